This design comes from an exercise in tuning for small area on the open sky130 flow, not from production work.
Where RTL was checked, it was by simulation tests only, not by an equivalence proof against the original.
Runs are listed by start time; runs that overlapped did not see each other's results, and the first one shown may already differ from the original design.
The series may have gaps, and a smaller design here may also do less where the tests do not look.
No functional check of the RTL was part of run 6.
No activity file was given, so power comes from the tool's default toggle rates.

--- flow/config.mk ---
export PLATFORM = sky130hd
export DESIGN_NAME = pwm_ctrl
export DESIGN_NICKNAME = pwm_ctrl
export VERILOG_FILES = /design/flow/design.v
export SDC_FILE = /design/flow/constraint.sdc
export NUM_CORES = 4
export LEC_CHECK = 0
export CAP_MARGIN = 20
export CORE_MARGIN = 2
export CORE_UTILIZATION = 40
export SLEW_MARGIN = 20
--- flow/constraint.sdc ---
create_clock -name core_clock -period 10.0 [get_ports {clock}]
set_input_delay 2.0000 -clock core_clock [delete_from_list [all_inputs] [get_ports {clock}]]
set_output_delay 2.0000 -clock core_clock [all_outputs]
set_load 0.01 [all_outputs]
--- flow/design.v ---
module pwm_ctrl #(
  parameter 	NUM_CH = 8,
  parameter 	CNT_WIDTH = 16
)(
  input clock, 
  input resetn, 
  input read, 
  input write, 
  input [5:0] address,
  input chipselect,
  input [3:0] byteenable,
  input [31:0] writedata,
  output [31:0] readdata,
  output logic [NUM_CH-1:0] 	pwm_out_ff
);
localparam CTRL_1_REG_ADDR   = 10'h0;
localparam CTRL_2_REG_ADDR   = 10'h1;
localparam CH_CTRL_REG_ADDR  = 10'h2;
logic [NUM_CH-1:0]      ch_en_ff;
logic [CNT_WIDTH-1:0]   cnt_max_ff;
logic [CNT_WIDTH-1:0]   ch_duty_ff [NUM_CH-1:0];
logic [CNT_WIDTH-1:0]   cnt_ff;
integer i, k, l;
genvar j;
logic [3:0] local_byteenable;
logic ctrl_1_reg_sel;
logic ctrl_2_reg_sel;
logic [NUM_CH-1:0] ch_duty_n_reg_sel;
logic [31:0] ctrl_1_read_data;
logic [31:0] ctrl_2_read_data;
logic [31:0] ch_duty_n_read_data;
logic [31:0] byteenable_ext;
logic [63:0] byteenable_ext_2;
assign ctrl_1_reg_sel   = address == CTRL_1_REG_ADDR;
assign ctrl_2_reg_sel   = address == CTRL_2_REG_ADDR;
always_comb
for (i = 0; i < NUM_CH ; i=i+1)
  begin
  ch_duty_n_reg_sel[i]  = address == (CH_CTRL_REG_ADDR + i);
  end
assign local_byteenable = (chipselect & write) ? byteenable : 4'd0;
assign readdata = (ctrl_1_read_data   & {32{ctrl_1_reg_sel}}) |
		  (ctrl_2_read_data   & {32{ctrl_2_reg_sel}}) |
		  ch_duty_n_read_data ;
assign byteenable_ext = {{8{local_byteenable[3]}},
			 {8{local_byteenable[2]}},
			 {8{local_byteenable[1]}},
			 {8{local_byteenable[0]}}};
always_ff@(posedge clock, negedge resetn)
  if (!resetn)
    cnt_max_ff <= {CNT_WIDTH{1'b1}};
  else if (ctrl_1_reg_sel)
    cnt_max_ff <=  ~byteenable_ext & cnt_max_ff |
                    byteenable_ext & writedata;		  
assign ctrl_1_read_data = cnt_max_ff;
always_ff@(posedge clock, negedge resetn)
  if (!resetn)
    ch_en_ff <= {NUM_CH{1'b0}};
  else if (ctrl_2_reg_sel)
    ch_en_ff <= ~byteenable_ext & ch_en_ff | 
          	 byteenable_ext & writedata;
assign ctrl_2_read_data = ch_en_ff;
generate
  for (j=0; j<NUM_CH; j=j+1) 
  begin: ch_duty
    always_ff@(posedge clock, negedge resetn)
    begin
      if (!resetn)
        ch_duty_ff[j] <= {CNT_WIDTH{1'b0}};
      else if (ch_duty_n_reg_sel[j])
        ch_duty_ff[j] <= ~byteenable_ext & ch_duty_ff[j] | 
          	          byteenable_ext & writedata;
    end
  end
endgenerate
always_comb
begin
  ch_duty_n_read_data = 32'd0;
  for (k=0; k<NUM_CH; k=k+1)
     ch_duty_n_read_data = ch_duty_n_read_data | 
			   ({{{32-CNT_WIDTH}{1'b0}},ch_duty_ff[k]} &
			   {32{ch_duty_n_reg_sel[k]}});
end
always_ff@(posedge clock, negedge resetn)
  if (!resetn)
    cnt_ff <= 'd0;
  else if (!(|ch_en_ff) || cnt_ff == cnt_max_ff)
    cnt_ff <= 'd0;
  else 
    cnt_ff <= cnt_ff + 1;
always_ff@(posedge clock, negedge resetn)
  if (!resetn)
    pwm_out_ff <= {NUM_CH{1'b0}};
  else for (l=0; l<NUM_CH; l=l+1) 
    pwm_out_ff[l] <= (cnt_ff < ch_duty_ff[l]) && ch_en_ff[l];
endmodule
--- flow/run.sh ---
#!/bin/bash
# synth_recipe.tcl (not shown) runs the flow's synth.tcl, then flattens the netlist and writes it again
# the make line also repeats each setting of config.mk as NAME=value (left out here)
make -C /OpenROAD-flow-scripts/flow DESIGN_CONFIG=/design/flow/config.mk WORK_HOME=/design/flow/orfs CLKGATE_MAP_FILE= SYNTH_SCRIPT=/design/flow/synth_recipe.tcl finish
==> results of run 1 <==
## cell families (layout without fill, tap and decap cells)
| family | after synthesis | in the layout | share of synthesized area |
|---|---|---|---|
| AOI/OAI and AO/OA | 177 | 177 | 0.119 |
| xor gates and xnor gates | 30 | 30 | 0.0242 |
| adders and majority gates | 121 | 121 | 0.139 |
| buffers and inverters | 175 | 215 | 0.0698 |
| DFF | 176 | 176 | 0.407 |
| muxes | 137 | 137 | 0.142 |
| other | 1 | 16 | 0.000345 |
| and+or+nand+nor | 187 | 187 | 0.0991 |
## cell type report
class                   instances  area [µm²]  area share
flip-flops and latches        176        4420       0.362
clock inverters                 9         135      0.0111
repair buffers                 58         564      0.0462
well taps                     341         427      0.0349
inverters                     126         473      0.0387
clock buffers                  22         454      0.0372
multi-input cells             668        5750       0.470
## worst max-delay path, cell delays in order
cell and delay (ns):
clkdlybuf4s50_1 0.76, and3b_1 0.52, a22o_1 0.30, a221oi_1 0.53, nand4_1 0.29, clkdlybuf4s50_1 0.56
## per-layer routing
metal | global-route usage | vias to the layer above | wire length (µm)
met5 | 0 | - | 0
met4 | 0.0555 | 0 | 561
met3 | 0.0341 | 33 | 1040
met2 | 0.347 | 181 | 13700
met1 | 0.287 | 3992 | 13600
li1 | - | 3687 | -
## worst max-delay path by stage
stage                     startpoint  slack [ns]  cells past startpoint           end
after floorplan           address[2]        4.76                      7   readdata[3]
after global placement    address[5]        3.08                      7  readdata[15]
after detailed placement  address[5]        3.05                      7  readdata[15]
after CTS                 address[5]        3.06                      7  readdata[15]
after global routing      address[5]        2.88                      7  readdata[15]
final                     address[0]        3.03                      6   readdata[7]
## layout by cell type (no fill, tap or decap), types with 25 or more instances in the layout
cell type,synthesis,routed
mux2_2,136,136
clkdlybuf4s50_1,0,50
ha_1,121,121
a21oi_1,26,26
inv_1,126,126
a22oi_1,32,32
nand4_1,26,26
nand3_1,25,25
nand2_1,39,39
o21ai_0,27,27
dfrtp_1,160,160
## power by group
group | switching [mW] | internal [mW] | total, mW
sequential | 0.0399 | 0.749 | 0.789
combinational | 0.112 | 0.0851 | 0.197
clock | 0.287 | 0.399 | 0.687
total | 0.439 | 1.23 | 1.67
==> results by group, run 1 <==
Synthesis
  • Async set or reset register ratio after synthesis: 1.00
  • Yosys top cell area share: 0.368
  • Synth top area cells: dfrtp_1 (37%), mux2_2 (14%), ha_1 (14%), inv_1 (4.3%), dfstp_2 (3.9%)
  • Most common cell in the netlist: dfrtp_1
  • Synth Register Bits: 176
  • Cell Area, Synth: 10900 µm²
  • Yosys Warn Count: 2
  • Post-synth EDFFs: 0
  • Sequential share of the synthesized area: 0.407
  • Synth Area per Inst: 10.8 µm²
  • Post-synth top area cell: dfrtp_1
  • Synth Flop Type: dfrtp_1
  • Synth cell types: 54
  • Syn Inst Count: 1004
  • Most frequent cells after synthesis: dfrtp_1 (160), mux2_2 (136), inv_1 (126)

Timing
  • RSZ-0062 raised after global routing: false
  • Clock skew: 0.00925 ns
  • Final period util: 0.697
  • Setup TNS: 0 ns
  • Final Hold Fails: 0
  • Minimum clock period: 6.97 ns
  • Final WS setup: 3.03 ns
  • Fmax: 0.144 GHz
  • WHS: 0.534 ns
  • Slew Viols, Final: 0
  • Setup violators final: 0
  • Worst rel slew slack: 0.273
  • Worst Tran Pin Value: 1.09 ns

GRT
  • Initial antenna violation count: 0
  • Vias in the first global route: 7897
  • First-pass GRT wire length: 45700 µm
  • Largest net degree at the start of global routing: 67
  • Gr usage total: 0.210
  • Gr ovfl total: 0

Job
  • MaxCap Viol Count: 0

Worst hold path
  • Hold depth: 1
  • Min-Delay Path Class: register to register

Final layout
  • Ant diodes: 0
  • Post-Layout Cell Count: 1400
  • Layout cells sized above 1: 0.195
  • P&R area growth vs syn: 12.4%
  • Fillcell total: 2500
  • Final core utilization: 0.456
  • Final-stage net count: 1215
  • Final non-filler cell area: 12200 µm²

Run status
  • Run status: complete, no violations

Die
  • Die Ht: 169 µm
  • Initial core utilization: 0.406
  • Ports: 87
  • Die width: 169 µm
  • Core ar.: 26800 µm²
  • DIE AREA: 28500 µm²
  • Row cnt: 60

Power and ir drop
  • Pleak: 5.81 nW
  • Worst VDD drop: 0.000107 V
  • Total chip power: 1.67 mW
  • PD cells: 137 nW/µm²

Placement
  • Placed instance count: 1369
  • Input/output buffers: 51
  • Global placer's final weighted congestion: 0.859
  • Pre-CTS WS: 3.05 ns
  • Area of placed instances: 11600 µm²
  • Detailed Place HPWL: 20900 µm

Clocking
  • Post-CTS Setup Bufs: 0
  • CTS max path bufs: 2
  • Hold Buf Count CTS: 0
  • Worst-skew pair later-pin latency: 0.43 ns
  • CTS Buf Count: 17
  • Post-CTS Resized: 0
  • Root buf cell: clkbuf_16
  • Clock Sinks: 176
  • TritonCTS clock tree: built
  • Clock Pin Slew Worst Setup and Hold Paths: 0.06 ns
  • CTS HTree Levels: 4

Detailed routing
  • DRT iter0 DRCs: 552
  • Via Count: 7893
  • Vias per Instance: 5.64
  • Final wirelength: 28900 µm
  • Residual DRC: 0
  • Drt first pass iters: 5
  • DRT antenna net count: 0
  • Wirelength per Cell: 20.6 µm

Critical path
  • Max FO, Critical Path: 18
  • CP required: 8.00 ns
  • Worst reg2reg path endpoint: pwm_out_ff[4]
  • Reg2reg start: cnt_ff[7]
  • Crit. End Element: output pin
  • Startpoint Class: primary input
  • Reg2reg path depth: 6
  • Critical path type: primary input to output pin
  • Crit path DAT: 4.97 ns
  • Internal reg-to-reg setup slack: 7.53 ns
==> run 2: changes to the inputs <==
==> flow/design.v (replaced) <==
module pwm_ctrl #(
  parameter 	NUM_CH = 8,
  parameter 	CNT_WIDTH = 16
)(
  input clock,
  input resetn,
  input read,
  input write,
  input [5:0] address,
  input chipselect,
  input [3:0] byteenable,
  input [31:0] writedata,
  output [31:0] readdata,
  output logic [NUM_CH-1:0] 	pwm_out_ff
);
integer i;
genvar j, k;
logic              we;
logic              sel_max;
logic              sel_en;
logic [NUM_CH-1:0] sel_duty;
assign we      = chipselect & write;
assign sel_max = address == 6'd0;
assign sel_en  = address == 6'd1;
always_comb
  for (i = 0; i < NUM_CH; i = i + 1)
    sel_duty[i] = address == 6'(i + 2);
logic [15:0] wd_max;
logic [15:0] wd_duty;
assign wd_max  = writedata[15:0] | {{8{~byteenable[1]}}, {8{~byteenable[0]}}};
assign wd_duty = writedata[15:0] & {{8{byteenable[1]}}, {8{byteenable[0]}}};
logic              max_wr_ff;
logic [CNT_WIDTH-1:0] max_raw_ff;
logic [CNT_WIDTH-1:0] cnt_max;
always_ff @(posedge clock, negedge resetn)
  if (!resetn)
    max_wr_ff <= 1'b0;
  else if (we && sel_max)
    max_wr_ff <= 1'b1;
generate
  for (k = 0; k < 2; k = k + 1) begin: max_byte
    always_ff @(posedge clock)
      if (we && sel_max && (byteenable[k] || !max_wr_ff))
        max_raw_ff[8*k +: 8] <= wd_max[8*k +: 8];
  end
endgenerate
assign cnt_max = max_raw_ff | {CNT_WIDTH{~max_wr_ff}};
logic [NUM_CH-1:0] ch_en_ff;
always_ff @(posedge clock, negedge resetn)
  if (!resetn)
    ch_en_ff <= {NUM_CH{1'b0}};
  else if (we && sel_en && byteenable[0])
    ch_en_ff <= writedata[NUM_CH-1:0];
logic [NUM_CH-1:0]    duty_wr_ff;
logic [CNT_WIDTH-1:0] duty_raw_ff [NUM_CH-1:0];
generate
  for (j = 0; j < NUM_CH; j = j + 1) begin: ch
    always_ff @(posedge clock, negedge resetn)
      if (!resetn)
        duty_wr_ff[j] <= 1'b0;
      else if (we && sel_duty[j])
        duty_wr_ff[j] <= 1'b1;
    for (k = 0; k < 2; k = k + 1) begin: duty_byte
      always_ff @(posedge clock)
        if (we && sel_duty[j] && (byteenable[k] || !duty_wr_ff[j]))
          duty_raw_ff[j][8*k +: 8] <= wd_duty[8*k +: 8];
    end
  end
endgenerate
logic [15:0] rd;
always_comb begin
  rd = (cnt_max & {16{sel_max}}) |
       ({8'd0, ch_en_ff} & {16{sel_en}});
  for (i = 0; i < NUM_CH; i = i + 1)
    rd = rd | (duty_raw_ff[i] & {16{sel_duty[i] & duty_wr_ff[i]}});
end
assign readdata = {16'd0, rd};
logic [CNT_WIDTH-1:0] cnt_ff;
always_ff @(posedge clock)
  if (!(|ch_en_ff) || cnt_ff == cnt_max)
    cnt_ff <= '0;
  else
    cnt_ff <= cnt_ff + 1'b1;
function automatic logic less(input logic [CNT_WIDTH-1:0] c,
                              input logic [CNT_WIDTH-1:0] d);
  logic lt;
  lt = 1'b0;
  for (int b = 0; b < CNT_WIDTH; b = b + 1)
    lt = (~c[b] & d[b]) | ((~c[b] | d[b]) & lt);
  less = lt;
endfunction
always_ff @(posedge clock, negedge resetn)
  if (!resetn)
    pwm_out_ff <= {NUM_CH{1'b0}};
  else
    for (i = 0; i < NUM_CH; i = i + 1)
      pwm_out_ff[i] <= ch_en_ff[i] && duty_wr_ff[i] && less(cnt_ff, duty_raw_ff[i]);
endmodule
==> run 2 against run 1 <==
Net effect: worst hold slack improved by 0.014 ns; critical endpoint is now readdata[4]; wire length increased by 6.5%; combinational power decreased by 45%; sequential power increased by 9.1%; count of clock-buffer cells in the layout decreased by 5; core utilization increased by 0.88 points; register-to-register slack got worse by 1.2 ns; critical path depth increased by 1; cell count decreased by 9.8%; sequential share of layout area increased by 12 points; largest cell class is now registers; area after synthesis decreased by 11%; worst setup slack got worse by 0.45 ns.
==> results by group, run 2 <==
Timing
  • Worst rel slew slack: 0.222 (was 0.273)
  • RSZ-0062 raised after global routing: false (unchanged)
  • Final Hold Fails: 0 (unchanged)
  • Slew Viols, Final: 0 (unchanged)
  • Clock skew: 0.00847 ns (was 0.00925 ns)
  • Worst Tran Pin Value: 1.17 ns (was 1.09 ns)
  • Setup TNS: 0 ns (unchanged)
  • Final period util: 0.742 (was 0.697)
  • Minimum clock period: 7.42 ns (was 6.97 ns)
  • Fmax: 0.135 GHz (was 0.144 GHz)
  • Setup violators final: 0 (unchanged)

GRT
  • Largest net degree at the start of global routing: 31 (was 67)
  • Gr ovfl total: 0 (unchanged)
  • Gr usage total: 0.241 (was 0.210)
  • Initial antenna violation count: 0 (unchanged)
  • Vias in the first global route: 7274 (was 7897)
  • First-pass GRT wire length: 45200 µm (was 45700 µm)

Detailed routing
  • Residual DRC: 0 (unchanged)
  • Vias per Instance: 6.05 (was 5.64)
  • Drt first pass iters: 6 (was 5)
  • Final wirelength: 30800 µm (was 28900 µm)
  • Wirelength per Cell: 24.4 µm (was 20.6 µm)
  • DRT iter0 DRCs: 1080 (was 552)
  • DRT antenna net count: 0 (unchanged)
  • Via Count: 7643 (was 7893)

Clocking
  • CTS max path bufs: 2 (unchanged)
  • Clock Sinks: 185 (was 176)
  • Worst-skew pair later-pin latency: 0.43 ns (about the same)
  • Root buf cell: clkbuf_16 (unchanged)
  • CTS Buf Count: 17 (unchanged)
  • Hold Buf Count CTS: 0 (unchanged)
  • CTS HTree Levels: 4 (unchanged)
  • TritonCTS clock tree: built (unchanged)
  • Post-CTS Resized: 0 (unchanged)
  • Clock Pin Slew Worst Setup and Hold Paths: 0.07 ns (was 0.06 ns)
  • Post-CTS Setup Bufs: 0 (unchanged)

Synthesis
  • Synth Area per Inst: 10.7 µm² (was 10.8 µm²)
  • Sequential share of the synthesized area: 0.547 (was 0.407)
  • Synth Register Bits: 185 (was 176)
  • Most frequent cells after synthesis: edfxtp_1 (144), a21oi_1 (63), nand2_1 (55) (was dfrtp_1 (160), mux2_2 (136), inv_1 (126))
  • Synth top area cells: edfxtp_1 (45%), dfrtp_1 (6.5%), dfxtp_1 (3.3%), a21oi_1 (3.3%), maj3_1 (2.6%) (was dfrtp_1 (37%), mux2_2 (14%), ha_1 (14%), inv_1 (4.3%), dfstp_2 (3.9%))
  • Cell Area, Synth: 9630 µm² (was 10900 µm²)
  • Post-synth top area cell: edfxtp_1 (was dfrtp_1)
  • Post-synth EDFFs: 144 (was 0)
  • Async set or reset register ratio after synthesis: 0.135 (was 1.00)
  • Synth Flop Type: edfxtp_1 (was dfrtp_1)
  • Yosys top cell area share: 0.449 (was 0.368)
  • Syn Inst Count: 899 (was 1004)
  • Most common cell in the netlist: edfxtp_1 (was dfrtp_1)
  • Yosys Warn Count: 2 (unchanged)
  • Synth cell types: 63 (was 54)

Critical path
  • CP required: 8.00 ns (about the same)
  • CP max stage cell: nor4_1 (was clkdlybuf4s50_1)
  • Crit path DAT: 5.42 ns (was 4.97 ns)
  • Worst reg2reg path endpoint: pwm_out_ff[6] (was pwm_out_ff[4])
  • Crit. End Element: output pin (unchanged)
  • Crit path largest cell delay: 0.76 ns (about the same)
  • Most used cell, CP: clkdlybuf4s50_1 (unchanged)
  • Internal reg-to-reg setup slack: 6.29 ns (was 7.53 ns)
  • Critical Path Start: address[0] (unchanged)
  • Startpoint Class: primary input (unchanged)
  • Worst path cell trace: clkdlybuf4s50_1 > nor4_1 > nand2_1 > o21ai_0 > a221oi_1 > nand4_1 > clkdlybuf4s50_1 (was clkdlybuf4s50_1 > and3b_1 > a22o_1 > a221oi_1 > nand4_1 > clkdlybuf4s50_1)
  • Critical path type: primary input to output pin (unchanged)
  • Max FO, Critical Path: 14 (was 18)
  • Reg2reg start: cnt_ff[7] (unchanged)
  • Worst Path Buf+Inv: 2 (unchanged)
  • Reg2reg path depth: 9 (was 6)
  • Cell family with most CP delay: simple AND/OR/NAND/NOR gates (was buffers and inverters)

Final layout
  • Most frequent cells in the layout: edfxtp_1 (144), a21oi_1 (60), nand2_1 (55), inv_1 (53), clkdlybuf4s50_1 (51) (was dfrtp_1 (160), mux2_2 (136), inv_1 (126), ha_1 (121), clkdlybuf4s50_1 (50))
  • Commonest non-fill, non-tap cell in the layout: edfxtp_1 (was dfrtp_1)
  • Layout cells sized above 1: 0.0731 (was 0.195)
  • Final-stage net count: 979 (was 1215)
  • Ant diodes: 0 (unchanged)
  • Regs by FF count: duty_raw_ff x128, cnt_ff x16, max_raw_ff x16
  • Max reg flops: 128
  • Fillcell total: 2255 (was 2500)
  • Largest Register: duty_raw_ff
  • Final non-filler cell area: 10900 µm² (was 12200 µm²)
  • P&R area growth vs syn: 13.7% (was 12.4%)

Die
  • Core ar.: 23500 µm² (was 26800 µm²)
  • Initial core utilization: 0.409 (was 0.406)
  • Row cnt: 56 (was 60)
  • Die Ht: 159 µm (was 169 µm)
  • Ports: 87 (unchanged)
  • DIE AREA: 25300 µm² (was 28500 µm²)
  • Die width: 159 µm (was 169 µm)

Worst hold path
  • Min-Delay Path Class: register to register (unchanged)
  • Hold depth: 1 (unchanged)
  • WHS Endpoint: duty_wr_ff[6]
  • HP Start: duty_wr_ff[6]

Power and ir drop
  • Worst VDD drop: 0.0000964 V (was 0.000107 V)
  • Clock share of power: 0.404 (was 0.411)
  • Comb pwr share: 0.067 (was 0.118)
  • Register share of total power: 0.529 (was 0.472)
  • Int Power: 1.21 mW (was 1.23 mW)
  • Sw power: 0.415 mW (was 0.439 mW)
  • Pleak: 3.79 nW (was 5.81 nW)
  • PD cells: 149 nW/µm² (was 137 nW/µm²)
  • Sw frac: 0.255 (was 0.263)

Placement
  • Area of placed instances: 10400 µm² (was 11600 µm²)
  • Detailed Place HPWL: 21800 µm (was 20900 µm)
  • Input/output buffers: 51 (unchanged)
  • Global placer's final weighted congestion: 0.879 (was 0.859)

Run status
  • Run status: complete, no violations (unchanged)

Job
  • MaxCap Viol Count: 0 (unchanged)
run 2: through the flow:
stage | total power, mW | hold WS, ns | instances | util | setup WS, ns
after floorplan | 0.940 | 0.485 | 914 | - | 4.50
after global placement | 0.983 | 0.515 | 1230 | 0.440 | 2.82
after detailed placement | 0.985 | 0.521 | 1231 | 0.441 | 2.68
after CTS | 1.63 | 0.541 | 1263 | 0.465 | 2.68
after global routing | 1.67 | 0.573 | 1263 | 0.465 | 2.37
final | 1.63 | 0.548 | 1263 | 0.465 | 2.58
run 2: layer usage:
layer | share of wire | vias to the layer above | global-route usage
li1 | - | 3428 | -
met2 | 0.45 | 372 | 0.373
met5 | 0 | - | 0
met1 | 0.43 | 3789 | 0.330
met4 | 0.038 | 0 | 0.102
met3 | 0.078 | 54 | 0.0508
run 2: kinds of logic (layout without fill, tap and decap cells):
logic type | Yosys count | after routing | share of synthesized area
AND/OR/NAND/NOR | 260 | 260 | 0.140
AO/OA/AOI/OAI | 257 | 257 | 0.186
flip-flops | 185 | 185 | 0.547
buffers and inverters | 129 | 159 | 0.0574
adder cells (fa/ha/maj) | 30 | 30 | 0.0320
XOR/XNOR | 22 | 22 | 0.0200
multiplexers | 15 | 15 | 0.0166
other | 1 | 16 | 0.000390
run 2: worst max-delay path by stage:
| stage | end | cells after the start | slack, ns |
|---|---|---|---|
| 6_report | readdata[4] | 7 | 2.58 |
| 5_1_grt | readdata[4] | 7 | 2.37 |
| 4_1_cts | readdata[4] | 7 | 2.68 |
| 3_5_place_dp | readdata[4] | 7 | 2.68 |
| 3_3_place_gp | readdata[4] | 7 | 2.82 |
| 2_1_floorplan | readdata[6] | 6 | 4.50 |
run 2: layout make-up:
type / instances / area [µm²] / share of cell area
clock buffer: 17 / 425 / 0.0389
clock inverter: 15 / 134 / 0.0122
inverter: 63 / 236 / 0.0216
multi-input combinational: 600 / 3870 / 0.354
sequential: 185 / 5270 / 0.481
tap: 319 / 399 / 0.0365
timing repair buffer: 64 / 608 / 0.0556
run 2: power groups by stage:
| stage | Combinational [mW] | Sequential, mW | Clock, mW |
|---|---|---|---|
| final | 0.109 | 0.861 | 0.657 |
| after global placement | 0.107 | 0.877 | 0 |
| after global routing | 0.118 | 0.863 | 0.693 |
| after CTS | 0.108 | 0.860 | 0.662 |
| after floorplan | 0.0723 | 0.868 | 0 |
| after detailed placement | 0.108 | 0.877 | 0 |
==> run 3: changes to the inputs <==
--- a/flow/config.mk
+++ b/flow/config.mk
@@ -8,4 +8,6 @@
 export CAP_MARGIN = 20
 export CORE_MARGIN = 2
 export CORE_UTILIZATION = 40
+export CTS_BUF_LIST = sky130_fd_sc_hd__clkbuf_2 sky130_fd_sc_hd__clkbuf_4 sky130_fd_sc_hd__clkbuf_8
+export CTS_CLUSTER_SIZE = 30
 export SLEW_MARGIN = 20
==> run 3 against run 2 <==
Net effect: die area did not move; worst hold slack improved by 0.0089 ns; cell count did not move; fmax rose by 0.61%; critical endpoint unchanged; sequential power barely moved; total power fell by 10%.
==> results by group, run 3 <==
Synthesis
  • Most frequent cells after synthesis: edfxtp_1 (144), a21oi_1 (63), nand2_1 (55) (unchanged)
  • Synth top area cells: edfxtp_1 (45%), dfrtp_1 (6.5%), dfxtp_1 (3.3%), a21oi_1 (3.3%), maj3_1 (2.6%) (unchanged)
  • Synth Flop Type: edfxtp_1 (unchanged)
  • Yosys Warn Count: 2 (unchanged)
  • Syn Inst Count: 899 (unchanged)
  • Synth Area per Inst: 10.7 µm² (unchanged)
  • Cell Area, Synth: 9630 µm² (unchanged)
  • Post-synth EDFFs: 144 (unchanged)
  • Async set or reset register ratio after synthesis: 0.135 (unchanged)
  • Synth Register Bits: 185 (unchanged)
  • Post-synth top area cell: edfxtp_1 (unchanged)
  • Synth cell types: 63 (unchanged)
  • Most common cell in the netlist: edfxtp_1 (unchanged)
  • Yosys top cell area share: 0.449 (unchanged)
  • Sequential share of the synthesized area: 0.547 (unchanged)

Critical path
  • Internal reg-to-reg setup slack: 6.25 ns (was 6.29 ns)
  • Crit path largest cell delay: 0.77 ns (was 0.76 ns)
  • CP max stage cell: nor4_1 (unchanged)
  • Most used cell, CP: clkdlybuf4s50_1 (unchanged)
  • Crit path DAT: 5.37 ns (was 5.42 ns)
  • Reg2reg path depth: 9 (unchanged)
  • Reg2reg start: cnt_ff[7] (unchanged)
  • CP required: 8.00 ns (about the same)
  • Cell family with most CP delay: simple AND/OR/NAND/NOR gates (unchanged)
  • Worst path cell trace: clkdlybuf4s50_1 > nor4_1 > nand2_1 > o21ai_0 > a221oi_1 > nand4_1 > clkdlybuf4s50_1 (unchanged)
  • Worst reg2reg path endpoint: pwm_out_ff[6] (unchanged)
  • Critical path type: primary input to output pin (unchanged)
  • Critical Path Start: address[0] (unchanged)
  • Max FO, Critical Path: 14 (unchanged)
  • Startpoint Class: primary input (unchanged)
  • Crit. End Element: output pin (unchanged)
  • Worst Path Buf+Inv: 2 (unchanged)

Clocking
  • Root buf cell: clkbuf_8 (was clkbuf_16)
  • CTS HTree Levels: 4 (unchanged)
  • Post-CTS Setup Bufs: 0 (unchanged)
  • Worst-skew pair later-pin latency: 0.48 ns (was 0.43 ns)
  • Hold Buf Count CTS: 0 (unchanged)
  • CTS Buf Count: 17 (unchanged)
  • Clock Pin Slew Worst Setup and Hold Paths: 0.10 ns (was 0.07 ns)
  • Post-CTS Resized: 0 (unchanged)
  • TritonCTS clock tree: built (unchanged)
  • Clock Sinks: 185 (unchanged)
  • CTS max path bufs: 2 (unchanged)

Timing
  • Final Hold Fails: 0 (unchanged)
  • Clock skew: 0.0106 ns (was 0.00847 ns)
  • Setup violators final: 0 (unchanged)
  • Final period util: 0.737 (was 0.742)
  • Slew Viols, Final: 0 (unchanged)
  • Fmax: 0.136 GHz (was 0.135 GHz)
  • Worst Tran Pin Value: 1.15 ns (was 1.17 ns)
  • Minimum clock period: 7.37 ns (was 7.42 ns)
  • RSZ-0062 raised after global routing: false (unchanged)
  • Setup TNS: 0 ns (unchanged)
  • Worst rel slew slack: 0.236 (was 0.222)

Placement
  • Placed instance count: 1231 (unchanged)
  • Area of placed instances: 10400 µm² (unchanged)
  • Input/output buffers: 51 (unchanged)
  • Global placer's final weighted congestion: 0.879 (unchanged)
  • Detailed Place HPWL: 21800 µm (unchanged)

Final layout
  • Max reg flops: 128 (unchanged)
  • Post-Layout Cell Count: 1263 (unchanged)
  • Final-stage net count: 979 (unchanged)
  • Most frequent cells in the layout: edfxtp_1 (144), a21oi_1 (60), nand2_1 (55), inv_1 (53), clkdlybuf4s50_1 (51) (unchanged)
  • Largest Register: duty_raw_ff (unchanged)
  • Layout cells sized above 1: 0.0731 (unchanged)
  • P&R area growth vs syn: 11.7% (was 13.7%)
  • Regs by FF count: duty_raw_ff x128, cnt_ff x16, max_raw_ff x16 (unchanged)
  • Final non-filler cell area: 10800 µm² (was 10900 µm²)
  • Final core utilization: 0.457 (was 0.465)
  • Ant diodes: 0 (unchanged)
  • Commonest non-fill, non-tap cell in the layout: edfxtp_1 (unchanged)

Power and ir drop
  • Worst VDD drop: 0.0000902 V (was 0.0000964 V)
  • Register share of total power: 0.590 (was 0.529)
  • Pleak: 3.71 nW (was 3.79 nW)
  • Sw power: 0.395 mW (was 0.415 mW)
  • Int Power: 1.06 mW (was 1.21 mW)
  • Sw frac: 0.271 (was 0.255)
  • Clock share of power: 0.335 (was 0.404)
  • PD cells: 136 nW/µm² (was 149 nW/µm²)
  • Comb pwr share: 0.075 (was 0.067)

Die
  • Initial core utilization: 0.409 (unchanged)
  • Die width: 159 µm (unchanged)
  • DIE AREA: 25300 µm² (unchanged)
  • Core ar.: 23500 µm² (unchanged)
  • Ports: 87 (unchanged)
  • Die Ht: 159 µm (unchanged)
  • Row cnt: 56 (unchanged)

Detailed routing
  • Via Count: 7605 (was 7643)
  • DRT antenna net count: 0 (unchanged)
  • Residual DRC: 0 (unchanged)
  • DRT iter0 DRCs: 1050 (was 1080)
  • Wirelength per Cell: 24.3 µm (was 24.4 µm)
  • Final wirelength: 30700 µm (was 30800 µm)
  • Vias per Instance: 6.02 (was 6.05)
  • Drt first pass iters: 6 (unchanged)

GRT
  • First-pass GRT wire length: 44900 µm (was 45200 µm)
  • Initial antenna violation count: 0 (unchanged)
  • Gr ovfl total: 0 (unchanged)
  • Largest net degree at the start of global routing: 31 (unchanged)
  • Vias in the first global route: 7256 (was 7274)
  • Gr usage total: 0.240 (was 0.241)

Worst hold path
  • Hold depth: 1 (unchanged)
  • Min-Delay Path Class: register to register (unchanged)
  • HP Start: duty_wr_ff[6] (unchanged)
  • WHS Endpoint: duty_wr_ff[6] (unchanged)

Run status
  • Run status: complete, no violations (unchanged)

Job
  • MaxCap Viol Count: 0 (unchanged)
## run 3: cell counts after synthesis
No cell type changed its count.
## run 3: logic make-up after synthesis
group,share of synthesized area
buf+inv,0.0574
fa+ha+maj,0.0320
other cells,0.000390
compound gates,0.186
simple gates,0.140
xor+xnor,0.0200
flops,0.547
mux,0.0166
## run 3: worst max path at each step
stage	end	slack, ns	cells after the start
after floorplan	readdata[6]	4.50	6
after global placement	readdata[4]	2.82	7
after detailed placement	readdata[4]	2.68	7
after CTS	readdata[4]	2.68	7
after global routing	readdata[4]	2.37	7
final	readdata[4]	2.63	7
## run 3: area by class of cell
| type | count | area, µm² |
|---|---|---|
| fillers | 2282 | 12800 |
| flip-flops and latches | 185 | 5270 |
| multi-input cells | 600 | 3870 |
| repair buffers | 64 | 608 |
| well taps | 319 | 399 |
| inverters | 63 | 236 |
| clock buffers | 17 | 234 |
| clock inverters | 15 | 134 |
## run 3: worst register-to-register path: stages, from the launching register on
cell and delay (ns):
dfxtp_1 0.75, clkinv_1 0.48, a221o_1 0.49, o31ai_1 0.55, a21oi_1 0.14, o221ai_1 0.32
a221oi_1 0.13, a311oi_1 0.45, maj3_1 0.28, nor2_1 0.05
## run 3: metrics by stage
step | hold slack [ns] | total power [mW] | setup WS, ns
5_1_grt | 0.581 | 1.50 | 2.37
4_1_cts | 0.548 | 1.46 | 2.68
2_1_floorplan | 0.485 | 0.940 | 4.50
3_3_place_gp | 0.515 | 0.983 | 2.82
6_report | 0.557 | 1.46 | 2.63
3_5_place_dp | 0.521 | 0.985 | 2.68
## run 3: power by group through the flow
stage / Combinational, mW / Sequential, mW / Clock, mW
2_1_floorplan: 0.0723 / 0.868 / 0
3_3_place_gp: 0.107 / 0.877 / 0
3_5_place_dp: 0.108 / 0.877 / 0
4_1_cts: 0.108 / 0.860 / 0.492
5_1_grt: 0.118 / 0.863 / 0.523
6_report: 0.109 / 0.861 / 0.489
## run 3: routing by layer
| metal | routed length [µm] | global-route usage |
|---|---|---|
| met4 | 1180 | 0.102 |
| met5 | 0 | 0 |
| met1 | 13200 | 0.330 |
| met2 | 13900 | 0.371 |
| met3 | 2480 | 0.0474 |
==> run 4: changes to the inputs <==
==> flow/flow/run.sh (new file) <==
#!/bin/bash
set -e
cat >> config.mk <<'EOC'
export BUFFER_PORTS_ARGS = -buffer_cell sky130_fd_sc_hd__buf_1
export CTS_ARGS = -sink_clustering_enable -repair_clock_nets -dont_use_dummy_load -sink_clustering_size 30 -sink_clustering_max_diameter 200 -buf_list {sky130_fd_sc_hd__clkbuf_8}
EOC
bash standard.sh > standard.log 2>&1
==> flow/standard.sh (new file) <==
#!/bin/bash
# synth_recipe.tcl (not shown) runs the flow's synth.tcl, then flattens the netlist and writes it again
# the make line also repeats each setting of config.mk as NAME=value (left out here)
make -C /OpenROAD-flow-scripts/flow DESIGN_CONFIG=/design/flow/config.mk WORK_HOME=/design/flow/orfs CLKGATE_MAP_FILE= SYNTH_SCRIPT=/design/flow/synth_recipe.tcl "${@:-finish}"
--- a/flow/config.mk
+++ b/flow/config.mk
@@ -8,6 +8,6 @@
 export CAP_MARGIN = 20
 export CORE_MARGIN = 2
 export CORE_UTILIZATION = 40
-export CTS_BUF_LIST = sky130_fd_sc_hd__clkbuf_2 sky130_fd_sc_hd__clkbuf_4 sky130_fd_sc_hd__clkbuf_8
-export CTS_CLUSTER_SIZE = 30
 export SLEW_MARGIN = 20
+export BUFFER_PORTS_ARGS = -buffer_cell sky130_fd_sc_hd__buf_1
+export CTS_ARGS = -sink_clustering_enable -repair_clock_nets -dont_use_dummy_load -sink_clustering_size 30 -sink_clustering_max_diameter 200 -buf_list {sky130_fd_sc_hd__clkbuf_8}
removed: flow/run.sh
==> run 4 against run 3 <==
Net effect: clock power is about 20% lower; die area stayed put; still clean on timing, DRC and antenna; global-route usage hardly changed; critical endpoint unchanged; wire length is 0.16% higher; synthesized cell count stayed put; first-iteration DRC count is 1.3% lower; sequential share of layout area is 2.1 points higher; area after synthesis stayed put; combinational power is 9% lower; critical path type unchanged.
==> results by group, run 4 <==
Run status
  • Run status: complete, no violations (unchanged)

Clocking
  • Hold Buf Count CTS: 0 (unchanged)
  • TritonCTS clock tree: built (unchanged)
  • CTS max path bufs: 2 (unchanged)
  • Clock Pin Slew Worst Setup and Hold Paths: 0.07 ns (was 0.10 ns)
  • CTS HTree Levels: 4 (unchanged)
  • Post-CTS Resized: 0 (unchanged)
  • Post-CTS Setup Bufs: 0 (unchanged)
  • CTS Buf Count: 17 (unchanged)
  • Worst-skew pair later-pin latency: 0.47 ns (was 0.48 ns)
  • Clock Sinks: 185 (unchanged)
  • Root buf cell: clkbuf_8 (unchanged)

Synthesis
  • Synth Area in Simple Gates: 0.140 (unchanged)
  • Post-synth top area cell: edfxtp_1 (unchanged)
  • Main combinational cell family by area after synthesis: compound AO/OA/AOI/OAI gates (unchanged)
  • Yosys Warn Count: 2 (unchanged)
  • Synth Flop Type: edfxtp_1 (unchanged)
  • Most frequent cells after synthesis: edfxtp_1 (144), a21oi_1 (63), nand2_1 (55) (unchanged)
  • Post-synthesis compound-gate area fraction: 0.186 (unchanged)
  • Post-synth EDFFs: 144 (unchanged)
  • XOR/XNOR share of the synthesized area: 0.0200 (unchanged)
  • Synth Register Bits: 185 (unchanged)
  • Cell Area, Synth: 9630 µm² (unchanged)
  • Adder-cell share of the synthesized area: 0.0320 (unchanged)
  • Synth top area cells: edfxtp_1 (45%), dfrtp_1 (6.5%), dfxtp_1 (3.3%), a21oi_1 (3.3%), maj3_1 (2.6%) (unchanged)
  • Synth Area per Inst: 10.7 µm² (unchanged)
  • Synth cell types: 63 (unchanged)
  • Syn Inst Count: 899 (unchanged)
  • Post-synthesis mux area share: 0.0166 (unchanged)
  • Most common cell in the netlist: edfxtp_1 (unchanged)
  • Async set or reset register ratio after synthesis: 0.135 (unchanged)
  • Yosys top cell area share: 0.449 (unchanged)
  • Sequential share of the synthesized area: 0.547 (unchanged)

GRT
  • Initial antenna violation count: 0 (unchanged)
  • Largest net degree at the start of global routing: 31 (unchanged)
  • First-pass GRT wire length: 45200 µm (was 44900 µm)
  • Gr usage total: 0.240 (about the same)
  • Gr ovfl total: 0 (unchanged)
  • Vias in the first global route: 7249 (was 7256)

Critical path
  • Reg2reg start: cnt_ff[7] (unchanged)
  • Max FO, Critical Path: 14 (unchanged)
  • Crit path DAT: 4.60 ns (was 5.37 ns)
  • Critical Path Start: address[5] (was address[0])
  • Critical path type: primary input to output pin (unchanged)
  • Crit. End Element: output pin (unchanged)
  • CP required: 8.00 ns (about the same)
  • Startpoint Class: primary input (unchanged)
  • Reg2reg path depth: 9 (unchanged)
  • CP Capture Point: readdata[4] (unchanged)
  • Worst reg2reg path endpoint: pwm_out_ff[6] (unchanged)
  • Internal reg-to-reg setup slack: 6.41 ns (was 6.25 ns)

Timing
  • Minimum clock period: 6.60 ns (was 7.37 ns)
  • Clock skew: 0.0284 ns (was 0.0106 ns)
  • RSZ-0062 raised after global routing: false (unchanged)
  • Setup TNS: 0 ns (unchanged)
  • Final WS setup: 3.40 ns (was 2.63 ns)
  • Setup violators final: 0 (unchanged)
  • Worst rel slew slack: 0.242 (was 0.236)
  • Final period util: 0.660 (was 0.737)
  • Fmax: 0.151 GHz (was 0.136 GHz)
  • Final Hold Fails: 0 (unchanged)
  • Slew Viols, Final: 0 (unchanged)
  • Worst Tran Pin Value: 1.14 ns (was 1.15 ns)
  • WHS: 0.559 ns (was 0.557 ns)

Final layout
  • Final non-filler cell area: 10300 µm² (was 10800 µm²)
  • Ant diodes: 0 (unchanged)
  • Most frequent cells in the layout: edfxtp_1 (144), a21oi_1 (61), nand2_1 (55), inv_1 (53), buf_1 (51) (was edfxtp_1 (144), a21oi_1 (60), nand2_1 (55), inv_1 (53), clkdlybuf4s50_1 (51))
  • Layout cells sized above 1: 0.0591 (was 0.0731)
  • Regs by FF count: duty_raw_ff x128, cnt_ff x16, max_raw_ff x16 (unchanged)
  • Final core utilization: 0.438 (was 0.457)
  • Commonest non-fill, non-tap cell in the layout: edfxtp_1 (unchanged)
  • P&R area growth vs syn: 7.11% (was 11.7%)
  • Largest Register: duty_raw_ff (unchanged)
  • Max reg flops: 128 (unchanged)
  • Post-Layout Cell Count: 1250 (was 1263)
  • Final-stage net count: 981 (was 979)

Die
  • Die Ht: 159 µm (unchanged)
  • Die width: 159 µm (unchanged)
  • Row cnt: 56 (unchanged)
  • Core ar.: 23500 µm² (unchanged)
  • Ports: 87 (unchanged)
  • DIE AREA: 25300 µm² (unchanged)
  • Initial core utilization: 0.409 (unchanged)

Power and ir drop
  • Clock share of power: 0.288 (was 0.335)
  • Worst VDD drop: 0.0000793 V (was 0.0000902 V)
  • Pleak: 3.53 nW (was 3.71 nW)
  • Sw frac: 0.243 (was 0.271)
  • Sw power: 0.327 mW (was 0.395 mW)
  • Comb pwr share: 0.074 (was 0.075)
  • Int Power: 1.02 mW (was 1.06 mW)
  • PD cells: 131 nW/µm² (was 136 nW/µm²)
  • Register share of total power: 0.638 (was 0.590)
  • Total chip power: 1.35 mW (was 1.46 mW)

Job
  • MaxCap Viol Count: 0 (unchanged)

Detailed routing
  • DRT iter0 DRCs: 1036 (was 1050)
  • Via Count: 7579 (was 7605)
  • Drt first pass iters: 9 (was 6)
  • Vias per Instance: 6.06 (was 6.02)
  • Wirelength per Cell: 24.6 µm (was 24.3 µm)
  • DRT antenna net count: 0 (unchanged)
  • Residual DRC: 0 (unchanged)
  • Final wirelength: 30800 µm (was 30700 µm)

Placement
  • Pre-CTS WS: 3.49 ns (was 2.68 ns)
  • Input/output buffers: 51 (unchanged)
  • Detailed Place HPWL: 21800 µm (about the same)
  • Area of placed instances: 10100 µm² (was 10400 µm²)
  • Global placer's final weighted congestion: 0.864 (was 0.879)
  • Placed instance count: 1231 (unchanged)

Worst hold path
  • Min-Delay Path Class: register to register (unchanged)
## run 4: changes by cell type in the layout (fill, tap and decap cells not counted), moves of 2 or more
cell / change
inv_6: -5
clkdlybuf4s50_1: -51
inv_8: -4
clkinv_4: -3
buf_1: +51
clkinvlp_4: -2
## run 4: layout make-up
class | count | area [µm²]
clock buffers | 17 | 234
fillers | 2262 | 13200
inverters | 63 | 236
multi-input cells | 600 | 3870
flip-flops and latches | 185 | 5270
well taps | 319 | 399
repair buffers | 66 | 304
## run 4: cells by family after synthesis
group	count (synthesis)
other cells	1
fa+ha+maj	30
simple gates	260
xor+xnor	22
compound gates	257
buf+inv	129
flops	185
mux	15
## run 4: worst min path at each step
| stage | startpoint | end | slack [ns] | depth (start not counted) |
|---|---|---|---|---|
| global placement | duty_wr_ff[2] | duty_wr_ff[2] | 0.52 | 1 |
| detailed placement | duty_wr_ff[6] | duty_wr_ff[6] | 0.53 | 1 |
| global route | duty_wr_ff[0] | duty_wr_ff[0] | 0.59 | 1 |
| CTS | duty_wr_ff[6] | duty_wr_ff[6] | 0.55 | 1 |
| floorplan | duty_wr_ff[0] | duty_wr_ff[0] | 0.49 | 1 |
| finish | duty_wr_ff[2] | duty_wr_ff[2] | 0.56 | 1 |
## run 4: power by group through the flow
stage               clock (mW)  sequential (mW)  combinational (mW)
global placement             0            0.877              0.0965
floorplan                    0            0.868              0.0723
detailed placement           0            0.877              0.0975
finish                   0.389            0.861              0.0995
global route             0.423            0.863               0.109
CTS                      0.392            0.860              0.0978
## run 4: layer usage
metal,global-route usage,routed length (µm),part of all wire,up-vias
li1,-,-,-,3410
met1,0.337,13200,0.43,3691
met2,0.373,14000,0.45,422
met3,0.0354,2460,0.080,56
met4,0.102,1140,0.037,0
met5,0,0,0,-
## run 4: critical path, cell delays in order
cell	delay, ns
buf_1	0.08
nor4_1	0.78
nand2_1	0.62
o21ai_0	0.65
a221oi_1	0.12
nand4_1	0.18
buf_1	0.17
==> run 5: changes to the inputs <==
==> flow/flow/run.sh (replaced) <==
#!/bin/bash
set -e
cp standard.sh standard.sh.orig_copy
echo 'export BUFFER_PORTS_ARGS = -buffer_cell sky130_fd_sc_hd__buf_1' >> config.mk
bash standard.sh > standard.log 2>&1
--- a/flow/config.mk
+++ b/flow/config.mk
@@ -10,4 +10,3 @@
 export CORE_UTILIZATION = 40
 export SLEW_MARGIN = 20
 export BUFFER_PORTS_ARGS = -buffer_cell sky130_fd_sc_hd__buf_1
-export CTS_ARGS = -sink_clustering_enable -repair_clock_nets -dont_use_dummy_load -sink_clustering_size 30 -sink_clustering_max_diameter 200 -buf_list {sky130_fd_sc_hd__clkbuf_8}
==> run 5 against run 4 <==
Net effect: still clean on timing, DRC and antenna; worst hold slack worse by 0.0094 ns; core utilization up 1.6 points; sequential share of layout area down 1.8 points; critical path depth unchanged; critical path type unchanged; largest cell class unchanged; largest power group unchanged.
==> results by group, run 5 <==
GRT
  • Initial antenna violation count: 0 (unchanged)
  • First-pass GRT wire length: 45300 µm (was 45200 µm)
  • Vias in the first global route: 7249 (unchanged)
  • Gr ovfl total: 0 (unchanged)
  • Gr usage total: 0.240 (about the same)
  • Largest net degree at the start of global routing: 31 (unchanged)

Synthesis
  • Async set or reset register ratio after synthesis: 0.135 (unchanged)
  • Syn Inst Count: 899 (unchanged)
  • Sequential share of the synthesized area: 0.547 (unchanged)
  • Synth top area cells: edfxtp_1 (45%), dfrtp_1 (6.5%), dfxtp_1 (3.3%), a21oi_1 (3.3%), maj3_1 (2.6%) (unchanged)
  • Yosys top cell area share: 0.449 (unchanged)
  • Cell Area, Synth: 9630 µm² (unchanged)
  • Synth cell types: 63 (unchanged)
  • Post-synth top area cell: edfxtp_1 (unchanged)
  • Yosys Warn Count: 2 (unchanged)
  • Most frequent cells after synthesis: edfxtp_1 (144), a21oi_1 (63), nand2_1 (55) (unchanged)
  • Synth Register Bits: 185 (unchanged)
  • Post-synth EDFFs: 144 (unchanged)
  • Synth Flop Type: edfxtp_1 (unchanged)
  • Synth Area per Inst: 10.7 µm² (unchanged)
  • Most common cell in the netlist: edfxtp_1 (unchanged)

Detailed routing
  • DRT antenna net count: 0 (unchanged)
  • Drt first pass iters: 8 (was 9)
  • Final wirelength: 30900 µm (was 30800 µm)
  • Residual DRC: 0 (unchanged)
  • Vias per Instance: 6.13 (was 6.06)
  • Via Count: 7754 (was 7579)
  • DRT iter0 DRCs: 1095 (was 1036)
  • Wirelength per Cell: 24.4 µm (was 24.6 µm)

Clocking
  • Hold Buf Count CTS: 0 (unchanged)
  • Clock Pin Slew Worst Setup and Hold Paths: 0.07 ns (about the same)
  • Clock Sinks: 185 (unchanged)
  • Post-CTS Setup Bufs: 0 (unchanged)
  • Post-CTS Resized: 0 (unchanged)
  • CTS HTree Levels: 4 (unchanged)
  • CTS max path bufs: 2 (unchanged)
  • Worst-skew pair later-pin latency: 0.44 ns (was 0.47 ns)
  • Root buf cell: clkbuf_16 (was clkbuf_8)
  • CTS Buf Count: 17 (unchanged)
  • TritonCTS clock tree: built (unchanged)

Critical path
  • Startpoint Class: primary input (unchanged)
  • Critical path type: primary input to output pin (unchanged)
  • Crit. End Element: output pin (unchanged)
  • Max FO, Critical Path: 14 (unchanged)
  • CP required: 8.00 ns (about the same)
  • CP max stage cell: nor4_1 (unchanged)
  • Worst path cell trace: buf_1 > nor4_1 > nand2_1 > o21ai_0 > a221oi_1 > nand4_1 > buf_1 (unchanged)
  • Most used cell, CP: buf_1 (unchanged)
  • Crit path DAT: 4.60 ns (about the same)
  • Crit path largest cell delay: 0.78 ns (about the same)

Power and ir drop
  • Clock share of power: 0.427 (was 0.288)
  • Worst VDD drop: 0.000117 V (was 0.0000793 V)
  • Comb pwr share: 0.059 (was 0.074)
  • Pleak: 3.71 nW (was 3.53 nW)
  • Int Power: 1.28 mW (was 1.02 mW)
  • Register share of total power: 0.513 (was 0.638)
  • Sw power: 0.395 mW (was 0.327 mW)
  • PD cells: 157 nW/µm² (was 131 nW/µm²)
  • Sw frac: 0.235 (was 0.243)

Timing
  • Clock skew: 0.0116 ns (was 0.0284 ns)
  • Setup violators final: 0 (unchanged)
  • Worst rel slew slack: 0.239 (was 0.242)
  • Minimum clock period: 6.60 ns (about the same)
  • Worst Tran Pin Value: 1.14 ns (about the same)
  • Final period util: 0.660 (about the same)
  • Final Hold Fails: 0 (unchanged)
  • RSZ-0062 raised after global routing: false (unchanged)
  • Fmax: 0.151 GHz (about the same)
  • Slew Viols, Final: 0 (unchanged)
  • Setup TNS: 0 ns (unchanged)

Die
  • Die width: 159 µm (unchanged)
  • DIE AREA: 25300 µm² (unchanged)
  • Die Ht: 159 µm (unchanged)
  • Row cnt: 56 (unchanged)
  • Initial core utilization: 0.409 (unchanged)
  • Core ar.: 23500 µm² (unchanged)
  • Ports: 87 (unchanged)

Final layout
  • Layout cells sized above 1: 0.0729 (was 0.0591)
  • Final-stage net count: 981 (unchanged)
  • Most frequent cells in the layout: edfxtp_1 (144), a21oi_1 (61), nand2_1 (55), inv_1 (53), buf_1 (51) (unchanged)
  • Ant diodes: 0 (unchanged)
  • P&R area growth vs syn: 11.1% (was 7.11%)
  • Post-Layout Cell Count: 1265 (was 1250)
  • Max reg flops: 128 (unchanged)
  • Commonest non-fill, non-tap cell in the layout: edfxtp_1 (unchanged)
  • Largest Register: duty_raw_ff (unchanged)
  • Fillcell total: 2217 (was 2262)
  • Regs by FF count: duty_raw_ff x128, cnt_ff x16, max_raw_ff x16 (unchanged)

Job
  • MaxCap Viol Count: 0 (unchanged)

Run status
  • Run status: complete, no violations (unchanged)

Placement
  • Detailed Place HPWL: 21800 µm (unchanged)
  • Global placer's final weighted congestion: 0.864 (unchanged)
  • Input/output buffers: 51 (unchanged)
  • Placed instance count: 1231 (unchanged)

Worst hold path
  • Min-Delay Path Class: register to register (unchanged)
run 5: cell counts after synthesis:
No cell type changed its count.
run 5: metrics by stage:
stage / worst slack [ns] / hold slack (ns) / instance area, µm² / power, mW / utilization
3_5_place_dp: 3.49 / 0.532 / 10100 / 0.975 / 0.427
2_1_floorplan: 4.50 / 0.485 / 9680 / 0.940 / -
4_1_cts: 3.49 / 0.548 / 10700 / 1.68 / 0.453
5_1_grt: 3.28 / 0.584 / 10700 / 1.72 / 0.454
3_3_place_gp: 3.51 / 0.515 / 10000 / 0.973 / 0.427
6_report: 3.40 / 0.550 / 10700 / 1.68 / 0.454
run 5: final timing paths:
kind / startpoint / endpoint / slack, ns / cells after the start
max: address[5] / readdata[4] / 3.40 / 7
min: duty_wr_ff[1] / duty_wr_ff[1] / 0.55 / 1
max reg2reg: cnt_ff[7] / pwm_out_ff[6] / 6.35 / 9
min reg2reg: duty_wr_ff[1] / duty_wr_ff[1] / 0.55 / 1
max in group asynchronous: resetn / duty_wr_ff[4] / 8.18 / 2
min in group asynchronous: resetn / pwm_out_ff[6] / 1.54 / 2
run 5: cell type report:
class / count / area, µm² / area share
tap: 319 / 399 / 0.0373
inverter: 63 / 236 / 0.0221
multi-input combinational: 600 / 3870 / 0.362
sequential: 185 / 5270 / 0.493
timing repair buffer: 66 / 304 / 0.0284
clock inverter: 12 / 164 / 0.0153
clock buffer: 20 / 457 / 0.0427
run 5: cells by family after synthesis:
group | share of synthesized area
buf+inv | 0.0574
fa+ha+maj | 0.0320
mux | 0.0166
other cells | 0.000390
compound gates | 0.186
simple gates | 0.140
flops | 0.547
xor+xnor | 0.0200
run 5: critical path: cells and delay by family:
kind,cells,cell delay (ns)
AOI/OAI and AO/OA,2,0.80
buffers and inverters,2,0.24
and+or+nand+nor,3,1.57
run 5: routing by layer:
metal | share of wire | track usage | vias up
li1 | - | - | 3420
met1 | 0.43 | 0.336 | 3823
met2 | 0.46 | 0.376 | 444
met3 | 0.079 | 0.0310 | 67
met4 | 0.039 | 0.106 | 0
met5 | 0 | 0 | -
run 5: power groups by stage:
stage,clock network (mW),logic (mW),registers (mW)
final,0.717,0.0996,0.861
after global routing,0.751,0.108,0.863
after floorplan,0,0.0723,0.868
after CTS,0.717,0.0978,0.861
after global placement,0,0.0965,0.877
after detailed placement,0,0.0975,0.877
==> run 6: changes to the inputs <==
--- a/flow/design.v
+++ b/flow/design.v
@@ -63,7 +63,7 @@
     for (k = 0; k < 2; k = k + 1) begin: duty_byte
       always_ff @(posedge clock)
         if (we && sel_duty[j] && (byteenable[k] || !duty_wr_ff[j]))
-          duty_raw_ff[j][8*k +: 8] <= wd_duty[8*k +: 8];
+          duty_raw_ff[j][8*k +: 8] <= ~wd_duty[8*k +: 8];
     end
   end
 endgenerate
@@ -72,7 +72,7 @@
   rd = (cnt_max & {16{sel_max}}) |
        ({8'd0, ch_en_ff} & {16{sel_en}});
   for (i = 0; i < NUM_CH; i = i + 1)
-    rd = rd | (duty_raw_ff[i] & {16{sel_duty[i] & duty_wr_ff[i]}});
+    rd = rd | (~duty_raw_ff[i] & {16{sel_duty[i] & duty_wr_ff[i]}});
 end
 assign readdata = {16'd0, rd};
 logic [CNT_WIDTH-1:0] cnt_ff;
@@ -94,5 +94,5 @@
     pwm_out_ff <= {NUM_CH{1'b0}};
   else
     for (i = 0; i < NUM_CH; i = i + 1)
-      pwm_out_ff[i] <= ch_en_ff[i] && duty_wr_ff[i] && less(cnt_ff, duty_raw_ff[i]);
+      pwm_out_ff[i] <= ch_en_ff[i] && duty_wr_ff[i] && less(cnt_ff, ~duty_raw_ff[i]);
 endmodule
==> flow/flow/run.sh (replaced) <==
#!/bin/bash
# The standard layout (standard.sh) with three changes:
#  - synthesis maps logic with an area-oriented ABC script (flow/synth.tcl);
#  - the port buffers are buf_1 cells;
#  - the clock tree uses clkbuf_8 cells and no dummy loads.
set -e
export FLOW_ABC_SCRIPT=$PWD/flow/abc_area_min.script
cat >> config.mk <<'EOC'
export BUFFER_PORTS_ARGS = -buffer_cell sky130_fd_sc_hd__buf_1
export CTS_ARGS = -sink_clustering_enable -repair_clock_nets -dont_use_dummy_load -buf_list {sky130_fd_sc_hd__clkbuf_8}
EOC
bash standard.sh SYNTH_SCRIPT=$PWD/flow/synth.tcl finish > standard.log 2>&1
==> flow/flow/abc_area_min.script (new file) <==
strash
ifraig
dc2
dch -f
map -a
==> flow/flow/synth.tcl (new file) <==
# synth_recipe.tcl (the standard synthesis) with one change: ABC maps the
# logic with the area-oriented script in abc_area_min.script.
proc synth {args} { yosys synth -nofsm -noshare {*}$args }
proc abc {args} {
  set i [lsearch -exact $args -script]
  if {$i >= 0} { lset args [expr {$i + 1}] $::env(FLOW_ABC_SCRIPT) }
  yosys abc {*}$args
}
source $::env(SCRIPTS_DIR)/synth.tcl
# left out here: clear keep_hierarchy, flatten, clean up, hide names made inside functions, write 1_2_yosys.v
--- a/flow/config.mk
+++ b/flow/config.mk
@@ -10,3 +10,4 @@
 export CORE_UTILIZATION = 40
 export SLEW_MARGIN = 20
 export BUFFER_PORTS_ARGS = -buffer_cell sky130_fd_sc_hd__buf_1
+export CTS_ARGS = -sink_clustering_enable -repair_clock_nets -dont_use_dummy_load -buf_list {sky130_fd_sc_hd__clkbuf_8}
==> run 6 against run 5 <==
Net effect: worst setup slack got worse by 0.90 ns; critical path depth rose by 4; area after synthesis fell by 9.6%; worst hold slack got worse by 0.043 ns; final area fell by 11%; sequential power fell by 2%; global-route usage rose by 1.1 points; first-iteration DRC count fell by 13%; via count fell by 6.1%; wire length fell by 8.6%; flip-flop and latch count did not move; largest cell class unchanged; highest routed layer unchanged.
==> results by group, run 6 <==
Synthesis
  • Post-synth EDFFs: 144 (unchanged)
  • Sequential share of the synthesized area: 0.606 (was 0.547)
  • Syn Inst Count: 838 (was 899)
  • Yosys top cell area share: 0.497 (was 0.449)
  • Synth Area per Inst: 10.4 µm² (was 10.7 µm²)
  • Async set or reset register ratio after synthesis: 0.135 (unchanged)
  • Synth Register Bits: 185 (unchanged)
  • Most frequent cells after synthesis: edfxtp_1 (144), nand2_1 (99), clkinv_1 (97) (was edfxtp_1 (144), a21oi_1 (63), nand2_1 (55))
  • Most common cell in the netlist: edfxtp_1 (unchanged)
  • Synth cell types: 34 (was 63)
  • Synth Flop Type: edfxtp_1 (unchanged)
  • Cell Area, Synth: 8700 µm² (was 9630 µm²)
  • Post-synth top area cell: edfxtp_1 (unchanged)
  • Synth top area cells: edfxtp_1 (50%), dfrtp_1 (7.2%), o22ai_1 (5.6%), nand2_1 (4.3%), a21oi_1 (4.3%) (was edfxtp_1 (45%), dfrtp_1 (6.5%), dfxtp_1 (3.3%), a21oi_1 (3.3%), maj3_1 (2.6%))
  • Yosys Warn Count: 2 (unchanged)

Placement
  • Input/output buffers: 51 (unchanged)
  • Detailed Place HPWL: 19800 µm (was 21800 µm)
  • Pre-CTS WS: 2.58 ns (was 3.49 ns)
  • Global placer's final weighted congestion: 0.891 (was 0.864)

Final layout
  • Ant diodes: 0 (unchanged)
  • Commonest non-fill, non-tap cell in the layout: edfxtp_1 (unchanged)
  • Regs by FF count: duty_raw_ff x128, cnt_ff x16, max_raw_ff x16 (unchanged)
  • Most frequent cells in the layout: edfxtp_1 (144), nand2_1 (99), clkinv_1 (97), o22ai_1 (78), nor2_1 (77) (was edfxtp_1 (144), a21oi_1 (61), nand2_1 (55), inv_1 (53), buf_1 (51))
  • P&R area growth vs syn: 9.33% (was 11.1%)
  • Max reg flops: 128 (unchanged)
  • Largest Register: duty_raw_ff (unchanged)
  • Final-stage net count: 966 (was 981)
  • Layout cells sized above 1: 0.0568 (was 0.0729)

Timing
  • Final WS setup: 2.49 ns (was 3.40 ns)
  • Minimum clock period: 7.51 ns (was 6.60 ns)
  • Fmax: 0.133 GHz (was 0.151 GHz)
  • Clock skew: 0.0254 ns (was 0.0116 ns)
  • Worst rel slew slack: 0.188 (was 0.239)
  • Final Hold Fails: 0 (unchanged)
  • Setup TNS: 0 ns (unchanged)
  • Final period util: 0.751 (was 0.660)
  • Worst Tran Pin Value: 1.22 ns (was 1.14 ns)
  • Setup violators final: 0 (unchanged)
  • Slew Viols, Final: 0 (unchanged)
  • RSZ-0062 raised after global routing: false (unchanged)

GRT
  • First-pass GRT wire length: 41500 µm (was 45300 µm)
  • M1 GR Usage: 0.345 (was 0.336)
  • Met2 Use GR: 0.395 (was 0.376)
  • Gr ovfl total: 0 (unchanged)
  • Vias in the first global route: 6994 (was 7249)
  • Met3 GRT Util: 0.0578 (was 0.0310)
  • Initial antenna violation count: 0 (unchanged)
  • Top Usage Layer GRT: met2 (unchanged)
  • Gr usage total: 0.252 (was 0.240)
  • Largest net degree at the start of global routing: 26 (was 31)

Clocking
  • CTS Buf Count: 17 (unchanged)
  • Post-CTS Setup Bufs: 0 (unchanged)
  • Hold Buf Count CTS: 0 (unchanged)
  • CTS max path bufs: 2 (unchanged)
  • Clock Pin Slew Worst Setup and Hold Paths: 0.10 ns (was 0.07 ns)
  • Worst-skew pair later-pin latency: 0.47 ns (was 0.44 ns)
  • Post-CTS Resized: 0 (unchanged)
  • Root buf cell: clkbuf_8 (was clkbuf_16)
  • Clock Sinks: 185 (unchanged)
  • CTS HTree Levels: 4 (unchanged)
  • TritonCTS clock tree: built (unchanged)

Job
  • MaxCap Viol Count: 0 (unchanged)

Die
  • Ports: 87 (unchanged)
  • Initial core utilization: 0.411 (was 0.409)
  • DIE AREA: 22900 µm² (was 25300 µm²)
  • Row cnt: 53 (was 56)
  • Die width: 151 µm (was 159 µm)
  • Core ar.: 21200 µm² (was 23500 µm²)
  • Die Ht: 151 µm (was 159 µm)

Power and ir drop
  • PD cells: 140 nW/µm² (was 157 nW/µm²)
  • Pleak: 3.07 nW (was 3.71 nW)
  • Worst VDD drop: 0.0000820 V (was 0.000117 V)

Critical path
  • Startpoint Class: primary input (unchanged)
  • Max FO, Critical Path: 10 (was 14)
  • CP required: 8.00 ns (about the same)
  • Crit. End Element: output pin (unchanged)
  • Crit path DAT: 5.51 ns (was 4.60 ns)
  • Critical path type: primary input to output pin (unchanged)

Detailed routing
  • Drt first pass iters: 5 (was 8)
  • Vias per Instance: 6.12 (was 6.13)
  • DRT antenna net count: 0 (unchanged)
  • DRT iter0 DRCs: 951 (was 1095)
  • Via Count: 7284 (was 7754)
  • Final wirelength: 28200 µm (was 30900 µm)
  • Residual DRC: 0 (unchanged)
  • Wirelength per Cell: 23.7 µm (was 24.4 µm)

Run status
  • Run status: complete, no violations (unchanged)

Worst hold path
  • Min-Delay Path Class: register to register (unchanged)
[run 6: changes by cell type after synthesis, moves of 24 or more]
| cell | delta |
|---|---|
| inv_1 | -53 |
| nor2_1 | +30 |
| o22ai_1 | +64 |
| clkinv_1 | +91 |
| nor2b_1 | -29 |
| maj3_1 | -24 |
| nand2b_1 | -39 |
| nand2_1 | +44 |
| clkbuf_1 | -43 |
[run 6: per-stage QoR]
| step | cells | instance area [µm²] | utilization | hold WS, ns | total power [mW] |
|---|---|---|---|---|---|
| 3_3_place_gp | 1174 | 9260 | 0.438 | 0.479 | 0.952 |
| 3_5_place_dp | 1174 | 9270 | 0.438 | 0.489 | 0.953 |
| 6_report | 1191 | 9510 | 0.450 | 0.506 | 1.33 |
| 4_1_cts | 1191 | 9500 | 0.449 | 0.497 | 1.33 |
| 5_1_grt | 1191 | 9510 | 0.450 | 0.518 | 1.36 |
| 2_1_floorplan | 853 | 8760 | - | 0.461 | 0.913 |
[run 6: per-layer routing]
metal	wire length, µm	vias to the layer above
met1	11800	3528
li1	-	3295
met5	0	-
met4	771	0
met2	12900	412
met3	2810	49
[run 6: final timing paths]
path	start	to	slack (ns)	depth (start not counted)
setup / recovery	address[5]	readdata[15]	2.49	11
hold / removal	duty_raw_ff[3][15]	pwm_out_ff[3]	0.51	1
setup reg to reg	cnt_ff[2]	pwm_out_ff[4]	6.44	15
hold reg to reg	duty_raw_ff[3][15]	pwm_out_ff[3]	0.51	1
max in group asynchronous	resetn	max_wr_ff	8.22	2
min in group asynchronous	resetn	pwm_out_ff[3]	1.50	2
[run 6: kinds of logic (layout without fill, tap and decap cells)]
group	after synthesis	in the layout	synth area share
xor+xnor	5	5	0.00503
compound gates	287	287	0.211
flops	185	185	0.606
buf+inv	113	176	0.0557
simple gates	245	245	0.120
other cells	1	16	0.000431
fa+ha+maj	2	2	0.00259
[run 6: layout make-up]
class                      instances  area, µm²
tap                              275        344
fill                            2016      11600
clock buffer                      17        234
inverter                          97        364
sequential                       185       5270
multi-input combinational        555       3030
timing repair buffer              62        274
[run 6: power breakdown]
part | internal (mW) | switching [mW] | total [mW] | leakage (nW)
logic | 0.0271 | 0.0652 | 0.0923 | 1.14
clock network | 0.151 | 0.239 | 0.390 | 0.122
registers | 0.834 | 0.0107 | 0.845 | 1.81
total | 1.01 | 0.315 | 1.33 | 3.07
[run 6: critical path: stages]
cell	delay (ns)
buf_1	0.07
nor2_1	0.14
clkinv_1	0.10
nor3_1	0.66
clkinv_1	0.19
nor3_2	0.79
clkinv_1	0.81
o22ai_1	0.37
nor4_1	0.08
o211ai_1	0.11
buf_1	0.19
==> run 7: changes to the inputs <==
--- a/flow/design.v
+++ b/flow/design.v
@@ -25,26 +25,24 @@
 always_comb
   for (i = 0; i < NUM_CH; i = i + 1)
     sel_duty[i] = address == 6'(i + 2);
-logic [15:0] wd_max;
 logic [15:0] wd_duty;
-assign wd_max  = writedata[15:0] | {{8{~byteenable[1]}}, {8{~byteenable[0]}}};
 assign wd_duty = writedata[15:0] & {{8{byteenable[1]}}, {8{byteenable[0]}}};
-logic              max_wr_ff;
+logic [1:0]           max_wr_ff;
 logic [CNT_WIDTH-1:0] max_raw_ff;
 logic [CNT_WIDTH-1:0] cnt_max;
-always_ff @(posedge clock, negedge resetn)
-  if (!resetn)
-    max_wr_ff <= 1'b0;
-  else if (we && sel_max)
-    max_wr_ff <= 1'b1;
 generate
   for (k = 0; k < 2; k = k + 1) begin: max_byte
+    always_ff @(posedge clock, negedge resetn)
+      if (!resetn)
+        max_wr_ff[k] <= 1'b0;
+      else if (we && sel_max && byteenable[k])
+        max_wr_ff[k] <= 1'b1;
     always_ff @(posedge clock)
-      if (we && sel_max && (byteenable[k] || !max_wr_ff))
-        max_raw_ff[8*k +: 8] <= wd_max[8*k +: 8];
+      if (we && sel_max && byteenable[k])
+        max_raw_ff[8*k +: 8] <= writedata[8*k +: 8];
+    assign cnt_max[8*k +: 8] = max_raw_ff[8*k +: 8] | {8{~max_wr_ff[k]}};
   end
 endgenerate
-assign cnt_max = max_raw_ff | {CNT_WIDTH{~max_wr_ff}};
 logic [NUM_CH-1:0] ch_en_ff;
 always_ff @(posedge clock, negedge resetn)
   if (!resetn)
==> run 7 against run 6 <==
Net effect: final area fell by 0.85%; via count is 1.1% lower; total power grew 9.4%; synthesized cell count is 2.1% lower; non-clock buffer count grew 2; register-to-register slack better by 0.16 ns; clock power decreased by 2%.
==> results by group, run 7 <==
Clocking
  • Clock Sinks: 186 (was 185)
  • Hold Buf Count CTS: 0 (unchanged)
  • CTS Buf Count: 17 (unchanged)
  • Clock Pin Slew Worst Setup and Hold Paths: 0.09 ns (was 0.10 ns)
  • Post-CTS Setup Bufs: 0 (unchanged)
  • Post-CTS Resized: 0 (unchanged)
  • Root buf cell: clkbuf_8 (unchanged)
  • Worst-skew pair later-pin latency: 0.48 ns (was 0.47 ns)
  • CTS HTree Levels: 4 (unchanged)
  • CTS max path bufs: 2 (unchanged)
  • TritonCTS clock tree: built (unchanged)

Final layout
  • Largest Register: duty_raw_ff (unchanged)
  • Layout cells sized above 1: 0.0422 (was 0.0568)
  • Area of the multi-input gates: 2930 µm² (was 3030 µm²)
  • Commonest non-fill, non-tap cell in the layout: edfxtp_1 (unchanged)
  • Final-stage net count: 950 (was 966)
  • Regs by FF count: duty_raw_ff x128, cnt_ff x16, max_raw_ff x16 (unchanged)
  • Max reg flops: 128 (unchanged)
  • Fillcell total: 2048 (was 2016)
  • Ant diodes: 0 (unchanged)
  • Register Area: 5300 µm² (was 5270 µm²)
  • P&R area growth vs syn: 9.45% (was 9.33%)
  • Most frequent cells in the layout: edfxtp_1 (144), o22ai_1 (97), nor2_1 (91), clkinv_1 (90), a21oi_1 (84) (was edfxtp_1 (144), nand2_1 (99), clkinv_1 (97), o22ai_1 (78), nor2_1 (77))

Synthesis
  • Synth Flop Type: edfxtp_1 (unchanged)
  • Synth Register Bits: 186 (was 185)
  • Yosys Warn Count: 2 (unchanged)
  • Post-synth EDFFs: 144 (unchanged)
  • Most common cell in the netlist: edfxtp_1 (unchanged)
  • Synth top area cells: edfxtp_1 (50%), dfrtp_1 (7.6%), o22ai_1 (7.0%), a21oi_1 (5.1%), nor2_1 (4.0%) (was edfxtp_1 (50%), dfrtp_1 (7.2%), o22ai_1 (5.6%), nand2_1 (4.3%), a21oi_1 (4.3%))
  • Syn Inst Count: 820 (was 838)
  • Post-synth top area cell: edfxtp_1 (unchanged)
  • Yosys top cell area share: 0.502 (was 0.497)
  • Most frequent cells after synthesis: edfxtp_1 (144), o22ai_1 (97), nor2_1 (91) (was edfxtp_1 (144), nand2_1 (99), clkinv_1 (97))
  • Synth cell types: 33 (was 34)
  • Synth Area per Inst: 10.5 µm² (was 10.4 µm²)
  • Cell Area, Synth: 8620 µm² (was 8700 µm²)
  • Async set or reset register ratio after synthesis: 0.140 (was 0.135)
  • Sequential share of the synthesized area: 0.614 (was 0.606)

Die
  • Ports: 87 (unchanged)
  • Initial core utilization: 0.409 (was 0.411)
  • DIE AREA: 22700 µm² (was 22900 µm²)
  • Row cnt: 53 (unchanged)
  • Core ar.: 21100 µm² (was 21200 µm²)
  • Die width: 151 µm (about the same)
  • Die Ht: 151 µm (about the same)

Power and ir drop
  • Comb pwr share: 0.116 (was 0.070)
  • PD cells: 154 nW/µm² (was 140 nW/µm²)
  • Pleak: 3.16 nW (was 3.07 nW)
  • Worst VDD drop: 0.0000767 V (was 0.0000820 V)
  • Register share of total power: 0.620 (was 0.637)
  • Sw power: 0.394 mW (was 0.315 mW)
  • Clock share of power: 0.264 (was 0.294)
  • Sw frac: 0.272 (was 0.238)
  • Int Power: 1.06 mW (was 1.01 mW)

Critical path
  • Crit. End Element: output pin (unchanged)
  • Max FO, Critical Path: 13 (was 10)
  • Crit path DAT: 4.95 ns (was 5.51 ns)
  • CP required: 8.00 ns (about the same)
  • Critical path type: primary input to output pin (unchanged)
  • Reg2reg path depth: 16 (was 15)
  • Startpoint Class: primary input (unchanged)

Placement
  • Detailed Place HPWL: 19400 µm (was 19800 µm)
  • Input/output buffers: 51 (unchanged)
  • Global placer's final weighted congestion: 0.939 (was 0.891)
  • Pre-CTS WS: 3.19 ns (was 2.58 ns)

Worst hold path
  • Min-Delay Path Class: register to register (unchanged)
  • Hold depth: 1 (unchanged)

GRT
  • Gr ovfl total: 0 (unchanged)
  • Initial antenna violation count: 0 (unchanged)
  • M1 GR Usage: 0.351 (was 0.345)
  • Top Usage Layer GRT: met2 (unchanged)
  • Met3 GRT Util: 0.0485 (was 0.0578)
  • Largest net degree at the start of global routing: 27 (was 26)
  • Vias in the first global route: 6805 (was 6994)
  • Met2 Use GR: 0.388 (was 0.395)
  • First-pass GRT wire length: 40900 µm (was 41500 µm)
  • Gr usage total: 0.248 (was 0.252)

Detailed routing
  • Final wirelength: 27700 µm (was 28200 µm)
  • DRT antenna net count: 0 (unchanged)
  • Wirelength per Cell: 23.6 µm (was 23.7 µm)
  • Vias per Instance: 6.13 (was 6.12)
  • Drt first pass iters: 7 (was 5)
  • Via Count: 7204 (was 7284)
  • Residual DRC: 0 (unchanged)
  • DRT iter0 DRCs: 1044 (was 951)

Timing
  • Final WS setup: 3.05 ns (was 2.49 ns)
  • Setup TNS: 0 ns (unchanged)
  • Fmax: 0.144 GHz (was 0.133 GHz)
  • Final Hold Fails: 0 (unchanged)
  • Slew Viols, Final: 0 (unchanged)
  • Setup violators final: 0 (unchanged)
  • RSZ-0062 raised after global routing: false (unchanged)
  • Final period util: 0.695 (was 0.751)
  • Worst Tran Pin Value: 1.11 ns (was 1.22 ns)
  • Minimum clock period: 6.95 ns (was 7.51 ns)
  • Clock skew: 0.0262 ns (was 0.0254 ns)
  • Worst rel slew slack: 0.259 (was 0.188)

Job
  • MaxCap Viol Count: 0 (unchanged)

Run status
  • Run status: complete, no violations (unchanged)
run 7: cell types whose count changed in the layout (fill, tap and decap cells not counted), sizes merged, moves of 8 or more:
cell and change:
a21oi +13, o21ai -14, or2 -10, nand2 -29, nand3 +8, nor2 +14, o22ai +19
run 7: logic make-up (layout without fill, tap and decap cells):
kind of cell / count (synthesis) / in the layout / share of synthesized area
compound gates: 286 / 286 / 0.207
other cells: 1 / 16 / 0.000435
xor+xnor: 11 / 11 / 0.0112
fa+ha+maj: 1 / 1 / 0.00145
flops: 186 / 186 / 0.614
buf+inv: 106 / 171 / 0.0531
simple gates: 229 / 229 / 0.113
run 7: power by group through the flow:
| stage | logic [mW] | clock network, mW | registers (mW) |
|---|---|---|---|
| detailed placement | 0.165 | 0 | 0.915 |
| finish | 0.168 | 0.383 | 0.901 |
| floorplan | 0.114 | 0 | 0.898 |
| global route | 0.186 | 0.415 | 0.906 |
| CTS | 0.166 | 0.387 | 0.898 |
| global placement | 0.164 | 0 | 0.915 |
run 7: area by class of cell:
class,instances,share of cell area
sequential,186,0.561
timing repair buffer,64,0.0306
inverter,90,0.0358
tap,275,0.0365
clock buffer,17,0.0248
multi-input combinational,543,0.311
run 7: worst max-delay path, cell delays in order:
cell and delay, ns:
buf_1 0.07, nor2_1 0.17, clkinv_1 0.09, nor3_1 0.60, nand3_1 0.94, clkinv_1 0.61
a21oi_1 0.12, o2111ai_1 0.14, buf_1 0.20
run 7: per-stage QoR:
stage / instance area, µm² / utilization / hold slack, ns / total power, mW / cells
detailed placement: 9190 / 0.436 / 0.496 / 1.08 / 1158
global placement: 9190 / 0.436 / 0.503 / 1.08 / 1158
CTS: 9430 / 0.447 / 0.508 / 1.45 / 1175
floorplan: 8670 / - / 0.465 / 1.01 / 835
global route: 9430 / 0.447 / 0.540 / 1.51 / 1175
finish: 9430 / 0.447 / 0.512 / 1.45 / 1175
run 7: worst paths after layout:
check / to / slack (ns) / from
min: pwm_out_ff[2] / 0.51 / duty_raw_ff[2][15]
max reg2reg: pwm_out_ff[7] / 6.60 / cnt_ff[1]
max: readdata[9] / 3.05 / address[5]
min reg2reg: pwm_out_ff[2] / 0.51 / duty_raw_ff[2][15]
max in group asynchronous: ch_en_ff[4] / 8.20 / resetn
min in group asynchronous: pwm_out_ff[2] / 1.50 / resetn
run 7: layer usage:
layer | share of wire | up-vias | wire [µm]
met5 | 0 | - | 0
met4 | 0.024 | 0 | 676
met3 | 0.095 | 43 | 2640
met2 | 0.47 | 387 | 12900
met1 | 0.41 | 3534 | 11400
li1 | - | 3240 | -
==> run 8: changes to the inputs <==
--- a/flow/flow/run.sh
+++ b/flow/flow/run.sh
@@ -7,6 +7,6 @@
 export FLOW_ABC_SCRIPT=$PWD/flow/abc_area_min.script
 cat >> config.mk <<'EOC'
 export BUFFER_PORTS_ARGS = -buffer_cell sky130_fd_sc_hd__buf_1
-export CTS_ARGS = -sink_clustering_enable -repair_clock_nets -dont_use_dummy_load -buf_list {sky130_fd_sc_hd__clkbuf_8}
+export CTS_ARGS = -repair_clock_nets -dont_use_dummy_load -buf_list {sky130_fd_sc_hd__clkbuf_4 sky130_fd_sc_hd__clkbuf_8}
 EOC
 bash standard.sh SYNTH_SCRIPT=$PWD/flow/synth.tcl finish > standard.log 2>&1
--- a/flow/config.mk
+++ b/flow/config.mk
@@ -10,4 +10,4 @@
 export CORE_UTILIZATION = 40
 export SLEW_MARGIN = 20
 export BUFFER_PORTS_ARGS = -buffer_cell sky130_fd_sc_hd__buf_1
-export CTS_ARGS = -sink_clustering_enable -repair_clock_nets -dont_use_dummy_load -buf_list {sky130_fd_sc_hd__clkbuf_8}
+export CTS_ARGS = -repair_clock_nets -dont_use_dummy_load -buf_list {sky130_fd_sc_hd__clkbuf_4 sky130_fd_sc_hd__clkbuf_8}
==> run 8 against run 7 <==
Net effect: core utilization did not move; non-clock buffer count stayed put; flip-flop and latch count did not move; wire length is the same; via count did not move; synthesized cell count is the same; still clean; global-route usage unchanged; die area stayed put; critical endpoint unchanged; worst hold slack unchanged; combinational power about the same; fmax is the same.
==> results by group, run 8 <==
Die
  • DIE AREA: 22700 µm² (unchanged)
  • Ports: 87 (unchanged)
  • Die Ht: 151 µm (unchanged)
  • Core ar.: 21100 µm² (unchanged)
  • Initial core utilization: 0.409 (unchanged)
  • Row cnt: 53 (unchanged)
  • Die width: 151 µm (unchanged)

Synthesis
  • Sequential share of the synthesized area: 0.614 (unchanged)
  • Main combinational cell family by area after synthesis: compound AO/OA/AOI/OAI gates (unchanged)
  • Syn Inst Count: 820 (unchanged)
  • Most frequent cells after synthesis: edfxtp_1 (144), o22ai_1 (97), nor2_1 (91) (unchanged)
  • Synth cell types: 33 (unchanged)
  • Synth Register Bits: 186 (unchanged)
  • Yosys Warn Count: 2 (unchanged)
  • Synth Flop Type: edfxtp_1 (unchanged)
  • Post-synth top area cell: edfxtp_1 (unchanged)
  • Synth top area cells: edfxtp_1 (50%), dfrtp_1 (7.6%), o22ai_1 (7.0%), a21oi_1 (5.1%), nor2_1 (4.0%) (unchanged)
  • Most common cell in the netlist: edfxtp_1 (unchanged)
  • Cell Area, Synth: 8620 µm² (unchanged)
  • Async set or reset register ratio after synthesis: 0.140 (unchanged)
  • Synth Area in Simple Gates: 0.113 (unchanged)
  • Post-synthesis compound-gate area fraction: 0.207 (unchanged)
  • Synth Area per Inst: 10.5 µm² (unchanged)
  • Yosys top cell area share: 0.502 (unchanged)
  • Post-synth EDFFs: 144 (unchanged)
  • XOR/XNOR share of the synthesized area: 0.0112 (unchanged)
  • Post-synthesis mux area share: 0 (unchanged)
  • Adder-cell share of the synthesized area: 0.00145 (unchanged)

Clocking
  • Hold Buf Count CTS: 0 (unchanged)
  • Worst-skew pair later-pin latency: 0.48 ns (about the same)
  • CTS max path bufs: 2 (unchanged)
  • CTS Buf Count: 17 (unchanged)
  • Clock Sinks: 186 (unchanged)
  • TritonCTS clock tree: built (unchanged)
  • Root buf cell: clkbuf_8 (unchanged)
  • Clock Pin Slew Worst Setup and Hold Paths: 0.09 ns (about the same)
  • CTS HTree Levels: 4 (unchanged)
  • Post-CTS Resized: 0 (unchanged)
  • Post-CTS Setup Bufs: 0 (unchanged)

Timing
  • Worst rel slew slack: 0.259 (unchanged)
  • Final period util: 0.695 (unchanged)
  • RSZ-0062 raised after global routing: false (unchanged)
  • Minimum clock period: 6.95 ns (unchanged)
  • Setup TNS: 0 ns (unchanged)
  • Setup violators final: 0 (unchanged)
  • Fmax: 0.144 GHz (unchanged)
  • Worst Tran Pin Value: 1.11 ns (unchanged)
  • Final Hold Fails: 0 (unchanged)
  • Slew Viols, Final: 0 (unchanged)
  • Clock skew: 0.0262 ns (unchanged)

Critical path
  • Crit path largest cell delay: 0.94 ns (about the same)
  • Critical path type: primary input to output pin (unchanged)
  • Crit path DAT: 4.95 ns (about the same)
  • Worst path cell trace: buf_1 > nor2_1 > clkinv_1 > nor3_1 > nand3_1 > clkinv_1 > a21oi_1 > o2111ai_1 > buf_1 (unchanged)
  • CP required: 8.00 ns (about the same)
  • Max FO, Critical Path: 13 (unchanged)
  • Startpoint Class: primary input (unchanged)
  • Crit. End Element: output pin (unchanged)
  • CP max stage cell: nand3_1 (unchanged)

Power and ir drop
  • Pleak: 3.16 nW (unchanged)
  • Sw frac: 0.272 (unchanged)
  • Int Power: 1.06 mW (unchanged)
  • Sw power: 0.394 mW (unchanged)
  • Comb pwr share: 0.116 (about the same)
  • PD cells: 154 nW/µm² (unchanged)
  • Clock share of power: 0.264 (about the same)
  • Register share of total power: 0.620 (about the same)
  • Worst VDD drop: 0.0000767 V (unchanged)

Detailed routing
  • Wirelength per Cell: 23.6 µm (unchanged)
  • Final wirelength: 27700 µm (unchanged)
  • Vias per Instance: 6.13 (unchanged)
  • Drt first pass iters: 7 (unchanged)
  • DRT iter0 DRCs: 1044 (unchanged)
  • DRT antenna net count: 0 (unchanged)
  • Residual DRC: 0 (unchanged)
  • Via Count: 7204 (unchanged)

GRT
  • Met3 GRT Util: 0.0485 (unchanged)
  • M1 GR Usage: 0.351 (unchanged)
  • Gr usage total: 0.248 (unchanged)
  • Top Usage Layer GRT: met2 (unchanged)
  • Gr ovfl total: 0 (unchanged)
  • First-pass GRT wire length: 40900 µm (unchanged)
  • Vias in the first global route: 6805 (unchanged)
  • Largest net degree at the start of global routing: 27 (unchanged)
  • Met2 Use GR: 0.388 (unchanged)
  • Initial antenna violation count: 0 (unchanged)

Final layout
  • Final core utilization: 0.447 (unchanged)
  • Largest Register: duty_raw_ff (unchanged)
  • Ant diodes: 0 (unchanged)
  • Layout cells sized above 1: 0.0422 (unchanged)
  • Regs by FF count: duty_raw_ff x128, cnt_ff x16, max_raw_ff x16 (unchanged)
  • P&R area growth vs syn: 9.45% (unchanged)
  • Commonest non-fill, non-tap cell in the layout: edfxtp_1 (unchanged)
  • Fillcell total: 2048 (unchanged)
  • Most frequent cells in the layout: edfxtp_1 (144), o22ai_1 (97), nor2_1 (91), clkinv_1 (90), a21oi_1 (84) (unchanged)
  • Max reg flops: 128 (unchanged)
  • Final-stage net count: 950 (unchanged)

Job
  • MaxCap Viol Count: 0 (unchanged)

Placement
  • Input/output buffers: 51 (unchanged)
  • Global placer's final weighted congestion: 0.939 (unchanged)
  • Detailed Place HPWL: 19400 µm (unchanged)

Worst hold path
  • Min-Delay Path Class: register to register (unchanged)

Run status
  • Run status: complete, no violations (unchanged)
==> run 8: cell counts after synthesis <==
Identical to the previous run, type by type.
==> run 8: power groups by stage <==
stage	logic (mW)	clock network (mW)	registers, mW
floorplan	0.114	0	0.898
global placement	0.164	0	0.915
detailed placement	0.165	0	0.915
CTS	0.166	0.387	0.898
global route	0.186	0.415	0.906
finish	0.168	0.383	0.901
==> run 8: path summary, 6_finish.rpt <==
check / from / endpoint / slack, ns / depth (start not counted)
setup reg to reg: cnt_ff[1] / pwm_out_ff[7] / 6.60 / 16
hold reg to reg: duty_raw_ff[2][15] / pwm_out_ff[2] / 0.51 / 1
min in group asynchronous: resetn / pwm_out_ff[2] / 1.50 / 2
max in group asynchronous: resetn / ch_en_ff[4] / 8.20 / 2
hold / removal: duty_raw_ff[2][15] / pwm_out_ff[2] / 0.51 / 1
setup / recovery: address[5] / readdata[9] / 3.05 / 9
==> run 8: logic make-up after synthesis <==
kind of cell             Yosys count
AND/OR/NAND/NOR                  229
adder cells (fa/ha/maj)            1
AO/OA/AOI/OAI                    286
XOR/XNOR                          11
buffers and inverters            106
other                              1
flip-flops                       186
==> run 8: routing by layer <==
metal | vias to the layer above | wire, µm | part of all wire
met3 | 43 | 2640 | 0.095
met5 | - | 0 | 0
met4 | 0 | 676 | 0.024
li1 | 3240 | - | -
met2 | 387 | 12900 | 0.47
met1 | 3534 | 11400 | 0.41
==> run 8: cell type report <==
type                            instances  area, µm²  area share
Tap cell                              275        344      0.0365
Multi-Input combinational cell        543       2930       0.311
Inverter                               90        338      0.0358
Timing Repair Buffer                   64        289      0.0306
Sequential cell                       186       5300       0.561
Clock buffer                           17        234      0.0248
==> run 8: metrics by stage <==
| step | power, mW | setup WS (ns) | area (µm²) | hold WS (ns) | cells |
|---|---|---|---|---|---|
| finish | 1.45 | 3.05 | 9430 | 0.512 | 1175 |
| global route | 1.51 | 3.00 | 9430 | 0.540 | 1175 |
| CTS | 1.45 | 3.20 | 9430 | 0.508 | 1175 |
| detailed placement | 1.08 | 3.19 | 9190 | 0.496 | 1158 |
| global placement | 1.08 | 3.27 | 9190 | 0.503 | 1158 |
| floorplan | 1.01 | 4.49 | 8670 | 0.465 | 835 |
==> run 8: worst max-delay path, delay by kind of cell <==
family	cells	cell delay, ns
buffers and inverters	4	0.97
AND/OR/NAND/NOR	3	1.71
AO/OA/AOI/OAI	2	0.26
==> run 9: changes to the inputs <==
--- a/flow/flow/run.sh
+++ b/flow/flow/run.sh
@@ -7,6 +7,6 @@
 export FLOW_ABC_SCRIPT=$PWD/flow/abc_area_min.script
 cat >> config.mk <<'EOC'
 export BUFFER_PORTS_ARGS = -buffer_cell sky130_fd_sc_hd__buf_1
-export CTS_ARGS = -repair_clock_nets -dont_use_dummy_load -buf_list {sky130_fd_sc_hd__clkbuf_4 sky130_fd_sc_hd__clkbuf_8}
+export CTS_ARGS = -sink_clustering_enable -repair_clock_nets -dont_use_dummy_load -buf_list {sky130_fd_sc_hd__clkbuf_8}
 EOC
 bash standard.sh SYNTH_SCRIPT=$PWD/flow/synth.tcl finish > standard.log 2>&1
==> flow/config.mk (replaced) <==
export PLATFORM = sky130hd
export DESIGN_NAME = pwm_ctrl
export DESIGN_NICKNAME = pwm_ctrl
export VERILOG_FILES = /design/flow/design.v
export SDC_FILE = /design/flow/constraint.sdc
export NUM_CORES = 4
export LEC_CHECK = 0
export CAP_MARGIN = 0
export CORE_MARGIN = 2
export CORE_UTILIZATION = 65
export SLEW_MARGIN = 0
export BUFFER_PORTS_ARGS = -buffer_cell sky130_fd_sc_hd__buf_1
export CTS_ARGS = -sink_clustering_enable -repair_clock_nets -dont_use_dummy_load -buf_list {sky130_fd_sc_hd__clkbuf_8}
==> run 9 against run 8 <==
Net effect: still clean on timing, DRC and antenna; via count up 3.3%; count of clock-buffer cells in the layout unchanged; worst setup slack better by 0.090 ns; critical endpoint unchanged; largest cell class unchanged.
==> results by group, run 9 <==
Run status
  • Run status: complete, no violations (unchanged)

Synthesis
  • Synth Area per Inst: 10.5 µm² (unchanged)
  • Adder-cell share of the synthesized area: 0.00145 (unchanged)
  • Synth top area cells: edfxtp_1 (50%), dfrtp_1 (7.6%), o22ai_1 (7.0%), a21oi_1 (5.1%), nor2_1 (4.0%) (unchanged)
  • Synth cell types: 33 (unchanged)
  • Post-synth top area cell: edfxtp_1 (unchanged)
  • XOR/XNOR share of the synthesized area: 0.0112 (unchanged)
  • Synth Area in Simple Gates: 0.113 (unchanged)
  • Post-synthesis mux area share: 0 (unchanged)
  • Main combinational cell family by area after synthesis: compound AO/OA/AOI/OAI gates (unchanged)
  • Sequential share of the synthesized area: 0.614 (unchanged)
  • Yosys Warn Count: 2 (unchanged)
  • Most frequent cells after synthesis: edfxtp_1 (144), o22ai_1 (97), nor2_1 (91) (unchanged)
  • Async set or reset register ratio after synthesis: 0.140 (unchanged)
  • Post-synth EDFFs: 144 (unchanged)
  • Most common cell in the netlist: edfxtp_1 (unchanged)
  • Cell Area, Synth: 8620 µm² (unchanged)
  • Synth Flop Type: edfxtp_1 (unchanged)
  • Synth Register Bits: 186 (unchanged)
  • Post-synthesis compound-gate area fraction: 0.207 (unchanged)
  • Yosys top cell area share: 0.502 (unchanged)
  • Syn Inst Count: 820 (unchanged)

Die
  • DIE AREA: 14200 µm² (was 22700 µm²)
  • Ports: 87 (unchanged)
  • Die width: 119 µm (was 151 µm)
  • Row cnt: 42 (was 53)
  • Die Ht: 119 µm (was 151 µm)
  • Initial core utilization: 0.659 (was 0.409)
  • Core ar.: 13100 µm² (was 21100 µm²)

Power and ir drop
  • Comb pwr share: 0.116 (about the same)
  • Clock share of power: 0.262 (was 0.264)
  • Int Power: 1.06 mW (about the same)
  • PD cells: 157 nW/µm² (was 154 nW/µm²)
  • Worst VDD drop: 0.000115 V (was 0.0000767 V)
  • Total chip power: 1.45 mW (about the same)
  • Pleak: 3.11 nW (was 3.16 nW)
  • Sw power: 0.389 mW (was 0.394 mW)
  • Register share of total power: 0.622 (was 0.620)
  • Sw frac: 0.269 (was 0.272)

GRT
  • Gr usage total: 0.381 (was 0.248)
  • Largest net degree at the start of global routing: 27 (unchanged)
  • First-pass GRT wire length: 39400 µm (was 40900 µm)
  • Initial antenna violation count: 0 (unchanged)
  • Vias in the first global route: 7028 (was 6805)
  • Gr ovfl total: 0 (unchanged)

Critical path
  • Critical Path Start: address[5] (unchanged)
  • CP Capture Point: readdata[9] (unchanged)
  • Reg2reg start: cnt_ff[1] (unchanged)
  • Reg2reg path depth: 16 (unchanged)
  • Internal reg-to-reg setup slack: 6.51 ns (was 6.60 ns)
  • Startpoint Class: primary input (unchanged)
  • Worst reg2reg path endpoint: pwm_out_ff[7] (unchanged)
  • CP required: 8.00 ns (about the same)
  • Crit. End Element: output pin (unchanged)
  • Max FO, Critical Path: 13 (unchanged)
  • Critical path type: primary input to output pin (unchanged)
  • Crit path DAT: 4.86 ns (was 4.95 ns)

Detailed routing
  • Vias per Instance: 6.98 (was 6.13)
  • Via Count: 7440 (was 7204)
  • Wirelength per Cell: 24.9 µm (was 23.6 µm)
  • DRT antenna net count: 0 (unchanged)
  • Uppermost routed layer: met4 (unchanged)
  • Metal-1 WL: 10200 µm (was 11400 µm)
  • DR WL met3: 3330 µm (was 2640 µm)
  • WL met2: 12000 µm (was 12900 µm)
  • DRT iter0 DRCs: 1381 (was 1044)
  • Residual DRC: 0 (unchanged)
  • Drt first pass iters: 6 (was 7)
  • Final wirelength: 26500 µm (was 27700 µm)

Timing
  • Final WS setup: 3.14 ns (was 3.05 ns)
  • RSZ-0062 raised after global routing: false (unchanged)
  • Worst Tran Pin Value: 1.32 ns (was 1.11 ns)
  • Setup TNS: 0 ns (unchanged)
  • Fmax: 0.146 GHz (was 0.144 GHz)
  • Clock skew: 0.0209 ns (was 0.0262 ns)
  • Final Hold Fails: 0 (unchanged)
  • Slew Viols, Final: 0 (unchanged)
  • Minimum clock period: 6.86 ns (was 6.95 ns)
  • Worst rel slew slack: 0.120 (was 0.259)
  • Setup violators final: 0 (unchanged)
  • Final period util: 0.686 (was 0.695)

Clocking
  • CTS max path bufs: 2 (unchanged)
  • Root buf cell: clkbuf_8 (unchanged)
  • Clock Sinks: 186 (unchanged)
  • CTS HTree Levels: 4 (unchanged)
  • Post-CTS Resized: 0 (unchanged)
  • CTS Buf Count: 17 (unchanged)
  • Worst-skew pair later-pin latency: 0.47 ns (was 0.48 ns)
  • Clock Pin Slew Worst Setup and Hold Paths: 0.09 ns (about the same)
  • Post-CTS Setup Bufs: 0 (unchanged)
  • Hold Buf Count CTS: 0 (unchanged)
  • TritonCTS clock tree: built (unchanged)

Final layout
  • Final core utilization: 0.705 (was 0.447)
  • Ant diodes: 0 (unchanged)
  • P&R area growth vs syn: 7.01% (was 9.45%)
  • Commonest non-fill, non-tap cell in the layout: edfxtp_1 (unchanged)
  • Max reg flops: 128 (unchanged)
  • Largest Register: duty_raw_ff (unchanged)
  • Regs by FF count: duty_raw_ff x128, cnt_ff x16, max_raw_ff x16 (unchanged)
  • Final non-filler cell area: 9220 µm² (was 9430 µm²)
  • Fillcell total: 1011 (was 2048)
  • Layout cells sized above 1: 0.0281 (was 0.0422)
  • Most frequent cells in the layout: edfxtp_1 (144), o22ai_1 (97), nor2_1 (91), clkinv_1 (90), a21oi_1 (87) (was edfxtp_1 (144), o22ai_1 (97), nor2_1 (91), clkinv_1 (90), a21oi_1 (84))
  • Final-stage net count: 940 (was 950)

Placement
  • Input/output buffers: 51 (unchanged)
  • Detailed Place HPWL: 18400 µm (was 19400 µm)
  • Pre-CTS WS: 3.32 ns (was 3.19 ns)
  • Area of placed instances: 8990 µm² (was 9190 µm²)
  • Global placer's final weighted congestion: 0.907 (was 0.939)

Job
  • MaxCap Viol Count: 0 (unchanged)

Worst hold path
  • Min-Delay Path Class: register to register (unchanged)
==> run 9: cell types whose count changed in the layout (fill, tap and decap cells not counted), sizes merged <==
cell	delta
buf	-10
==> run 9: power groups by stage <==
stage / Clock [mW] / Combinational, mW / Sequential, mW
6_report: 0.378 / 0.168 / 0.899
5_1_grt: 0.401 / 0.182 / 0.903
4_1_cts: 0.377 / 0.163 / 0.896
3_5_place_dp: 0 / 0.162 / 0.913
3_3_place_gp: 0 / 0.157 / 0.911
2_1_floorplan: 0 / 0.114 / 0.898
==> run 9: cells by family (layout without fill, tap and decap cells) <==
family	after synthesis	after routing
xor+xnor	11	11
other cells	1	16
flops	186	186
buf+inv	106	161
simple gates	229	229
compound gates	286	286
fa+ha+maj	1	1
==> run 9: stage by stage <==
stage          hold slack [ns]  std cells
2_1_floorplan            0.465        835
3_3_place_gp             0.499       1049
3_5_place_dp             0.497       1049
4_1_cts                  0.517       1066
5_1_grt                  0.538       1066
6_report                 0.515       1066
==> run 9: routing by layer <==
metal,track usage,up-vias
met3,0.103,82
met1,0.534,3543
met2,0.560,594
met4,0.174,0
li1,-,3221
met5,0,-
==> run 9: area by class of cell <==
cell class / instances / area [µm²] / share of cell area
clock buffers: 17 / 234 / 0.0254
inverters: 90 / 338 / 0.0366
multi-input cells: 543 / 2920 / 0.317
flip-flops and latches: 186 / 5300 / 0.574
well taps: 176 / 220 / 0.0239
repair buffers: 54 / 214 / 0.0232
==> run 9: worst max-delay path, stage by stage <==
cell and delay, ns:
buf_1 0.07, nor2_1 0.17, clkinv_1 0.08, nor3_1 0.54, nand3_1 0.95, clkinv_1 0.58
a21oi_1 0.14, o2111ai_1 0.13, buf_1 0.19
==> run 9: worst min path at each step <==
stage                       startpoint       endpoint  slack (ns)  cells past startpoint
detailed placement  duty_raw_ff[0][15]  pwm_out_ff[0]        0.50                      1
CTS                 duty_raw_ff[0][15]  pwm_out_ff[0]        0.52                      1
floorplan           duty_raw_ff[3][15]  pwm_out_ff[3]        0.46                      1
global placement    duty_raw_ff[0][15]  pwm_out_ff[0]        0.50                      1
global route        duty_raw_ff[0][15]  pwm_out_ff[0]        0.54                      1
finish              duty_raw_ff[0][15]  pwm_out_ff[0]        0.52                      1
==> run 10: changes to the inputs <==
--- a/flow/flow/run.sh
+++ b/flow/flow/run.sh
@@ -7,6 +7,6 @@
 export FLOW_ABC_SCRIPT=$PWD/flow/abc_area_min.script
 cat >> config.mk <<'EOC'
 export BUFFER_PORTS_ARGS = -buffer_cell sky130_fd_sc_hd__buf_1
-export CTS_ARGS = -sink_clustering_enable -repair_clock_nets -dont_use_dummy_load -buf_list {sky130_fd_sc_hd__clkbuf_8}
+export CTS_ARGS = -sink_clustering_enable -repair_clock_nets -dont_use_dummy_load -sink_clustering_size 50 -sink_clustering_max_diameter 300 -sink_clustering_buffer sky130_fd_sc_hd__clkbuf_16 -buf_list {sky130_fd_sc_hd__clkbuf_16}
 EOC
 bash standard.sh SYNTH_SCRIPT=$PWD/flow/synth.tcl finish > standard.log 2>&1
--- a/flow/config.mk
+++ b/flow/config.mk
@@ -10,4 +10,4 @@
 export CORE_UTILIZATION = 65
 export SLEW_MARGIN = 0
 export BUFFER_PORTS_ARGS = -buffer_cell sky130_fd_sc_hd__buf_1
-export CTS_ARGS = -sink_clustering_enable -repair_clock_nets -dont_use_dummy_load -buf_list {sky130_fd_sc_hd__clkbuf_8}
+export CTS_ARGS = -sink_clustering_enable -repair_clock_nets -dont_use_dummy_load -sink_clustering_size 50 -sink_clustering_max_diameter 300 -sink_clustering_buffer sky130_fd_sc_hd__clkbuf_16 -buf_list {sky130_fd_sc_hd__clkbuf_16}
==> run 10 against run 9 <==
Net effect: still clean; cell count stayed put; fmax is 0.41% higher; clock power is 44% higher; area after synthesis stayed put; flip-flop and latch count stayed put; via count is 0.90% lower; worst setup slack better by 0.028 ns; clock skew is 0.0065 ns lower; worst hold slack worse by 0.0061 ns; critical endpoint unchanged.
==> results by group, run 10 <==
Run status
  • Run status: complete, no violations (unchanged)

Timing
  • RSZ-0062 raised after global routing: false (unchanged)
  • Worst Tran Pin Value: 1.32 ns (about the same)
  • Final Hold Fails: 0 (unchanged)
  • Final period util: 0.683 (was 0.686)
  • Setup TNS: 0 ns (unchanged)
  • Setup violators final: 0 (unchanged)
  • Slew Viols, Final: 0 (unchanged)
  • Worst rel slew slack: 0.121 (was 0.120)
  • Fmax: 0.146 GHz (about the same)
  • Clock skew: 0.0145 ns (was 0.0209 ns)
  • Minimum clock period: 6.83 ns (was 6.86 ns)

GRT
  • Largest net degree at the start of global routing: 27 (unchanged)
  • First-pass GRT wire length: 39700 µm (was 39400 µm)
  • Vias in the first global route: 7065 (was 7028)
  • Gr ovfl total: 0 (unchanged)
  • Initial antenna violation count: 0 (unchanged)
  • Gr usage total: 0.382 (was 0.381)

Clocking
  • Root buf cell: clkbuf_16 (was clkbuf_8)
  • Worst-skew pair later-pin latency: 0.43 ns (was 0.47 ns)
  • TritonCTS clock tree: built (unchanged)
  • CTS HTree Levels: 4 (unchanged)
  • Post-CTS Setup Bufs: 0 (unchanged)
  • CTS max path bufs: 2 (unchanged)
  • Clock Sinks: 186 (unchanged)
  • Clock Pin Slew Worst Setup and Hold Paths: 0.07 ns (was 0.09 ns)
  • Post-CTS Resized: 0 (unchanged)
  • Hold Buf Count CTS: 0 (unchanged)
  • CTS Buf Count: 17 (unchanged)

Placement
  • Detailed Place HPWL: 18400 µm (unchanged)
  • Global placer's final weighted congestion: 0.907 (unchanged)
  • Placed instance count: 1049 (unchanged)
  • Input/output buffers: 51 (unchanged)

Final layout
  • Regs by FF count: duty_raw_ff x128, cnt_ff x16, max_raw_ff x16 (unchanged)
  • Ant diodes: 0 (unchanged)
  • Commonest non-fill, non-tap cell in the layout: edfxtp_1 (unchanged)
  • Final-stage net count: 940 (unchanged)
  • Layout cells sized above 1: 0.0281 (unchanged)
  • P&R area growth vs syn: 9.23% (was 7.01%)
  • Max reg flops: 128 (unchanged)
  • Largest Register: duty_raw_ff (unchanged)
  • Post-Layout Cell Count: 1066 (unchanged)
  • Most frequent cells in the layout: edfxtp_1 (144), o22ai_1 (97), nor2_1 (91), clkinv_1 (90), a21oi_1 (87) (unchanged)

Critical path
  • Reg2reg path depth: 16 (unchanged)
  • Reg2reg start: cnt_ff[1] (unchanged)
  • Worst reg2reg path endpoint: pwm_out_ff[7] (unchanged)
  • Critical Path Start: address[5] (unchanged)
  • Crit path largest cell delay: 0.94 ns (was 0.95 ns)
  • Critical path type: primary input to output pin (unchanged)
  • CP required: 8.00 ns (about the same)
  • Max FO, Critical Path: 13 (unchanged)
  • Internal reg-to-reg setup slack: 6.49 ns (was 6.51 ns)
  • Worst path cell trace: buf_1 > nor2_1 > clkinv_1 > nor3_1 > nand3_1 > clkinv_1 > a21oi_1 > o2111ai_1 > buf_1 (unchanged)
  • CP max stage cell: nand3_1 (unchanged)
  • Startpoint Class: primary input (unchanged)
  • Crit path DAT: 4.83 ns (was 4.86 ns)
  • Crit. End Element: output pin (unchanged)
  • CP Capture Point: readdata[9] (unchanged)

Synthesis
  • Async set or reset register ratio after synthesis: 0.140 (unchanged)
  • Cell Area, Synth: 8620 µm² (unchanged)
  • Synth Register Bits: 186 (unchanged)
  • Yosys Warn Count: 2 (unchanged)
  • Synth top area cells: edfxtp_1 (50%), dfrtp_1 (7.6%), o22ai_1 (7.0%), a21oi_1 (5.1%), nor2_1 (4.0%) (unchanged)
  • Synth cell types: 33 (unchanged)
  • Most frequent cells after synthesis: edfxtp_1 (144), o22ai_1 (97), nor2_1 (91) (unchanged)
  • Synth Area per Inst: 10.5 µm² (unchanged)
  • Post-synth EDFFs: 144 (unchanged)
  • Syn Inst Count: 820 (unchanged)
  • Synth Flop Type: edfxtp_1 (unchanged)
  • Yosys top cell area share: 0.502 (unchanged)
  • Most common cell in the netlist: edfxtp_1 (unchanged)
  • Post-synth top area cell: edfxtp_1 (unchanged)
  • Sequential share of the synthesized area: 0.614 (unchanged)

Die
  • Initial core utilization: 0.659 (unchanged)
  • DIE AREA: 14200 µm² (unchanged)
  • Ports: 87 (unchanged)
  • Die Ht: 119 µm (unchanged)
  • Die width: 119 µm (unchanged)
  • Row cnt: 42 (unchanged)
  • Core ar.: 13100 µm² (unchanged)

Job
  • MaxCap Viol Count: 0 (unchanged)

Detailed routing
  • DRT iter0 DRCs: 1207 (was 1381)
  • Via Count: 7373 (was 7440)
  • Drt first pass iters: 6 (unchanged)
  • DRT antenna net count: 0 (unchanged)
  • Wirelength per Cell: 24.8 µm (was 24.9 µm)
  • Residual DRC: 0 (unchanged)
  • Vias per Instance: 6.92 (was 6.98)
  • Final wirelength: 26500 µm (about the same)

Power and ir drop
  • Pleak: 3.19 nW (was 3.11 nW)
  • Total chip power: 1.62 mW (was 1.45 mW)
  • Worst VDD drop: 0.000122 V (was 0.000115 V)
  • PD cells: 172 nW/µm² (was 157 nW/µm²)

Worst hold path
  • Min-Delay Path Class: register to register (unchanged)
  • HP Start: duty_raw_ff[0][15] (unchanged)
run 10: worst min path at each step:
stage                     cells after the start             to
after floorplan                               1  pwm_out_ff[3]
after global placement                        1  pwm_out_ff[0]
after detailed placement                      1  pwm_out_ff[0]
after CTS                                     1  pwm_out_ff[0]
after global routing                          1  pwm_out_ff[0]
final                                         1  pwm_out_ff[0]
run 10: per-stage QoR:
step | util | hold slack, ns | instance area (µm²) | worst slack [ns]
2_1_floorplan | - | 0.465 | 8670 | 4.49
4_1_cts | 0.719 | 0.513 | 9410 | 3.31
3_5_place_dp | 0.687 | 0.497 | 8990 | 3.32
3_3_place_gp | 0.687 | 0.499 | 8990 | 3.38
6_report | 0.719 | 0.509 | 9410 | 3.17
5_1_grt | 0.719 | 0.533 | 9410 | 3.07
run 10: final cells by class:
type	count	area, µm²
clock buffers	17	425
fillers	980	3670
inverters	90	338
multi-input cells	543	2920
flip-flops and latches	186	5300
well taps	176	220
repair buffers	54	214
run 10: cell families after synthesis:
kind of cell | after synthesis | synth area share
other | 1 | 0.000435
AO/OA/AOI/OAI | 286 | 0.207
AND/OR/NAND/NOR | 229 | 0.113
XOR/XNOR | 11 | 0.0112
buffers and inverters | 106 | 0.0531
flip-flops | 186 | 0.614
adder cells (fa/ha/maj) | 1 | 0.00145
run 10: layer usage:
layer	up-vias	share of wire	track usage
li1	3224	-	-
met2	537	0.45	0.566
met3	79	0.13	0.114
met5	-	0	0
met1	3533	0.38	0.523
met4	0	0.035	0.176
run 10: worst max-delay path: cells and delay by family:
kind            cells  cell delay [ns]
compound gates      2             0.27
buf+inv             4             0.91
simple gates        3             1.65
run 10: power breakdown:
| group | internal [mW] | total, mW | switching (mW) |
|---|---|---|---|
| combinational | 0.0611 | 0.169 | 0.108 |
| clock | 0.295 | 0.546 | 0.251 |
| sequential | 0.847 | 0.901 | 0.0543 |
==> run 11: changes to the inputs <==
==> flow/flow/run.sh (replaced) <==
#!/bin/bash
# The standard layout (standard.sh) with three changes:
#  - synthesis maps logic with an area-oriented ABC script (flow/synth.tcl);
#  - the port buffers are buf_1 cells;
#  - the clock tree uses clkbuf_8 cells and no dummy loads.
set -e
export FLOW_ABC_SCRIPT=$PWD/flow/abc_area_min.script
cat >> config.mk <<'EOC'
export BUFFER_PORTS_ARGS = -buffer_cell sky130_fd_sc_hd__buf_1
export CTS_ARGS = -sink_clustering_enable -repair_clock_nets -dont_use_dummy_load -sink_clustering_levels 1 -sink_clustering_size 30 -sink_clustering_max_diameter 300 -root_buf sky130_fd_sc_hd__clkbuf_16 -buf_list {sky130_fd_sc_hd__clkbuf_8}
EOC
bash standard.sh SYNTH_SCRIPT=$PWD/flow/synth.tcl finish > standard.log 2>&1
==> flow/config.mk (replaced) <==
export PLATFORM = sky130hd
export DESIGN_NAME = pwm_ctrl
export DESIGN_NICKNAME = pwm_ctrl
export VERILOG_FILES = /design/flow/design.v
export SDC_FILE = /design/flow/constraint.sdc
export NUM_CORES = 4
export LEC_CHECK = 0
export CAP_MARGIN = 0
export CORE_MARGIN = 2
export CORE_UTILIZATION = 65
export SLEW_MARGIN = 0
export BUFFER_PORTS_ARGS = -buffer_cell sky130_fd_sc_hd__buf_1
export CTS_ARGS = -sink_clustering_enable -repair_clock_nets -dont_use_dummy_load -sink_clustering_levels 1 -sink_clustering_size 30 -sink_clustering_max_diameter 300 -root_buf sky130_fd_sc_hd__clkbuf_16 -buf_list {sky130_fd_sc_hd__clkbuf_8}
==> run 11 against run 10 <==
Net effect: total power shrank 9.7%; cell count stayed put; largest power group unchanged; die area unchanged; synthesized cell count unchanged; critical path type unchanged; fmax is 0.51% lower; clock power fell by 28%; via count rose by 0.65%; count of clock-buffer cells in the layout stayed put; first-iteration DRC count increased by 3.7%; combinational power about the same; global-route usage is 0.15 points lower; final area is 1.9% lower.
==> results by group, run 11 <==
Run status
  • Run status: complete, no violations (unchanged)

Timing
  • RSZ-0062 raised after global routing: false (unchanged)
  • Minimum clock period: 6.86 ns (was 6.83 ns)
  • Setup TNS: 0 ns (unchanged)
  • WHS: 0.516 ns (was 0.509 ns)
  • Worst rel slew slack: 0.104 (was 0.121)
  • Final period util: 0.686 (was 0.683)
  • Worst Tran Pin Value: 1.34 ns (was 1.32 ns)
  • Final Hold Fails: 0 (unchanged)
  • Fmax: 0.146 GHz (about the same)
  • Slew Viols, Final: 0 (unchanged)
  • Setup violators final: 0 (unchanged)
  • Clock skew: 0.0215 ns (was 0.0145 ns)

Synthesis
  • Syn Inst Count: 820 (unchanged)
  • Post-synth EDFFs: 144 (unchanged)
  • Synth cell types: 33 (unchanged)
  • Yosys Warn Count: 2 (unchanged)
  • Synth Register Bits: 186 (unchanged)
  • Cell Area, Synth: 8620 µm² (unchanged)
  • Synth top area cells: edfxtp_1 (50%), dfrtp_1 (7.6%), o22ai_1 (7.0%), a21oi_1 (5.1%), nor2_1 (4.0%) (unchanged)
  • Most common cell in the netlist: edfxtp_1 (unchanged)
  • Synth Area per Inst: 10.5 µm² (unchanged)
  • Sequential share of the synthesized area: 0.614 (unchanged)
  • Yosys top cell area share: 0.502 (unchanged)
  • Most frequent cells after synthesis: edfxtp_1 (144), o22ai_1 (97), nor2_1 (91) (unchanged)
  • Synth Flop Type: edfxtp_1 (unchanged)
  • Async set or reset register ratio after synthesis: 0.140 (unchanged)
  • Post-synth top area cell: edfxtp_1 (unchanged)

Final layout
  • Largest Register: duty_raw_ff (unchanged)
  • Fillcell total: 1010 (was 980)
  • Final-stage net count: 940 (unchanged)
  • P&R area growth vs syn: 7.14% (was 9.23%)
  • Final core utilization: 0.706 (was 0.719)
  • Final non-filler cell area: 9230 µm² (was 9410 µm²)
  • Max reg flops: 128 (unchanged)
  • Ant diodes: 0 (unchanged)
  • Layout cells sized above 1: 0.0281 (unchanged)
  • Regs by FF count: duty_raw_ff x128, cnt_ff x16, max_raw_ff x16 (unchanged)
  • Commonest non-fill, non-tap cell in the layout: edfxtp_1 (unchanged)
  • Most frequent cells in the layout: edfxtp_1 (144), o22ai_1 (97), nor2_1 (91), clkinv_1 (90), a21oi_1 (87) (unchanged)

Power and ir drop
  • Worst VDD drop: 0.000114 V (was 0.000122 V)
  • Sw power: 0.392 mW (was 0.413 mW)
  • Register share of total power: 0.616 (was 0.558)
  • Sw frac: 0.268 (was 0.255)
  • PD cells: 158 nW/µm² (was 172 nW/µm²)
  • Pleak: 3.11 nW (was 3.19 nW)
  • Comb pwr share: 0.115 (was 0.105)
  • Int Power: 1.07 mW (was 1.20 mW)
  • Clock share of power: 0.269 (was 0.338)

Critical path
  • Crit path largest cell delay: 0.96 ns (was 0.94 ns)
  • Reg2reg start: cnt_ff[1] (unchanged)
  • Worst path cell trace: buf_1 > nor2_1 > clkinv_1 > nor3_1 > nand3_1 > clkinv_1 > a21oi_1 > o2111ai_1 > buf_1 (unchanged)
  • Reg2reg path depth: 16 (unchanged)
  • CP required: 8.00 ns (about the same)
  • Worst reg2reg path endpoint: pwm_out_ff[7] (unchanged)
  • Crit. End Element: output pin (unchanged)
  • Crit path DAT: 4.86 ns (was 4.83 ns)
  • Startpoint Class: primary input (unchanged)
  • Internal reg-to-reg setup slack: 6.52 ns (was 6.49 ns)
  • Max FO, Critical Path: 13 (unchanged)
  • CP max stage cell: nand3_1 (unchanged)
  • Critical path type: primary input to output pin (unchanged)

GRT
  • Initial antenna violation count: 0 (unchanged)
  • Gr usage total: 0.380 (was 0.382)
  • Largest net degree at the start of global routing: 27 (unchanged)
  • Vias in the first global route: 7022 (was 7065)
  • First-pass GRT wire length: 39400 µm (was 39700 µm)
  • Gr ovfl total: 0 (unchanged)

Placement
  • Input/output buffers: 51 (unchanged)
  • Detailed Place HPWL: 18400 µm (unchanged)
  • Area of placed instances: 8990 µm² (unchanged)
  • Global placer's final weighted congestion: 0.907 (unchanged)

Clocking
  • Clock Sinks: 186 (unchanged)
  • Worst-skew pair later-pin latency: 0.40 ns (was 0.43 ns)
  • Root buf cell: clkbuf_16 (unchanged)
  • Post-CTS Setup Bufs: 0 (unchanged)
  • TritonCTS clock tree: built (unchanged)
  • CTS HTree Levels: 4 (unchanged)
  • CTS Buf Count: 17 (unchanged)
  • Post-CTS Resized: 0 (unchanged)
  • Hold Buf Count CTS: 0 (unchanged)
  • CTS max path bufs: 2 (unchanged)
  • Clock Pin Slew Worst Setup and Hold Paths: 0.09 ns (was 0.07 ns)

Worst hold path
  • WHS Endpoint: pwm_out_ff[0] (unchanged)
  • Hold depth: 1 (unchanged)
  • HP Start: duty_raw_ff[0][15] (unchanged)
  • Min-Delay Path Class: register to register (unchanged)

Die
  • Ports: 87 (unchanged)
  • DIE AREA: 14200 µm² (unchanged)
  • Row cnt: 42 (unchanged)
  • Die width: 119 µm (unchanged)
  • Die Ht: 119 µm (unchanged)
  • Core ar.: 13100 µm² (unchanged)
  • Initial core utilization: 0.659 (unchanged)

Detailed routing
  • Vias per Instance: 6.96 (was 6.92)
  • Final wirelength: 26500 µm (about the same)
  • Via Count: 7421 (was 7373)
  • DRT iter0 DRCs: 1252 (was 1207)
  • Residual DRC: 0 (unchanged)
  • Wirelength per Cell: 24.8 µm (about the same)
  • DRT antenna net count: 0 (unchanged)
  • Drt first pass iters: 7 (was 6)

Job
  • MaxCap Viol Count: 0 (unchanged)
==> run 11: cell count changes in the layout (fill, tap and decap cells not counted) <==
cell | previous run | this run
clkbuf_16 | 17 | 1
clkbuf_8 | 0 | 16
==> run 11: cell type report <==
cell class,instances,area [µm²],share of cell area
well taps,176,220,0.0239
repair buffers,54,214,0.0232
inverters,90,338,0.0366
clock buffers,17,245,0.0266
flip-flops and latches,186,5300,0.574
multi-input cells,543,2920,0.316
==> run 11: power groups by stage <==
stage          sequential [mW]  clock (mW)  combinational (mW)
3_3_place_gp             0.911           0               0.157
3_5_place_dp             0.913           0               0.162
6_report                 0.900       0.392               0.168
4_1_cts                  0.896       0.388               0.163
5_1_grt                  0.903       0.412               0.182
2_1_floorplan            0.898           0               0.114
==> run 11: how the worst max path moves through the flow <==
stage	start	cells after the start	end	slack [ns]
after global routing	address[5]	9	readdata[9]	3.10
after detailed placement	address[5]	9	readdata[9]	3.32
after CTS	address[5]	9	readdata[9]	3.31
after floorplan	address[5]	7	readdata[4]	4.49
after global placement	address[5]	9	readdata[9]	3.38
final	address[5]	9	readdata[9]	3.14
==> run 11: kinds of logic after synthesis <==
logic type,count (synthesis),synth area share
buf+inv,106,0.0531
compound gates,286,0.207
other cells,1,0.000435
fa+ha+maj,1,0.00145
xor+xnor,11,0.0112
flops,186,0.614
simple gates,229,0.113
==> run 11: worst max-delay path: cells and delay by family <==
kind,cells,cell delay (ns)
buffers and inverters,4,0.92
and+or+nand+nor,3,1.67
AOI/OAI and AO/OA,2,0.27
==> run 11: stage by stage <==
stage / cells / power (mW) / worst slack, ns
6_report: 1066 / 1.46 / 3.14
5_1_grt: 1066 / 1.50 / 3.10
4_1_cts: 1066 / 1.45 / 3.31
3_5_place_dp: 1049 / 1.08 / 3.32
3_3_place_gp: 1049 / 1.07 / 3.38
2_1_floorplan: 835 / 1.01 / 4.49
==> run 11: layer usage <==
| layer | track usage | share of wire |
|---|---|---|
| met2 | 0.558 | 0.45 |
| met4 | 0.179 | 0.042 |
| met1 | 0.534 | 0.38 |
| met5 | 0 | 0 |
| met3 | 0.102 | 0.13 |
==> run 12: changes to the inputs <==
==> flow/flow/run.sh (replaced) <==
#!/bin/bash
# The standard layout (standard.sh) with three changes:
#  - synthesis maps logic with an area-oriented ABC script (flow/synth.tcl);
#  - the port buffers are buf_1 cells;
#  - the clock tree uses clkbuf_8 cells and no dummy loads.
set -e
export FLOW_ABC_SCRIPT=$PWD/flow/abc_area_min.script
cat >> config.mk <<'EOC'
export BUFFER_PORTS_ARGS = -buffer_cell sky130_fd_sc_hd__buf_1
export CTS_ARGS = -sink_clustering_enable -repair_clock_nets -dont_use_dummy_load -buf_list {sky130_fd_sc_hd__clkbuf_8}
EOC
bash standard.sh SYNTH_SCRIPT=$PWD/flow/synth.tcl finish > standard.log 2>&1
==> flow/flow/abc_area_min.script (replaced) <==
strash
ifraig
dc2
dch -f
&get -n
&nf -a -R 1000
&st
&dch -f
&nf -a -R 1000
&put
==> flow/config.mk (replaced) <==
export PLATFORM = sky130hd
export DESIGN_NAME = pwm_ctrl
export DESIGN_NICKNAME = pwm_ctrl
export VERILOG_FILES = /design/flow/design.v
export SDC_FILE = /design/flow/constraint.sdc
export NUM_CORES = 4
export LEC_CHECK = 0
export CAP_MARGIN = 0
export CORE_MARGIN = 2
export CORE_UTILIZATION = 65
export SLEW_MARGIN = 0
export BUFFER_PORTS_ARGS = -buffer_cell sky130_fd_sc_hd__buf_1
export CTS_ARGS = -sink_clustering_enable -repair_clock_nets -dont_use_dummy_load -buf_list {sky130_fd_sc_hd__clkbuf_8}
==> run 12 against run 11 <==
Net effect: global-route usage decreased by 3.4 points; core utilization increased by 0.72 points; clock skew increased by 0.0060 ns; wire length decreased by 11%; fmax increased by 8.4%; area after synthesis decreased by 2.9%; critical path depth decreased by 1; worst hold slack got worse by 0.012 ns; sequential share of layout area increased by 1.8 points; sequential power decreased by 3.7%; final area decreased by 3.0%; first-iteration DRC count decreased by 14%; critical path type unchanged; critical endpoint is now readdata[8]; largest cell class unchanged; highest routed layer unchanged.
==> results by group, run 12 <==
Critical path
  • Critical path type: primary input to output pin (unchanged)
  • CP required: 8.00 ns (about the same)
  • Internal reg-to-reg setup slack: 6.54 ns (was 6.52 ns)
  • Worst path cell trace: buf_1 > nand2b_1 > nor2_1 > nand2_1 > o22ai_1 > nor4_1 > o221ai_1 > buf_1 (was buf_1 > nor2_1 > clkinv_1 > nor3_1 > nand3_1 > clkinv_1 > a21oi_1 > o2111ai_1 > buf_1)
  • CP Capture Point: readdata[8] (was readdata[9])
  • Crit path largest cell delay: 0.61 ns (was 0.96 ns)
  • Reg2reg start: cnt_ff[2] (was cnt_ff[1])
  • Reg2reg path depth: 16 (unchanged)
  • Max FO, Critical Path: 16 (was 13)
  • CP max stage cell: nand2_1 (was nand3_1)
  • Most used cell, CP: buf_1
  • Worst reg2reg path endpoint: pwm_out_ff[4] (was pwm_out_ff[7])
  • Startpoint Class: primary input (unchanged)
  • Crit path DAT: 4.33 ns (was 4.86 ns)
  • Critical Path Start: address[1] (was address[5])
  • Crit. End Element: output pin (unchanged)

Final layout
  • Register Area: 5300 µm² (unchanged)
  • Max reg flops: 128 (unchanged)
  • P&R area growth vs syn: 7.11% (was 7.14%)
  • Fillcell total: 979 (was 1010)
  • Commonest non-fill, non-tap cell in the layout: edfxtp_1 (unchanged)
  • Final-stage net count: 844 (was 940)
  • Largest Register: duty_raw_ff (unchanged)
  • Regs by FF count: duty_raw_ff x128, cnt_ff x16, max_raw_ff x16 (unchanged)
  • Most frequent cells in the layout: edfxtp_1 (144), o22ai_1 (87), nand2_1 (78), a21oi_1 (66), nor2_1 (65) (was edfxtp_1 (144), o22ai_1 (97), nor2_1 (91), clkinv_1 (90), a21oi_1 (87))
  • Final non-filler cell area: 8960 µm² (was 9230 µm²)
  • Post-Layout Cell Count: 967 (was 1066)
  • Final core utilization: 0.713 (was 0.706)
  • Layout cells sized above 1: 0.0239 (was 0.0281)
  • Area of the multi-input gates: 2990 µm² (was 2920 µm²)

Die
  • Row cnt: 41 (was 42)
  • Core ar.: 12600 µm² (was 13100 µm²)
  • DIE AREA: 13800 µm² (was 14200 µm²)
  • Initial core utilization: 0.666 (was 0.659)
  • Die width: 117 µm (was 119 µm)
  • Ports: 87 (unchanged)
  • Die Ht: 117 µm (was 119 µm)

Timing
  • Final period util: 0.633 (was 0.686)
  • WHS: 0.504 ns (was 0.516 ns)
  • Slew Viols, Final: 0 (unchanged)
  • Minimum clock period: 6.33 ns (was 6.86 ns)
  • RSZ-0062 raised after global routing: false (unchanged)
  • Final Hold Fails: 0 (unchanged)
  • Clock skew: 0.0276 ns (was 0.0215 ns)
  • Setup violators final: 0 (unchanged)
  • Fmax: 0.158 GHz (was 0.146 GHz)
  • Worst rel slew slack: 0.139 (was 0.104)
  • Setup TNS: 0 ns (unchanged)
  • Worst Tran Pin Value: 1.29 ns (was 1.34 ns)

Detailed routing
  • Via Count: 6958 (was 7421)
  • DRT antenna net count: 0 (unchanged)
  • Wirelength per Cell: 24.5 µm (was 24.8 µm)
  • Drt first pass iters: 8 (was 7)
  • Vias per Instance: 7.20 (was 6.96)
  • Residual DRC: 0 (unchanged)
  • DRT iter0 DRCs: 1077 (was 1252)
  • Final wirelength: 23700 µm (was 26500 µm)

GRT
  • M1 GR Usage: 0.496 (was 0.534)
  • Gr usage total: 0.346 (was 0.380)
  • Met2 Use GR: 0.504 (was 0.558)
  • Largest net degree at the start of global routing: 27 (unchanged)
  • Met3 GRT Util: 0.121 (was 0.102)
  • Initial antenna violation count: 2 (was 0)
  • Gr ovfl total: 0 (unchanged)
  • First-pass GRT wire length: 35900 µm (was 39400 µm)
  • Vias in the first global route: 6355 (was 7022)
  • Top Usage Layer GRT: met2 (unchanged)

Power and ir drop
  • Worst VDD drop: 0.000175 V (was 0.000114 V)
  • Pleak: 3.02 nW (was 3.11 nW)
  • PD cells: 147 nW/µm² (was 158 nW/µm²)

Clocking
  • Post-CTS Setup Bufs: 0 (unchanged)
  • Hold Buf Count CTS: 0 (unchanged)
  • Clock Pin Slew Worst Setup and Hold Paths: 0.08 ns (was 0.09 ns)
  • Clock Sinks: 186 (unchanged)
  • CTS Buf Count: 17 (unchanged)
  • Root buf cell: clkbuf_8 (was clkbuf_16)
  • Post-CTS Resized: 0 (unchanged)
  • TritonCTS clock tree: built (unchanged)
  • CTS max path bufs: 2 (unchanged)
  • Worst-skew pair later-pin latency: 0.47 ns (was 0.40 ns)
  • CTS HTree Levels: 4 (unchanged)

Synthesis
  • Post-synth top area cell: edfxtp_1 (unchanged)
  • Cell Area, Synth: 8360 µm² (was 8620 µm²)
  • Synth Area per Inst: 11.5 µm² (was 10.5 µm²)
  • Syn Inst Count: 725 (was 820)
  • Synth cell types: 33 (unchanged)
  • Synth Flop Type: edfxtp_1 (unchanged)
  • Post-synth EDFFs: 144 (unchanged)
  • Async set or reset register ratio after synthesis: 0.140 (unchanged)
  • Most common cell in the netlist: edfxtp_1 (unchanged)
  • Sequential share of the synthesized area: 0.633 (was 0.614)
  • Synth Register Bits: 186 (unchanged)
  • Synth top area cells: edfxtp_1 (52%), dfrtp_1 (7.8%), o22ai_1 (6.5%), a21oi_1 (3.9%), dfxtp_1 (3.8%) (was edfxtp_1 (50%), dfrtp_1 (7.6%), o22ai_1 (7.0%), a21oi_1 (5.1%), nor2_1 (4.0%))
  • Most frequent cells after synthesis: edfxtp_1 (144), o22ai_1 (87), nand2_1 (78) (was edfxtp_1 (144), o22ai_1 (97), nor2_1 (91))
  • Yosys top cell area share: 0.517 (was 0.502)
  • Yosys Warn Count: 2 (unchanged)

Job
  • MaxCap Viol Count: 0 (unchanged)

Run status
  • Run status: complete, no violations (unchanged)

Placement
  • Input/output buffers: 51 (unchanged)
  • Global placer's final weighted congestion: 0.980 (was 0.907)
  • Area of placed instances: 8720 µm² (was 8990 µm²)
  • Placed instance count: 949 (was 1049)
  • Detailed Place HPWL: 16200 µm (was 18400 µm)

Worst hold path
  • Min-Delay Path Class: register to register (unchanged)
run 12: cell count changes in the layout (fill, tap and decap cells not counted), moves of 8 or more:
| cell | change |
|---|---|
| nand2_1 | +8 |
| nand2b_1 | +12 |
| o22ai_1 | -10 |
| nand3_1 | -29 |
| and3_1 | +13 |
| mux2_1 | +8 |
| clkinv_1 | -86 |
| xor2_1 | -9 |
| nor4_1 | +12 |
| o21ai_0 | +19 |
| a21oi_1 | -21 |
| nor2_1 | -26 |
| o22a_1 | +9 |
run 12: stage by stage:
step	power [mW]	worst slack, ns
2_1_floorplan	0.923	4.55
3_3_place_gp	0.950	3.82
3_5_place_dp	0.953	3.79
4_1_cts	1.31	3.79
5_1_grt	1.35	3.58
6_report	1.32	3.67
run 12: logic make-up (layout without fill, tap and decap cells):
| kind of cell | after synthesis | in the layout | synth area share |
|---|---|---|---|
| AND/OR/NAND/NOR | 225 | 225 | 0.124 |
| adder cells (fa/ha/maj) | 1 | 1 | 0.00150 |
| XOR/XNOR | 9 | 9 | 0.00942 |
| other | 1 | 17 | 0.000448 |
| buffers and inverters | 20 | 74 | 0.0162 |
| flip-flops | 186 | 186 | 0.633 |
| AO/OA/AOI/OAI | 275 | 275 | 0.205 |
| multiplexers | 8 | 8 | 0.0108 |
run 12: worst max-delay path: cells and delay by family:
kind            cells  cell delay (ns)
buf+inv             2             0.43
compound gates      2             0.48
simple gates        4             1.40
run 12: final cells by class:
cell class,instances,share of cell area
Timing Repair Buffer,53,0.0230
Tap cell,172,0.0240
Inverter,4,0.00168
Sequential cell,186,0.591
Clock buffer,17,0.0261
Multi-Input combinational cell,534,0.334
Antenna cell,1,0.000279
run 12: worst min-delay path by stage:
| stage | from | end | slack (ns) | cells after the start |
|---|---|---|---|---|
| finish | max_wr_ff[1] | max_wr_ff[1] | 0.50 | 1 |
| global placement | max_wr_ff[1] | max_wr_ff[1] | 0.47 | 1 |
| CTS | max_wr_ff[1] | max_wr_ff[1] | 0.51 | 1 |
| floorplan | duty_raw_ff[2][15] | pwm_out_ff[2] | 0.45 | 1 |
| detailed placement | duty_raw_ff[2][15] | pwm_out_ff[2] | 0.48 | 1 |
| global route | max_wr_ff[1] | max_wr_ff[1] | 0.52 | 1 |
run 12: layer usage:
layer / up-vias / part of all wire
met5: - / 0
met1: 3310 / 0.38
met3: 73 / 0.15
li1: 3010 / -
met2: 565 / 0.44
met4: 0 / 0.027
run 12: where the power goes:
part | switching, mW | internal (mW) | total, mW | leakage (nW)
clock | 0.227 | 0.150 | 0.377 | 0.122
combinational | 0.0493 | 0.0228 | 0.0720 | 0.947
sequential | 0.0237 | 0.844 | 0.867 | 1.95
==> run 13: changes to the inputs <==
--- a/flow/flow/run.sh
+++ b/flow/flow/run.sh
@@ -7,6 +7,7 @@
 export FLOW_ABC_SCRIPT=$PWD/flow/abc_area_min.script
 cat >> config.mk <<'EOC'
 export BUFFER_PORTS_ARGS = -buffer_cell sky130_fd_sc_hd__buf_1
+export SKIP_REPAIR_TIE_FANOUT = 1
 export CTS_ARGS = -sink_clustering_enable -repair_clock_nets -dont_use_dummy_load -buf_list {sky130_fd_sc_hd__clkbuf_8}
 EOC
 bash standard.sh SYNTH_SCRIPT=$PWD/flow/synth.tcl finish > standard.log 2>&1
--- a/flow/config.mk
+++ b/flow/config.mk
@@ -10,4 +10,5 @@
 export CORE_UTILIZATION = 65
 export SLEW_MARGIN = 0
 export BUFFER_PORTS_ARGS = -buffer_cell sky130_fd_sc_hd__buf_1
+export SKIP_REPAIR_TIE_FANOUT = 1
 export CTS_ARGS = -sink_clustering_enable -repair_clock_nets -dont_use_dummy_load -buf_list {sky130_fd_sc_hd__clkbuf_8}
==> run 13 against run 12 <==
Net effect: sequential power barely moved; die area did not move; fmax rose by 1.1%; area after synthesis did not move; wire length rose by 0.87%; final area fell by 0.57%; worst hold slack barely moved; largest power group unchanged.
==> results by group, run 13 <==
Run status
  • Run status: complete, no violations (unchanged)

Timing
  • Worst Tran Pin Value: 1.25 ns (was 1.29 ns)
  • Final Hold Fails: 0 (unchanged)
  • Worst rel slew slack: 0.169 (was 0.139)
  • Fmax: 0.160 GHz (was 0.158 GHz)
  • Minimum clock period: 6.27 ns (was 6.33 ns)
  • Setup TNS: 0 ns (unchanged)
  • Slew Viols, Final: 0 (unchanged)
  • RSZ-0062 raised after global routing: false (unchanged)
  • Clock skew: 0.0277 ns (was 0.0276 ns)
  • Final period util: 0.627 (was 0.633)
  • Setup violators final: 0 (unchanged)

Critical path
  • Reg2reg path depth: 16 (unchanged)
  • Startpoint Class: primary input (unchanged)
  • Reg2reg start: cnt_ff[2] (unchanged)
  • Worst reg2reg path endpoint: pwm_out_ff[4] (unchanged)
  • Critical path type: primary input to output pin (unchanged)
  • CP required: 8.00 ns (about the same)
  • Max FO, Critical Path: 16 (unchanged)
  • Crit. End Element: output pin (unchanged)
  • Internal reg-to-reg setup slack: 6.49 ns (was 6.54 ns)
  • Crit path DAT: 4.27 ns (was 4.33 ns)

Power and ir drop
  • Pleak: 2.98 nW (was 3.02 nW)
  • Clock share of power: 0.289 (was 0.287)
  • Sw frac: 0.231 (was 0.228)
  • Sw power: 0.305 mW (was 0.300 mW)
  • Int Power: 1.02 mW (about the same)
  • Comb pwr share: 0.054 (was 0.055)
  • Worst VDD drop: 0.000110 V (was 0.000175 V)
  • Register share of total power: 0.656 (was 0.659)
  • PD cells: 148 nW/µm² (was 147 nW/µm²)

Worst hold path
  • HP Start: max_wr_ff[1] (unchanged)
  • WHS Endpoint: max_wr_ff[1] (unchanged)
  • Min-Delay Path Class: register to register (unchanged)
  • Hold depth: 1 (unchanged)

Synthesis
  • Yosys Warn Count: 2 (unchanged)
  • Post-synth EDFFs: 144 (unchanged)
  • Async set or reset register ratio after synthesis: 0.140 (unchanged)
  • Cell Area, Synth: 8360 µm² (unchanged)
  • Yosys top cell area share: 0.517 (unchanged)
  • Synth Register Bits: 186 (unchanged)
  • Sequential share of the synthesized area: 0.633 (unchanged)
  • Synth Flop Type: edfxtp_1 (unchanged)
  • Synth cell types: 33 (unchanged)
  • Most frequent cells after synthesis: edfxtp_1 (144), o22ai_1 (87), nand2_1 (78) (unchanged)
  • Syn Inst Count: 725 (unchanged)
  • Synth top area cells: edfxtp_1 (52%), dfrtp_1 (7.8%), o22ai_1 (6.5%), a21oi_1 (3.9%), dfxtp_1 (3.8%) (unchanged)
  • Post-synth top area cell: edfxtp_1 (unchanged)
  • Most common cell in the netlist: edfxtp_1 (unchanged)
  • Synth Area per Inst: 11.5 µm² (unchanged)

GRT
  • Vias in the first global route: 6490 (was 6355)
  • Gr usage total: 0.350 (was 0.346)
  • Largest net degree at the start of global routing: 27 (unchanged)
  • Initial antenna violation count: 0 (was 2)
  • Gr ovfl total: 0 (unchanged)
  • First-pass GRT wire length: 36400 µm (was 35900 µm)

Job
  • MaxCap Viol Count: 0 (unchanged)

Final layout
  • Largest Register: duty_raw_ff (unchanged)
  • P&R area growth vs syn: 6.49% (was 7.11%)
  • Final-stage net count: 830 (was 844)
  • Commonest non-fill, non-tap cell in the layout: edfxtp_1 (unchanged)
  • Most frequent cells in the layout: edfxtp_1 (144), o22ai_1 (87), nand2_1 (78), a21oi_1 (66), nor2_1 (65) (unchanged)
  • Ant diodes: 0 (was 1)
  • Post-Layout Cell Count: 952 (was 967)
  • Layout cells sized above 1: 0.0256 (was 0.0239)
  • Fillcell total: 965 (was 979)
  • Max reg flops: 128 (unchanged)
  • Final core utilization: 0.709 (was 0.713)
  • Regs by FF count: duty_raw_ff x128, cnt_ff x16, max_raw_ff x16 (unchanged)

Detailed routing
  • DRT antenna net count: 0 (unchanged)
  • Residual DRC: 0 (unchanged)
  • DRT iter0 DRCs: 1255 (was 1077)
  • Final wirelength: 23900 µm (was 23700 µm)
  • Drt first pass iters: 7 (was 8)
  • Wirelength per Cell: 25.1 µm (was 24.5 µm)
  • Via Count: 6869 (was 6958)
  • Vias per Instance: 7.22 (was 7.20)

Die
  • Ports: 87 (unchanged)
  • Row cnt: 41 (unchanged)
  • Initial core utilization: 0.666 (unchanged)
  • Die width: 117 µm (unchanged)
  • DIE AREA: 13800 µm² (unchanged)
  • Core ar.: 12600 µm² (unchanged)
  • Die Ht: 117 µm (unchanged)

Clocking
  • Post-CTS Resized: 0 (unchanged)
  • CTS HTree Levels: 4 (unchanged)
  • CTS Buf Count: 17 (unchanged)
  • Post-CTS Setup Bufs: 0 (unchanged)
  • Clock Pin Slew Worst Setup and Hold Paths: 0.09 ns (was 0.08 ns)
  • Root buf cell: clkbuf_8 (unchanged)
  • Worst-skew pair later-pin latency: 0.47 ns (about the same)
  • CTS max path bufs: 2 (unchanged)
  • TritonCTS clock tree: built (unchanged)
  • Clock Sinks: 186 (unchanged)
  • Hold Buf Count CTS: 0 (unchanged)

Placement
  • Placed instance count: 935 (was 949)
  • Detailed Place HPWL: 16400 µm (was 16200 µm)
  • Global placer's final weighted congestion: 0.925 (was 0.980)
  • Input/output buffers: 51 (unchanged)
-- run 13: critical path, stage by stage --
cell and delay (ns):
buf_1 0.09, or4b_1 0.59, nor3_1 0.21, nand2_1 0.55
o22ai_1 0.41, nor4_1 0.11, o221ai_1 0.11, buf_1 0.19
-- run 13: area by class of cell --
cell class	instances	area [µm²]	area share
Multi-Input combinational cell	519	2930	0.329
Tap cell	172	215	0.0242
Clock buffer	17	234	0.0263
Timing Repair Buffer	54	214	0.0240
Sequential cell	186	5300	0.594
Inverter	4	15.0	0.00169
-- run 13: worst max path at each step --
stage,end,cells after the start,start
2_1_floorplan,readdata[7],6,address[3]
3_3_place_gp,readdata[10],8,address[3]
3_5_place_dp,readdata[10],8,address[3]
4_1_cts,readdata[10],8,address[3]
5_1_grt,readdata[10],8,address[3]
6_report,readdata[10],8,address[3]
-- run 13: through the flow --
step	power [mW]	setup slack [ns]	hold slack [ns]	instance area (µm²)
2_1_floorplan	0.923	4.55	0.451	8360
3_3_place_gp	0.950	3.77	0.472	8670
3_5_place_dp	0.953	3.78	0.481	8670
4_1_cts	1.32	3.79	0.505	8910
5_1_grt	1.36	3.64	0.519	8910
6_report	1.32	3.73	0.504	8910
-- run 13: cell families (layout without fill, tap and decap cells) --
kind of cell               Yosys count  count (layout)  share of synthesized area
other                                1               1                   0.000448
DFF                                186             186                      0.633
muxes                                8               8                     0.0108
buffers and inverters               20              75                     0.0162
adders and majority gates            1               1                    0.00150
AOI/OAI and AO/OA                  275             275                      0.205
xor gates and xnor gates             9               9                    0.00942
and+or+nand+nor                    225             225                      0.124
-- run 13: layer usage --
layer	vias to the layer above	wire length (µm)	track usage
met5	-	0	0
met4	0	433	0.105
met1	3333	9580	0.517
li1	2997	-	-
met2	491	10900	0.521
met3	48	2940	0.0875
-- run 13: power by group through the flow --
| stage | registers, mW | clock network, mW | logic (mW) |
|---|---|---|---|
| 3_5_place_dp | 0.883 | 0 | 0.0706 |
| 5_1_grt | 0.869 | 0.409 | 0.0781 |
| 2_1_floorplan | 0.875 | 0 | 0.0475 |
| 6_report | 0.867 | 0.382 | 0.0720 |
| 3_3_place_gp | 0.882 | 0 | 0.0683 |
| 4_1_cts | 0.866 | 0.379 | 0.0710 |
==> run 14: changes to the inputs <==
--- a/flow/flow/run.sh
+++ b/flow/flow/run.sh
@@ -1,8 +1,9 @@
 #!/bin/bash
-# The standard layout (standard.sh) with three changes:
-#  - synthesis maps logic with an area-oriented ABC script (flow/synth.tcl);
+# The standard layout (standard.sh) with these changes:
+#  - synthesis maps logic with an area-oriented ABC script (flow/synth.tcl,
+#    flow/abc_area_min.script); everything else in synthesis is unchanged;
 #  - the port buffers are buf_1 cells;
-#  - the clock tree uses clkbuf_8 cells and no dummy loads.
+#  - one tie cell drives all constant outputs (no tie fanout repair);
 set -e
 export FLOW_ABC_SCRIPT=$PWD/flow/abc_area_min.script
 cat >> config.mk <<'EOC'
==> run 14 against run 13 <==
Net effect: still clean; worst hold slack did not move; synthesized cell count did not move; flip-flop and latch count did not move; count of clock-buffer cells in the layout did not move; global-route usage did not move; core utilization did not move; worst setup slack did not move; via count did not move.
==> results by group, run 14 <==
Timing
  • Final period util: 0.627 (unchanged)
  • Final Hold Fails: 0 (unchanged)
  • Clock skew: 0.0277 ns (unchanged)
  • RSZ-0062 raised after global routing: false (unchanged)
  • Worst Tran Pin Value: 1.25 ns (unchanged)
  • Setup TNS: 0 ns (unchanged)
  • Slew Viols, Final: 0 (unchanged)
  • WHS: 0.504 ns (unchanged)
  • Fmax: 0.160 GHz (unchanged)
  • Setup violators final: 0 (unchanged)
  • Worst rel slew slack: 0.169 (unchanged)
  • Minimum clock period: 6.27 ns (unchanged)

Synthesis
  • Synth Register Bits: 186 (unchanged)
  • Sequential share of the synthesized area: 0.633 (unchanged)
  • Synth Area per Inst: 11.5 µm² (unchanged)
  • Cell Area, Synth: 8360 µm² (unchanged)
  • Most frequent cells after synthesis: edfxtp_1 (144), o22ai_1 (87), nand2_1 (78) (unchanged)
  • Most common cell in the netlist: edfxtp_1 (unchanged)
  • Synth Flop Type: edfxtp_1 (unchanged)
  • Yosys Warn Count: 2 (unchanged)
  • Synth cell types: 33 (unchanged)
  • Post-synth EDFFs: 144 (unchanged)
  • Synth top area cells: edfxtp_1 (52%), dfrtp_1 (7.8%), o22ai_1 (6.5%), a21oi_1 (3.9%), dfxtp_1 (3.8%) (unchanged)
  • Async set or reset register ratio after synthesis: 0.140 (unchanged)
  • Post-synth top area cell: edfxtp_1 (unchanged)
  • Yosys top cell area share: 0.517 (unchanged)
  • Syn Inst Count: 725 (unchanged)

Clocking
  • CTS HTree Levels: 4 (unchanged)
  • Worst-skew pair later-pin latency: 0.47 ns (about the same)
  • TritonCTS clock tree: built (unchanged)
  • CTS Buf Count: 17 (unchanged)
  • Clock Sinks: 186 (unchanged)
  • Root buf cell: clkbuf_8 (unchanged)
  • Post-CTS Setup Bufs: 0 (unchanged)
  • Hold Buf Count CTS: 0 (unchanged)
  • Post-CTS Resized: 0 (unchanged)
  • Clock Pin Slew Worst Setup and Hold Paths: 0.09 ns (about the same)
  • CTS max path bufs: 2 (unchanged)

GRT
  • Top Usage Layer GRT: met2 (unchanged)
  • Vias in the first global route: 6490 (unchanged)
  • Met3 GRT Util: 0.0875 (unchanged)
  • Met2 Use GR: 0.521 (unchanged)
  • M1 GR Usage: 0.517 (unchanged)
  • Gr ovfl total: 0 (unchanged)
  • Largest net degree at the start of global routing: 27 (unchanged)
  • First-pass GRT wire length: 36400 µm (unchanged)
  • Initial antenna violation count: 0 (unchanged)
  • Gr usage total: 0.350 (unchanged)

Final layout
  • Commonest non-fill, non-tap cell in the layout: edfxtp_1 (unchanged)
  • Regs by FF count: duty_raw_ff x128, cnt_ff x16, max_raw_ff x16 (unchanged)
  • Layout cells sized above 1: 0.0256 (unchanged)
  • Most frequent cells in the layout: edfxtp_1 (144), o22ai_1 (87), nand2_1 (78), a21oi_1 (66), nor2_1 (65) (unchanged)
  • Fillcell total: 965 (unchanged)
  • Max reg flops: 128 (unchanged)
  • Ant diodes: 0 (unchanged)
  • Largest Register: duty_raw_ff (unchanged)
  • P&R area growth vs syn: 6.49% (unchanged)
  • Final-stage net count: 830 (unchanged)

Placement
  • Detailed Place HPWL: 16400 µm (unchanged)
  • Global placer's final weighted congestion: 0.925 (unchanged)
  • Input/output buffers: 51 (unchanged)

Die
  • Row cnt: 41 (unchanged)
  • Initial core utilization: 0.666 (unchanged)
  • DIE AREA: 13800 µm² (unchanged)
  • Core ar.: 12600 µm² (unchanged)
  • Ports: 87 (unchanged)
  • Die width: 117 µm (unchanged)
  • Die Ht: 117 µm (unchanged)

Critical path
  • Crit path DAT: 4.27 ns (about the same)
  • CP required: 8.00 ns (about the same)
  • Critical path type: primary input to output pin (unchanged)
  • Startpoint Class: primary input (unchanged)
  • Crit. End Element: output pin (unchanged)
  • Max FO, Critical Path: 16 (unchanged)

Power and ir drop
  • Worst VDD drop: 0.000110 V (unchanged)
  • Clock share of power: 0.289 (about the same)
  • Pleak: 2.98 nW (unchanged)
  • Int Power: 1.02 mW (unchanged)
  • Sw frac: 0.231 (unchanged)
  • Comb pwr share: 0.054 (about the same)
  • PD cells: 148 nW/µm² (unchanged)
  • Sw power: 0.305 mW (unchanged)
  • Register share of total power: 0.656 (about the same)

Detailed routing
  • Vias per Instance: 7.22 (unchanged)
  • Final wirelength: 23900 µm (unchanged)
  • Wirelength per Cell: 25.1 µm (unchanged)
  • DRT antenna net count: 0 (unchanged)
  • Residual DRC: 0 (unchanged)
  • DRT iter0 DRCs: 1255 (unchanged)
  • Drt first pass iters: 7 (unchanged)
  • Via Count: 6869 (unchanged)

Job
  • MaxCap Viol Count: 0 (unchanged)

Worst hold path
  • Min-Delay Path Class: register to register (unchanged)

Run status
  • Run status: complete, no violations (unchanged)
[run 14: final cells by class]
cell class	instances	area, µm²	area share
clock buffers	17	234	0.0263
inverters	4	15.0	0.00169
multi-input cells	519	2930	0.329
flip-flops and latches	186	5300	0.594
well taps	172	215	0.0242
repair buffers	54	214	0.0240
[run 14: worst paths after layout]
path,start,endpoint,slack (ns),cells after the start
worst min register to register,max_wr_ff[1],max_wr_ff[1],0.50,1
max in group asynchronous,resetn,ch_en_ff[4],8.22,2
min in group asynchronous,resetn,pwm_out_ff[2],1.51,2
worst min-delay path,max_wr_ff[1],max_wr_ff[1],0.50,1
worst max register to register,cnt_ff[2],pwm_out_ff[4],6.49,16
worst max-delay path,address[3],readdata[10],3.73,8
[run 14: metal layers]
metal | routed length, µm | up-vias
met3 | 2940 | 48
met4 | 433 | 0
met1 | 9580 | 3333
met2 | 10900 | 491
met5 | 0 | -
li1 | - | 2997
[run 14: per-stage QoR]
stage          utilization  power, mW  area, µm²  setup WS [ns]  std cells
3_5_place_dp         0.690      0.953       8670           3.78        935
5_1_grt              0.709       1.36       8910           3.64        952
3_3_place_gp         0.690      0.950       8670           3.77        935
4_1_cts              0.709       1.32       8910           3.79        952
6_report             0.709       1.32       8910           3.73        952
2_1_floorplan            -      0.923       8360           4.55        725
[run 14: cells by family (layout without fill, tap and decap cells)]
logic type / Yosys count / after routing / synth area share
compound gates: 275 / 275 / 0.205
simple gates: 225 / 225 / 0.124
flops: 186 / 186 / 0.633
buf+inv: 20 / 75 / 0.0162
xor+xnor: 9 / 9 / 0.00942
mux: 8 / 8 / 0.0108
fa+ha+maj: 1 / 1 / 0.00150
other cells: 1 / 1 / 0.000448
[run 14: critical path, stage by stage]
cell and delay, ns:
buf_1 0.09, or4b_1 0.59, nor3_1 0.21, nand2_1 0.55, o22ai_1 0.41, nor4_1 0.11
o221ai_1 0.11, buf_1 0.19
[run 14: power groups by stage]
stage	Clock [mW]	Combinational [mW]	Sequential, mW
finish	0.382	0.0720	0.867
global route	0.409	0.0781	0.869
CTS	0.379	0.0710	0.866
detailed placement	0	0.0706	0.883
global placement	0	0.0683	0.882
floorplan	0	0.0475	0.875
==> run 15: changes to the inputs <==
--- a/flow/design.v
+++ b/flow/design.v
@@ -43,12 +43,18 @@
     assign cnt_max[8*k +: 8] = max_raw_ff[8*k +: 8] | {8{~max_wr_ff[k]}};
   end
 endgenerate
+logic              en_wr_ff;
+logic [NUM_CH-1:0] en_raw_ff;
 logic [NUM_CH-1:0] ch_en_ff;
 always_ff @(posedge clock, negedge resetn)
   if (!resetn)
-    ch_en_ff <= {NUM_CH{1'b0}};
+    en_wr_ff <= 1'b0;
   else if (we && sel_en && byteenable[0])
-    ch_en_ff <= writedata[NUM_CH-1:0];
+    en_wr_ff <= 1'b1;
+always_ff @(posedge clock)
+  if (we && sel_en && byteenable[0])
+    en_raw_ff <= writedata[NUM_CH-1:0];
+assign ch_en_ff = en_raw_ff & {NUM_CH{en_wr_ff}};
 logic [NUM_CH-1:0]    duty_wr_ff;
 logic [CNT_WIDTH-1:0] duty_raw_ff [NUM_CH-1:0];
 generate
==> run 15 against run 14 <==
Net effect: area after synthesis unchanged; largest cell class unchanged; global-route usage up 0.27 points; worst setup slack better by 0.017 ns; critical path depth unchanged; wire length up 0.72%; combinational power down 22%; synthesized cell count down 3.7%.
==> results by group, run 15 <==
Run status
  • Run status: complete, no violations (unchanged)

Placement
  • Pre-CTS WS: 3.84 ns (was 3.78 ns)
  • Detailed Place HPWL: 16600 µm (was 16400 µm)
  • Input/output buffers: 51 (unchanged)
  • Global placer's final weighted congestion: 0.978 (was 0.925)

Power and ir drop
  • PD cells: 146 nW/µm² (was 148 nW/µm²)
  • Pleak: 2.89 nW (was 2.98 nW)
  • Worst VDD drop: 0.000128 V (was 0.000110 V)

Synthesis
  • Synth Area per Inst: 12.0 µm² (was 11.5 µm²)
  • Yosys Warn Count: 2 (unchanged)
  • Synth Flop Type: edfxtp_1 (unchanged)
  • Async set or reset register ratio after synthesis: 0.102 (was 0.140)
  • Synth top area cells: edfxtp_1 (55%), o22ai_1 (6.4%), dfrtp_1 (5.7%), dfxtp_1 (3.8%), a21oi_1 (3.2%) (was edfxtp_1 (52%), dfrtp_1 (7.8%), o22ai_1 (6.5%), a21oi_1 (3.9%), dfxtp_1 (3.8%))
  • Post-synth EDFFs: 152 (was 144)
  • Syn Inst Count: 698 (was 725)
  • Synth cell types: 35 (was 33)
  • Most frequent cells after synthesis: edfxtp_1 (152), o22ai_1 (86), nand2_1 (56) (was edfxtp_1 (144), o22ai_1 (87), nand2_1 (78))
  • Sequential share of the synthesized area: 0.641 (was 0.633)
  • Yosys top cell area share: 0.546 (was 0.517)
  • Cell Area, Synth: 8360 µm² (unchanged)
  • Synth Register Bits: 187 (was 186)
  • Post-synth top area cell: edfxtp_1 (unchanged)
  • Most common cell in the netlist: edfxtp_1 (unchanged)

Detailed routing
  • DRT iter0 DRCs: 1290 (was 1255)
  • Final wirelength: 24000 µm (was 23900 µm)
  • Vias per Instance: 7.35 (was 7.22)
  • Via Count: 6787 (was 6869)
  • DRT antenna net count: 0 (unchanged)
  • Residual DRC: 0 (unchanged)
  • Wirelength per Cell: 26.0 µm (was 25.1 µm)
  • Drt first pass iters: 8 (was 7)

GRT
  • Vias in the first global route: 6378 (was 6490)
  • Initial antenna violation count: 0 (unchanged)
  • Largest net degree at the start of global routing: 23 (was 27)
  • Gr ovfl total: 0 (unchanged)
  • Gr usage total: 0.353 (was 0.350)
  • First-pass GRT wire length: 36500 µm (was 36400 µm)

Final layout
  • Commonest non-fill, non-tap cell in the layout: edfxtp_1 (unchanged)
  • Most frequent cells in the layout: edfxtp_1 (152), o22ai_1 (86), nand2_1 (56), a21oi_1 (53), buf_1 (51) (was edfxtp_1 (144), o22ai_1 (87), nand2_1 (78), a21oi_1 (66), nor2_1 (65))
  • P&R area growth vs syn: 6.31% (was 6.49%)
  • Max reg flops: 128 (unchanged)
  • Regs by FF count: duty_raw_ff x128, cnt_ff x16, max_raw_ff x16 (unchanged)
  • Ant diodes: 0 (unchanged)
  • Fillcell total: 918 (was 965)
  • Largest Register: duty_raw_ff (unchanged)
  • Layout cells sized above 1: 0.0240 (was 0.0256)
  • Final-stage net count: 801 (was 830)

Timing
  • Clock skew: 0.0196 ns (was 0.0277 ns)
  • Slew Viols, Final: 0 (unchanged)
  • Setup violators final: 0 (unchanged)
  • RSZ-0062 raised after global routing: false (unchanged)
  • Worst Tran Pin Value: 1.39 ns (was 1.25 ns)
  • Fmax: 0.160 GHz (about the same)
  • Setup TNS: 0 ns (unchanged)
  • Final WS setup: 3.75 ns (was 3.73 ns)
  • WHS: 0.517 ns (was 0.504 ns)
  • Minimum clock period: 6.25 ns (was 6.27 ns)
  • Final Hold Fails: 0 (unchanged)
  • Final period util: 0.625 (was 0.627)
  • Worst rel slew slack: 0.0762 (was 0.169)

Critical path
  • Startpoint Class: primary input (unchanged)
  • Max FO, Critical Path: 16 (unchanged)
  • Crit. End Element: output pin (unchanged)
  • Critical path type: primary input to output pin (unchanged)
  • CP required: 8.00 ns (about the same)
  • Crit path DAT: 4.25 ns (was 4.27 ns)

Die
  • Die width: 117 µm (unchanged)
  • Core ar.: 12600 µm² (unchanged)
  • Ports: 87 (unchanged)
  • Row cnt: 41 (unchanged)
  • DIE AREA: 13800 µm² (unchanged)
  • Die Ht: 117 µm (unchanged)
  • Initial core utilization: 0.666 (unchanged)

Clocking
  • Root buf cell: clkbuf_8 (unchanged)
  • Post-CTS Setup Bufs: 0 (unchanged)
  • Clock Pin Slew Worst Setup and Hold Paths: 0.08 ns (was 0.09 ns)
  • Post-CTS Resized: 0 (unchanged)
  • Hold Buf Count CTS: 0 (unchanged)
  • CTS HTree Levels: 4 (unchanged)
  • Worst-skew pair later-pin latency: 0.47 ns (about the same)
  • Clock Sinks: 187 (was 186)
  • CTS Buf Count: 17 (unchanged)
  • CTS max path bufs: 2 (unchanged)
  • TritonCTS clock tree: built (unchanged)

Worst hold path
  • Min-Delay Path Class: register to register (unchanged)

Job
  • MaxCap Viol Count: 0 (unchanged)
## run 15: logic make-up after synthesis
logic type / share of synthesized area
xor+xnor: 0.0136
flops: 0.641
simple gates: 0.116
fa+ha+maj: 0.00150
buf+inv: 0.0157
compound gates: 0.212
other cells: 0.000448
## run 15: report_power, final
group	leakage, nW	switching (mW)	total [mW]	internal [mW]
clock network	0.122	0.231	0.382	0.150
registers	1.92	0.0148	0.864	0.849
logic	0.845	0.0391	0.0559	0.0168
total	2.89	0.285	1.30	1.02
## run 15: metrics by stage
| step | total power [mW] | cell area [µm²] | std cells | util |
|---|---|---|---|---|
| 6_report | 1.30 | 8890 | 923 | 0.708 |
| 5_1_grt | 1.34 | 8890 | 923 | 0.708 |
| 4_1_cts | 1.30 | 8890 | 923 | 0.708 |
| 3_5_place_dp | 0.935 | 8660 | 906 | 0.689 |
| 3_3_place_gp | 0.933 | 8660 | 906 | 0.689 |
| 2_1_floorplan | 0.912 | 8360 | 698 | - |
## run 15: final timing paths
kind / startpoint / endpoint / slack (ns) / cells after the start
max: address[3] / readdata[0] / 3.75 / 8
min: duty_raw_ff[2][15] / pwm_out_ff[2] / 0.52 / 1
max reg2reg: cnt_ff[2] / pwm_out_ff[3] / 6.53 / 13
min reg2reg: duty_raw_ff[2][15] / pwm_out_ff[2] / 0.52 / 1
max in group asynchronous: resetn / duty_wr_ff[0] / 7.58 / 1
min in group asynchronous: resetn / max_wr_ff[0] / 1.73 / 1
## run 15: layout make-up
class / count / area (µm²) / share of cell area
clock buffer: 17 / 234 / 0.0263
inverter: 3 / 11.3 / 0.00127
multi-input combinational: 492 / 2870 / 0.323
sequential: 187 / 5360 / 0.603
tap: 172 / 215 / 0.0242
timing repair buffer: 52 / 199 / 0.0224
## run 15: metal layers
metal  up-vias  global-route usage  routed length, µm
li1       2938                   -                  -
met1      3240               0.524               9710
met2       550               0.509              10700
met3        59              0.0919               2950
met4         0               0.126                680
met5         -                   0                  0
## run 15: critical path: stages
cell      delay [ns]
buf_1           0.09
or4b_1          0.60
nor2_1          0.19
nand2_1         0.52
o21ai_0         0.42
nor4_1          0.13
o211ai_1        0.10
buf_1           0.19
==> run 16: changes to the inputs <==
--- a/flow/design.v
+++ b/flow/design.v
@@ -43,18 +43,12 @@
     assign cnt_max[8*k +: 8] = max_raw_ff[8*k +: 8] | {8{~max_wr_ff[k]}};
   end
 endgenerate
-logic              en_wr_ff;
-logic [NUM_CH-1:0] en_raw_ff;
 logic [NUM_CH-1:0] ch_en_ff;
 always_ff @(posedge clock, negedge resetn)
   if (!resetn)
-    en_wr_ff <= 1'b0;
+    ch_en_ff <= {NUM_CH{1'b0}};
   else if (we && sel_en && byteenable[0])
-    en_wr_ff <= 1'b1;
-always_ff @(posedge clock)
-  if (we && sel_en && byteenable[0])
-    en_raw_ff <= writedata[NUM_CH-1:0];
-assign ch_en_ff = en_raw_ff & {NUM_CH{en_wr_ff}};
+    ch_en_ff <= writedata[NUM_CH-1:0];
 logic [NUM_CH-1:0]    duty_wr_ff;
 logic [CNT_WIDTH-1:0] duty_raw_ff [NUM_CH-1:0];
 generate
--- a/flow/config.mk
+++ b/flow/config.mk
@@ -7,7 +7,8 @@
 export LEC_CHECK = 0
 export CAP_MARGIN = 0
 export CORE_MARGIN = 2
-export CORE_UTILIZATION = 65
+export CORE_UTILIZATION = 80
+export PLACE_DENSITY = 0.85
 export SLEW_MARGIN = 0
 export BUFFER_PORTS_ARGS = -buffer_cell sky130_fd_sc_hd__buf_1
 export SKIP_REPAIR_TIE_FANOUT = 1
==> run 16 against run 15 <==
Net effect: flip-flop and latch count is 1 lower; clock skew is 0.0081 ns higher; final area is 0.34% lower; still clean on timing, DRC and antenna; critical path depth is 1 higher; sequential power hardly changed.
==> results by group, run 16 <==
Run status
  • Run status: complete, no violations (unchanged)

Clocking
  • CTS Buf Count: 17 (unchanged)
  • CTS max path bufs: 2 (unchanged)
  • TritonCTS clock tree: built (unchanged)
  • Root buf cell: clkbuf_8 (unchanged)
  • Hold Buf Count CTS: 0 (unchanged)
  • Post-CTS Resized: 0 (unchanged)
  • Worst-skew pair later-pin latency: 0.47 ns (about the same)
  • Post-CTS Setup Bufs: 0 (unchanged)
  • Clock Sinks: 186 (was 187)
  • CTS HTree Levels: 4 (unchanged)
  • Clock Pin Slew Worst Setup and Hold Paths: 0.08 ns (about the same)

Detailed routing
  • Wirelength per Cell: 26.3 µm (was 26.0 µm)
  • Residual DRC: 0 (unchanged)
  • Final wirelength: 24100 µm (was 24000 µm)
  • Vias per Instance: 7.88 (was 7.35)
  • Drt first pass iters: 10 (was 8)
  • DRT iter0 DRCs: 1715 (was 1290)
  • DRT antenna net count: 0 (unchanged)
  • Via Count: 7215 (was 6787)

Power and ir drop
  • Sw power: 0.304 mW (was 0.285 mW)
  • Int Power: 1.02 mW (about the same)
  • Pleak: 2.98 nW (was 2.89 nW)
  • Comb pwr share: 0.056 (was 0.043)
  • Worst VDD drop: 0.000119 V (was 0.000128 V)
  • Clock share of power: 0.288 (was 0.293)
  • PD cells: 149 nW/µm² (was 146 nW/µm²)
  • Register share of total power: 0.657 (was 0.664)
  • Sw frac: 0.230 (was 0.219)

Critical path
  • Critical path type: primary input to output pin (unchanged)
  • Worst reg2reg path endpoint: pwm_out_ff[4] (was pwm_out_ff[3])
  • Startpoint Class: primary input (unchanged)
  • Max FO, Critical Path: 16 (unchanged)
  • Crit. End Element: output pin (unchanged)
  • CP required: 8.00 ns (about the same)
  • Reg2reg path depth: 16 (was 13)
  • Internal reg-to-reg setup slack: 6.48 ns (was 6.53 ns)
  • Reg2reg start: cnt_ff[2] (unchanged)
  • Crit path DAT: 4.41 ns (was 4.25 ns)

Synthesis
  • Synth Flop Type: edfxtp_1 (unchanged)
  • Yosys Warn Count: 2 (unchanged)
  • Synth Register Bits: 186 (was 187)
  • Async set or reset register ratio after synthesis: 0.140 (was 0.102)
  • Post-synth EDFFs: 144 (was 152)
  • Cell Area, Synth: 8360 µm² (unchanged)
  • Synth Area per Inst: 11.5 µm² (was 12.0 µm²)
  • Synth top area cells: edfxtp_1 (52%), dfrtp_1 (7.8%), o22ai_1 (6.5%), a21oi_1 (3.9%), dfxtp_1 (3.8%) (was edfxtp_1 (55%), o22ai_1 (6.4%), dfrtp_1 (5.7%), dfxtp_1 (3.8%), a21oi_1 (3.2%))
  • Post-synth top area cell: edfxtp_1 (unchanged)
  • Sequential share of the synthesized area: 0.633 (was 0.641)
  • Yosys top cell area share: 0.517 (was 0.546)
  • Synth cell types: 33 (was 35)
  • Most frequent cells after synthesis: edfxtp_1 (144), o22ai_1 (87), nand2_1 (78) (was edfxtp_1 (152), o22ai_1 (86), nand2_1 (56))
  • Most common cell in the netlist: edfxtp_1 (unchanged)
  • Syn Inst Count: 725 (was 698)

Die
  • Die Ht: 106 µm (was 117 µm)
  • Initial core utilization: 0.818 (was 0.666)
  • Row cnt: 37 (was 41)
  • DIE AREA: 11300 µm² (was 13800 µm²)
  • Core ar.: 10200 µm² (was 12600 µm²)
  • Die width: 106 µm (was 117 µm)
  • Ports: 87 (unchanged)

Timing
  • Slew Viols, Final: 0 (unchanged)
  • Setup violators final: 0 (unchanged)
  • Fmax: 0.156 GHz (was 0.160 GHz)
  • Clock skew: 0.0277 ns (was 0.0196 ns)
  • Final Hold Fails: 0 (unchanged)
  • Worst Tran Pin Value: 1.28 ns (was 1.39 ns)
  • Minimum clock period: 6.41 ns (was 6.25 ns)
  • Setup TNS: 0 ns (unchanged)
  • Worst rel slew slack: 0.149 (was 0.0762)
  • Final period util: 0.641 (was 0.625)
  • RSZ-0062 raised after global routing: false (unchanged)

Final layout
  • Regs by FF count: duty_raw_ff x128, cnt_ff x16, max_raw_ff x16 (unchanged)
  • P&R area growth vs syn: 5.95% (was 6.31%)
  • Largest Register: duty_raw_ff (unchanged)
  • Final-stage net count: 830 (was 801)
  • Layout cells sized above 1: 0.0256 (was 0.0240)
  • Commonest non-fill, non-tap cell in the layout: edfxtp_1 (unchanged)
  • Final core utilization: 0.866 (was 0.708)
  • Max reg flops: 128 (unchanged)
  • Most frequent cells in the layout: edfxtp_1 (144), o22ai_1 (87), nand2_1 (78), a21oi_1 (66), nor2_1 (65) (was edfxtp_1 (152), o22ai_1 (86), nand2_1 (56), a21oi_1 (53), buf_1 (51))
  • Ant diodes: 0 (unchanged)

GRT
  • First-pass GRT wire length: 35900 µm (was 36500 µm)
  • Gr ovfl total: 0 (unchanged)
  • Initial antenna violation count: 0 (unchanged)
  • Gr usage total: 0.433 (was 0.353)
  • Vias in the first global route: 6804 (was 6378)
  • Largest net degree at the start of global routing: 27 (was 23)

Placement
  • Global placer's final weighted congestion: 0.973 (was 0.978)
  • Input/output buffers: 51 (unchanged)
  • Detailed Place HPWL: 16200 µm (was 16600 µm)

Worst hold path
  • HP Start: max_wr_ff[1] (was duty_raw_ff[2][15])
  • Min-Delay Path Class: register to register (unchanged)
  • Hold depth: 1 (unchanged)
  • WHS Endpoint: max_wr_ff[1] (was pwm_out_ff[2])

Job
  • MaxCap Viol Count: 0 (unchanged)
## run 16: changes by cell type in the layout (fill, tap and decap cells not counted), sizes merged, moves of 7 or more
cell | previous run | this run
a21oi | 53 | 66
nand2 | 56 | 78
a221oi | 9 | 16
dfrtp | 19 | 26
nor2b | 15 | 7
a211oi | 15 | 5
nand3 | 11 | 0
mux2 | 0 | 8
nor2 | 47 | 65
edfxtp | 152 | 144
## run 16: routing by layer
metal	wire length, µm	up-vias	GRT usage
met5	0	-	0
met4	1130	0	0.190
met3	3960	144	0.147
met2	10900	780	0.649
met1	8100	3295	0.586
li1	-	2996	-
## run 16: critical path, cell delays in order
cell and delay, ns:
buf_1 0.09, nor3_1 0.07, nand2b_1 0.23, nor2_1 0.12
nand2_1 0.70, o22ai_1 0.20, nor4_1 0.63, o211ai_1 0.18
buf_1 0.17
## run 16: power by group through the flow
stage | combinational (mW) | sequential [mW] | clock, mW
after floorplan | 0.0475 | 0.875 | 0
after global placement | 0.0663 | 0.882 | 0
after detailed placement | 0.0705 | 0.882 | 0
after CTS | 0.0712 | 0.866 | 0.372
after global routing | 0.0790 | 0.869 | 0.397
final | 0.0737 | 0.867 | 0.380
## run 16: cell type report
| class | count | area (µm²) |
|---|---|---|
| clock buffers | 17 | 234 |
| fillers | 519 | 1370 |
| inverters | 4 | 15.0 |
| multi-input cells | 519 | 2930 |
| flip-flops and latches | 186 | 5300 |
| well taps | 136 | 170 |
| repair buffers | 54 | 214 |
## run 16: stage by stage
step	cells	area (µm²)	power, mW	setup WS [ns]	hold slack (ns)
finish	916	8860	1.32	3.59	0.502
detailed placement	899	8630	0.953	3.78	0.477
CTS	916	8860	1.31	3.71	0.498
floorplan	725	8360	0.923	4.55	0.451
global route	916	8860	1.34	3.46	0.530
global placement	899	8630	0.948	3.86	0.474
## run 16: logic make-up after synthesis
group                      synth area share
muxes                                0.0108
buffers and inverters                0.0162
xor gates and xnor gates            0.00942
AOI/OAI and AO/OA                     0.205
DFF                                   0.633
other                              0.000448
adders and majority gates           0.00150
and+or+nand+nor                       0.124
## run 16: worst max path at each step
stage                     depth (start not counted)  slack [ns]  startpoint      endpoint
after global routing                              9        3.46  address[5]   readdata[2]
final                                             9        3.59  address[2]   readdata[2]
after floorplan                                   6        4.55  address[3]   readdata[7]
after global placement                            8        3.86  address[3]  readdata[15]
after detailed placement                          8        3.78  address[3]  readdata[15]
after CTS                                         8        3.71  address[3]   readdata[7]

[what the ideal ports hide]
The flow's constraints put no driver on any port. The routed layouts listed below were extracted and timed again, unchanged, in two steps. Step 1 sets driving cells, clkbuf_16 on the clock port and buf_2 on the other inputs (assumed; they add their load-dependent delay and slew). Step 2 also shifts input and output timing later by t, the mid clock arrival at the registers, as if the neighbouring blocks saw the same clock. Slacks: ideal / step 1 / step 2; pairs: ideal / step 1.
run | t, ns | setup slack, ns | pins driven straight from the clock port
run 1 | 0.476 | 3.034 / 3.000 / 3.000 | 1
run 2 | 0.478 | 2.580 / 2.558 / 2.558 | 1
run 3 | 0.514 | 2.626 / 2.603 / 2.603 | 1
run 4 | 0.495 | 3.396 / 3.376 / 3.376 | 1
run 5 | 0.481 | 3.395 / 3.374 / 3.374 | 1
run 6 | 0.499 | 2.492 / 2.472 / 2.472 | 1
run 7 | 0.504 | 3.053 / 3.033 / 3.033 | 1
run 8 | 0.504 | 3.053 / 3.033 / 3.033 | 1
run 9 | 0.499 | 3.143 / 3.124 / 3.124 | 1
run 10 | 0.468 | 3.171 / 3.152 / 3.152 | 1
run 11 | 0.427 | 3.136 / 3.117 / 3.117 | 1
run 12 | 0.499 | 3.666 / 3.645 / 3.645 | 1
run 13 | 0.492 | 3.735 / 3.714 / 3.714 | 1
run 14 | 0.492 | 3.735 / 3.714 / 3.714 | 1
run 15 | 0.494 | 3.752 / 3.730 / 3.730 | 1
run 16 | 0.495 | 3.591 / 3.563 / 3.563 | 1
After both steps every run listed still meets setup and hold. The setup slack of run 1, which loses most, moves by -0.034 ns with the drivers and by -0.034 ns with both steps.
